This design comes from an exercise in tuning for small area, a short achievable clock period and few clock cycles on the open sky130 flow, not from production work.
RTL that was checked went through simulation tests only; none was proved equivalent to the original.
Runs are listed by start time; runs that overlapped did not see each other's results, and the first one shown may already differ from the original design.
The series may have gaps, and a smaller design here may also do less where the tests do not look.
Only the layout flow was run in runs 2 to 6, 8, 9, 12, 13 and 17; the RTL was not checked for function there.
Power is estimated from default activity; no workload was simulated.

## flow/design.v

```verilog
`timescale 1ns / 1ps
module alu(
    input [N:0] operB,
    input [N:0] operA,
    input [2:0] alu_fun,
    output carry,
    output zero,
	 output negative,
	 output [N:0] result
    );
	 localparam N = 31;
	 localparam [2:0] op_add = 3'd1, op_sub = 3'd2, op_nor = 3'd3, op_and = 3'd4, op_or = 3'd5, op_xor = 3'd6; 
	 reg [N+1:0] result_reg;
	 reg flag_carry, flag_zero, flag_negative;
	 always @ (*) begin
		case(alu_fun)
			op_add: result_reg = operA + operB;
			op_sub: result_reg = operA - operB;
			op_nor: result_reg = ~(operA | operB);
			op_and: result_reg = operA & operB;
			op_or:  result_reg = operA | operB;					  
			op_xor: result_reg = operA ^ operB;  
			default: result_reg = 0;
		endcase
		if(alu_fun == op_sub && operA < operB) flag_negative = 1;
		else flag_negative = 0;
		if (result_reg[N+1] == 1) flag_carry = 1;
		else flag_carry = 0;
		if (result_reg == 0) flag_zero = 1;
		else flag_zero = 0;
	 end
	 assign result = result_reg[N:0];
	 assign carry = flag_carry;
	 assign zero = flag_zero;
	 assign negative = flag_negative;
endmodule
`timescale 1ns / 1ps
module Mux_Sel_PC(
    input [31:0] output_ALU,
    input [31:0] output_reg,
    input [31:0] output_concat,
    input [1:0] sel_pc,
    output [31:0] output_sel_pc
    );
	reg [31:0] output_sel_pc_reg; 
	always @ (output_ALU or output_reg or output_concat or sel_pc)
	begin
		case (sel_pc)
			2'b00: output_sel_pc_reg = output_ALU;
			2'b01: output_sel_pc_reg = output_reg;
			2'b10: output_sel_pc_reg = output_concat;
			default: output_sel_pc_reg = output_ALU;
		endcase
	end
	assign output_sel_pc = output_sel_pc_reg;
endmodule
`timescale 1ns / 1ps
module Mux_OperA(
    input [31:0] input_number,
	 input [31:0] immediate_ext,
	 input [31:0] immediate_desp,
	 input [1:0] sel_operA,
    output [31:0] output_A
   );
	localparam mask4 = 32'h00000004;
	reg [31:0] output_reg;
	always @ (input_number or immediate_ext or immediate_desp or sel_operA)
	begin
		case (sel_operA)
			2'b00: output_reg = input_number;
			2'b01: output_reg = mask4;
			2'b10: output_reg = immediate_ext;
			2'b11: output_reg = immediate_desp;
		endcase
	end
	assign output_A = output_reg;
endmodule
`timescale 1ns / 1ps
module Mux_OperB(
    input [31:0] pc,
    input [31:0] input_number,
	 input sel_operb,
    output [31:0] output_Y
    );
	 assign output_Y = (sel_operb) ? input_number : pc;
endmodule
`timescale 1ns / 1ps
module Mux_Sel_Dir(
    input [31:0] pc,
    input [31:0] direction,
    input sel_dir,
    output [31:0] output_dir
    );
	 assign output_dir = (sel_dir) ? direction : pc;
endmodule
`timescale 1ns / 1ps
module Mux_Sel_Dat(
    input [31:0] output_reg_ALU,
    input [31:0] output_reg_mem,
    input sel_dat,
    output [31:0] output_Y
    );
	 assign output_Y = (sel_dat) ? output_reg_mem : output_reg_ALU;
endmodule
`timescale 1ns / 1ps
module Mux_Sel_Dest(
    input [4:0] rt,
    input [4:0] rd,
    input sel_dest,
    output [4:0] output_dir
    );
	assign output_dir = (sel_dest) ? rd : rt;
endmodule
`timescale 1ns / 1ps
module ExtensionSigno(
    input [15:0] immediate,
    output [31:0] output_imm
    );
	 assign output_imm = { {16{immediate[15]}}, immediate };
endmodule
`timescale 1ns / 1ps
module Desplazamiento_imm(
    input [31:0] immediate,
    output [31:0] output_imm
    );
	assign output_imm = immediate << 2;
endmodule
`timescale 1ns / 1ps
module Desplazamiento_jumpAddress(
    input [25:0] jumpAddress,
    output [27:0] output_jump
    );
	assign output_jump = jumpAddress << 2;
endmodule
`timescale 1ns / 1ps
module Concatenacion(
    input [27:0] output_jump,
    input [31:0] PC,
    output [31:0] output_concat
    );
	assign output_concat = { PC[31:28], output_jump }; 
endmodule
`timescale 1ns / 1ps
module RegA(
	input [31:0] data_input,
	input clk,
	output [31:0] data_output
   );
	reg [31:0] data_output_reg;
	always @ (posedge clk)
	begin
		data_output_reg <= data_input;
	end
	assign data_output = data_output_reg;
endmodule
`timescale 1ns / 1ps
module RegB(
	input [31:0] data_input,
	input clk,
	output [31:0] data_output
   );
	reg [31:0] data_output_reg;
	always @ (posedge clk)
	begin
		data_output_reg <= data_input;
	end
	assign data_output = data_output_reg;
endmodule
`timescale 1ns / 1ps
module RegPC(
	input [31:0] pc_in,
	input pc_ld,
	input clk,
	input reset,
	output [31:0] pc_out
   );
	reg [31:0] pc_reg;
	always @ (posedge clk or posedge reset) begin
		if(reset) pc_reg <= 32'h400000;
		else if(pc_ld) pc_reg <= pc_in;
	end
	assign pc_out = pc_reg;
endmodule
`timescale 1ns / 1ps
module RegInstruccion(
    input [31:0] instruction,
    input clk,
    input ir_w,
    output [25:0] jumpAddress,
    output [5:0] opcode,
    output [5:0] funct,
    output [4:0] rs,
    output [4:0] rt,
    output [4:0] rd,
    output [15:0] immediate
    );
	 reg [31:0] instruction_reg;
	 always @ (posedge clk) begin
		if(ir_w) instruction_reg <= instruction;
	 end
	 assign jumpAddress = instruction_reg[25:0];
	 assign opcode      = instruction_reg[31:26];
	 assign funct       = instruction_reg[5:0];
	 assign rs          = instruction_reg[25:21];
	 assign rt          = instruction_reg[20:16];
	 assign rd          = instruction_reg[15:11];
	 assign immediate   = instruction_reg[15:0];
endmodule
`timescale 1ns / 1ps
module RegALU(
	input [31:0] data_input,
	input clk,
	output [31:0] data_output
   );
	reg [31:0] data_output_reg;
	always @ (posedge clk)
	begin
		data_output_reg <= data_input;
	end
	assign data_output = data_output_reg;
endmodule
`timescale 1ns / 1ps
module RegMemoria(
	input [31:0] data_input,
	input clk,
	output [31:0] data_output
   );
	reg [31:0] data_output_reg;
	always @ (posedge clk)
	begin
		data_output_reg <= data_input;
	end
	assign data_output = data_output_reg;
endmodule
`timescale 1ns / 1ps
module BancoRegistros(
    input clk,
    input reset,
    input [4:0] dir_a,
    input [4:0] dir_b,
    input [4:0] dir_wra,
    input [31:0] di,
    input reg_wr,
    output [31:0] doa,
    output [31:0] dob
    );
	 reg [31:0] registers [0:31];
	 integer i;
	always @ (posedge clk or posedge reset) begin
		if(reset) begin
			for(i = 0; i < 32; i = i + 1)
				registers[i] <= (i < 14) ? i : ((i == 14) ? 32'h400000 : 32'd0);
		end
		else if(reg_wr) registers[dir_wra] <= di;
	end
	assign doa = registers[dir_a];
	assign dob = registers[dir_b];
endmodule
`timescale 1ns / 1ps
module MIPS(
    input clk,
	 input reset,
	 input [31:0] memOutput,
	 output [31:0] memDir,
	 output [31:0] memDato,
	 output mem_wd,
	 output mem_rd
    );
	 localparam [2:0] 
		fetch = 3'd0,
		deco  = 3'd1,
		exe 	= 3'd2,
		mem	= 3'd3,
		wb		= 3'd4;
	 reg [2:0] state_reg, state_next;	
	 reg pc_ld, ir_w, reg_rd, reg_wr, mem_wd_reg, mem_rd_reg;
	 reg sel_dir, sel_dest, sel_dat, sel_operB;
	 reg [1:0] sel_pc, sel_operA;
	 reg [2:0] alu_fun;
	 wire [31:0] pc_out, muxSelDir_out, output_sel_pc, output_operA, output_operB, result_alu, 
					extSign_out, regA_out, regB_out, despImm_out, conc_out, 
					banRegA_out, banRegB_out, regALU_out, muxSelDat_out, regMem_out;
	 wire [25:0] jumpAddress;
	 wire [27:0] despAddr_out;
	 wire [5:0] opcode, funct;
	 wire [4:0] rs, rt, rd, muxSelDest_out;
	 wire [15:0] immediate;
	 wire carry_alu, zero_alu, negative_alu;
	 RegPC regPC_unit(
		.pc_in(output_sel_pc),
		.pc_ld(pc_ld),
		.clk(clk),
		.reset(reset),
		.pc_out(pc_out)
	 );
	Mux_Sel_Dir muxSelDir(
		.pc(pc_out),
		.direction(regALU_out),
		.sel_dir(sel_dir),
		.output_dir(memDir)
	 );
	 RegInstruccion regInst_unit(
		.instruction(memOutput),
		.clk(clk),
		.ir_w(ir_w),
		.jumpAddress(jumpAddress),
		.opcode(opcode),
		.funct(funct),
		.rs(rs),
		.rt(rt),
		.rd(rd),
		.immediate(immediate)
	 );
	 Mux_Sel_PC muxSelPC(
		.output_ALU(result_alu),
		.output_reg(regALU_out),
		.output_concat(conc_out),
		.sel_pc(sel_pc),
		.output_sel_pc(output_sel_pc)
	 );
	 Mux_OperA muxOperA(
		.input_number(regB_out),
		.immediate_ext(extSign_out),
		.immediate_desp(despImm_out),
		.sel_operA(sel_operA),
		.output_A(output_operA)
	 );
	 Mux_OperB muxOperB(
		.pc(pc_out),
		.input_number(regA_out),
		.sel_operb(sel_operB),
		.output_Y(output_operB)
	 );
	 alu alu_unit(
		.operB(output_operA),
		.operA(output_operB),
		.alu_fun(alu_fun),
		.carry(carry_alu),
		.zero(zero_alu),
		.negative(negative_alu),
		.result(result_alu)
	 );
	 Mux_Sel_Dest muxSelDest(
		.rt(rt),
		.rd(rd),
		.sel_dest(sel_dest),
		.output_dir(muxSelDest_out)
	 );
	 ExtensionSigno extSign(
		.immediate(immediate),
		.output_imm(extSign_out)
	 );
	 RegA regiA(
		.data_input(banRegA_out),
		.clk(clk),
		.data_output(regA_out)
	 );
	 RegB regiB(
		.data_input(banRegB_out),
		.clk(clk),
		.data_output(regB_out)
	 );
	 Desplazamiento_imm despImm(
		.immediate(extSign_out),
		.output_imm(despImm_out)
	 );
	 Desplazamiento_jumpAddress despAddr(
		.jumpAddress(jumpAddress),
		.output_jump(despAddr_out)
	 );
	 Concatenacion conc(
		.output_jump(despAddr_out),
		.PC(pc_out),
		.output_concat(conc_out)
	 );
	 BancoRegistros banReg(
		.clk(clk),
		.reset(reset),
		.dir_a(rs),
		.dir_b(rt),
		.dir_wra(muxSelDest_out),
		.di(muxSelDat_out),
		.reg_wr(reg_wr),
		.doa(banRegA_out),
		.dob(banRegB_out)
	 );
	 RegALU regiALU(
		.data_input(result_alu),
		.clk(clk),
		.data_output(regALU_out)
	 );
	 RegMemoria regiMem(
		.data_input(memOutput),
		.clk(clk),
		.data_output(regMem_out)
	 );
	 Mux_Sel_Dat muxSelDat(
		.output_reg_ALU(regALU_out),
		.output_reg_mem(regMem_out),
		.sel_dat(sel_dat),
		.output_Y(muxSelDat_out)
	 );
	 always @(posedge clk, posedge reset) begin
       if (reset) state_reg <= fetch;
       else state_reg <= state_next;
	 end
	 reg [2:0] alu_fun_r;
	 always @ * begin
		case(funct)
			6'h20: alu_fun_r = 3'd1;  
			6'h24: alu_fun_r = 3'd4;  
			6'h27: alu_fun_r = 3'd3;  
			6'h25: alu_fun_r = 3'd5;  
			6'h22: alu_fun_r = 3'd2;  
			default: alu_fun_r = 3'd1;
		endcase
	 end
	 always @ * begin
		state_next = state_reg;
		pc_ld 	  = 0;
		ir_w 		  = 0;
		reg_rd 	  = 0;
		reg_wr 	  = 0;
		sel_dir 	  = 0;
		sel_dest   = 0;
		sel_dat 	  = 0;
		sel_operB  = 0;
		sel_pc 	  = 0;
		sel_operA  = 0;
		alu_fun 	  = 3'd1;
		mem_wd_reg = 0;
		mem_rd_reg = 0;
		case(state_reg)
			fetch: begin
						state_next = deco;
						pc_ld 	  = 1;
						mem_rd_reg = 1;
						ir_w 		  = 1;
						sel_operA  = 1;
					 end
			deco: begin
						reg_rd 	  = 1;
						if(opcode == 6'h2) begin
							sel_pc = 2'd2;
							pc_ld 	  = 1;
							state_next = fetch;
						end
						else state_next = exe;
					end
			exe: begin
						case(opcode)
							6'h0: begin
										state_next = wb;
										sel_operB  = 1;
										alu_fun    = alu_fun_r;
									end
							6'h4: begin   
										sel_operA  = 2'd3;
										pc_ld 	  = (regA_out == regB_out);
										state_next = fetch;
									end
							6'h5: begin   
										sel_operA  = 2'd3;
										pc_ld 	  = (regA_out != regB_out);
										state_next = fetch;
									end
							6'h23: begin   
										state_next = mem;
										sel_operB  = 1;
										sel_operA  = 2'd2;
									end
							6'h2B: begin   
										state_next = mem;
										sel_operB  = 1;
										sel_operA  = 2'd2;
									end
							default: ;
						endcase
				  end
			mem: begin
						sel_dir 	  = 1;
						sel_operB  = 1;
						sel_operA  = 2'd2;
						if(opcode == 6'h2B) begin   
							state_next = fetch;
							mem_wd_reg = 1;
						end
						else begin   
							state_next = wb;
							mem_rd_reg = 1;
						end
				  end
			wb: begin
						state_next = fetch;
						reg_wr 	  = 1;
						if(opcode == 6'h23) begin
							sel_dat 	  = 1;
							sel_dir 	  = 1;
						end else begin
							sel_dest   = 1;
							sel_operB  = 1;
							alu_fun    = alu_fun_r;
						end
				 end
			default: state_next = fetch;
		endcase
	 end
	 assign mem_rd  = mem_rd_reg;
	 assign memDato = regB_out;
	 assign mem_wd  = mem_wd_reg;
endmodule
```

## flow/run.sh

```bash
#!/bin/bash
# synth_recipe.tcl (not shown) runs the flow's synth.tcl, then flattens the netlist and writes it again
# the make line also repeats each setting of config.mk as NAME=value (left out here)
make -C /OpenROAD-flow-scripts/flow DESIGN_CONFIG=/design/flow/config.mk WORK_HOME=/design/flow/orfs CLKGATE_MAP_FILE= SYNTH_SCRIPT=/design/flow/synth_recipe.tcl finish
```

## flow/config.mk

```make
export PLATFORM = sky130hd
export DESIGN_NAME = MIPS
export DESIGN_NICKNAME = MIPS
export VERILOG_FILES = /design/flow/design.v
export SDC_FILE = /design/flow/constraint.sdc
export NUM_CORES = 4
export LEC_CHECK = 0
export CAP_MARGIN = 20
export CELL_PAD_IN_SITES_DETAIL_PLACEMENT = 1
export CELL_PAD_IN_SITES_GLOBAL_PLACEMENT = 2
export CORE_MARGIN = 2
export CORE_UTILIZATION = 32
export PLACE_DENSITY = 0.55
export SLEW_MARGIN = 20
```

## flow/constraint.sdc

```tcl
create_clock -name core_clock -period 7.5 [get_ports {clk}]
set_input_delay 1.5000 -clock core_clock [delete_from_list [all_inputs] [get_ports {clk}]]
set_output_delay 1.5000 -clock core_clock [all_outputs]
set_load 0.01 [all_outputs]
```

==> results of run 1 <==
final timing paths:
kind                                                        end                            startpoint  slack (ps)  cells after the start
setup / recovery              regPC_unit.pc_reg[27]$_DFFE_PP0P_              state_reg[0]$_DFFE_PP0P_         550                     22
hold / removal             banReg.registers[22][14]$_DFFE_PP0P_  banReg.registers[22][14]$_DFFE_PP0P_         510                      2
setup reg to reg              regPC_unit.pc_reg[27]$_DFFE_PP0P_              state_reg[0]$_DFFE_PP0P_         550                     22
hold reg to reg            banReg.registers[22][14]$_DFFE_PP0P_  banReg.registers[22][14]$_DFFE_PP0P_         510                      2
max in group asynchronous   banReg.registers[9][28]$_DFFE_PP0P_                                 reset        4340                      4
min in group asynchronous     regPC_unit.pc_reg[25]$_DFFE_PP0P_                                 reset        1270                      2
metrics by stage:
step | utilization | instances | instance area, um^2 | worst slack, ps | hold WS [ps]
after global routing | 0.3764 | 8646 | 68770 | 131.2 | 537.3
final | 0.3766 | 8655 | 68790 | 546.1 | 512.3
after CTS | 0.3760 | 8642 | 68700 | 320.0 | 511.6
after detailed placement | 0.3486 | 8364 | 63690 | 369.1 | 498.5
after floorplan | - | 6203 | 58670 | -8581 | 461.6
after global placement | 0.3477 | 8357 | 63510 | 274.4 | 488.0
critical path: stages, from the launching register on:
cell,delay [ps]
dfrtp_1,680
clkinv_1,540
o21ai_4,320
o221ai_4,290
a222oi_1,540
inv_1,180
nor4_1,330
buf_4,220
nor2b_1,210
a21oi_1,110
xnor2_1,160
ha_1,380
nand3_1,190
a211oi_1,220
o31ai_1,190
a21boi_1,530
a21oi_1,360
o311ai_0,420
buf_4,200
xor2_1,60
a222oi_1,410
a21oi_1,120
a21o_1,170
area by class of cell:
type                            instances  area (um^2)
Sequential cell                      1219        30060
Multi-Input combinational cell       4343        27320
Antenna cell                           10        25.02
Inverter                               85        325.3
Tap cell                             2385         2984
Fill cell                           20282       113900
Clock inverter                         38        469.2
Timing Repair Buffer                  335         3070
Clock buffer                          240         4541
what timing repair did:
| action | CTS | global route |
|---|---|---|
| hold buffers | 0 | 0 |
| setup endpoints to repair | 0 | 2 |
| resized for setup | 0 | 2 |
where the power goes:
part	internal, W	switching (W)
Sequential	0.00913	0.00263
Clock	0.00443	0.00314
Combinational	0.00460	0.00880
metal layers:
metal  global-route usage  vias up
li1                     -    22818
met1               0.5421    29428
met2               0.5890     3336
met3               0.1091      856
met4               0.1775       14
met5                    0        -
Yosys cell counts, types with 6 or more instances:
| master | instances | area, um^2 |
|---|---|---|
| o21ai_0 | 555 | 2778 |
| dfstp_2 | 27 | 709.4 |
| nor3_1 | 26 | 130.1 |
| a211oi_1 | 7 | 52.55 |
| a31oi_1 | 12 | 75.07 |
| o221ai_1 | 17 | 148.9 |
| xor2_1 | 52 | 455.4 |
| inv_1 | 84 | 315.3 |
| a22oi_1 | 341 | 2560 |
| xnor2_1 | 42 | 367.9 |
| o31ai_1 | 9 | 67.56 |
| a21o_1 | 17 | 127.6 |
| o21a_1 | 7 | 52.55 |
| clkbuf_1 | 521 | 1956 |
| edfxtp_1 | 32 | 960.9 |
| ha_1 | 96 | 1201 |
| o32a_1 | 64 | 640.6 |
| nand2b_1 | 11 | 68.82 |
| buf_1 | 29 | 108.9 |
| nor4_1 | 10 | 62.56 |
| a222oi_1 | 7 | 70.07 |
| buf_2 | 6 | 30.03 |
| a22o_1 | 323 | 2829 |
| dfrtp_1 | 1032 | 25820 |
| o21ai_1 | 6 | 30.03 |
| nand4_1 | 135 | 844.6 |
| nand3b_1 | 9 | 67.56 |
| dfxtp_1 | 128 | 2562 |
| or3_1 | 12 | 75.07 |
| mux2i_1 | 72 | 720.7 |
| o22ai_1 | 7 | 43.79 |
| nand2_1 | 619 | 2323 |
| nand3_1 | 86 | 430.4 |
| nor2_1 | 675 | 2534 |
| and2_1 | 7 | 43.79 |
| a221oi_1 | 322 | 2820 |
| mux2_2 | 43 | 484.2 |
| a21oi_1 | 677 | 3388 |
cell families (layout without fill, tap and decap cells):
group / Yosys count / after routing / share of synthesized area
flops: 1219 / 1219 / 0.5124
simple gates: 1618 / 1618 / 0.1162
other cells: 0 / 10 / 0
fa+ha+maj: 97 / 97 / 0.02082
compound gates: 2419 / 2419 / 0.2749
mux: 115 / 115 / 0.02054
xor+xnor: 94 / 94 / 0.01403
buf+inv: 641 / 698 / 0.04114
==> run notes, run 1 <==
status=complete, no violations; worst skew pair latency=820 ps; gr usage total=0.3985; Initial Util=0.3211; Worst slew margin=0.1534; fraction of registers with async set/reset=0.8687; Remaining DRCs=0; first-pass GRT wire length=505.8 mm; die area=0.1868 mm^2; sequential element share of the synthesized area=0.5124; IO Count=100; clock-pin slew on the worst setup and hold paths=60 ps; CTS HTree Levels=4; Max Clock Freq=0.1438 GHz; ys flop type=dfrtp_1; vias in the first global route=54.79k; Setup CP Type=reg2reg; Worst Skew=31.31 ps; Final HPWL DP=225.4 mm; TritonCTS clock tree=done; row count=157; final hold viol count=0; # nets final=6,264; Design Power=0.03274 W; Yosys reg bits=1,219; chip width=432.2 um; Top reg by flops=banReg.registers; Max Slew Vio Count=0; Post-synth EDFFs=32; Clock Tree Buf Depth=3; Avg Vias per Cell=6.522; Leak=29.48 nW; die height=432.2 um; met1 wire length=159.0 mm; commonest non-fill, non-tap cell in the layout=dfrtp_1; power per cell area=475.9 mW/mm^2; PortBufs=99; synth unique cells=77; fin crit period=6954 ps; Syn. warnings=12; CORE AREA=0.1827 mm^2; Num CTS Buffers=149; Largest register FFs=1,024; Post-Syn Area=0.05867 mm^2; area added between synthesis and finish=17.26%; Post-Syn Nets=6,334; via count=56.45k; Worst Setup Start Kind=register; total grt overflow=0; Final setup viols=0; drt total wl=377.8 mm; # clock sinks=1,219; WL/cell=43.65 um; Hold Path Class=reg2reg; clk root buf=clkbuf_16; Cells after Synth=6,203; most frequent cells in the layout=dfrtp_1 (1,032), a21oi_1 (676), nor2_1 (605); layout cells sized above 1=0.1105; TNS Setup=0 ps; Routability Congestion=0.8995; Crit Path Max Fanout=15; WL met2=161.7 mm; Setup crit end kind=register; initial DRC count=7,211; DR WL met3=38.16 mm; max-cap viol count=0; CP Data Required Time=8190 ps; uppermost layer routed=met5; worst-margin pin slew=1267 ps; period utilisation layout=0.9272; antenna violations before repair=39; Final ANT Viol Nets=0; largest net degree at the start of global routing=167; RSZ-0062 raised after global routing=no; Setup Fix Bufs, Post-CTS=0; TritonRoute pass-1 iters=7; VDD IR max=0.2486 mV; Critical Path AT=7650 ps; Avg Cell Area, Syn=9.458 um^2
Testbench counts, summed over its fixed seeds: cycles 147,968.
==> inputs of run 2 (changes only) <==
==> flow/design.v (replaced) <==
`timescale 1ns / 1ps
module MIPS(
    input clk,
    input reset,
    input [31:0] memOutput,
    output [31:0] memDir,
    output [31:0] memDato,
    output mem_wd,
    output mem_rd
    );
  reg [31:0] fa;           
  reg [29:0] fpc;          
  reg        mcyc;         
  reg        mlw;          
  reg [4:0]  mrt;          
  reg        wd_r;         
  reg [31:0] md;           
  reg [31:0] ir;
  reg        vD;
  reg        vE;
  reg [31:0] A, B, SD;
  reg [29:0] tgtE;         
  reg [4:0]  rsE, rtE, rdE;
  reg        eR, eLw, eSw, eBeq, eBne, eJ, ePred, eSub, eBrt;
  reg [1:0]  eOp;          
  reg [31:0] rf [0:31];
  reg [31:0] valid;
  assign memDir  = fa;
  assign memDato = md;
  assign mem_wd  = wd_r;
  assign mem_rd  = ~wd_r;
  wire [31:0] sum = A + B + {31'd0, eSub};
  reg  [31:0] alu;
  always @* begin
    case (eOp)
      2'd1: alu = A & B;
      2'd2: alu = A | B;
      2'd3: alu = ~(A | B);
      default: alu = sum;
    endcase
  end
  wire eAct   = vE & ~mcyc;
  wire eq     = (A == B);
  wire eTaken = eJ | (eBeq & eq) | (eBne & ~eq);
  wire eRedir = eAct & (eBeq | eBne | eJ) & (eTaken ^ ePred);
  wire eWr    = eAct & eR;
  wire eMem   = eAct & (eLw | eSw);
  wire [5:0] op    = ir[31:26];
  wire [4:0] rs    = ir[25:21];
  wire [4:0] rt    = ir[20:16];
  wire [4:0] rd    = ir[15:11];
  wire [5:0] funct = ir[5:0];
  wire dR   = (op == 6'h00);
  wire dLw  = (op == 6'h23);
  wire dSw  = (op == 6'h2B);
  wire dBeq = (op == 6'h04);
  wire dBne = (op == 6'h05);
  wire dJ   = (op == 6'h02);
  wire dSub = dR & (funct == 6'h22);
  wire dImm = dLw | dSw;
  reg [1:0] dOp;
  always @* begin
    dOp = 2'd0;
    if (dR)
      case (funct)
        6'h24: dOp = 2'd1;
        6'h25: dOp = 2'd2;
        6'h27: dOp = 2'd3;
        default: dOp = 2'd0;
      endcase
  end
  function [31:0] rinit(input [4:0] i);
    rinit = (i < 5'd14) ? {27'd0, i} : ((i == 5'd14) ? 32'h00400000 : 32'd0);
  endfunction
  reg [31:0] rfA, rfB;
  integer k;
  always @* begin
    rfA = valid[rs] ? 32'd0 : rinit(rs);
    rfB = valid[rt] ? 32'd0 : rinit(rt);
    for (k = 0; k < 32; k = k + 1) begin
      rfA = rfA | ({32{(rs == k) & valid[k]}} & rf[k]);
      rfB = rfB | ({32{(rt == k) & valid[k]}} & rf[k]);
    end
  end
  wire [31:0] srcA = (eWr && rdE == rs) ? alu : rfA;
  wire [31:0] srcB = (eWr && rdE == rt) ? alu : rfB;
  wire [31:0] immx = {{16{ir[15]}}, ir[15:0]};
  wire [31:0] nB   = dImm ? immx : (dSub ? ~srcB : srcB);
  wire dAct   = vD & ~mcyc & ~eRedir;
  wire dBr    = dBeq | dBne;
  wire [29:0] dTgt  = dJ ? {fpc[29:26], ir[25:0]} : fpc + {{14{ir[15]}}, ir[15:0]};
  wire dPred  = (dJ | (dBr & ir[15])) & ~(vE & eSw);
  wire dRedir = dAct & dPred;
  wire [9:0] fidx = fpc[9:0];
  wire [9:0] sidx = fa[11:2];
  wire sHit = (sidx == fidx - 10'd1) | (sidx == fidx - 10'd2);
  wire [29:0] fpcBack = fpc - 30'd2;
  wire        rfWe = (mcyc & mlw) | eWr;
  wire [4:0]  rfWa = mcyc ? mrt : rdE;
  wire [31:0] rfWd = mcyc ? memOutput : alu;
  always @(posedge clk) begin
    if (rfWe) rf[rfWa] <= rfWd;
  end
  always @(posedge clk or posedge reset) begin
    if (reset) valid <= 32'd0;
    else if (rfWe) valid[rfWa] <= 1'b1;
  end
  reg [29:0] fpcN;
  always @* begin
    if (eRedir)      fpcN = tgtE;
    else if (dRedir) fpcN = dTgt;
    else             fpcN = fpc + 30'd1;
  end
  always @(posedge clk or posedge reset) begin
    if (reset) begin
      fa   <= 32'h00400000;
      fpc  <= 30'h00100000;
      mcyc <= 1'b0;
      wd_r <= 1'b0;
      vD   <= 1'b0;
      vE   <= 1'b0;
    end else if (mcyc) begin
      mcyc <= 1'b0;
      wd_r <= 1'b0;
      if (~mlw & sHit) begin
        vD  <= 1'b0;
        vE  <= 1'b0;
        fpc <= fpcBack;
        fa  <= {fpcBack, 2'b00};
      end else
        fa <= {fpc, 2'b00};
    end else begin
      mcyc <= eMem;
      wd_r <= eMem & eSw;
      vE   <= dAct;
      vD   <= ~(eRedir | dRedir);
      fpc  <= fpcN;
      fa   <= eMem ? alu : {fpcN, 2'b00};
    end
  end
  always @(posedge clk) begin
    if (mcyc) begin
      if (mlw) begin
        if (rsE == mrt) A <= memOutput;
        if (eBrt && rtE == mrt) B <= eSub ? ~memOutput : memOutput;
        if (rtE == mrt) SD <= memOutput;
      end
    end else begin
      if (eMem) begin
        mlw <= eLw;
        mrt <= rtE;
        md  <= SD;
      end
      ir    <= memOutput;
      A     <= srcA;
      B     <= nB;
      SD    <= srcB;
      tgtE  <= dPred ? fpc : dTgt;
      rsE   <= rs;
      rtE   <= rt;
      rdE   <= rd;
      eR    <= dR;
      eLw   <= dLw;
      eSw   <= dSw;
      eBeq  <= dBeq;
      eBne  <= dBne;
      eJ    <= dJ;
      ePred <= dPred;
      eSub  <= dSub;
      eBrt  <= ~dImm;
      eOp   <= dOp;
    end
  end
endmodule
==> run 2 against run 1 <==
Net effect:
- still clean on timing, DRC and antenna
- setup slack gained 1700 ps
- count of clock-buffer cells in the layout shrank 54
- sequential power is essentially flat
- area after synthesis grew 9.8%
- synthesized cell count shrank 17%
- final area grew 8.6%
- global-route usage shrank 4.2 points
==> run notes, run 2 <==
synth unique cells=100; Final setup viols=0; die area=0.2048 mm^2; # clock sinks=1,344; Avg Vias per Cell=6.730; CP peak stage delay=840 ps; clock-pin slew on the worst setup and hold paths=60 ps; Max Slew Vio Count=0; TritonCTS clock tree=done; CTS HTree Levels=4; TritonRoute pass-1 iters=7; PortBufs=99; period utilisation layout=0.6971; worst-margin pin slew=1270 ps; RSZ-0062 raised after global routing=no; via count=54.04k; Initial Util=0.3222; Cells after Synth=5,156; fin crit period=5228 ps; Final ANT Viol Nets=0; Syn. warnings=1; chip width=452.6 um; commonest non-fill, non-tap cell in the layout=edfxtp_1; CP max-delay cell=nand3_1; Worst slew margin=0.1533; top-count cell post-synth=edfxtp_1; Num CTS Buffers=159; dpl cells=7,728; top post-synthesis cells by count=edfxtp_1 (1,246), a22oi_1 (805), nand2_1 (325); Top reg by flops=rf; # hold bufs at CTS=0; row count=164; Setup Fix Bufs, Post-CTS=0; post_cts resized=0; clk root buf=clkbuf_16; antenna violations before repair=26; flop-to-flop setup slack=2270 ps; total grt overflow=0; # fillers=20.96k; most frequent cells in the layout=edfxtp_1 (1,246), a22oi_1 (805), nand2_1 (324); Critical Path AT=5760 ps; Worst Setup Start Kind=register; Remaining DRCs=0; Avg Cell Area, Syn=12.49 um^2; post-synth top area share=0.5810; top post-synthesis cells by area=edfxtp_1 (58%), a22oi_1 (9.4%), dfrtp_1 (3.7%); power per cell area=401.2 mW/mm^2; IO Count=100; WL/cell=46.57 um; ys flop type=edfxtp_1; Clock Tree Buf Depth=3; TNS Setup=0 ps; first-pass GRT wire length=492.6 mm; Worst Skew=34.29 ps; die height=452.6 um; CP bufs+invs=1; Setup crit end kind=register; Post-Syn Nets=5,295; layout cells sized above 1=0.1250; Post-Layout Inst Area=0.07471 mm^2; worst skew pair latency=860 ps; Final Non-Filler Cells=8,030; max-cap viol count=0; status=complete, no violations; Post-Syn Area=0.06440 mm^2; placed cell areas=0.06943 mm^2; VDD IR max=0.2524 mV; Post-synth EDFFs=1,246; CP Data Required Time=8030 ps; Crit Path Max Fanout=18; final hold viol count=0; largest net degree at the start of global routing=61; gr usage total=0.3562; sequential element share of the synthesized area=0.6191; Largest register FFs=1,024; Yosys reg bits=1,344; area added between synthesis and finish=16.01%; Max Clock Freq=0.1913 GHz; Hold Path Class=reg2reg; # nets final=5,374; fraction of registers with async set/reset=0.07292; cells along the critical path=nor3b_1 -> and3_2 -> buf_4 -> a22oi_1 -> nand4_1 -> a2111oi_0 -> nand3_1 -> nand2_1 -> o21ai_0 -> o41ai_1; drt total wl=373.9 mm; initial DRC count=9,328; Min Hold Slack=418.0 ps; CP top delay family=simple AND/OR/NAND/NOR gates; CORE AREA=0.1999 mm^2; Routability Congestion=0.8914; Leak=25.30 nW; Setup CP Type=reg2reg; Final HPWL DP=234.3 mm; vias in the first global route=52.86k; post-synth top area cell=edfxtp_1
## run 2: cell types whose count changed after synthesis, sizes merged, moves of 73 or more
| cell | delta |
|---|---|
| edfxtp | +1214 |
| dfrtp | -936 |
| a21oi | -492 |
| a22oi | +464 |
| nor2 | -422 |
| o21ai | -400 |
| nand2 | -294 |
| a221oi | -256 |
| a22o | -255 |
| clkbuf | -216 |
| dfxtp | -128 |
| and3 | +100 |
| xnor2 | +73 |
## run 2: cell type report
cell class / count / area [um^2] / area share
Antenna cell: 6 / 15.01 / 0.0002010
Clock buffer: 186 / 4205 / 0.05629
Clock inverter: 108 / 997.2 / 0.01335
Inverter: 120 / 459.2 / 0.006147
Multi-Input combinational cell: 3288 / 23090 / 0.3091
Sequential cell: 1344 / 39870 / 0.5337
Tap cell: 2656 / 3323 / 0.04448
Timing Repair Buffer: 322 / 2743 / 0.03671
## run 2: path summary, 6_finish.rpt
path                                   from          endpoint  cells past startpoint
max reg2reg                ir[16]$_DFFE_PN_   B[26]$_DFFE_PP_                     10
min                        SD[10]$_DFFE_PP_  md[10]$_DFFE_PP_                      0
max in group asynchronous             reset   fa[6]$_DFF_PP0_                      3
min in group asynchronous             reset  fa[23]$_DFF_PP0_                      2
min reg2reg                SD[10]$_DFFE_PP_  md[10]$_DFFE_PP_                      0
max                        ir[16]$_DFFE_PN_   B[26]$_DFFE_PP_                     10
## run 2: kinds of logic (layout without fill, tap and decap cells)
kind of cell,count (synthesis),count (layout),synth area share
and+or+nand+nor,1256,1256,0.09932
AOI/OAI and AO/OA,1666,1666,0.1891
xor gates and xnor gates,173,173,0.02353
other,0,6,0
DFF,1344,1344,0.6191
adders and majority gates,105,105,0.02075
muxes,88,88,0.01539
buffers and inverters,524,736,0.03282
## run 2: per-layer routing
| layer | wire length [um] | share of wire | vias to the layer above | global-route usage |
|---|---|---|---|---|
| li1 | - | - | 20851 | - |
| met1 | 143100 | 0.38 | 28028 | 0.4529 |
| met2 | 166800 | 0.45 | 4069 | 0.5531 |
| met3 | 39000 | 0.10 | 1073 | 0.08720 |
| met4 | 24810 | 0.066 | 20 | 0.2023 |
| met5 | 213 | 0.00057 | - | 0.003265 |
## run 2: through the flow
| step | setup slack (ps) | utilization | power [W] |
|---|---|---|---|
| 4_1_cts | 2393 | 0.3734 | 0.02987 |
| 3_3_place_gp | 2138 | 0.3468 | 0.02183 |
| 2_1_floorplan | 2938 | - | 0.01690 |
| 5_1_grt | 2202 | 0.3737 | 0.03101 |
| 3_5_place_dp | 2386 | 0.3474 | 0.02194 |
| 6_report | 2272 | 0.3738 | 0.02997 |
## run 2: where the power goes
group / internal, W / leakage, nW / switching (W)
sequential: 0.0109 / 12.9 / 0.000926
clock: 0.00454 / 2.54 / 0.00345
combinational: 0.00285 / 9.84 / 0.00730
total: 0.0183 / 25.3 / 0.0117
==> inputs of run 3 (changes only) <==
--- a/flow/config.mk
+++ b/flow/config.mk
@@ -7,2 +7,3 @@
 export LEC_CHECK = 0
+export ABC_CLOCK_PERIOD_IN_PS = 3000
 export CAP_MARGIN = 20
@@ -13,2 +14,3 @@
 export PLACE_DENSITY = 0.55
+export SETUP_SLACK_MARGIN = 4.0
 export SLEW_MARGIN = 20
==> run 3 against run 2 <==
Net effect:
- global-route usage is 1.9 points higher
- wire length up 6.7%
- register-to-register slack better by 1400 ps
- sequential power hardly changed
- clock power rose by 6.1%
- critical endpoint is now rf[13][30]$_DFFE_PP_
- die area unchanged
- flip-flop and latch count did not move
- highest routed layer unchanged
- still clean on timing, DRC and antenna
- sequential share of layout area shrank 4.8 points
- largest power group is now combinational cells
- area after synthesis unchanged
==> run notes, run 3 <==
TritonCTS clock tree=done; post-synth top area cell=edfxtp_1; worst-margin pin slew=1211 ps; placed cell areas=0.06934 mm^2; initial DRC count=9,939; antenna violations before repair=25; Max Slew Vio Count=0; CTS HTree Levels=4; via count=57.08k; Post-synth EDFFs=1,246; worst skew pair latency=840 ps; Crit Path Max Fanout=8; commonest non-fill, non-tap cell in the layout=edfxtp_1; Top reg by flops=rf; die area=0.2048 mm^2; Critical Path Source=eSub$_DFFE_PN_; VDD IR max=0.2680 mV; CP peak stage delay=420 ps; period utilisation layout=0.5154; row count=164; drt total wl=399.0 mm; IO Count=100; Cells after Synth=5,156; area added between synthesis and finish=27.39%; Initial Util=0.3222; ys flop type=edfxtp_1; Leak=28.25 nW; Post-Syn Area=0.06440 mm^2; Worst slew margin=0.1900; total grt overflow=0; gr usage total=0.3748; Final ANT Viol Nets=0; TritonRoute pass-1 iters=9; Avg Cell Area, Syn=12.49 um^2; chip width=452.6 um; first-pass GRT wire length=517.0 mm; most frequent cells in the layout=edfxtp_1 (1,246), a22oi_1 (790), buf_4 (359); Avg Vias per Cell=6.797; largest net degree at the start of global routing=120; TNS Setup=0 ps; Yosys reg bits=1,344; clock-pin slew on the worst setup and hold paths=60 ps; Hold Path Class=reg2reg; Syn. warnings=1; hold path startpoint=SD[7]$_DFFE_PP_; Routability Congestion=0.8843; WL/cell=47.52 um; Final setup viols=0; RSZ-0062 raised after global routing=yes; cells along the critical path=fa_2 -> inv_2 -> fa_2 -> nor2b_2 -> o31a_1 -> o31ai_4 -> nand4b_1 -> buf_6 -> and3_4 -> a31o_4 -> a21oi_4 -> mux2_4 -> o31ai_4 -> buf_12 -> o21ai_4; # clock sinks=1,344; Max Clock Freq=0.2587 GHz; synth unique cells=100; vias in the first global route=54.96k; post-synth top area share=0.5810; max-cap viol count=0; CP bufs+invs=3; r2r startpoint=eSub$_DFFE_PN_; die height=452.6 um; # hold bufs at CTS=0; Post-Syn Nets=5,295; Worst Setup Start Kind=register; Setup CP Type=reg2reg; # fillers=20.57k; Final HPWL DP=231.1 mm; status=complete, no violations; critical path depth=15; CP max-delay cell=edfxtp_1; layout cells sized above 1=0.2400; Setup crit end kind=register; CP Data Required Time=7980 ps; Post-Layout Inst Area=0.08204 mm^2; CP top delay family=compound AO/OA/AOI/OAI gates; top post-synthesis cells by count=edfxtp_1 (1,246), a22oi_1 (805), nand2_1 (325); power per cell area=407.7 mW/mm^2; sequential element share of the synthesized area=0.6191; fin crit period=3865 ps; Largest register FFs=1,024; final hold viol count=0; CORE AREA=0.1999 mm^2; # nets final=5,740; clk root buf=clkbuf_16; PortBufs=99; top post-synthesis cells by area=edfxtp_1 (58%), a22oi_1 (9.4%), dfrtp_1 (3.7%); Reg2Reg Depth=15; top-count cell post-synth=edfxtp_1; Worst Skew=51.06 ps; Critical Path AT=4350 ps; Clock Tree Buf Depth=3; Num CTS Buffers=160; worst hold stages=0; Remaining DRCs=0; fraction of registers with async set/reset=0.07292
==> run 3: cell counts after synthesis <==
No cell type changed its count.
==> run 3: worst register-to-register path, cell delays in order (launching register included) <==
cell and delay (ps):
edfxtp_1 420, fa_2 420, inv_2 70, fa_2 220
nor2b_2 50, o31a_1 350, o31ai_4 290, nand4b_1 140
buf_6 160, and3_4 170, a31o_4 230, a21oi_4 120
mux2_4 330, o31ai_4 220, buf_12 190, o21ai_4 170
==> run 3: layer usage <==
layer  vias up  global-route usage  share of wire
met4        21              0.2356          0.075
met5         -            0.002099        0.00080
li1      21670                   -              -
met1     29904              0.4670           0.37
met3      1153              0.1101           0.11
met2      4332              0.5690           0.44
==> run 3: worst paths after layout <==
check,slack (ps),end
worst max-delay path,3630,rf[13][30]$_DFFE_PP_
worst min-delay path,410,md[7]$_DFFE_PP_
worst max register to register,3630,rf[13][30]$_DFFE_PP_
worst min register to register,410,md[7]$_DFFE_PP_
max in group asynchronous,5220,fpc[2]$_DFFE_PP0N_
min in group asynchronous,1090,fpc[21]$_DFFE_PP0N_
==> run 3: what timing repair did <==
| item | 4_1_cts | 5_1_grt |
|---|---|---|
| setup endpoints to repair | 2128 | 1005 |
| pin swaps | 133 | 126 |
| setup buffers | 241 | 107 |
| cloned | 21 | 9 |
| gates resized for setup | 481 | 305 |
==> run 3: per-stage QoR <==
step,setup WS (ps),total power (W),utilization,hold slack (ps),cells
finish,3635,0.03345,0.4105,413.9,8398
detailed placement,2528,0.02198,0.3469,405.7,7717
CTS,3611,0.03241,0.3980,418.2,8270
global placement,1893,0.02186,0.3465,409.2,7713
floorplan,3886,0.01691,-,400.3,5156
global route,3546,0.03439,0.4104,427.0,8389
==> run 3: final cells by class <==
cell class	instances	area, um^2	share of cell area
well taps	2656	3323	0.04051
clock buffers	189	4323	0.05270
diodes	12	30.03	0.0003660
clock inverters	102	1252	0.01527
multi-input cells	3310	25770	0.3141
repair buffers	665	6989	0.08520
inverters	120	466.7	0.005689
flip-flops and latches	1344	39880	0.4862
==> run 3: power by group <==
part,internal (W),switching (W),leakage (nW)
clock network,0.00502,0.00346,2.73
logic,0.00446,0.00875,12.6
registers,0.0109,0.000869,12.9
total,0.0204,0.0131,28.3
==> run 3: logic make-up after synthesis <==
logic type	synth area share
adders and majority gates	0.02075
buffers and inverters	0.03282
AOI/OAI and AO/OA	0.1891
muxes	0.01539
DFF	0.6191
xor gates and xnor gates	0.02353
and+or+nand+nor	0.09932
==> inputs of run 4 (changes only) <==
==> flow/design.v (replaced) <==
`timescale 1ns / 1ps
module MIPS(
    input clk,
    input reset,
    input [31:0] memOutput,
    output [31:0] memDir,
    output [31:0] memDato,
    output mem_wd,
    output mem_rd
    );
  reg [31:0] fa;           
  reg [9:0]  fpc;          
  reg        mcyc;         
  reg        mlw;          
  reg [4:0]  mrt;          
  reg        wd_r;         
  reg [31:0] md;           
  reg [31:0] ir;           
  reg [9:0]  pcD;
  reg        vD, pD;       
  reg        vE;           
  reg [31:0] A, B, SD;
  reg [9:0]  pcE;
  reg [9:0]  tgtE;         
  reg [4:0]  rsE, rtE, rdE;
  reg        eR, eLw, eSw, eBeq, eBne, ePred, eSub, eBrt;
  reg [1:0]  eOp;          
  reg [31:0] rf [0:31];
  reg [31:0] valid;
  assign memDir  = fa;
  assign memDato = md;
  assign mem_wd  = wd_r;
  assign mem_rd  = ~wd_r;
  wire [32:0] sum33 = {A, 1'b1} + {B ^ {32{eSub}}, eSub};
  wire [31:0] sum   = sum33[32:1];
  reg  [31:0] alu;
  always @* begin
    case (eOp)
      2'd1: alu = A & B;
      2'd2: alu = A | B;
      2'd3: alu = ~(A | B);
      default: alu = sum;
    endcase
  end
  wire eAct   = vE & ~mcyc;
  wire eq     = (A == B);
  wire eTaken = (eBeq & eq) | (eBne & ~eq);
  wire eRedir = eAct & (eBeq | eBne) & (eTaken ^ ePred);
  wire eWr    = eAct & eR;
  wire eMem   = eAct & (eLw | eSw);
  wire [5:0] op    = ir[31:26];
  wire [4:0] rs    = ir[25:21];
  wire [4:0] rt    = ir[20:16];
  wire [4:0] rd    = ir[15:11];
  wire [5:0] funct = ir[5:0];
  wire dR   = (op == 6'h00);
  wire dLw  = (op == 6'h23);
  wire dSw  = (op == 6'h2B);
  wire dBeq = (op == 6'h04);
  wire dBne = (op == 6'h05);
  wire dSub = dR & (funct == 6'h22);
  wire dImm = dLw | dSw;
  reg [1:0] dOp;
  always @* begin
    dOp = 2'd0;
    if (dR)
      case (funct)
        6'h24: dOp = 2'd1;
        6'h25: dOp = 2'd2;
        6'h27: dOp = 2'd3;
        default: dOp = 2'd0;
      endcase
  end
  reg [31:0] selA, selB;   
  reg [4:0]  iniA, iniB;   
  reg [31:0] rfA, rfB;
  integer k;
  always @* begin
    rfA = {9'd0, iniA[4], 18'd0, iniA[3:0]};
    rfB = {9'd0, iniB[4], 18'd0, iniB[3:0]};
    for (k = 0; k < 32; k = k + 1) begin
      rfA = rfA | ({32{selA[k]}} & rf[k]);
      rfB = rfB | ({32{selB[k]}} & rf[k]);
    end
  end
  wire [31:0] srcA = (eWr && rdE == rs) ? alu : rfA;
  wire [31:0] srcB = (eWr && rdE == rt) ? alu : rfB;
  wire [31:0] immx = {{16{ir[15]}}, ir[15:0]};
  wire [31:0] nB   = dImm ? immx : srcB;
  wire dAct   = vD & ~mcyc & ~eRedir;
  wire [9:0] dFall = pcD + 10'd1;
  wire [9:0] dTgt  = dFall + ir[9:0];
  wire [5:0] fop  = memOutput[31:26];
  wire fJ    = (fop == 6'h02);
  wire fBr   = (fop == 6'h04) | (fop == 6'h05);
  wire fPred = fJ | (fBr & memOutput[15]) | (fop == 6'h05);
  wire [9:0] fTgt = fJ ? memOutput[9:0] : fpc + 10'd1 + memOutput[9:0];
  wire [9:0] sidx = fa[11:2];
  wire hitE = vE & (sidx == pcE);
  wire hitD = vD & (sidx == pcD);
  wire        rfWe = (mcyc & mlw) | eWr;
  wire [4:0]  rfWa = mcyc ? mrt : rdE;
  wire [31:0] rfWd = mcyc ? memOutput : alu;
  always @(posedge clk) begin
    if (rfWe) rf[rfWa] <= rfWd;
  end
  wire [31:0] wdec  = rfWe ? (32'd1 << rfWa) : 32'd0;
  wire [31:0] vNext = valid | wdec;
  always @(posedge clk or posedge reset) begin
    if (reset) valid <= 32'd0;
    else valid <= vNext;
  end
  function [4:0] ini(input [4:0] i, input v);
    ini = v ? 5'd0 : ((i < 5'd14) ? {1'b0, i[3:0]} : {(i == 5'd14), 4'd0});
  endfunction
  wire [4:0] nRs = mcyc ? rs : memOutput[25:21];
  wire [4:0] nRt = mcyc ? rt : memOutput[20:16];
  always @(posedge clk) begin
    selA <= (32'd1 << nRs) & vNext;
    selB <= (32'd1 << nRt) & vNext;
    iniA <= ini(nRs, vNext[nRs]);
    iniB <= ini(nRt, vNext[nRt]);
  end
  reg [9:0] fpcN;
  always @* begin
    if (mcyc) begin
      if (~mlw & hitE)      fpcN = pcE;
      else if (~mlw & hitD) fpcN = pcD;
      else                  fpcN = fpc;
    end
    else if (eRedir) fpcN = tgtE;
    else if (fPred)  fpcN = fTgt;
    else             fpcN = fpc + 10'd1;
  end
  always @(posedge clk or posedge reset) begin
    if (reset) begin
      fpc  <= 10'd0;
      fa[11:2] <= 10'd0;
      mcyc <= 1'b0;
      wd_r <= 1'b0;
      vD   <= 1'b0;
      vE   <= 1'b0;
    end else begin
      fpc <= fpcN;
      fa[11:2] <= eMem ? alu[11:2] : fpcN;
      if (mcyc) begin
        mcyc <= 1'b0;
        wd_r <= 1'b0;
        if (~mlw & hitE) vE <= 1'b0;
        if (~mlw & (hitE | hitD)) vD <= 1'b0;
      end else begin
        mcyc <= eMem;
        wd_r <= eMem & eSw;
        vE   <= dAct;
        vD   <= ~eRedir;
      end
    end
  end
  always @(posedge clk) begin
    fa[31:12] <= alu[31:12];
    fa[1:0]   <= alu[1:0];
    md        <= SD;
    if (mcyc) begin
      if (mlw) begin
        if (rsE == mrt) A <= memOutput;
        if (eBrt && rtE == mrt) B <= memOutput;
        if (rtE == mrt) SD <= memOutput;
      end
    end else begin
      if (eMem) begin
        mlw <= eLw;
        mrt <= rtE;
      end
      ir    <= memOutput;
      pcD   <= fpc;
      pD    <= fPred;
      A     <= srcA;
      B     <= nB;
      SD    <= srcB;
      pcE   <= pcD;
      tgtE  <= pD ? dFall : dTgt;
      rsE   <= rs;
      rtE   <= rt;
      rdE   <= rd;
      eR    <= dR;
      eLw   <= dLw;
      eSw   <= dSw;
      eBeq  <= dBeq;
      eBne  <= dBne;
      ePred <= pD;
      eSub  <= dSub;
      eBrt  <= ~dImm;
      eOp   <= dOp;
    end
  end
endmodule
--- a/flow/config.mk
+++ b/flow/config.mk
@@ -7,3 +7,2 @@
 export LEC_CHECK = 0
-export ABC_CLOCK_PERIOD_IN_PS = 3000
 export CAP_MARGIN = 20
==> run 4 against run 3 <==
Net effect:
- still clean on timing, DRC and antenna
- count of clock-buffer cells in the layout up 25
- maximum frequency fell by 2.3%
- sequential power is essentially flat
- critical endpoint is now rf[31][20]$_DFFE_PP_
- largest power group unchanged
==> run notes, run 4 <==
status=complete, no violations; first-pass GRT wire length=476.7 mm; uppermost layer routed=met5; PnR worst setup slack=3545 ps; worst skew pair latency=850 ps; WL/cell=47.89 um; Clock Tree Buf Depth=3; fraction of registers with async set/reset=0.04006; vias in the first global route=50.45k; WL met2=160.8 mm; sequential element share of the synthesized area=0.6535; Largest register FFs=1,024; Avg Cell Area, Syn=13.40 um^2; Max Slew Vio Count=0; top post-synthesis cells by count=edfxtp_1 (1,214), a22oi_1 (572), a22o_1 (225); TritonCTS clock tree=done; total grt overflow=0; largest net degree at the start of global routing=105; ys flop type=edfxtp_1; top post-synthesis cells by area=edfxtp_1 (59%), a22oi_1 (6.9%), dfxtp_1 (4.1%); antenna violations before repair=29; final hold viol count=0; DR WL met3=47.59 mm; Critical Path AT=4590 ps; CTS HTree Levels=4; post-synth top area cell=edfxtp_1; max-cap viol count=0; area of the multi-input gates=0.02298 mm^2; area added between synthesis and finish=27.05%; met1 wire length=141.2 mm; register area=0.04051 mm^2; Leak=27.00 nW; PortBufs=99; Yosys reg bits=1,398; IO Count=100; # nets final=5,215; most frequent cells in the layout=edfxtp_1 (1,214), a22oi_1 (571), buf_4 (258); via count=52.69k; top-count cell post-synth=edfxtp_1; Final ANT Viol Nets=0; Post-synth EDFFs=1,214; commonest non-fill, non-tap cell in the layout=edfxtp_1; chip width=443.6 um; Post-Syn Nets=4,766; TNS Setup=0 ps; die height=443.6 um; Final HPWL DP=214.1 mm; power per cell area=415.8 mW/mm^2; Cells after Synth=4,615; post-synth top area share=0.5894; Initial Util=0.3215; # hold bufs at CTS=0; initial DRC count=8,942; Remaining DRCs=0; TritonRoute pass-1 iters=6; synth unique cells=88; CP Data Required Time=8130 ps; Final setup viols=0; Min Hold Slack=340.6 ps; Setup crit end kind=register; Setup CP Type=reg2reg; period utilisation layout=0.5273; drt total wl=370.6 mm; row count=161; Post-Syn Area=0.06185 mm^2; RSZ-0062 raised after global routing=yes; gr usage total=0.3595; Syn. warnings=1; Routability Congestion=0.8859; Worst Skew=33.01 ps; Final Non-Filler Cells=7,739; # fillers=19.39k; Max Clock Freq=0.2528 GHz; layout cells sized above 1=0.2269; # clock sinks=1,398; Worst Setup Start Kind=register; Avg Vias per Cell=6.808; worst-margin pin slew=1401 ps; VDD IR max=0.2782 mV; dpl cells=7,153; Crit Path Max Fanout=8; die area=0.1968 mm^2; Top reg by flops=rf; clock-pin slew on the worst setup and hold paths=60 ps; CORE AREA=0.1924 mm^2; fin crit period=3955 ps; pre-CTS setup slack=2650 ps; Num CTS Buffers=159; Worst slew margin=0.06247; clk root buf=clkbuf_16; Hold Path Class=reg2reg
[run 4: changes by cell type in the layout (fill, tap and decap cells not counted), moves of 64 or more]
| cell | change |
|---|---|
| buf_4 | -101 |
| nand2_1 | -108 |
| dfxtp_1 | +64 |
| a221oi_1 | +169 |
| a21oi_1 | -71 |
| a22o_1 | +159 |
| nor2_1 | -99 |
| dfxtp_2 | +64 |
| a22oi_1 | -219 |
[run 4: layout make-up]
cell class	count	share of cell area
flip-flops and latches	1398	0.5155
well taps	2526	0.04022
repair buffers	542	0.07583
diodes	13	0.0004140
clock buffers	214	0.05747
clock inverters	83	0.01064
multi-input cells	2813	0.2925
inverters	150	0.007484
[run 4: where the power goes]
part	leakage, nW	switching, W	internal (W)
Clock	2.62	0.00346	0.00469
Combinational	11.2	0.00792	0.00470
Sequential	13.2	0.000863	0.0110
Total	27.0	0.0122	0.0204
[run 4: through the flow]
stage                       util  power [W]  instance area [um^2]
final                     0.4084    0.03267                 78580
after detailed placement  0.3493    0.02011                 67210
after global placement    0.3490    0.02003                 67150
after global routing      0.4083    0.03349                 78550
after CTS                 0.3943    0.03031                 75860
after floorplan                -    0.01577                 62080
[run 4: cell families (layout without fill, tap and decap cells)]
group	Yosys count	in the layout	synth area share
multiplexers	79	79	0.01331
other	0	13	0
flip-flops	1398	1398	0.6535
XOR/XNOR	118	118	0.01671
buffers and inverters	440	989	0.02723
adder cells (fa/ha/maj)	117	117	0.02391
AND/OR/NAND/NOR	924	933	0.07758
AO/OA/AOI/OAI	1539	1566	0.1877
[run 4: repair_timing]
item                       in CTS  in global routing
setup endpoints to repair    1675               1104
gates cloned                   24                 38
resized for setup             348                252
pin swaps                      87                107
setup buffers                 144                 69
[run 4: layer usage]
metal / GRT usage / vias up
met5: 0 / -
met4: 0.1701 / 28
met3: 0.1128 / 1079
met2: 0.5441 / 4174
met1: 0.4670 / 27527
li1: - / 19881
[run 4: critical path, stage by stage (launching register included)]
cell	delay (ps)
edfxtp_1	430
buf_12	180
buf_12	140
xor2_1	160
ha_1	320
and3_4	200
buf_6	110
buf_6	110
a221oi_4	310
a21oi_4	120
buf_12	150
a211oi_4	250
buf_4	160
mux2_4	300
a221oi_4	290
buf_6	180
o21a_4	300
[run 4: path summary, 6_finish.rpt]
check,from,to,slack [ps],cells past startpoint
worst max-delay path,eSub$_DFFE_PN_,rf[31][20]$_DFFE_PP_,3540,16
worst min-delay path,SD[0]$_DFFE_PP_,md[0]$_DFF_P_,340,0
worst max register to register,eSub$_DFFE_PN_,rf[31][20]$_DFFE_PP_,3540,16
worst min register to register,SD[0]$_DFFE_PP_,md[0]$_DFF_P_,340,0
max in group asynchronous,reset,fa[5]$_DFF_PP0_,5460,3
min in group asynchronous,reset,mcyc$_DFF_PP0_,1290,3
==> inputs of run 5 (changes only) <==
--- a/flow/config.mk
+++ b/flow/config.mk
@@ -13,3 +13,3 @@
 export PLACE_DENSITY = 0.55
-export SETUP_SLACK_MARGIN = 4.0
+export SETUP_SLACK_MARGIN = 4.6
 export SLEW_MARGIN = 20
==> run 5 against run 4 <==
Net effect:
- sequential share of layout area decreased by 1.4 points
- via count rose by 1.2%
- sequential power barely moved
- synthesized cell count unchanged
- final area up 2.9%
- clock power down 2.7%
- register-to-register slack improved by 170 ps
- global-route usage grew 0.99 points
- non-clock buffer count increased by 110
- power up 3.9%
- maximum frequency rose by 4.6%
- flip-flop and latch count is the same
- critical endpoint is now rf[17][13]$_DFFE_PP_
==> run notes, run 5 <==
xor/xnor cell area share of the yosys netlist=0.01671; initial DRC count=8,870; pre-CTS setup slack=2693 ps; Avg Vias per Cell=6.785; top post-synthesis cells by count=edfxtp_1 (1,214), a22oi_1 (572), a22o_1 (225); Post-Layout Inst Area=0.08085 mm^2; RSZ-0062 raised after global routing=yes; CP peak stage delay=400 ps; Critical Path Source=eSub$_DFFE_PN_; post-synth top area share=0.5894; vias in the first global route=51.63k; most frequent cells in the layout=edfxtp_1 (1,214), a22oi_1 (571), buf_4 (317); Final setup viols=0; largest net degree at the start of global routing=72; Crit Path Max Fanout=8; adder-cell share of the synthesized area=0.02391; post-layout util=0.4202; Max Clock Freq=0.2644 GHz; synth unique cells=88; drt total wl=375.4 mm; Setup CP Type=reg2reg; Largest register FFs=1,024; VDD IR max=0.2756 mV; antenna violations before repair=26; Routability Congestion=0.8874; layout cells sized above 1=0.2837; Top reg by flops=rf; placed cell areas=0.06765 mm^2; CP max-delay cell=a2111oi_4; CTS HTree Levels=4; power per cell area=419.7 mW/mm^2; Remaining DRCs=0; post-synthesis mux area share=0.01331; area added between synthesis and finish=30.72%; first-pass GRT wire length=488.3 mm; Num CTS Buffers=162; Setup crit end kind=register; worst-margin pin slew=1286 ps; Initial Util=0.3215; IO Count=100; fin crit period=3783 ps; via count=53.30k; main combinational cell family by area after synthesis=compound AO/OA/AOI/OAI gates; Post-synth EDFFs=1,214; chip width=443.6 um; r2r startpoint=eSub$_DFFE_PN_; top post-synthesis cells by area=edfxtp_1 (59%), a22oi_1 (6.9%), dfxtp_1 (4.1%); hold path startpoint=SD[11]$_DFFE_PP_; Leak=27.81 nW; # clock sinks=1,398; Syn. warnings=1; CORE AREA=0.1924 mm^2; fraction of registers with async set/reset=0.04006; ys flop type=edfxtp_1; CP Data Required Time=8010 ps; CP bufs+invs=6; # hold bufs at CTS=0; Critical Path AT=4290 ps; sequential element share of the synthesized area=0.6535; clk root buf=clkbuf_16; Post-Syn Nets=4,766; period utilisation layout=0.5043; die area=0.1968 mm^2; WL/cell=47.78 um; max-cap viol count=0; Clock Tree Buf Depth=3; Final ANT Viol Nets=0; worst skew pair latency=850 ps; Avg Cell Area, Syn=13.40 um^2; cells along the critical path=buf_6 -> buf_12 -> xor2_2 -> ha_1 -> a21o_1 -> buf_4 -> a22o_4 -> a22o_4 -> or2_4 -> a2111oi_4 -> a211oi_4 -> buf_12 -> buf_12 -> nand2_8 -> buf_12 -> nand2_8; post-synth top area cell=edfxtp_1; Worst Skew=29.14 ps; clock-pin slew on the worst setup and hold paths=60 ps; commonest non-fill, non-tap cell in the layout=edfxtp_1; Final Non-Filler Cells=7,856; total grt overflow=0; Worst Setup Start Kind=register; Hold Path Class=reg2reg; Synth Area in Compound Gates=0.1877; final hold viol count=0; TNS Setup=0 ps; Post-Syn Area=0.06185 mm^2; top-count cell post-synth=edfxtp_1; # nets final=5,337; Max Slew Vio Count=0; gr usage total=0.3693; status=complete, no violations; die height=443.6 um; Synth Area in Simple Gates=0.07758; TritonRoute pass-1 iters=6; PortBufs=99; Worst slew margin=0.1362; Cells after Synth=4,615; dpl cells=7,150; TritonCTS clock tree=done; Yosys reg bits=1,398; CP top delay family=compound AO/OA/AOI/OAI gates; CP dominant cell by count=buf_12; Final HPWL DP=213.5 mm; row count=161; PnR worst setup slack=3717 ps
run 5: cell count changes in the layout (fill, tap and decap cells not counted), sizes merged, moves of 2 or more:
cell / previous run / this run
clkinv: 60 / 53
clkdlybuf4s15: 0 / 15
inv: 152 / 150
dlygate4sd2: 2 / 12
o21ai: 173 / 181
diode: 13 / 18
bufbuf: 0 / 2
clkdlybuf4s50: 95 / 16
clkinvlp: 8 / 11
buf: 425 / 597
clkbuf: 232 / 223
run 5: per-stage QoR:
step	hold slack, ps	total power [W]
2_1_floorplan	323.3	0.01609
3_3_place_gp	324.9	0.02008
3_5_place_dp	327.9	0.02017
4_1_cts	335.1	0.03204
5_1_grt	352.4	0.03476
6_report	336.7	0.03393
run 5: final timing paths:
| path | slack, ps | depth (start not counted) | to |
|---|---|---|---|
| worst max-delay path | 3720 | 16 | rf[17][13]$_DFFE_PP_ |
| worst min-delay path | 340 | 0 | md[11]$_DFF_P_ |
| worst max register to register | 3720 | 16 | rf[17][13]$_DFFE_PP_ |
| worst min register to register | 340 | 0 | md[11]$_DFF_P_ |
| max in group asynchronous | 5440 | 3 | mcyc$_DFF_PP0_ |
| min in group asynchronous | 1280 | 3 | wd_r$_DFF_PP0_ |
run 5: cells by family after synthesis:
| logic type | after synthesis |
|---|---|
| flops | 1398 |
| fa+ha+maj | 117 |
| compound gates | 1539 |
| simple gates | 924 |
| xor+xnor | 118 |
| buf+inv | 440 |
| mux | 79 |
run 5: timing repair:
| item | in CTS | in global routing |
|---|---|---|
| buffers inserted | 221 | 107 |
| gates cloned | 55 | 14 |
| setup endpoints to repair | 2316 | 1326 |
| gates resized for setup | 787 | 311 |
| pin swaps | 135 | 121 |
run 5: report_power, final:
group / switching (W) / internal [W] / leakage [nW]
sequential: 0.000796 / 0.0111 / 13.2
clock: 0.00341 / 0.00452 / 2.48
combinational: 0.00862 / 0.00554 / 12.2
run 5: metal layers:
metal	vias to the layer above	track usage	part of all wire
met1	27941	0.4777	0.38
met2	4092	0.5493	0.43
met5	-	0	0.00024
met4	14	0.2031	0.065
li1	20124	-	-
met3	1131	0.1151	0.12
run 5: area by class of cell:
class,count,area [um^2]
Timing Repair Buffer,652,6952
Antenna cell,18,45.04
Inverter,150,626.9
Fill cell,19203,111500
Tap cell,2526,3161
Clock inverter,76,700.7
Clock buffer,214,4393
Sequential cell,1398,40550
Multi-Input combinational cell,2822,24420
==> inputs of run 6 (changes only) <==
--- a/flow/design.v
+++ b/flow/design.v
@@ -21,3 +21,3 @@
   reg        vE;           
-  reg [31:0] A, B, SD;
+  reg [31:0] A, B, SD;     
   reg [9:0]  pcE;
@@ -25,4 +25,6 @@
   reg [4:0]  rsE, rtE, rdE;
+  reg        eSkip1;
   reg        eR, eLw, eSw, eBeq, eBne, ePred, eSub, eBrt;
   reg [1:0]  eOp;          
+  reg        eAdd;         
   reg [31:0] rf [0:31];
@@ -33,13 +35,14 @@
   assign mem_rd  = ~wd_r;
-  wire [32:0] sum33 = {A, 1'b1} + {B ^ {32{eSub}}, eSub};
+  wire [32:0] sum33 = {A, 1'b1} + {B, eSub};
   wire [31:0] sum   = sum33[32:1];
-  reg  [31:0] alu;
+  reg  [31:0] logic_r;
   always @* begin
     case (eOp)
-      2'd1: alu = A & B;
-      2'd2: alu = A | B;
-      2'd3: alu = ~(A | B);
-      default: alu = sum;
+      2'd1: logic_r = A & B;
+      2'd2: logic_r = A | B;
+      2'd3: logic_r = ~(A | B);
+      default: logic_r = 32'd0;
     endcase
   end
+  wire [31:0] alu = (sum & {32{eAdd}}) | logic_r;
   wire eAct   = vE & ~mcyc;
@@ -47,3 +50,4 @@
   wire eTaken = (eBeq & eq) | (eBne & ~eq);
-  wire eRedir = eAct & (eBeq | eBne) & (eTaken ^ ePred);
+  wire eKill  = eAct & (eBeq | eBne) & eTaken & ~ePred & eSkip1 & vD & ~pD;
+  wire eRedir = eAct & (eBeq | eBne) & (eTaken ^ ePred) & ~eKill;
   wire eWr    = eAct & eR;
@@ -88,3 +92,3 @@
   wire [31:0] immx = {{16{ir[15]}}, ir[15:0]};
-  wire [31:0] nB   = dImm ? immx : srcB;
+  wire [31:0] nB   = dImm ? immx : (srcB ^ {32{dSub}});
   wire dAct   = vD & ~mcyc & ~eRedir;
@@ -95,3 +99,4 @@
   wire fBr   = (fop == 6'h04) | (fop == 6'h05);
-  wire fPred = fJ | (fBr & memOutput[15]) | (fop == 6'h05);
+  wire fSkip1 = (memOutput[15:0] == 16'd1);
+  wire fPred = fJ | (fBr & memOutput[15]) | ((fop == 6'h05) & ~fSkip1);
   wire [9:0] fTgt = fJ ? memOutput[9:0] : fpc + 10'd1 + memOutput[9:0];
@@ -102,8 +107,12 @@
   wire [4:0]  rfWa = mcyc ? mrt : rdE;
-  wire [31:0] rfWd = mcyc ? memOutput : alu;
-  always @(posedge clk) begin
-    if (rfWe) rf[rfWa] <= rfWd;
-  end
+  wire [31:0] wOther = mcyc ? memOutput : logic_r;
+  wire [31:0] rfWd   = (sum & {32{~mcyc & eAdd}}) | wOther;
   wire [31:0] wdec  = rfWe ? (32'd1 << rfWa) : 32'd0;
   wire [31:0] vNext = valid | wdec;
+  wire [31:0] wkeep = ~wdec;
+  integer w;
+  always @(posedge clk) begin
+    for (w = 0; w < 32; w = w + 1)
+      rf[w] <= (rfWd & {32{wdec[w]}}) | (rf[w] & {32{wkeep[w]}});
+  end
   always @(posedge clk or posedge reset) begin
@@ -144,3 +153,3 @@
       fpc <= fpcN;
-      fa[11:2] <= eMem ? alu[11:2] : fpcN;
+      fa[11:2] <= eMem ? sum[11:2] : fpcN;
       if (mcyc) begin
@@ -153,3 +162,3 @@
         wd_r <= eMem & eSw;
-        vE   <= dAct;
+        vE   <= dAct & ~eKill;
         vD   <= ~eRedir;
@@ -159,4 +168,4 @@
   always @(posedge clk) begin
-    fa[31:12] <= alu[31:12];
-    fa[1:0]   <= alu[1:0];
+    fa[31:12] <= sum[31:12];
+    fa[1:0]   <= sum[1:0];
     md        <= SD;
@@ -165,3 +174,3 @@
         if (rsE == mrt) A <= memOutput;
-        if (eBrt && rtE == mrt) B <= memOutput;
+        if (eBrt && rtE == mrt) B <= memOutput ^ {32{eSub}};
         if (rtE == mrt) SD <= memOutput;
@@ -190,2 +199,3 @@
       ePred <= pD;
+      eSkip1 <= (ir[15:0] == 16'd1);
       eSub  <= dSub;
@@ -193,2 +203,3 @@
       eOp   <= dOp;
+      eAdd  <= (dOp == 2'd0);
     end
--- a/flow/config.mk
+++ b/flow/config.mk
@@ -13,3 +13,3 @@
 export PLACE_DENSITY = 0.55
-export SETUP_SLACK_MARGIN = 4.6
+export SETUP_SLACK_MARGIN = 4.2
 export SLEW_MARGIN = 20
==> run 6 against run 5 <==
Net effect:
- still clean
- flip-flop and latch count increased by 2
- via count decreased by 3.7%
- count of clock-buffer cells in the layout unchanged
- power decreased by 13%
- final area decreased by 6.6%
- setup slack improved by 330 ps
- non-clock buffer count decreased by 233
- critical endpoint is now A[9]$_DFFE_PP_
- largest cell class unchanged
==> run notes, run 6 <==
Syn. warnings=2; max-cap viol count=0; largest net degree at the start of global routing=63; PnR worst setup slack=4044 ps; fin crit period=3456 ps; row count=161; area added between synthesis and finish=22.02%; CP Data Required Time=8100 ps; post-synth top area cell=edfxtp_1; first-pass GRT wire length=462.1 mm; synth unique cells=102; antenna violations before repair=24; ys flop type=edfxtp_1; chip width=443.8 um; post-synth top area share=0.5899; Yosys reg bits=1,400; TNS Setup=0 ps; Initial Util=0.3217; flop-to-flop setup slack=4040 ps; Critical Path AT=4060 ps; Worst Skew=31.98 ps; CORE AREA=0.1924 mm^2; Clock Tree Buf Depth=3; IO Count=100; drt total wl=357.0 mm; top post-synthesis cells by area=edfxtp_1 (59%), a22oi_1 (7.2%), dfxtp_1 (4.1%); commonest non-fill, non-tap cell in the layout=edfxtp_1; Switch Pwr=0.01083 W; Routability Congestion=0.8883; Cells after Synth=4,585; CTS HTree Levels=4; gr usage total=0.3476; Post-synth EDFFs=1,216; Remaining DRCs=0; top-count cell post-synth=edfxtp_1; clock-pin slew on the worst setup and hold paths=60 ps; Max Clock Freq=0.2894 GHz; Worst Setup Start Kind=register; top post-synthesis cells by count=edfxtp_1 (1,216), a22oi_1 (594), clkbuf_1 (226); Setup crit end kind=register; Post-Syn Nets=4,706; Num CTS Buffers=162; Setup CP Type=reg2reg; Crit Path Max Fanout=13; logic gate share of total power=0.327; RSZ-0062 raised after global routing=yes; Clk network pwr share=0.274; initial DRC count=8,437; Net Sw Frac=0.3657; total grt overflow=0; die height=443.8 um; Avg Cell Area, Syn=13.50 um^2; hold path startpoint=SD[30]$_DFFE_PP_; dpl cells=7,102; Max Slew Vio Count=0; Final setup viols=0; VDD IR max=0.2670 mV; Avg Vias per Cell=6.779; WL/cell=47.13 um; clk root buf=clkbuf_16; pre-CTS setup slack=2569 ps; most frequent cells in the layout=edfxtp_1 (1,216), a22oi_1 (592), buf_4 (248); internal power=0.01878 W; # nets final=5,020; Leak=25.83 nW; period utilisation layout=0.4608; Final Non-Filler Cells=7,574; TritonRoute pass-1 iters=9; DR WL met3=43.25 mm; vias in the first global route=49.14k; Post-Syn Area=0.06190 mm^2; worst-margin pin slew=1244 ps; Reg2Reg Depth=8; # clock sinks=1,400; Final HPWL DP=207.2 mm; layout cells sized above 1=0.2026; power per cell area=392.1 mW/mm^2; Hold Path Sink=md[30]$_DFF_P_; via count=51.34k; WL met2=156.9 mm; final hold viol count=0; worst hold stages=0; Final ANT Viol Nets=0; fraction of registers with async set/reset=0.04000; Worst slew margin=0.1704; uppermost layer routed=met5; die area=0.1970 mm^2; PortBufs=99; sequential element share of the synthesized area=0.6540; worst skew pair latency=840 ps; met1 wire length=136.6 mm; status=complete, no violations; Hold Path Class=reg2reg; Min Hold Slack=338.8 ps; reg-to-reg critical path endpoint=A[9]$_DFFE_PP_; register share of total power=0.399; TritonCTS clock tree=done; Design Power=0.02961 W; r2r startpoint=selA[15]$_DFF_P_
==> run 6: cell count changes after synthesis, moves of 19 or more <==
cell	previous run	this run
a22oi_1	572	594
buf_1	65	35
ha_1	115	84
inv_1	150	129
mux2_2	22	59
nand3_1	98	120
o211ai_1	26	5
or4_1	29	10
xnor2_1	57	99
==> run 6: final cells by class <==
cell class                      count  area, um^2
Multi-Input combinational cell   2782       22000
Antenna cell                       13       32.53
Fill cell                       19570      116900
Clock buffer                      214        4405
Inverter                          134       520.5
Timing Repair Buffer              419        3979
Clock inverter                     86       848.3
Sequential cell                  1400       40580
Tap cell                         2526        3161
==> run 6: what timing repair did <==
action	CTS	global route
gates resized for setup	251	194
hold buffers	0	0
buffers inserted	71	55
cloned	15	17
pin swaps	42	58
setup endpoints to repair	2001	955
==> run 6: logic make-up after synthesis <==
kind of cell    share of synthesized area
compound gates                     0.1859
buf+inv                           0.02693
fa+ha+maj                         0.01795
flops                              0.6540
mux                               0.01999
xor+xnor                          0.02151
simple gates                      0.07374
==> run 6: worst max-delay path, cell delays in order (launching register included) <==
cell and delay, ps:
dfxtp_2 990, buf_4 520, buf_4 400, a22oi_1 180, nand3_1 190, nor4_2 80, nand2_1 330, o21ai_0 140
o21ai_0 360
==> run 6: stage by stage <==
step | area (um^2) | utilization
2_1_floorplan | 62030 | -
3_3_place_gp | 66740 | 0.3469
3_5_place_dp | 66770 | 0.3471
4_1_cts | 73870 | 0.3840
5_1_grt | 75510 | 0.3925
6_report | 75520 | 0.3926
==> run 6: worst max path at each step <==
stage | start | end | slack [ps] | depth (start not counted)
floorplan | mcyc$_DFF_PP0_ | iniA[0]$_SDFF_PP0_ | 2620 | 10
global placement | memOutput[12] | fa[3]$_DFF_PP0_ | 2600 | 10
detailed placement | memOutput[12] | fa[3]$_DFF_PP0_ | 2570 | 10
CTS | memOutput[21] | iniA[1]$_SDFF_PP0_ | 3870 | 8
global route | B[0]$_DFFE_PP_ | B[30]$_DFFE_PP_ | 4030 | 14
finish | selA[15]$_DFF_P_ | A[9]$_DFFE_PP_ | 4040 | 8
==> run 6: per-layer routing <==
metal  up-vias  global-route usage
met1     26928              0.4510
li1      19400                   -
met3      1029              0.1025
met5         -                   0
met2      3974              0.5309
met4        10              0.1665
==> run 6: power by group through the flow <==
| stage | registers, W | clock network [W] | logic [W] |
|---|---|---|---|
| 2_1_floorplan | 0.0116 | 0 | 0.00411 |
| 3_3_place_gp | 0.0120 | 0 | 0.00764 |
| 3_5_place_dp | 0.0120 | 0 | 0.00769 |
| 4_1_cts | 0.0118 | 0.00816 | 0.00867 |
| 5_1_grt | 0.0119 | 0.00844 | 0.0101 |
| 6_report | 0.0118 | 0.00811 | 0.00968 |
==> inputs of run 7 (changes only) <==
--- a/flow/design.v
+++ b/flow/design.v
@@ -109,10 +109,7 @@
   wire [31:0] rfWd   = (sum & {32{~mcyc & eAdd}}) | wOther;
+  always @(posedge clk) begin
+    if (rfWe) rf[rfWa] <= rfWd;
+  end
   wire [31:0] wdec  = rfWe ? (32'd1 << rfWa) : 32'd0;
   wire [31:0] vNext = valid | wdec;
-  wire [31:0] wkeep = ~wdec;
-  integer w;
-  always @(posedge clk) begin
-    for (w = 0; w < 32; w = w + 1)
-      rf[w] <= (rfWd & {32{wdec[w]}}) | (rf[w] & {32{wkeep[w]}});
-  end
   always @(posedge clk or posedge reset) begin
--- a/flow/config.mk
+++ b/flow/config.mk
@@ -7,2 +7,3 @@
 export LEC_CHECK = 0
+export ABC_CLOCK_PERIOD_IN_PS = 2500
 export CAP_MARGIN = 20
==> run 7 against run 6 <==
Net effect:
- setup slack better by 4.4 ps
- sequential share of layout area down 0.25 points
- sequential power about the same
- final area up 0.50%
- synthesized cell count down 0.13%
- register-to-register slack about the same
- area after synthesis about the same
- clock power about the same
- core utilization up 0.19 points
- wire length down 0.26%
- count of clock-buffer cells in the layout up 8
- non-clock buffer count up 16
- critical endpoint is now rf[19][31]$_DFFE_PP_
==> run notes, run 7 <==
CTS HTree Levels=4; post-synth top area share=0.5904; sequential element share of the synthesized area=0.6545; Crit Path Max Fanout=8; register area=0.04059 mm^2; chip width=443.6 um; Avg Vias per Cell=6.742; Hold Path Class=reg2reg; CORE AREA=0.1924 mm^2; drt total wl=356.1 mm; gr usage total=0.3460; reg-to-reg critical path endpoint=rf[19][31]$_DFFE_PP_; Remaining DRCs=0; TNS Setup=0 ps; worst skew pair latency=850 ps; final hold viol count=0; Post-Syn Nets=4,700; Cells after Synth=4,579; largest net degree at the start of global routing=75; ys flop type=edfxtp_1; Post-synth EDFFs=1,216; worst-margin pin slew=1235 ps; fin crit period=3452 ps; area added between synthesis and finish=22.72%; IO Count=100; via count=51.05k; Num CTS Buffers=160; layout cells sized above 1=0.2105; row count=161; Routability Congestion=0.8856; post-synth top area cell=edfxtp_1; RSZ-0062 raised after global routing=yes; max-cap viol count=0; Final setup viols=0; Critical Path AT=4040 ps; Worst Skew=40.58 ps; clk root buf=clkbuf_16; commonest non-fill, non-tap cell in the layout=edfxtp_1; PortBufs=99; Post-Syn Area=0.06185 mm^2; dpl cells=7,117; Setup CP Type=reg2reg; flop-to-flop setup slack=4050 ps; Yosys reg bits=1,400; top post-synthesis cells by area=edfxtp_1 (59%), a22oi_1 (6.8%), dfxtp_1 (4.1%); antenna violations before repair=22; most frequent cells in the layout=edfxtp_1 (1,216), a22oi_1 (563), buf_4 (258); clock-pin slew on the worst setup and hold paths=60 ps; WL/cell=47.02 um; Leak=25.90 nW; first-pass GRT wire length=460.2 mm; Setup crit end kind=register; period utilisation layout=0.4602; area of the multi-input gates=0.02213 mm^2; Worst Setup Start Kind=register; Max Slew Vio Count=0; Final Non-Filler Cells=7,572; synth unique cells=96; TritonRoute pass-1 iters=9; Max Clock Freq=0.2897 GHz; Final HPWL DP=209.1 mm; top post-synthesis cells by count=edfxtp_1 (1,216), a22oi_1 (564), a221oi_1 (233); r2r startpoint=A[0]$_DFFE_PP_; Initial Util=0.3215; vias in the first global route=49.13k; Syn. warnings=1; # fillers=19.56k; Worst slew margin=0.1765; initial DRC count=7,697; top-count cell post-synth=edfxtp_1; fraction of registers with async set/reset=0.04000; Setup crit end=rf[19][31]$_DFFE_PP_; die height=443.6 um; VDD IR max=0.2664 mV; Reg2Reg Depth=12; Clock Tree Buf Depth=3; Avg Cell Area, Syn=13.51 um^2; die area=0.1968 mm^2; total grt overflow=0; worst hold stages=0; Final ANT Viol Nets=0; Largest register FFs=1,024; # nets final=5,026; power per cell area=399.4 mW/mm^2; TritonCTS clock tree=done; CP Data Required Time=8090 ps; Critical Path Source=A[0]$_DFFE_PP_; status=complete, no violations; Top reg by flops=rf; # clock sinks=1,400
==> run 7: cell types whose count changed after synthesis, sizes merged, moves of 12 or more <==
cell | previous run | this run
a221oi | 221 | 237
mux2 | 59 | 71
a21oi | 128 | 101
and2 | 25 | 8
a22o | 208 | 225
nor2 | 135 | 170
o21ai | 159 | 180
nor3 | 92 | 121
buf | 67 | 53
a22oi | 597 | 564
or3 | 21 | 5
==> run 7: worst max-delay path, stage by stage, from the launching register on <==
cell and delay, ps:
edfxtp_1 420, buf_6 150, fa_2 360, a211oi_4 300, nor3_4 110, o211ai_1 360
nand3_2 180, a221oi_4 410, xnor2_4 150, a221oi_4 290, buf_6 170, a21oi_4 100
clkbuf_16 210
==> run 7: power breakdown <==
part | switching (W) | leakage, nW | internal, W
combinational | 0.00690 | 10.2 | 0.00345
sequential | 0.000809 | 13.1 | 0.0111
clock | 0.00345 | 2.57 | 0.00463
==> run 7: logic make-up after synthesis <==
kind of cell    Yosys count  synth area share
fa+ha+maj                87           0.01797
xor+xnor                146           0.02092
buf+inv                 425           0.02834
compound gates         1498            0.1835
flops                  1400            0.6545
mux                     123           0.02155
simple gates            900           0.07320
==> run 7: layer usage <==
| layer | vias up | routed length (um) | global-route usage |
|---|---|---|---|
| li1 | 19372 | - | - |
| met1 | 26870 | 136700 | 0.4440 |
| met2 | 3762 | 158600 | 0.5421 |
| met3 | 1023 | 40770 | 0.09668 |
| met4 | 22 | 19910 | 0.1578 |
| met5 | - | 135 | 0 |
==> run 7: through the flow <==
stage	power [W]	util	hold WS, ps	instance area, um^2	setup slack (ps)
final	0.03031	0.3945	338.4	75900	4048
after global routing	0.03116	0.3945	347.2	75890	3944
after global placement	0.02007	0.3479	323.8	66930	2504
after CTS	0.02910	0.3857	340.4	74200	4007
after detailed placement	0.02011	0.3483	327.9	67000	2566
after floorplan	0.01591	-	323.3	62030	3973
==> run 7: timing repair <==
action	in CTS	in global routing
setup buffers	73	49
endpoints found under the hold margin	0	0
pin swaps	52	60
hold buffers	0	0
resized for setup	296	214
cloned	8	22
endpoints found under the setup margin	1979	898
==> run 7: how the worst min path moves through the flow <==
stage                           startpoint        endpoint  slack, ps
after floorplan            SD[0]$_DFFE_PP_   md[0]$_DFF_P_        320
after global placement    SD[29]$_DFFE_PP_  md[29]$_DFF_P_        320
after detailed placement   SD[7]$_DFFE_PP_   md[7]$_DFF_P_        330
after CTS                 SD[27]$_DFFE_PP_  md[27]$_DFF_P_        340
after global routing      SD[13]$_DFFE_PP_  md[13]$_DFF_P_        350
final                     SD[27]$_DFFE_PP_  md[27]$_DFF_P_        340
==> run 7: layout make-up <==
type / count / area share
clock inverter: 76 / 0.01047
multi-input combinational: 2774 / 0.2915
antenna: 5 / 0.0001649
timing repair buffer: 435 / 0.05556
sequential: 1400 / 0.5348
clock buffer: 222 / 0.05897
inverter: 134 / 0.006808
tap: 2526 / 0.04164
Testbench counts for the RTL of run 7, summed over its fixed seeds: cycles 56,325.
==> inputs of run 8 (changes only) <==
--- a/flow/design.v
+++ b/flow/design.v
@@ -35,4 +35,16 @@
   assign mem_rd  = ~wd_r;
-  wire [32:0] sum33 = {A, 1'b1} + {B, eSub};
-  wire [31:0] sum   = sum33[32:1];
+  wire [32:0] g0 = {A & B, eSub};
+  wire [32:0] p0 = {A ^ B, 1'b0};
+  wire [32:0] g1 = g0 | (p0 & {g0[31:0], 1'b0});
+  wire [32:0] p1 = p0 & {p0[31:0], 1'b0};
+  wire [32:0] g2 = g1 | (p1 & {g1[30:0], 2'b0});
+  wire [32:0] p2 = p1 & {p1[30:0], 2'b0};
+  wire [32:0] g3 = g2 | (p2 & {g2[28:0], 4'b0});
+  wire [32:0] p3 = p2 & {p2[28:0], 4'b0};
+  wire [32:0] g4 = g3 | (p3 & {g3[24:0], 8'b0});
+  wire [32:0] p4 = p3 & {p3[24:0], 8'b0};
+  wire [32:0] g5 = g4 | (p4 & {g4[16:0], 16'b0});
+  wire [32:0] p5 = p4 & {p4[16:0], 16'b0};
+  wire [32:0] g6 = g5 | (p5 & {g5[0:0], 32'b0});
+  wire [31:0] sum = p0[32:1] ^ g6[31:0];
   reg  [31:0] logic_r;
@@ -121,9 +133,9 @@
   endfunction
-  wire [4:0] nRs = mcyc ? rs : memOutput[25:21];
-  wire [4:0] nRt = mcyc ? rt : memOutput[20:16];
+  wire [4:0] mRs = memOutput[25:21];
+  wire [4:0] mRt = memOutput[20:16];
   always @(posedge clk) begin
-    selA <= (32'd1 << nRs) & vNext;
-    selB <= (32'd1 << nRt) & vNext;
-    iniA <= ini(nRs, vNext[nRs]);
-    iniB <= ini(nRt, vNext[nRt]);
+    selA <= mcyc ? ((32'd1 << rs) & vNext) : ((32'd1 << mRs) & vNext);
+    selB <= mcyc ? ((32'd1 << rt) & vNext) : ((32'd1 << mRt) & vNext);
+    iniA <= mcyc ? ini(rs, vNext[rs]) : ini(mRs, vNext[mRs]);
+    iniB <= mcyc ? ini(rt, vNext[rt]) : ini(mRt, vNext[mRt]);
   end
--- a/flow/config.mk
+++ b/flow/config.mk
@@ -7,3 +7,2 @@
 export LEC_CHECK = 0
-export ABC_CLOCK_PERIOD_IN_PS = 2500
 export CAP_MARGIN = 20
==> run 8 against run 7 <==
Net effect:
- now fails the layout checks on max-capacitance violations, max-slew violations
- area after synthesis is 0.12% lower
- final area increased by 2.1%
- maximum frequency decreased by 3.1%
- critical endpoint is now SD[24]$_DFFE_PP_
- cell count is 0.94% higher
- largest power group unchanged
- hold slack worse by 5.5 ps
- wire length up 1.4%
- clock skew is 1.3 ps lower
- sequential power is essentially flat
- sequential share of layout area is 1.1 points lower
==> run notes, run 8 <==
Post-Syn Area=0.06177 mm^2; total grt overflow=0; post-synth top area share=0.5911; die area=0.1966 mm^2; pre-CTS setup slack=2574 ps; SO Faults=max-capacitance violations, max-slew violations; synth unique cells=93; Worst Skew=39.25 ps; # nets final=5,093; Design Power=0.03071 W; Largest register FFs=1,024; Worst Setup Start Kind=register; Avg Cell Area, Syn=13.52 um^2; Remaining DRCs=0; PnR worst setup slack=3938 ps; commonest non-fill, non-tap cell in the layout=edfxtp_1; fin crit period=3562 ps; Post-Syn Nets=4,691; Top reg by flops=rf; TritonCTS clock tree=done; TNS Setup=0 ps; most frequent cells in the layout=edfxtp_1 (1,216), a22oi_1 (627), buf_4 (308); Clk network pwr share=0.271; Routability Congestion=0.8636; worst skew pair latency=840 ps; dpl cells=7,069; Crit Path Max Fanout=4; Min Hold Slack=332.9 ps; max-cap viol count=1; Setup CP Type=reg2reg; Post-synth EDFFs=1,216; Leak=26.65 nW; Max Clock Freq=0.2807 GHz; antenna violations before repair=24; initial DRC count=8,846; Syn. warnings=1; top-count cell post-synth=edfxtp_1; Net Sw Frac=0.3643; row count=161; largest net degree at the start of global routing=117; IO Count=100; ys flop type=edfxtp_1; top post-synthesis cells by area=edfxtp_1 (59%), a22oi_1 (7.6%), dfxtp_1 (4.1%); CP Data Required Time=8040 ps; worst-margin pin slew=1527 ps; Hold Path Class=reg2reg; VDD IR max=0.2653 mV; drt total wl=361.2 mm; Critical Path AT=4100 ps; Final HPWL DP=197.0 mm; CORE AREA=0.1922 mm^2; Final setup viols=0; internal power=0.01952 W; Cells after Synth=4,570; Clock Tree Buf Depth=3; Switch Pwr=0.01119 W; CTS HTree Levels=4; chip width=443.4 um; top post-synthesis cells by count=edfxtp_1 (1,216), a22oi_1 (627), clkbuf_1 (246); PortBufs=99; period utilisation layout=0.4750; clk root buf=clkbuf_16; Initial Util=0.3214; TritonRoute pass-1 iters=9; gr usage total=0.3492; status=failed layout checks; die height=443.4 um; vias in the first global route=49.87k; Final ANT Viol Nets=0; logic gate share of total power=0.343; via count=51.90k; fraction of registers with async set/reset=0.04000; final hold viol count=0; clock-pin slew on the worst setup and hold paths=60 ps; area added between synthesis and finish=25.44%; # fillers=19.48k; # clock sinks=1,400; post-synth top area cell=edfxtp_1; power per cell area=396.3 mW/mm^2; Avg Vias per Cell=6.791; Worst slew margin=-0.01810; sequential element share of the synthesized area=0.6553; Max Slew Vio Count=14; Yosys reg bits=1,400; register share of total power=0.385; WL/cell=47.26 um; Setup crit end kind=register; RSZ-0062 raised after global routing=yes; Final Non-Filler Cells=7,643; Num CTS Buffers=164; layout cells sized above 1=0.2390; first-pass GRT wire length=464.9 mm
==> run 8: cell count changes after synthesis, moves of 14 or more <==
cell,previous run,this run
a22o_1,225,194
a221oi_1,233,200
a22oi_1,564,627
mux4_2,1,17
clkbuf_1,226,246
o21ai_0,173,149
xnor2_1,91,105
mux2i_1,51,35
==> run 8: power groups by stage <==
stage | sequential (W) | clock (W) | combinational [W]
2_1_floorplan | 0.0116 | 0 | 0.00408
3_3_place_gp | 0.0120 | 0 | 0.00740
3_5_place_dp | 0.0120 | 0 | 0.00748
4_1_cts | 0.0118 | 0.00838 | 0.00914
5_1_grt | 0.0119 | 0.00866 | 0.0109
6_report | 0.0118 | 0.00834 | 0.0105
==> run 8: cell families (layout without fill, tap and decap cells) <==
kind of cell | after synthesis | after routing | synth area share
flip-flops | 1400 | 1400 | 0.6553
XOR/XNOR | 156 | 156 | 0.02212
buffers and inverters | 441 | 933 | 0.02720
AND/OR/NAND/NOR | 889 | 894 | 0.07174
multiplexers | 126 | 167 | 0.02540
adder cells (fa/ha/maj) | 87 | 87 | 0.01799
AO/OA/AOI/OAI | 1471 | 1471 | 0.1803
other | 0 | 9 | 0
==> run 8: routing by layer <==
layer,part of all wire,GRT usage,routed length (um),vias to the layer above
li1,-,-,-,19547
met1,0.38,0.4536,137000,27087
met2,0.43,0.5340,156200,4153
met3,0.12,0.09936,45060,1099
met4,0.063,0.1706,22910,14
met5,0.00025,0,92,-
==> run 8: cell type report <==
type / instances / area (um^2) / share of cell area
well taps: 2526 / 3161 / 0.04079
repair inverters: 3 / 33.78 / 0.0004360
flip-flops and latches: 1400 / 40590 / 0.5238
clock buffers: 216 / 4607 / 0.05945
diodes: 9 / 22.52 / 0.0002907
repair buffers: 489 / 4707 / 0.06075
multi-input cells: 2775 / 22950 / 0.2962
inverters: 139 / 551.8 / 0.007121
clock inverters: 86 / 868.3 / 0.01121
==> run 8: timing repair <==
| action | in CTS | in global routing |
|---|---|---|
| pin swaps | 81 | 98 |
| gates cloned | 36 | 24 |
| endpoints found under the setup margin | 1976 | 758 |
| hold buffers | 0 | 0 |
| resized for setup | 401 | 207 |
| setup buffers | 112 | 90 |
==> run 8: worst paths after layout <==
kind	endpoint	slack [ps]	cells after the start	start
max reg2reg	SD[24]$_DFFE_PP_	3940	16	B[0]$_DFFE_PP_
min in group asynchronous	fpc[1]$_DFF_PP0_	1240	3	reset
min reg2reg	md[15]$_DFF_P_	330	0	SD[15]$_DFFE_PP_
max in group asynchronous	mcyc$_DFF_PP0_	5540	3	reset
min	md[15]$_DFF_P_	330	0	SD[15]$_DFFE_PP_
max	SD[24]$_DFFE_PP_	3940	16	B[0]$_DFFE_PP_
==> run 8: through the flow <==
step	util	cell area (um^2)
after floorplan	-	62060
after global placement	0.3472	66720
after detailed placement	0.3476	66810
after CTS	0.3930	75520
after global routing	0.4031	77460
final	0.4032	77490
==> run 8: worst max-delay path, stage by stage, from the launching register on <==
cell and delay (ps):
edfxtp_1 470, buf_4 180, buf_4 120, ha_1 190, a21o_1 190, a21oi_4 130, o31a_1 150, buf_6 130
o21ai_4 70, buf_12 160, buf_8 120, buf_4 140, a21oi_4 200, and4_4 250, nor3_4 60, a31o_1 210
o21ai_0 500
==> inputs of run 9 (changes only) <==
--- a/flow/config.mk
+++ b/flow/config.mk
@@ -11,4 +11,7 @@
 export CORE_MARGIN = 2
-export CORE_UTILIZATION = 32
-export PLACE_DENSITY = 0.55
+export CORE_UTILIZATION = 45
+export CTS_BUF_LIST = sky130_fd_sc_hd__clkbuf_16
+export CTS_CLUSTER_DIAMETER = 70
+export CTS_CLUSTER_SIZE = 24
+export PLACE_DENSITY = 0.65
 export SETUP_SLACK_MARGIN = 4.2
==> run 9 against run 8 <==
Net effect:
- the run now finishes clean
- hold slack improved by 8.7 ps
- clock skew rose by 13 ps
- die area fell by 29%
- cell count fell by 12%
- final area fell by 4.9%
- critical path depth fell by 7
- non-clock buffer count fell by 59
- global-route usage rose by 9.4 points
- clock power fell by 26%
- flip-flop and latch count did not move
- sequential power barely moved
- count of clock-buffer cells in the layout fell by 114
- largest cell class unchanged
- highest routed layer unchanged
==> run notes, run 9 <==
post-synthesis mux area share=0.02540; clk root buf=clkbuf_16; GR Util met3=0.1598; Routability Congestion=0.9124; Avg Cell Area, Syn=13.52 um^2; logic gate share of total power=0.353; main combinational cell family by area after synthesis=compound AO/OA/AOI/OAI gates; CP max-delay cell=nor4_1; cells along the critical path=buf_4 -> buf_4 -> a22o_1 -> a221oi_1 -> nand3_1 -> nor4_1 -> nand2_1 -> and3_1 -> a2111oi_2; row count=135; Clock Tree Buf Depth=3; post-synth top area share=0.5911; Worst Setup Start Kind=register; via count=51.84k; top post-synthesis cells by area=edfxtp_1 (59%), a22oi_1 (7.6%), dfxtp_1 (4.1%); Net Sw Frac=0.3808; VDD IR max=0.2651 mV; Synth Area in Compound Gates=0.1803; CP Data Required Time=8080 ps; Max Slew Vio Count=0; CP dominant cell by count=buf_4; GR peak layer=met2; placed cell areas=0.06572 mm^2; Largest register FFs=1,024; # clock sinks=1,400; layout cells sized above 1=0.2150; xor/xnor cell area share of the yosys netlist=0.02212; # nets final=4,964; ys flop type=edfxtp_1; post-synth top area cell=edfxtp_1; top post-synthesis cells by count=edfxtp_1 (1,216), a22oi_1 (627), clkbuf_1 (246); Top reg by flops=rf; register share of total power=0.425; CORE AREA=0.1358 mm^2; first-pass GRT wire length=423.6 mm; sequential element share of the synthesized area=0.6553; Leak=25.24 nW; Switch Pwr=0.01057 W; period utilisation layout=0.4831; adder-cell share of the synthesized area=0.01799; Final setup viols=0; Syn. warnings=1; die area=0.1403 mm^2; final hold viol count=0; Setup crit end kind=register; Clk network pwr share=0.223; total grt overflow=0; most frequent cells in the layout=edfxtp_1 (1,216), a22oi_1 (627), buf_4 (271); power per cell area=376.7 mW/mm^2; Cells after Synth=4,570; Final ANT Viol Nets=0; top-count cell post-synth=edfxtp_1; vias in the first global route=48.70k; r2r startpoint=selB[14]$_DFF_P_; Num CTS Buffers=100; Avg Vias per Cell=7.715; fin crit period=3623 ps; Min Hold Slack=341.6 ps; internal power=0.01718 W; PortBufs=99; max-cap viol count=0; synth unique cells=93; IO Count=100; area added between synthesis and finish=19.26%; Synth Area in Simple Gates=0.07174; Worst Skew=52.13 ps; Setup CP Type=reg2reg; TritonRoute pass-1 iters=6; Post-Syn Nets=4,691; Initial Util=0.4549; clock-pin slew on the worst setup and hold paths=100 ps; Max Clock Freq=0.2760 GHz; WL/cell=48.41 um; met1 GRT Util=0.5578; CTS HTree Levels=3; worst-margin pin slew=1326 ps; drt total wl=325.2 mm; dpl cells=6,308; # fillers=13.06k; Critical Path Source=selB[14]$_DFF_P_; fraction of registers with async set/reset=0.04000; TritonCTS clock tree=done; initial DRC count=9,949; Yosys reg bits=1,400; Worst slew margin=0.1147; Remaining DRCs=0; post-layout util=0.5425; Post-Layout Inst Area=0.07367 mm^2; gr usage total=0.4429; hold path startpoint=SD[3]$_DFFE_PP_; antenna violations before repair=20; TNS Setup=0 ps; status=complete, no violations; Final HPWL DP=178.0 mm; largest net degree at the start of global routing=78; CP bufs+invs=2; Hold Path Class=reg2reg; die height=374.5 um; flop-to-flop setup slack=3880 ps; chip width=374.5 um; Final Non-Filler Cells=6,719; CP top delay family=simple AND/OR/NAND/NOR gates; commonest non-fill, non-tap cell in the layout=edfxtp_1; CP peak stage delay=940 ps; met2 usage=0.6529; Post-synth EDFFs=1,216; # hold bufs at CTS=0; Critical Path AT=4200 ps; Post-Syn Area=0.06177 mm^2; worst skew pair latency=790 ps; RSZ-0062 raised after global routing=yes; Crit Path Max Fanout=17
==> run 9: cell count changes in the layout (fill, tap and decap cells not counted), sizes merged, moves of 3 or more <==
cell,delta
buf,-61
bufinv,-11
clkbuf,-110
clkdlybuf4s15,+3
clkdlybuf4s50,+11
clkinv,-29
diode,+3
dlygate4sd2,-14
inv,+38
mux2,-6
==> run 9: layer usage <==
metal	routed length, um	vias to the layer above
met3	48640	1475
met2	137200	4868
met1	113500	26248
met4	25770	20
li1	-	19225
met5	164	-
==> run 9: final timing paths <==
| check | cells past startpoint | end |
|---|---|---|
| min in group asynchronous | 3 | fpc[7]$_DFF_PP0_ |
| worst max register to register | 9 | B[29]$_DFFE_PP_ |
| worst min-delay path | 0 | md[3]$_DFF_P_ |
| worst max-delay path | 9 | B[29]$_DFFE_PP_ |
| worst min register to register | 0 | md[3]$_DFF_P_ |
| max in group asynchronous | 3 | mcyc$_DFF_PP0_ |
==> run 9: cell type report <==
class / count / area (um^2) / area share
clock buffer: 102 / 2552 / 0.03465
inverter: 139 / 551.8 / 0.007490
clock inverter: 83 / 1084 / 0.01471
timing repair buffer: 430 / 4033 / 0.05474
timing repair inverter: 3 / 33.78 / 0.0004586
sequential: 1400 / 40580 / 0.5508
multi-input combinational: 2769 / 22580 / 0.3065
tap: 1781 / 2228 / 0.03025
antenna: 12 / 30.03 / 0.0004076
==> run 9: cell families after synthesis <==
group,after synthesis
AO/OA/AOI/OAI,1471
buffers and inverters,441
AND/OR/NAND/NOR,889
flip-flops,1400
multiplexers,126
adder cells (fa/ha/maj),87
XOR/XNOR,156
==> run 9: stage by stage <==
step	power (W)	setup WS [ps]
after floorplan	0.01569	3850
after global placement	0.01913	2744
after detailed placement	0.01924	2777
after CTS	0.02627	4018
after global routing	0.02839	3940
final	0.02775	3877
==> run 9: power by group through the flow <==
stage | Combinational (W) | Clock (W) | Sequential, W
after floorplan | 0.00408 | 0 | 0.0116
after global placement | 0.00719 | 0 | 0.0119
after detailed placement | 0.00728 | 0 | 0.0120
after CTS | 0.00836 | 0.00617 | 0.0117
after global routing | 0.0101 | 0.00641 | 0.0118
final | 0.00979 | 0.00618 | 0.0118
==> run 9: worst reg2reg max path, delay by kind of cell (launching register included) <==
family,cells,cell delay [ps]
AO/OA/AOI/OAI,3,870
buffers and inverters,2,660
flip-flops,1,320
AND/OR/NAND/NOR,4,1570
==> run 9: repair_timing <==
item                        CTS  global route
resized for setup           298           219
cloned                       23            27
setup endpoints to repair  1414           904
setup buffers                74            88
pin swaps                    45            82
==> inputs of run 10 (changes only) <==
--- a/flow/design.v
+++ b/flow/design.v
@@ -35,16 +35,4 @@
   assign mem_rd  = ~wd_r;
-  wire [32:0] g0 = {A & B, eSub};
-  wire [32:0] p0 = {A ^ B, 1'b0};
-  wire [32:0] g1 = g0 | (p0 & {g0[31:0], 1'b0});
-  wire [32:0] p1 = p0 & {p0[31:0], 1'b0};
-  wire [32:0] g2 = g1 | (p1 & {g1[30:0], 2'b0});
-  wire [32:0] p2 = p1 & {p1[30:0], 2'b0};
-  wire [32:0] g3 = g2 | (p2 & {g2[28:0], 4'b0});
-  wire [32:0] p3 = p2 & {p2[28:0], 4'b0};
-  wire [32:0] g4 = g3 | (p3 & {g3[24:0], 8'b0});
-  wire [32:0] p4 = p3 & {p3[24:0], 8'b0};
-  wire [32:0] g5 = g4 | (p4 & {g4[16:0], 16'b0});
-  wire [32:0] p5 = p4 & {p4[16:0], 16'b0};
-  wire [32:0] g6 = g5 | (p5 & {g5[0:0], 32'b0});
-  wire [31:0] sum = p0[32:1] ^ g6[31:0];
+  wire [32:0] sum33 = {A, 1'b1} + {B, eSub};
+  wire [31:0] sum   = sum33[32:1];
   reg  [31:0] logic_r;
@@ -133,9 +121,9 @@
   endfunction
-  wire [4:0] mRs = memOutput[25:21];
-  wire [4:0] mRt = memOutput[20:16];
+  wire [4:0] nRs = mcyc ? rs : memOutput[25:21];
+  wire [4:0] nRt = mcyc ? rt : memOutput[20:16];
   always @(posedge clk) begin
-    selA <= mcyc ? ((32'd1 << rs) & vNext) : ((32'd1 << mRs) & vNext);
-    selB <= mcyc ? ((32'd1 << rt) & vNext) : ((32'd1 << mRt) & vNext);
-    iniA <= mcyc ? ini(rs, vNext[rs]) : ini(mRs, vNext[mRs]);
-    iniB <= mcyc ? ini(rt, vNext[rt]) : ini(mRt, vNext[mRt]);
+    selA <= (32'd1 << nRs) & vNext;
+    selB <= (32'd1 << nRt) & vNext;
+    iniA <= ini(nRs, vNext[nRs]);
+    iniB <= ini(nRt, vNext[nRt]);
   end
--- a/flow/config.mk
+++ b/flow/config.mk
@@ -16,3 +16,3 @@
 export PLACE_DENSITY = 0.65
-export SETUP_SLACK_MARGIN = 4.2
+export SETUP_SLACK_MARGIN = 4.6
 export SLEW_MARGIN = 20
==> run 10 against run 9 <==
Net effect:
- sequential power is essentially flat
- maximum frequency grew 3.1%
- register-to-register slack improved by 110 ps
- count of clock-buffer cells in the layout up 5
- sequential share of layout area fell by 3.1 points
- area after synthesis rose by 0.12%
- critical path type unchanged
- critical endpoint is now B[12]$_DFFE_PP_
- largest cell class unchanged
==> run notes, run 10 <==
status=complete, no violations; WL/cell=50.46 um; Final HPWL DP=185.1 mm; max-cap viol count=0; Post-synth EDFFs=1,216; total grt overflow=0; RSZ-0062 raised after global routing=yes; cells along the critical path=inv_2 -> ha_4 -> a21o_1 -> nand4_1 -> buf_6 -> buf_4 -> buf_6 -> a21o_4 -> a211oi_4 -> buf_4 -> nor3_1 -> o31ai_2 -> buf_6 -> o21ai_4 -> mux2i_1 -> a311o_1; # clock sinks=1,400; Top reg by flops=rf; via count=54.83k; CP dominant cell by count=buf_6; Clock Tree Buf Depth=3; Worst Skew=61.82 ps; power per cell area=396.7 mW/mm^2; commonest non-fill, non-tap cell in the layout=edfxtp_1; ys flop type=edfxtp_1; hold path startpoint=SD[5]$_DFFE_PP_; Critical Path Source=A[0]$_DFFE_PP_; Hold Path Sink=md[5]$_DFF_P_; top post-synthesis cells by area=edfxtp_1 (59%), a22oi_1 (6.8%), dfxtp_1 (4.1%); fin crit period=3515 ps; worst hold stages=0; first-pass GRT wire length=460.8 mm; clock-pin slew on the worst setup and hold paths=90 ps; Hold Path Class=reg2reg; Remaining DRCs=0; largest net degree at the start of global routing=86; Critical Path AT=4020 ps; Initial Util=0.4515; Crit Path Max Fanout=5; Final setup viols=0; Avg Cell Area, Syn=13.51 um^2; synth unique cells=96; Cells after Synth=4,579; post-layout util=0.5703; Final ANT Viol Nets=0; initial DRC count=9,944; sequential element share of the synthesized area=0.6545; Leak=27.16 nW; Num CTS Buffers=104; Yosys reg bits=1,400; worst skew pair latency=800 ps; flop-to-flop setup slack=3980 ps; TritonCTS clock tree=done; top post-synthesis cells by count=edfxtp_1 (1,216), a22oi_1 (564), a221oi_1 (233); Max Clock Freq=0.2845 GHz; CP bufs+invs=6; final hold viol count=0; gr usage total=0.4835; Setup crit end kind=register; period utilisation layout=0.4687; TNS Setup=0 ps; die area=0.1404 mm^2; reg-to-reg critical path endpoint=B[12]$_DFFE_PP_; Reg2Reg Depth=16; chip width=374.7 um; vias in the first global route=52.05k; clk root buf=clkbuf_16; VDD IR max=0.3410 mV; CTS HTree Levels=3; worst-margin pin slew=1263 ps; post-synth top area share=0.5904; CP Data Required Time=8000 ps; pre-CTS setup slack=2661 ps; antenna violations before repair=27; Syn. warnings=1; Post-Syn Nets=4,700; Post-Syn Area=0.06185 mm^2; die height=374.7 um; Setup CP Type=reg2reg; Worst slew margin=0.1578; fraction of registers with async set/reset=0.04000; CP peak stage delay=440 ps; Max Slew Vio Count=0; r2r startpoint=A[0]$_DFFE_PP_; CP top delay family=compound AO/OA/AOI/OAI gates; Largest register FFs=1,024; CORE AREA=0.1370 mm^2; most frequent cells in the layout=edfxtp_1 (1,216), a22oi_1 (562), buf_4 (319); dpl cells=6,347; Routability Congestion=0.9049; drt total wl=352.6 mm; PnR worst setup slack=3985 ps; # nets final=5,215; layout cells sized above 1=0.2825; Final Non-Filler Cells=6,988; Avg Vias per Cell=7.846; TritonRoute pass-1 iters=8; CP max-delay cell=edfxtp_1; area added between synthesis and finish=26.32%; Worst Setup Start Kind=register; post-synth top area cell=edfxtp_1; IO Count=100; row count=136; top-count cell post-synth=edfxtp_1; PortBufs=99
-- run 10: metrics by stage --
stage | power (W) | cell area (um^2) | hold slack (ps)
final | 0.03099 | 78120 | 340.1
after global placement | 0.01972 | 65910 | 324.0
after detailed placement | 0.01985 | 65950 | 328.5
after global routing | 0.03153 | 78090 | 348.4
after CTS | 0.02931 | 76010 | 343.3
after floorplan | 0.01606 | 62440 | 323.3
-- run 10: how the worst max path moves through the flow --
stage,to,slack (ps),depth (start not counted)
after floorplan,fa[11]$_DFF_PP0_,3970,10
after global placement,fa[11]$_DFF_PP0_,2690,10
after detailed placement,fa[11]$_DFF_PP0_,2660,10
after CTS,B[31]$_DFFE_PP_,4050,12
after global routing,B[12]$_DFFE_PP_,3920,16
final,B[12]$_DFFE_PP_,3980,16
-- run 10: power by group --
part	switching [W]	leakage, nW	internal [W]
registers	0.000827	13.1	0.0110
clock network	0.00339	1.84	0.00299
logic	0.00798	12.2	0.00477
total	0.0122	27.2	0.0188
-- run 10: final cells by class --
class / instances / area (um^2)
antenna: 12 / 30.03
clock buffer: 107 / 2678
clock inverter: 87 / 1105
fill: 12926 / 58860
inverter: 134 / 539.3
multi-input combinational: 2828 / 24390
sequential: 1400 / 40630
tap: 1794 / 2245
timing repair buffer: 626 / 6510
-- run 10: cell families after synthesis --
kind of cell,after synthesis,share of synthesized area
mux,123,0.02155
fa+ha+maj,87,0.01797
compound gates,1498,0.1835
xor+xnor,146,0.02092
simple gates,900,0.07320
buf+inv,425,0.02834
flops,1400,0.6545
-- run 10: repair_timing --
| item | 4_1_cts | 5_1_grt |
|---|---|---|
| endpoints found under the setup margin | 2221 | 1300 |
| buffers inserted | 233 | 112 |
| gates resized for setup | 909 | 251 |
| gates cloned | 79 | 11 |
| endpoints found under the hold margin | 0 | 0 |
| pin swaps | 200 | 112 |
| hold buffers | 0 | 0 |
-- run 10: routing by layer --
layer | GRT usage | part of all wire
met4 | 0.3201 | 0.090
met5 | 0.001029 | 0.00096
met2 | 0.6834 | 0.40
met1 | 0.5995 | 0.34
met3 | 0.2108 | 0.17
Testbench counts for the RTL of run 10, summed over its fixed seeds: cycles 56,325.
==> inputs of run 11 (changes only) <==
--- a/flow/config.mk
+++ b/flow/config.mk
@@ -16,3 +16,3 @@
 export PLACE_DENSITY = 0.65
-export SETUP_SLACK_MARGIN = 4.6
+export SETUP_SLACK_MARGIN = 4.2
 export SLEW_MARGIN = 20
==> run 11 against run 10 <==
Net effect:
- global-route usage shrank 4.0 points
- highest routed layer unchanged
- clock power grew 2%
- cell count shrank 3.4%
- flip-flop and latch count unchanged
- area after synthesis unchanged
- setup slack lost 65 ps
- still clean
- non-clock buffer count shrank 195
- final area fell by 5.6%
==> run notes, run 11 <==
status=complete, no violations; Setup crit end kind=register; Initial Util=0.4515; layout cells sized above 1=0.2065; post-synth top area share=0.5904; # fillers=13.21k; vias in the first global route=48.47k; largest net degree at the start of global routing=67; via count=51.90k; most frequent cells in the layout=edfxtp_1 (1,216), a22oi_1 (563), buf_4 (254); area of the multi-input gates=0.02221 mm^2; top-count cell post-synth=edfxtp_1; fraction of registers with async set/reset=0.04000; die height=374.7 um; Remaining DRCs=0; hold path startpoint=SD[31]$_DFFE_PP_; Max Clock Freq=0.2793 GHz; fin crit period=3580 ps; Largest register FFs=1,024; worst skew pair latency=810 ps; TNS Setup=0 ps; RSZ-0062 raised after global routing=yes; TritonCTS clock tree=done; CP max-delay cell=clkdlybuf4s50_1; CP top delay family=buffers and inverters; Critical Path AT=4270 ps; Avg Vias per Cell=7.688; IO Count=100; Syn. warnings=1; Net Sw Frac=0.3835; power per cell area=389.5 mW/mm^2; clk root buf=clkbuf_16; TritonRoute pass-1 iters=7; PortBufs=99; period utilisation layout=0.4773; CTS HTree Levels=3; Yosys reg bits=1,400; dpl cells=6,364; row count=136; Cells after Synth=4,579; reg-to-reg critical path endpoint=B[14]$_DFFE_PP_; Reg2Reg Depth=12; logic gate share of total power=0.362; worst hold stages=0; register share of total power=0.412; Routability Congestion=0.9002; Hold Path Class=reg2reg; drt total wl=327.0 mm; # clock sinks=1,400; r2r startpoint=B[0]$_DFFE_PP_; Crit Path Max Fanout=9; clock-pin slew on the worst setup and hold paths=90 ps; WL/cell=48.45 um; Worst Skew=84.43 ps; sequential element share of the synthesized area=0.6545; Clock Tree Buf Depth=3; # hold bufs at CTS=0; top post-synthesis cells by area=edfxtp_1 (59%), a22oi_1 (6.8%), dfxtp_1 (4.1%); total grt overflow=0; final hold viol count=0; Switch Pwr=0.01101 W; VDD IR max=0.2641 mV; post-synth top area cell=edfxtp_1; max-cap viol count=0; CP bufs+invs=1; gr usage total=0.4434; die area=0.1404 mm^2; Avg Cell Area, Syn=13.51 um^2; Setup CP Type=in2reg; chip width=374.7 um; synth unique cells=96; first-pass GRT wire length=424.2 mm; Max Slew Vio Count=0; Final setup viols=0; Worst slew margin=0.1581; top post-synthesis cells by count=edfxtp_1 (1,216), a22oi_1 (564), a221oi_1 (233); Post-Syn Area=0.06185 mm^2; antenna violations before repair=18; register area=0.04058 mm^2; Hold Path Sink=md[31]$_DFF_P_; Leak=25.23 nW; Post-synth EDFFs=1,216; flop-to-flop setup slack=3980 ps; # nets final=4,970; commonest non-fill, non-tap cell in the layout=edfxtp_1; ys flop type=edfxtp_1; Clk network pwr share=0.226; CP Data Required Time=8190 ps; CORE AREA=0.1370 mm^2; area added between synthesis and finish=19.21%; Final HPWL DP=185.4 mm; Final ANT Viol Nets=0; Final Non-Filler Cells=6,750; Post-Syn Nets=4,700; Worst Setup Start Kind=input port; cells along the critical path=clkdlybuf4s50_1 -> mux2i_1 -> nand3_1 -> nor4_1; Top reg by flops=rf; worst-margin pin slew=1263 ps; internal power=0.01770 W; initial DRC count=8,805; CP peak stage delay=1060 ps; Num CTS Buffers=107
-- run 11: cell counts after synthesis --
Identical to the previous run, type by type.
-- run 11: cell families (layout without fill, tap and decap cells) --
kind of cell / after synthesis / in the layout / share of synthesized area
AOI/OAI and AO/OA: 1498 / 1499 / 0.1835
DFF: 1400 / 1400 / 0.6545
xor gates and xnor gates: 146 / 146 / 0.02092
and+or+nand+nor: 900 / 900 / 0.07320
adders and majority gates: 87 / 87 / 0.01797
muxes: 123 / 143 / 0.02155
other: 0 / 16 / 0
buffers and inverters: 425 / 765 / 0.02834
-- run 11: power by group through the flow --
stage	Combinational (W)	Sequential, W	Clock, W
final	0.0104	0.0118	0.00649
after global routing	0.0107	0.0119	0.00674
after CTS	0.00863	0.0118	0.00651
after detailed placement	0.00774	0.0120	0
after global placement	0.00765	0.0120	0
after floorplan	0.00422	0.0117	0
-- run 11: layout make-up --
class                           instances  share of cell area
Clock buffer                          111             0.03768
Clock inverter                         89             0.01572
Antenna cell                           16           0.0005431
Timing Repair Buffer                  431             0.05696
Sequential cell                      1400              0.5504
Multi-Input combinational cell       2775              0.3013
Tap cell                             1794             0.03045
Inverter                              134            0.006975
-- run 11: repair_timing --
action / 4_1_cts / 5_1_grt
pin swaps: 49 / 99
setup endpoints to repair: 1376 / 865
hold endpoints to repair: 0 / 0
gates resized for setup: 268 / 272
setup buffers: 61 / 72
gates cloned: 6 / 31
-- run 11: through the flow --
stage / setup WS, ps / hold slack (ps) / cell area (um^2) / utilization / total power (W)
6_report: 3920 / 330.5 / 73720 / 0.5382 / 0.02872
5_1_grt: 3914 / 337.0 / 73690 / 0.5380 / 0.02936
4_1_cts: 3966 / 333.0 / 71460 / 0.5217 / 0.02695
3_5_place_dp: 2450 / 327.9 / 65800 / 0.4803 / 0.01976
3_3_place_gp: 2422 / 325.7 / 65790 / 0.4803 / 0.01965
2_1_floorplan: 3973 / 323.3 / 62030 / - / 0.01591
-- run 11: layer usage --
| layer | track usage | wire [um] |
|---|---|---|
| met5 | 0 | 263 |
| met4 | 0.2495 | 23660 |
| met3 | 0.1389 | 47800 |
| met2 | 0.6653 | 140100 |
| met1 | 0.5699 | 115200 |
-- run 11: worst max-delay path by stage --
stage / startpoint / endpoint / slack, ps / depth (start not counted)
floorplan: memOutput[1] / fa[11]$_DFF_PP0_ / 3970 / 10
global placement: memOutput[12] / fa[6]$_DFF_PP0_ / 2420 / 10
detailed placement: memOutput[12] / fa[6]$_DFF_PP0_ / 2450 / 10
CTS: A[23]$_DFFE_PP_ / fa[6]$_DFF_PP0_ / 3970 / 12
global route: A[0]$_DFFE_PP_ / B[14]$_DFFE_PP_ / 3910 / 12
finish: memOutput[25] / iniA[1]$_SDFF_PP0_ / 3920 / 4
==> inputs of run 12 (changes only) <==
--- a/flow/design.v
+++ b/flow/design.v
@@ -24,3 +24,4 @@
   reg [9:0]  tgtE;         
-  reg [4:0]  rsE, rtE, rdE;
+  reg [4:0]  rdE;          
+  reg        fxA, fxB, fxS;  
   reg        eSkip1;
@@ -121,9 +122,9 @@
   endfunction
-  wire [4:0] nRs = mcyc ? rs : memOutput[25:21];
-  wire [4:0] nRt = mcyc ? rt : memOutput[20:16];
+  wire [4:0] mRs = memOutput[25:21];
+  wire [4:0] mRt = memOutput[20:16];
   always @(posedge clk) begin
-    selA <= (32'd1 << nRs) & vNext;
-    selB <= (32'd1 << nRt) & vNext;
-    iniA <= ini(nRs, vNext[nRs]);
-    iniB <= ini(nRt, vNext[nRt]);
+    selA <= mcyc ? ((32'd1 << rs) & vNext) : ((32'd1 << mRs) & vNext);
+    selB <= mcyc ? ((32'd1 << rt) & vNext) : ((32'd1 << mRt) & vNext);
+    iniA <= mcyc ? ini(rs, vNext[rs]) : ini(mRs, vNext[mRs]);
+    iniB <= mcyc ? ini(rt, vNext[rt]) : ini(mRt, vNext[mRt]);
   end
@@ -170,5 +171,5 @@
       if (mlw) begin
-        if (rsE == mrt) A <= memOutput;
-        if (eBrt && rtE == mrt) B <= memOutput ^ {32{eSub}};
-        if (rtE == mrt) SD <= memOutput;
+        if (fxA) A <= memOutput;
+        if (fxB) B <= memOutput ^ {32{eSub}};
+        if (fxS) SD <= memOutput;
       end
@@ -177,3 +178,3 @@
         mlw <= eLw;
-        mrt <= rtE;
+        mrt <= rdE;
       end
@@ -187,5 +188,6 @@
       tgtE  <= pD ? dFall : dTgt;
-      rsE   <= rs;
-      rtE   <= rt;
-      rdE   <= rd;
+      rdE   <= dLw ? rt : rd;
+      fxA   <= eLw & (rdE == rs);
+      fxB   <= eLw & (rdE == rt) & ~dImm;
+      fxS   <= eLw & (rdE == rt);
       eR    <= dR;
--- a/flow/config.mk
+++ b/flow/config.mk
@@ -13,4 +13,4 @@
 export CTS_BUF_LIST = sky130_fd_sc_hd__clkbuf_16
-export CTS_CLUSTER_DIAMETER = 70
-export CTS_CLUSTER_SIZE = 24
+export CTS_CLUSTER_DIAMETER = 80
+export CTS_CLUSTER_SIZE = 28
 export PLACE_DENSITY = 0.65
==> run 12 against run 11 <==
Net effect:
- count of clock-buffer cells in the layout is 26 lower
- first-iteration DRC count up 8.9%
- via count shrank 0.83%
- die area shrank 0.76%
- largest cell class unchanged
- area after synthesis fell by 0.77%
- highest routed layer unchanged
- power decreased by 5.6%
- now fails the layout checks on max-capacitance violations, max-slew violations
- clock skew shrank 25 ps
- hold slack improved by 9.3 ps
- setup slack worse by 78 ps
- sequential power hardly changed
- cell count decreased by 1.5%
- global-route usage grew 0.18 points
==> run notes, run 12 <==
Initial Util=0.4530; commonest non-fill, non-tap cell in the layout=edfxtp_1; gr usage total=0.4452; top post-synthesis cells by area=edfxtp_1 (59%), a22oi_1 (5.6%), dfxtp_1 (4.2%); CP peak stage delay=1670 ps; VDD IR max=0.3033 mV; flop-to-flop setup slack=3970 ps; total grt overflow=0; Final HPWL DP=177.9 mm; Final ANT Viol Nets=0; SO Faults=max-capacitance violations, max-slew violations; pre-CTS setup slack=2120 ps; status=failed layout checks; Avg Cell Area, Syn=13.58 um^2; clk root buf=clkbuf_16; top post-synthesis cells by count=edfxtp_1 (1,208), a22oi_1 (454), a22o_1 (284); drt total wl=324.8 mm; max-cap viol count=2; Remaining DRCs=0; Top reg by flops=rf; largest net degree at the start of global routing=77; Post-synth EDFFs=1,208; TritonCTS clock tree=done; sequential element share of the synthesized area=0.6557; CP bufs+invs=1; post-synth top area cell=edfxtp_1; first-pass GRT wire length=424.0 mm; ys flop type=edfxtp_1; Reg2Reg Depth=14; antenna violations before repair=22; IO Count=100; cells along the critical path=clkdlybuf4s50_1 -> nor3_1 -> a21oi_1 -> nor3_1; CP dominant cell by count=nor3_1; worst-margin pin slew=1777 ps; top-count cell post-synth=edfxtp_1; Worst Skew=59.01 ps; CORE AREA=0.1355 mm^2; die height=373.3 um; Avg Vias per Cell=7.744; Max Clock Freq=0.2734 GHz; Syn. warnings=1; layout cells sized above 1=0.2175; # clock sinks=1,392; power per cell area=371.6 mW/mm^2; clock-pin slew on the worst setup and hold paths=110 ps; most frequent cells in the layout=edfxtp_1 (1,208), a22oi_1 (453), buf_4 (286); vias in the first global route=48.63k; Worst slew margin=-0.1881; initial DRC count=9,586; post-synth top area share=0.5911; row count=135; dpl cells=6,254; via count=51.47k; # nets final=4,907; worst skew pair latency=770 ps; chip width=373.3 um; r2r startpoint=B[25]$_DFFE_PP_; Num CTS Buffers=82; reg-to-reg critical path endpoint=fa[9]$_DFF_PP0_; Setup CP Type=in2reg; TritonRoute pass-1 iters=7; Clock Tree Buf Depth=3; CP Data Required Time=8100 ps; Worst Setup Start Kind=input port; Design Power=0.02710 W; Post-Syn Nets=4,639; WL/cell=48.87 um; Final Non-Filler Cells=6,646; TNS Setup=0 ps; RSZ-0062 raised after global routing=yes; Cells after Synth=4,518; CP max-delay cell=clkdlybuf4s50_1; Critical Path Source=memOutput[18]; CTS HTree Levels=3; critical path depth=4; CP top delay family=buffers and inverters; PnR worst setup slack=3842 ps; Leak=24.83 nW; Routability Congestion=0.8936; Critical Path AT=4260 ps; final hold viol count=0; Hold Path Class=reg2reg; Setup crit end=selB[19]$_DFF_P_; Final setup viols=0; Setup crit end kind=register; synth unique cells=84; Largest register FFs=1,024; area added between synthesis and finish=18.83%; # hold bufs at CTS=0; PortBufs=99; Crit Path Max Fanout=14; fin crit period=3658 ps; Max Slew Vio Count=26; Post-Syn Area=0.06137 mm^2; die area=0.1393 mm^2; Yosys reg bits=1,392; period utilisation layout=0.4877; fraction of registers with async set/reset=0.04023
## run 12: repair_timing
item / 4_1_cts / 5_1_grt
hold endpoints to repair: 0 / 0
buffers inserted: 108 / 80
gates cloned: 20 / 20
gates resized for setup: 312 / 231
setup endpoints to repair: 1270 / 782
pin swaps: 73 / 105
## run 12: worst register-to-register path, stage by stage (launching register included)
cell and delay, ps:
edfxtp_1 450, inv_2 100, ha_4 220, nor4_4 330, nand4_1 350, nor2_2 280
mux2i_4 330, mux2i_2 320, nor2_2 80, buf_6 190, buf_4 130, buf_6 120
a211oi_4 190, a21oi_2 60, mux2_4 270
## run 12: report_power, final
part           switching [W]  leakage [nW]  total, W  internal [W]
Clock                0.00313          1.44   0.00546       0.00233
Combinational        0.00647          10.3   0.00996       0.00349
Sequential          0.000786          13.1    0.0117        0.0109
Total                 0.0104          24.8    0.0271        0.0167
## run 12: layer usage
layer  part of all wire  vias to the layer above  GRT usage  routed length [um]
li1                   -                    19026          -                   -
met3               0.15                     1326     0.1584               47560
met1               0.35                    26299     0.5618              114400
met2               0.43                     4803     0.6572              138100
met4              0.075                       14     0.2699               24480
met5            0.00068                        -          0                 221
## run 12: final cells by class
type / instances / area, um^2
fill: 13003 / 62540
clock inverter: 64 / 804.5
antenna: 14 / 35.03
timing repair buffer: 461 / 4483
inverter: 125 / 489.2
tap: 1781 / 2228
multi-input combinational: 2724 / 22420
clock buffer: 85 / 2127
sequential: 1392 / 40340
## run 12: kinds of logic after synthesis
family          after synthesis  share of synthesized area
simple gates                868                    0.06983
mux                         135                    0.02738
flops                      1392                     0.6557
xor+xnor                    135                    0.01927
compound gates             1473                     0.1832
fa+ha+maj                    87                    0.01810
buf+inv                     428                    0.02652
## run 12: how the worst min path moves through the flow
stage               slack (ps)             end  depth (start not counted)              from
floorplan                  320   md[0]$_DFF_P_                          0   SD[0]$_DFFE_PP_
global placement           320   md[4]$_DFF_P_                          0   SD[4]$_DFFE_PP_
detailed placement         330  md[10]$_DFF_P_                          0  SD[10]$_DFFE_PP_
CTS                        340  md[20]$_DFF_P_                          0  SD[20]$_DFFE_PP_
global route               330  md[20]$_DFF_P_                          0  SD[20]$_DFFE_PP_
finish                     340  md[20]$_DFF_P_                          0  SD[20]$_DFFE_PP_
## run 12: through the flow
stage | instance area (um^2) | hold slack (ps) | util
after floorplan | 61890 | 323.3 | -
after global placement | 65360 | 323.6 | 0.4825
after detailed placement | 65390 | 328.6 | 0.4827
after CTS | 70940 | 338.5 | 0.5237
after global routing | 72890 | 334.7 | 0.5381
final | 72930 | 339.8 | 0.5383
==> inputs of run 13 (changes only) <==
--- a/flow/config.mk
+++ b/flow/config.mk
@@ -11,7 +11,4 @@
 export CORE_MARGIN = 2
-export CORE_UTILIZATION = 45
-export CTS_BUF_LIST = sky130_fd_sc_hd__clkbuf_16
-export CTS_CLUSTER_DIAMETER = 80
-export CTS_CLUSTER_SIZE = 28
-export PLACE_DENSITY = 0.65
+export CORE_UTILIZATION = 32
+export PLACE_DENSITY = 0.55
 export SETUP_SLACK_MARGIN = 4.2
==> run 13 against run 12 <==
Net effect:
- the run now finishes clean
- count of clock-buffer cells in the layout is 122 higher
- largest cell class unchanged
- cell count up 13%
- combinational power barely moved
- clock power increased by about 50%
- setup slack improved by 110 ps
- power up 11%
- highest routed layer unchanged
- flip-flop and latch count unchanged
- register-to-register slack got worse by 20 ps
- via count is 0.42% higher
- clock skew decreased by 11 ps
- critical path depth is 7 higher
==> run notes, run 13 <==
status=complete, no violations; Top reg by flops=rf; post-synth top area share=0.5911; VDD IR max=0.2571 mV; hold path startpoint=SD[1]$_DFFE_PP_; Final setup viols=0; TNS Setup=0 ps; via count=51.68k; Worst Skew=48.04 ps; worst hold stages=0; ys flop type=edfxtp_1; Remaining DRCs=0; Yosys reg bits=1,392; Worst Setup Start Kind=register; most frequent cells in the layout=edfxtp_1 (1,208), a22oi_1 (453), a22o_1 (284); # nets final=4,989; # hold bufs at CTS=0; drt total wl=358.9 mm; worst skew pair latency=860 ps; Num CTS Buffers=161; post-synth top area cell=edfxtp_1; largest net degree at the start of global routing=101; Net Sw Frac=0.3651; RSZ-0062 raised after global routing=yes; chip width=441.9 um; # fillers=19.26k; die area=0.1953 mm^2; r2r startpoint=eSub$_DFFE_PN_; Final HPWL DP=197.9 mm; Syn. warnings=1; IO Count=100; Avg Vias per Cell=6.868; TritonRoute pass-1 iters=8; CTS HTree Levels=4; uppermost layer routed=met5; reg-to-reg critical path endpoint=rf[23][29]$_DFFE_PP_; Hold Path Class=reg2reg; Largest register FFs=1,024; Post-Syn Area=0.06137 mm^2; CP Data Required Time=8060 ps; Post-synth EDFFs=1,208; period utilisation layout=0.4733; Avg Cell Area, Syn=13.58 um^2; clock-pin slew on the worst setup and hold paths=60 ps; total grt overflow=0; WL met2=155.5 mm; post-layout util=0.3999; Clk network pwr share=0.273; Crit Path Max Fanout=8; vias in the first global route=49.02k; top post-synthesis cells by count=edfxtp_1 (1,208), a22oi_1 (454), a22o_1 (284); Leak=25.99 nW; Initial Util=0.3224; Final ANT Viol Nets=0; initial DRC count=9,000; area added between synthesis and finish=24.05%; flop-to-flop setup slack=3950 ps; logic gate share of total power=0.336; worst-margin pin slew=1299 ps; CORE AREA=0.1904 mm^2; Routability Congestion=0.8646; Reg2Reg Depth=11; Switch Pwr=0.01095 W; register share of total power=0.391; synth unique cells=84; fraction of registers with async set/reset=0.04023; Design Power=0.02999 W; Hold Path Sink=md[1]$_DFF_P_; # clock sinks=1,392; fin crit period=3550 ps; commonest non-fill, non-tap cell in the layout=edfxtp_1; Max Slew Vio Count=0; Critical Path AT=4110 ps; PortBufs=99; first-pass GRT wire length=461.3 mm; final hold viol count=0; met1 wire length=136.6 mm; layout cells sized above 1=0.2282; Min Hold Slack=340.1 ps; Clock Tree Buf Depth=3; WL/cell=47.70 um; Post-Syn Nets=4,639; Cells after Synth=4,518; top-count cell post-synth=edfxtp_1; row count=160; TritonCTS clock tree=done; sequential element share of the synthesized area=0.6557; internal power=0.01904 W; max-cap viol count=0; gr usage total=0.3488; area of the multi-input gates=0.02245 mm^2; top post-synthesis cells by area=edfxtp_1 (59%), a22oi_1 (5.6%), dfxtp_1 (4.2%); clk root buf=clkbuf_16; Setup CP Type=reg2reg; Max Clock Freq=0.2817 GHz; die height=441.9 um; power per cell area=394.0 mW/mm^2; antenna violations before repair=21; register area=0.04035 mm^2; Setup crit end kind=register; DR WL met3=44.13 mm; Worst slew margin=0.1337
==> run 13: worst max-delay path by stage <==
| stage | start | slack (ps) | depth (start not counted) | to |
|---|---|---|---|---|
| after global routing | eSub$_DFFE_PN_ | 3900 | 13 | B[27]$_DFFE_PP_ |
| after global placement | memOutput[6] | 2410 | 11 | fa[9]$_DFF_PP0_ |
| after CTS | ir[21]$_DFFE_PN_ | 3980 | 7 | A[1]$_DFFE_PP_ |
| final | eSub$_DFFE_PN_ | 3950 | 11 | rf[23][29]$_DFFE_PP_ |
| after floorplan | memOutput[0] | 4010 | 12 | fa[10]$_DFF_PP0_ |
| after detailed placement | memOutput[6] | 2450 | 11 | fa[9]$_DFF_PP0_ |
==> run 13: worst max-delay path, stage by stage, from the launching register on <==
cell and delay [ps]:
edfxtp_1 420, buf_12 150, fa_2 370, a211oi_4 310, o21ai_4 140, o2111ai_4 280, nand4_1 270, a41oi_2 280
xnor2_2 110, a221o_2 410, buf_12 170, mux2_4 350
==> run 13: area by class of cell <==
type	count	share of cell area
diodes	14	0.0004602
clock buffers	207	0.05846
clock inverters	88	0.01185
inverters	125	0.006558
multi-input cells	2737	0.2949
flip-flops and latches	1392	0.5300
well taps	2511	0.04127
repair buffers	449	0.05613
repair inverters	2	0.0002958
==> run 13: per-stage QoR <==
stage          cell area, um^2  std cells  setup WS [ps]
3_3_place_gp             66500       7011           2409
5_1_grt                  76100       7513           3897
6_report                 76130       7525           3950
3_5_place_dp             66530       7012           2452
2_1_floorplan            61890       4518           4008
4_1_cts                  74340       7414           3983
==> run 13: cell families after synthesis <==
group           after synthesis  synth area share
compound gates             1473            0.1832
flops                      1392            0.6557
simple gates                868           0.06983
buf+inv                     428           0.02652
xor+xnor                    135           0.01927
mux                         135           0.02738
fa+ha+maj                    87           0.01810
==> run 13: power groups by stage <==
stage | clock [W] | combinational [W] | sequential (W)
after detailed placement | 0 | 0.00758 | 0.0119
after global placement | 0 | 0.00754 | 0.0119
after global routing | 0.00852 | 0.0105 | 0.0118
after floorplan | 0 | 0.00412 | 0.0115
after CTS | 0.00824 | 0.00877 | 0.0117
final | 0.00819 | 0.0101 | 0.0117
==> run 13: repair_timing <==
item                       4_1_cts  5_1_grt
pin swaps                       62       51
setup buffers                   82       72
gates resized for setup        346      206
cloned                          25       24
setup endpoints to repair     1231      825
==> run 13: layer usage <==
metal | vias to the layer above | global-route usage
met5 | - | 0
met4 | 8 | 0.1792
met2 | 4234 | 0.5282
li1 | 19286 | -
met1 | 27082 | 0.4481
met3 | 1073 | 0.1086
==> inputs of run 14 (changes only) <==
--- a/flow/design.v
+++ b/flow/design.v
@@ -24,4 +24,3 @@
   reg [9:0]  tgtE;         
-  reg [4:0]  rdE;          
-  reg        fxA, fxB, fxS;  
+  reg [4:0]  rsE, rtE, rdE;
   reg        eSkip1;
@@ -122,9 +121,9 @@
   endfunction
-  wire [4:0] mRs = memOutput[25:21];
-  wire [4:0] mRt = memOutput[20:16];
+  wire [4:0] nRs = mcyc ? rs : memOutput[25:21];
+  wire [4:0] nRt = mcyc ? rt : memOutput[20:16];
   always @(posedge clk) begin
-    selA <= mcyc ? ((32'd1 << rs) & vNext) : ((32'd1 << mRs) & vNext);
-    selB <= mcyc ? ((32'd1 << rt) & vNext) : ((32'd1 << mRt) & vNext);
-    iniA <= mcyc ? ini(rs, vNext[rs]) : ini(mRs, vNext[mRs]);
-    iniB <= mcyc ? ini(rt, vNext[rt]) : ini(mRt, vNext[mRt]);
+    selA <= (32'd1 << nRs) & vNext;
+    selB <= (32'd1 << nRt) & vNext;
+    iniA <= ini(nRs, vNext[nRs]);
+    iniB <= ini(nRt, vNext[nRt]);
   end
@@ -171,5 +170,5 @@
       if (mlw) begin
-        if (fxA) A <= memOutput;
-        if (fxB) B <= memOutput ^ {32{eSub}};
-        if (fxS) SD <= memOutput;
+        if (rsE == mrt) A <= memOutput;
+        if (eBrt && rtE == mrt) B <= memOutput ^ {32{eSub}};
+        if (rtE == mrt) SD <= memOutput;
       end
@@ -178,3 +177,3 @@
         mlw <= eLw;
-        mrt <= rdE;
+        mrt <= rtE;
       end
@@ -188,6 +187,5 @@
       tgtE  <= pD ? dFall : dTgt;
-      rdE   <= dLw ? rt : rd;
-      fxA   <= eLw & (rdE == rs);
-      fxB   <= eLw & (rdE == rt) & ~dImm;
-      fxS   <= eLw & (rdE == rt);
+      rsE   <= rs;
+      rtE   <= rt;
+      rdE   <= rd;
       eR    <= dR;
--- a/flow/config.mk
+++ b/flow/config.mk
@@ -11,4 +11,7 @@
 export CORE_MARGIN = 2
-export CORE_UTILIZATION = 32
-export PLACE_DENSITY = 0.55
+export CORE_UTILIZATION = 45
+export CTS_BUF_LIST = sky130_fd_sc_hd__clkbuf_16
+export CTS_CLUSTER_DIAMETER = 50
+export CTS_CLUSTER_SIZE = 30
+export PLACE_DENSITY = 0.65
 export SETUP_SLACK_MARGIN = 4.2
==> run 14 against run 13 <==
Net effect:
- still clean on timing, DRC and antenna
- first-iteration DRC count up 2.3%
- combinational power hardly changed
- clock power decreased by 1%
- die area decreased by 28%
- core utilization grew 14 points
- power shrank 0.46%
- hold slack lost 5.5 ps
- non-clock buffer count shrank 29
- sequential power is essentially flat
- wire length decreased by 9.5%
- critical endpoint is now rf[29][31]$_DFFE_PP_
==> run notes, run 14 <==
status=complete, no violations; Initial Util=0.4515; Crit Path Max Fanout=8; initial DRC count=9,206; flop-to-flop setup slack=3910 ps; PortBufs=99; Final setup viols=0; CORE AREA=0.1370 mm^2; Worst slew margin=0.1575; IO Count=100; most frequent cells in the layout=edfxtp_1 (1,216), a22oi_1 (563), buf_4 (258); gr usage total=0.4486; Max Slew Vio Count=0; worst-margin pin slew=1264 ps; TritonCTS clock tree=done; die height=374.7 um; Setup crit end kind=register; area of the multi-input gates=0.02170 mm^2; Setup CP Type=reg2reg; r2r startpoint=eSub$_DFFE_PN_; TritonRoute pass-1 iters=7; commonest non-fill, non-tap cell in the layout=edfxtp_1; # hold bufs at CTS=0; Worst Skew=49.11 ps; Post-Syn Area=0.06185 mm^2; Avg Vias per Cell=7.613; Clock Tree Buf Depth=3; # fillers=13.19k; antenna violations before repair=15; Worst Setup Start Kind=register; post-synth top area share=0.5904; CTS HTree Levels=4; placed cell areas=0.06580 mm^2; # clock sinks=1,400; register area=0.04057 mm^2; ys flop type=edfxtp_1; Top reg by flops=rf; drt total wl=324.7 mm; first-pass GRT wire length=428.6 mm; via count=51.83k; chip width=374.7 um; Yosys reg bits=1,400; PnR worst setup slack=3912 ps; Max Clock Freq=0.2787 GHz; area added between synthesis and finish=20.44%; clock-pin slew on the worst setup and hold paths=60 ps; Reg2Reg Depth=13; Syn. warnings=1; TNS Setup=0 ps; total grt overflow=0; Critical Path AT=4270 ps; RSZ-0062 raised after global routing=yes; Setup crit end=rf[29][31]$_DFFE_PP_; clk root buf=clkbuf_16; Hold Path Class=reg2reg; Cells after Synth=4,579; synth unique cells=96; largest net degree at the start of global routing=68; vias in the first global route=49.37k; power per cell area=400.8 mW/mm^2; final hold viol count=0; pre-CTS setup slack=2450 ps; Post-Syn Nets=4,700; Routability Congestion=0.9002; WL/cell=47.70 um; worst skew pair latency=820 ps; top post-synthesis cells by count=edfxtp_1 (1,216), a22oi_1 (564), a221oi_1 (233); row count=136; period utilisation layout=0.4784; post-layout util=0.5438; post-synth top area cell=edfxtp_1; Post-synth EDFFs=1,216; Num CTS Buffers=154; Leak=25.76 nW; Final ANT Viol Nets=0; sequential element share of the synthesized area=0.6545; reg-to-reg critical path endpoint=rf[29][31]$_DFFE_PP_; max-cap viol count=0; Remaining DRCs=0; layout cells sized above 1=0.2090; Design Power=0.02985 W; fraction of registers with async set/reset=0.04000; Critical Path Source=eSub$_DFFE_PN_; # nets final=4,994; die area=0.1404 mm^2; top post-synthesis cells by area=edfxtp_1 (59%), a22oi_1 (6.8%), dfxtp_1 (4.1%); fin crit period=3588 ps; CP Data Required Time=8180 ps; VDD IR max=0.2502 mV; Final HPWL DP=185.4 mm; Avg Cell Area, Syn=13.51 um^2; Largest register FFs=1,024; Post-Layout Inst Area=0.07449 mm^2; top-count cell post-synth=edfxtp_1
==> run 14: cell types whose count changed after synthesis, sizes merged, moves of 11 or more <==
cell and delta:
a22oi +110, mux4 -16, nand4 -27, a21oi +12, nand3 +59, nand2 -11
mux2i +13, a221o -12, o31ai +12, nor4 +37, xnor2 +14, a221oi -46
nor3 -33, a22o -59
==> run 14: final cells by class <==
class / instances / area share
Sequential cell: 1400 / 0.5447
Clock inverter: 124 / 0.01725
Inverter: 134 / 0.006870
Multi-Input combinational cell: 2763 / 0.2913
Tap cell: 1794 / 0.03013
Timing Repair Buffer: 420 / 0.05437
Clock buffer: 164 / 0.05509
Antenna cell: 9 / 0.0003023
==> run 14: worst max-delay path, stage by stage, from the launching register on <==
cell      delay, ps
edfxtp_1        460
fa_2            460
a211oi_4        340
nor3_4          120
buf_12          140
o211ai_1        200
nand3_2         140
a221oi_4        420
xnor2_2         190
a221oi_2        100
buf_4           190
a21oi_4         410
buf_6           180
buf_16          110
==> run 14: layer usage <==
metal  global-route usage  routed length, um  vias up
li1                     -                  -    19328
met1               0.5684             115500    26607
met2               0.6637             138500     4614
met3               0.1585              46260     1261
met4               0.2627              24140       16
met5             0.004803                340        -
==> run 14: metrics by stage <==
| stage | hold WS [ps] | instances |
|---|---|---|
| 2_1_floorplan | 323.3 | 4579 |
| 3_3_place_gp | 325.7 | 6364 |
| 3_5_place_dp | 327.9 | 6364 |
| 5_1_grt | 341.4 | 6799 |
| 6_report | 334.7 | 6808 |
| 4_1_cts | 335.9 | 6729 |
==> run 14: how the worst min path moves through the flow <==
| stage | from | endpoint | slack, ps | cells past startpoint |
|---|---|---|---|---|
| global route | SD[23]$_DFFE_PP_ | md[23]$_DFF_P_ | 340 | 0 |
| global placement | SD[19]$_DFFE_PP_ | md[19]$_DFF_P_ | 330 | 0 |
| finish | SD[4]$_DFFE_PP_ | md[4]$_DFF_P_ | 330 | 0 |
| detailed placement | SD[19]$_DFFE_PP_ | md[19]$_DFF_P_ | 330 | 0 |
| CTS | SD[23]$_DFFE_PP_ | md[23]$_DFF_P_ | 340 | 0 |
| floorplan | SD[0]$_DFFE_PP_ | md[0]$_DFF_P_ | 320 | 0 |
==> run 14: logic make-up (layout without fill, tap and decap cells) <==
kind of cell / Yosys count / after routing / synth area share
compound gates: 1498 / 1499 / 0.1835
simple gates: 900 / 900 / 0.07320
flops: 1400 / 1400 / 0.6545
buf+inv: 425 / 842 / 0.02834
fa+ha+maj: 87 / 87 / 0.01797
mux: 123 / 131 / 0.02155
other cells: 0 / 9 / 0
xor+xnor: 146 / 146 / 0.02092
==> run 14: what timing repair did <==
action                                  CTS  global route
setup buffers                            66            59
cloned                                   11            11
gates resized for setup                 272           177
pin swaps                                50            62
setup endpoints to repair              1375           894
endpoints found under the hold margin     0             0
==> run 14: power by group <==
group | internal [W] | switching (W) | leakage, nW
logic | 0.00339 | 0.00657 | 9.99
clock network | 0.00445 | 0.00362 | 2.66
registers | 0.0111 | 0.000772 | 13.1
total | 0.0189 | 0.0110 | 25.8
Testbench counts for the RTL of run 14, summed over its fixed seeds: cycles 56,325.
==> inputs of run 15 (changes only) <==
==> flow/config.mk (replaced) <==
export PLATFORM = sky130hd
export DESIGN_NAME = MIPS
export DESIGN_NICKNAME = MIPS
export VERILOG_FILES = /design/flow/design.v
export SDC_FILE = /design/flow/constraint.sdc
export NUM_CORES = 4
export LEC_CHECK = 0
export CAP_MARGIN = 20
export CELL_PAD_IN_SITES_DETAIL_PLACEMENT = 0
export CELL_PAD_IN_SITES_GLOBAL_PLACEMENT = 1
export CORE_MARGIN = 2
export CORE_UTILIZATION = 60
export PLACE_DENSITY = 0.75
export SETUP_SLACK_MARGIN = 4.2
export SLEW_MARGIN = 20
==> run 15 against run 14 <==
Net effect:
- still clean on timing, DRC and antenna
- first-iteration DRC count is 37% higher
- hold slack barely moved
- global-route usage up 7.2 points
- count of clock-buffer cells in the layout grew 19
- synthesized cell count did not move
- clock skew down 9.7 ps
- non-clock buffer count down 85
- die area is 25% lower
- setup slack improved by 95 ps
- core utilization up 16 points
- maximum frequency grew 2.7%
- area after synthesis unchanged
- critical path type is now in2reg
- largest cell class unchanged
==> run notes, run 15 <==
CP peak stage delay=1000 ps; CP max-delay cell=mux2i_1; # nets final=4,902; worst-margin pin slew=1310 ps; via count=52.11k; RSZ-0062 raised after global routing=yes; Clock Tree Buf Depth=3; Avg Cell Area, Syn=13.51 um^2; VDD IR max=0.2935 mV; Min Hold Slack=334.2 ps; max-cap viol count=0; Routability Congestion=0.9620; TritonCTS clock tree=done; WL/cell=45.46 um; IO Count=100; Post-Syn Nets=4,700; first-pass GRT wire length=378.7 mm; row count=117; Max Slew Vio Count=0; initial DRC count=12.64k; layout cells sized above 1=0.1733; Max Clock Freq=0.2863 GHz; vias in the first global route=48.08k; total grt overflow=0; post-synth top area cell=edfxtp_1; TNS Setup=0 ps; worst skew pair latency=810 ps; Setup CP Type=in2reg; power per cell area=392.2 mW/mm^2; Worst Skew=39.46 ps; Avg Vias per Cell=8.311; Initial Util=0.6061; TritonRoute pass-1 iters=11; commonest non-fill, non-tap cell in the layout=edfxtp_1; # clock sinks=1,400; gr usage total=0.5203; Critical Path AT=4160 ps; largest net degree at the start of global routing=140; Remaining DRCs=0; Post-Syn Area=0.06185 mm^2; top post-synthesis cells by area=edfxtp_1 (59%), a22oi_1 (6.8%), dfxtp_1 (4.1%); chip width=325.1 um; antenna violations before repair=14; fraction of registers with async set/reset=0.04000; CORE AREA=0.1020 mm^2; Final HPWL DP=151.1 mm; Final ANT Viol Nets=0; Leak=24.82 nW; Largest register FFs=1,024; Syn. warnings=1; cells along the critical path=clkdlybuf4s50_1 -> mux2i_1 -> nand3_1 -> nor3_1; sequential element share of the synthesized area=0.6545; Post-synth EDFFs=1,216; fin crit period=3493 ps; drt total wl=285.0 mm; top-count cell post-synth=edfxtp_1; die area=0.1057 mm^2; Worst Setup Start Kind=input port; ys flop type=edfxtp_1; Yosys reg bits=1,400; die height=325.1 um; Num CTS Buffers=143; Worst slew margin=0.1267; CP Data Required Time=8170 ps; # fillers=7,071; final hold viol count=0; Hold Path Class=reg2reg; period utilisation layout=0.4657; Final setup viols=0; post-layout util=0.7070; clk root buf=clkbuf_16; top post-synthesis cells by count=edfxtp_1 (1,216), a22oi_1 (564), a221oi_1 (233); most frequent cells in the layout=edfxtp_1 (1,216), a22oi_1 (564), a221oi_1 (231); Top reg by flops=rf; status=complete, no violations; PortBufs=99; post-synth top area share=0.5904; synth unique cells=96; Setup crit end kind=register; Cells after Synth=4,579; CTS HTree Levels=4; area added between synthesis and finish=16.64%; clock-pin slew on the worst setup and hold paths=60 ps; Crit Path Max Fanout=9
## run 15: cell count changes in the layout (fill, tap and decap cells not counted), sizes merged, moves of 2 or more
cell,change
a21oi,+3
buf,-84
bufinv,+2
clkbuf,+19
clkdlybuf4s50,+6
clkinvlp,-9
dlygate4sd2,-8
dlymetal6s2s,+2
inv,-43
## run 15: where the power goes
part	leakage, nW	total [W]	internal, W	switching, W
logic	9.44	0.00925	0.00307	0.00618
registers	13.1	0.0118	0.0111	0.000750
clock network	2.27	0.00724	0.00409	0.00314
## run 15: timing repair
item                       in CTS  in global routing
cloned                          6                 12
pin swaps                      23                 66
hold buffers                    0                  0
buffers inserted               26                 53
gates resized for setup       162                201
hold endpoints to repair        0                  0
setup endpoints to repair    1003                838
## run 15: routing by layer
layer | routed length, um | GRT usage | vias to the layer above
met1 | 88150 | 0.6239 | 24845
met5 | 679 | 0.009058 | -
met4 | 28070 | 0.3734 | 32
met2 | 113400 | 0.7137 | 6154
met3 | 54750 | 0.2751 | 1956
li1 | - | - | 19123
## run 15: final timing paths
path                             startpoint            endpoint  slack, ps  depth (start not counted)
max in group asynchronous             reset      mcyc$_DFF_PP0_       5600                          3
min reg2reg                SD[24]$_DFFE_PP_      md[24]$_DFF_P_        330                          0
min                        SD[24]$_DFFE_PP_      md[24]$_DFF_P_        330                          0
max reg2reg                selB[19]$_DFF_P_     B[16]$_DFFE_PP_       4060                          9
min in group asynchronous             reset  valid[6]$_DFF_PP0_       1280                          3
max                           memOutput[18]     selB[1]$_DFF_P_       4010                          4
## run 15: worst max-delay path, delay by kind of cell
kind / cells / cell delay, ps
simple gates: 2 / 690
mux: 1 / 1000
buf+inv: 1 / 970
## run 15: layout make-up
| type | instances | area, um^2 | area share |
|---|---|---|---|
| antenna | 8 | 20.02 | 0.0002775 |
| clock buffer | 183 | 3885 | 0.05386 |
| clock inverter | 75 | 759.5 | 0.01053 |
| inverter | 134 | 509.2 | 0.007059 |
| multi-input combinational | 2767 | 21480 | 0.2977 |
| sequential | 1400 | 40590 | 0.5626 |
| tap | 1368 | 1712 | 0.02373 |
| timing repair buffer | 335 | 3187 | 0.04418 |
## run 15: stage by stage
step                worst slack [ps]  total power, W  instance area [um^2]  cells
finish                          4007         0.02829                 72140   6270
global route                    4003         0.02880                 72120   6262
CTS                             4090         0.02684                 70550   6196
detailed placement              2262         0.01928                 64970   5906
global placement                2279         0.01915                 64960   5906
floorplan                       3973         0.01591                 62030   4579
## run 15: kinds of logic (layout without fill, tap and decap cells)
kind of cell,count (synthesis),in the layout,synth area share
AOI/OAI and AO/OA,1498,1502,0.1835
xor gates and xnor gates,146,146,0.02092
adders and majority gates,87,87,0.01797
buffers and inverters,425,727,0.02834
DFF,1400,1400,0.6545
muxes,123,131,0.02155
other,0,8,0
and+or+nand+nor,900,901,0.07320
==> inputs of run 16 (changes only) <==
--- a/flow/config.mk
+++ b/flow/config.mk
@@ -13,3 +13,3 @@
 export PLACE_DENSITY = 0.75
-export SETUP_SLACK_MARGIN = 4.2
+export SETUP_SLACK_MARGIN = 3.9
 export SLEW_MARGIN = 20
==> run 16 against run 15 <==
Net effect:
- via count shrank 1.7%
- maximum frequency is 7.8% lower
- synthesized cell count unchanged
- area after synthesis is the same
- setup slack got worse by 300 ps
- global-route usage is 0.73 points lower
- largest power group unchanged
- sequential share of layout area up 1.3 points
- critical path depth grew 4
==> run notes, run 16 <==
status=complete, no violations; top post-synthesis cells by area=edfxtp_1 (59%), a22oi_1 (6.8%), dfxtp_1 (4.1%); CP peak stage delay=1060 ps; Initial Util=0.6061; Leak=24.15 nW; area added between synthesis and finish=13.95%; CP max-delay cell=nor3_1; Worst slew margin=0.02458; worst-margin pin slew=1451 ps; Setup CP Type=reg2reg; largest net degree at the start of global routing=133; CTS HTree Levels=4; CP top delay family=simple AND/OR/NAND/NOR gates; layout cells sized above 1=0.1382; Post-Syn Nets=4,700; Crit Path Max Fanout=19; Final setup viols=0; initial DRC count=11.49k; antenna violations before repair=14; cells along the critical path=buf_4 -> a221oi_1 -> nand4_1 -> nor3_1 -> nand2_1 -> o21ai_0 -> mux2i_1 -> a211oi_1; Avg Vias per Cell=8.258; Setup crit end kind=register; Post-synth EDFFs=1,216; chip width=325.1 um; TritonCTS clock tree=done; Avg Cell Area, Syn=13.51 um^2; die area=0.1057 mm^2; period utilisation layout=0.5052; # nets final=4,834; critical path depth=8; Num CTS Buffers=143; Worst Skew=40.05 ps; power per cell area=385.8 mW/mm^2; synth unique cells=96; clk root buf=clkbuf_16; Worst Setup Start Kind=register; # fillers=7,252; fin crit period=3789 ps; gr usage total=0.5130; row count=117; clock-pin slew on the worst setup and hold paths=60 ps; final hold viol count=0; Syn. warnings=1; Critical Path AT=4290 ps; max-cap viol count=0; Post-Syn Area=0.06185 mm^2; die height=325.1 um; ys flop type=edfxtp_1; worst hold stages=0; IO Count=100; first-pass GRT wire length=373.2 mm; post-synth top area share=0.5904; Max Slew Vio Count=0; RSZ-0062 raised after global routing=yes; Clock Tree Buf Depth=3; Reg2Reg Depth=8; commonest non-fill, non-tap cell in the layout=edfxtp_1; Max Clock Freq=0.2639 GHz; CORE AREA=0.1020 mm^2; post-synth top area cell=edfxtp_1; vias in the first global route=47.35k; PortBufs=99; Yosys reg bits=1,400; sequential element share of the synthesized area=0.6545; Min Hold Slack=335.5 ps; CP bufs+invs=1; Routability Congestion=0.9480; total grt overflow=0; Cells after Synth=4,579; via count=51.25k; Remaining DRCs=0; fraction of registers with async set/reset=0.04000; top-count cell post-synth=edfxtp_1; TNS Setup=0 ps; top post-synthesis cells by count=edfxtp_1 (1,216), a22oi_1 (564), a221oi_1 (233); # hold bufs at CTS=0; Final ANT Viol Nets=0; Top reg by flops=rf; Design Power=0.02719 W; # clock sinks=1,400; worst skew pair latency=790 ps; drt total wl=278.8 mm; CP Data Required Time=8000 ps; Final HPWL DP=149.4 mm; Hold Path Class=reg2reg; most frequent cells in the layout=edfxtp_1 (1,216), a22oi_1 (564), a221oi_1 (232); WL/cell=44.93 um; TritonRoute pass-1 iters=14; VDD IR max=0.2439 mV; Largest register FFs=1,024
==> run 16: changes by cell type in the layout (fill, tap and decap cells not counted), sizes merged, moves of 2 or more <==
cell           delta
clkinvlp          -2
clkdlybuf4s15     -2
dlygate4sd2       -3
diode             +2
clkinv           -10
mux2              -7
clkdlybuf4s50     +8
clkbuf            +8
buf              -56
==> run 16: report_power, final <==
part           internal (W)  total, W  switching (W)
Combinational       0.00247   0.00821        0.00574
Clock               0.00410   0.00717        0.00308
Sequential           0.0111    0.0118       0.000735
Total                0.0176    0.0272        0.00955
==> run 16: layout make-up <==
| type | count | area [um^2] | area share |
|---|---|---|---|
| sequential | 1400 | 40560 | 0.5756 |
| multi-input combinational | 2760 | 20610 | 0.2924 |
| clock buffer | 198 | 3949 | 0.05603 |
| timing repair buffer | 274 | 2477 | 0.03515 |
| tap | 1368 | 1712 | 0.02429 |
| clock inverter | 62 | 633.1 | 0.008983 |
| inverter | 134 | 508.0 | 0.007208 |
| antenna | 10 | 25.02 | 0.0003551 |
==> run 16: logic make-up after synthesis <==
| kind of cell | Yosys count | share of synthesized area |
|---|---|---|
| adder cells (fa/ha/maj) | 87 | 0.01797 |
| XOR/XNOR | 146 | 0.02092 |
| flip-flops | 1400 | 0.6545 |
| AO/OA/AOI/OAI | 1498 | 0.1835 |
| multiplexers | 123 | 0.02155 |
| AND/OR/NAND/NOR | 900 | 0.07320 |
| buffers and inverters | 425 | 0.02834 |
==> run 16: what timing repair did <==
item / CTS / global route
setup buffers: 6 / 16
cloned: 4 / 2
setup endpoints to repair: 541 / 589
resized for setup: 44 / 74
pin swaps: 4 / 13
==> run 16: final timing paths <==
check | slack, ps | endpoint | startpoint
max | 3710 | B[23]$_DFFE_PP_ | selB[2]$_DFF_P_
min | 340 | md[7]$_DFF_P_ | SD[7]$_DFFE_PP_
max reg2reg | 3710 | B[23]$_DFFE_PP_ | selB[2]$_DFF_P_
min reg2reg | 340 | md[7]$_DFF_P_ | SD[7]$_DFFE_PP_
max in group asynchronous | 5540 | mcyc$_DFF_PP0_ | reset
min in group asynchronous | 1320 | fpc[2]$_DFF_PP0_ | reset
==> run 16: routing by layer <==
layer	part of all wire	routed length [um]	vias up	GRT usage
met4	0.095	26570	34	0.3558
li1	-	-	18964	-
met2	0.40	111100	5930	0.7060
met5	0.0036	991	-	0.02717
met3	0.19	53410	1877	0.2747
met1	0.31	86750	24442	0.6140
==> run 16: metrics by stage <==
step	area [um^2]	cells	setup WS (ps)	utilization
after floorplan	61920	4579	3902	-
after global routing	70450	6197	3828	0.6905
final	70480	6206	3711	0.6907
after detailed placement	64990	5908	2374	0.6370
after CTS	69870	6178	3862	0.6848
after global placement	64980	5908	2364	0.6368
==> inputs of run 17 (changes only) <==
--- a/flow/design.v
+++ b/flow/design.v
@@ -24,3 +24,4 @@
   reg [9:0]  tgtE;         
-  reg [4:0]  rsE, rtE, rdE;
+  reg [4:0]  rdE;          
+  reg        fxA, fxB, fxS;  
   reg        eSkip1;
@@ -121,9 +122,9 @@
   endfunction
-  wire [4:0] nRs = mcyc ? rs : memOutput[25:21];
-  wire [4:0] nRt = mcyc ? rt : memOutput[20:16];
+  wire [4:0] mRs = memOutput[25:21];
+  wire [4:0] mRt = memOutput[20:16];
   always @(posedge clk) begin
-    selA <= (32'd1 << nRs) & vNext;
-    selB <= (32'd1 << nRt) & vNext;
-    iniA <= ini(nRs, vNext[nRs]);
-    iniB <= ini(nRt, vNext[nRt]);
+    selA <= mcyc ? ((32'd1 << rs) & vNext) : ((32'd1 << mRs) & vNext);
+    selB <= mcyc ? ((32'd1 << rt) & vNext) : ((32'd1 << mRt) & vNext);
+    iniA <= mcyc ? ini(rs, vNext[rs]) : ini(mRs, vNext[mRs]);
+    iniB <= mcyc ? ini(rt, vNext[rt]) : ini(mRt, vNext[mRt]);
   end
@@ -170,5 +171,5 @@
       if (mlw) begin
-        if (rsE == mrt) A <= memOutput;
-        if (eBrt && rtE == mrt) B <= memOutput ^ {32{eSub}};
-        if (rtE == mrt) SD <= memOutput;
+        if (fxA) A <= memOutput;
+        if (fxB) B <= memOutput ^ {32{eSub}};
+        if (fxS) SD <= memOutput;
       end
@@ -177,3 +178,3 @@
         mlw <= eLw;
-        mrt <= rtE;
+        mrt <= rdE;
       end
@@ -187,5 +188,6 @@
       tgtE  <= pD ? dFall : dTgt;
-      rsE   <= rs;
-      rtE   <= rt;
-      rdE   <= rd;
+      rdE   <= dLw ? rt : rd;
+      fxA   <= eLw & (rdE == rs);
+      fxB   <= eLw & (rdE == rt) & ~dImm;
+      fxS   <= eLw & (rdE == rt);
       eR    <= dR;
--- a/flow/config.mk
+++ b/flow/config.mk
@@ -13,3 +13,3 @@
 export PLACE_DENSITY = 0.75
-export SETUP_SLACK_MARGIN = 3.9
+export SETUP_SLACK_MARGIN = 4.2
 export SLEW_MARGIN = 20
==> run 17 against run 16 <==
Net effect:
- combinational power is 6.8% higher
- power is 3.1% higher
- clock power is 5.7% higher
- register-to-register slack better by 220 ps
- count of clock-buffer cells in the layout is 5 lower
- still clean on timing, DRC and antenna
- synthesized cell count is 1.3% lower
- wire length is 2.0% higher
==> run notes, run 17 <==
Worst Skew=43.25 ps; layout cells sized above 1=0.1965; Avg Vias per Cell=8.406; placed cell areas=0.06464 mm^2; Post-Layout Inst Area=0.07256 mm^2; Worst slew margin=0.1083; largest net degree at the start of global routing=154; worst-margin pin slew=1333 ps; Routability Congestion=0.9750; status=complete, no violations; Hold Path Sink=md[12]$_DFF_P_; Net Sw Frac=0.3494; CP Data Required Time=7960 ps; clock-pin slew on the worst setup and hold paths=60 ps; Largest register FFs=1,024; logic gate share of total power=0.313; via count=52.44k; Setup CP Type=reg2reg; TritonRoute pass-1 iters=11; Critical Path AT=4030 ps; IO Count=100; CTS HTree Levels=4; period utilisation layout=0.4754; Final ANT Viol Nets=0; Switch Pwr=0.009792 W; Syn. warnings=1; total grt overflow=0; Post-Syn Nets=4,639; commonest non-fill, non-tap cell in the layout=edfxtp_1; die height=323.8 um; Max Clock Freq=0.2805 GHz; power per cell area=386.2 mW/mm^2; CP peak stage delay=660 ps; # hold bufs at CTS=0; max-cap viol count=0; RSZ-0062 raised after global routing=yes; cells along the critical path=buf_4 -> a22o_1 -> a221oi_1 -> nand4_1 -> nor3_2 -> nand2_1 -> o21ai_2 -> mux2i_1 -> a211oi_2; row count=117; Final HPWL DP=152.5 mm; Post-Syn Area=0.06137 mm^2; area added between synthesis and finish=18.23%; Remaining DRCs=0; die area=0.1049 mm^2; TritonCTS clock tree=done; Reg2Reg Depth=9; Post-synth EDFFs=1,208; Worst Setup Start Kind=register; top-count cell post-synth=edfxtp_1; flop-to-flop setup slack=3930 ps; worst hold stages=0; Final Non-Filler Cells=6,238; Leak=24.88 nW; Final setup viols=0; first-pass GRT wire length=377.4 mm; Yosys reg bits=1,392; TNS Setup=0 ps; area of the multi-input gates=0.02183 mm^2; antenna violations before repair=22; r2r startpoint=selB[13]$_DFF_P_; post-synth top area cell=edfxtp_1; Cells after Synth=4,518; VDD IR max=0.3175 mV; drt total wl=284.4 mm; initial DRC count=12.55k; # fillers=7,031; chip width=323.8 um; register share of total power=0.416; Clock Tree Buf Depth=3; # nets final=4,852; register area=0.04033 mm^2; post-synth top area share=0.5911; top post-synthesis cells by area=edfxtp_1 (59%), a22oi_1 (5.6%), dfxtp_1 (4.2%); Clk network pwr share=0.271; Initial Util=0.6041; post-layout util=0.7142; worst skew pair latency=790 ps; fin crit period=3565 ps; CP max-delay cell=dfxtp_2; WL/cell=45.59 um; final hold viol count=0; ys flop type=edfxtp_1; top post-synthesis cells by count=edfxtp_1 (1,208), a22oi_1 (454), a22o_1 (284); sequential element share of the synthesized area=0.6557; synth unique cells=84; dpl cells=5,815; PortBufs=99; most frequent cells in the layout=edfxtp_1 (1,208), a22oi_1 (453), a22o_1 (284); # clock sinks=1,392; Setup crit end kind=register; fraction of registers with async set/reset=0.04023; CORE AREA=0.1016 mm^2; gr usage total=0.5302; Hold Path Class=reg2reg; Avg Cell Area, Syn=13.58 um^2; Crit Path Max Fanout=20; internal power=0.01823 W; hold path startpoint=SD[12]$_DFFE_PP_; Design Power=0.02802 W; Top reg by flops=rf; reg-to-reg critical path endpoint=B[27]$_DFFE_PP_; vias in the first global route=47.71k; Num CTS Buffers=145; Max Slew Vio Count=0; clk root buf=clkbuf_16
## run 17: cell count changes after synthesis, moves of 13 or more
| cell | change |
|---|---|
| nor4_1 | -36 |
| a221oi_1 | +50 |
| a22oi_1 | -110 |
| nand4_1 | +27 |
| clkbuf_1 | +17 |
| mux2i_1 | -15 |
| nand3_1 | -58 |
| a22o_1 | +59 |
| mux4_2 | +16 |
| nor3_1 | +33 |
| xnor2_1 | -13 |
| buf_1 | +16 |
## run 17: logic make-up after synthesis
kind of cell	synth area share
flops	0.6557
buf+inv	0.02652
mux	0.02738
fa+ha+maj	0.01810
simple gates	0.06983
xor+xnor	0.01927
compound gates	0.1832
## run 17: per-stage QoR
step	hold slack [ps]	setup WS, ps
after floorplan	323.3	4008
after global placement	325.3	2223
after detailed placement	326.9	2262
after CTS	337.6	4011
after global routing	340.7	3929
final	337.9	3935
## run 17: how the worst max path moves through the flow
stage	startpoint	endpoint	slack (ps)	depth (start not counted)
finish	selB[13]$_DFF_P_	B[27]$_DFFE_PP_	3930	9
global route	B[11]$_DFFE_PP_	B[27]$_DFFE_PP_	3930	13
CTS	memOutput[29]	fa[6]$_DFF_PP0_	4010	9
detailed placement	memOutput[0]	fa[9]$_DFF_PP0_	2260	11
global placement	memOutput[0]	fa[9]$_DFF_PP0_	2220	11
floorplan	memOutput[0]	fa[10]$_DFF_PP0_	4010	12
## run 17: timing repair
item,4_1_cts,5_1_grt
buffers inserted,42,69
setup endpoints to repair,1164,919
cloned,16,10
gates resized for setup,231,169
pin swaps,38,71
## run 17: critical path: cells and delay by family (launching register included)
family / cells / cell delay (ps)
muxes: 1 / 240
and+or+nand+nor: 3 / 980
AOI/OAI and AO/OA: 4 / 820
DFF: 1 / 660
buffers and inverters: 1 / 470
## run 17: layer usage
metal / global-route usage / up-vias / routed length, um
li1: - / 18976 / -
met1: 0.6405 / 25047 / 88310
met2: 0.7159 / 6340 / 111000
met3: 0.2951 / 2048 / 56200
met4: 0.3667 / 24 / 28240
met5: 0.01667 / - / 673
## run 17: area by class of cell
type                            count  share of cell area
Timing Repair Buffer              348             0.04423
Tap cell                         1368             0.02359
Clock buffer                      193             0.05608
Clock inverter                     72             0.01205
Multi-Input combinational cell   2719              0.3008
Inverter                          125            0.006691
Sequential cell                  1392              0.5558
Antenna cell                       21           0.0007243
## run 17: power groups by stage
stage | Sequential (W) | Combinational [W] | Clock (W)
final | 0.0117 | 0.00877 | 0.00758
after global routing | 0.0117 | 0.00903 | 0.00781
after CTS | 0.0116 | 0.00776 | 0.00750
after detailed placement | 0.0118 | 0.00696 | 0
after global placement | 0.0118 | 0.00689 | 0
after floorplan | 0.0115 | 0.00412 | 0

-- separate check: timing with driven ports --
The results above use ideal ports. As a check the final layouts listed here were re-extracted and re-timed, cells and wires unchanged. Step 1 assumes that a clkbuf_16 drives the clock port and a buf_2 every other input. Step 2 also shifts input and output timing later by t, the mid clock arrival at the registers, as if the neighbouring blocks saw the same clock. Slacks: no drivers / after step 1 / after step 2; pairs: no drivers / after step 1.
| run | t (ns) | slack for setup (ns) | worst setup path at the end | latest minus earliest clock arrival (ns) | worst data-port slew with drivers (ns) |
|---|---|---|---|---|---|
| run 1 | 0.902 | 0.546 / 0.546 / 0.546 | register to register | 0.032 / 0.032 | 0.08 |
| run 2 | 0.932 | 2.272 / 2.272 / 2.272 | register to register | 0.040 / 0.040 | 0.08 |
| run 3 | 0.915 | 3.635 / 3.635 / 3.540 | input to register | 0.051 / 0.051 | 0.08 |
| run 4 | 0.926 | 3.545 / 3.545 / 3.140 | input to register | 0.047 / 0.048 | 0.06 |
| run 5 | 0.919 | 3.717 / 3.717 / 3.450 | input to register | 0.031 / 0.030 | 0.05 |
| run 6 | 0.918 | 4.044 / 4.044 / 3.295 | input to register | 0.039 / 0.039 | 0.09 |
| run 7 | 0.915 | 4.048 / 4.048 / 3.324 | input to register | 0.041 / 0.041 | 0.17 |
| run 8 | 0.908 | 3.938 / 3.938 / 3.203 | input to register | 0.040 / 0.040 | 0.08 |
| run 9 | 0.843 | 3.877 / 3.877 / 3.380 | input to register | 0.053 / 0.053 | 0.06 |
| run 10 | 0.850 | 3.985 / 3.985 / 3.384 | input to register | 0.061 / 0.062 | 0.08 |
| run 11 | 0.852 | 3.920 / 3.969 / 3.118 | input to register | 0.085 / 0.085 | 0.09 |
| run 12 | 0.825 | 3.842 / 3.897 / 3.073 | input to register | 0.064 / 0.063 | 0.09 |
| run 13 | 0.922 | 3.950 / 3.950 / 3.175 | input to register | 0.049 / 0.049 | 0.10 |
| run 14 | 0.879 | 3.912 / 3.912 / 3.338 | input to register | 0.050 / 0.050 | 0.09 |
| run 15 | 0.868 | 4.007 / 4.058 / 3.193 | input to register | 0.039 / 0.040 | 0.07 |
| run 16 | 0.841 | 3.711 / 3.711 / 3.101 | input to register | 0.041 / 0.041 | 0.07 |
| run 17 | 0.843 | 3.935 / 3.935 / 3.266 | input to register | 0.049 / 0.049 | 0.07 |
The setup slack of run 15, which loses most, moves by +0.051 ns with the drivers and by -0.814 ns with both steps.
